Context: an optimization exercise on an open-source flow, tuned for small area and a short achievable clock period. The choices shown serve that exercise and are no tape-out recipe.
At most, simulation tests tie the RTL to the original design; equivalence was not proved.
Runs are listed by start time; runs that overlapped did not see each other's results, and the first one shown may already differ from the original design.
Some runs may be left out. An edit can pass the tests and still lose a function that they never use.
The RTL of run 2 was laid out without a check of its function.
Power figures rest on the tool's default switching activity, not on a simulated workload.

## run.sh

```bash
#!/bin/bash
# synth_recipe.tcl (not shown) runs the flow's synth.tcl, then flattens the netlist and writes it again
# the make line also repeats each setting of config.mk as NAME=value (left out here)
make -C /OpenROAD-flow-scripts/flow DESIGN_CONFIG=/design/flow/config.mk WORK_HOME=/design/flow/orfs CLKGATE_MAP_FILE= SYNTH_SCRIPT=/design/flow/synth_recipe.tcl finish
```

## config.mk

```make
export PLATFORM = sky130hd
export DESIGN_NAME = pipeline
export DESIGN_NICKNAME = pipeline
export VERILOG_FILES = /design/flow/design.v
export SDC_FILE = /design/flow/constraint.sdc
export NUM_CORES = 4
export LEC_CHECK = 0
export CAP_MARGIN = 20
export CORE_MARGIN = 2
export CORE_UTILIZATION = 30
export SLEW_MARGIN = 20
```

## constraint.sdc

```tcl
create_clock -name core_clock -period 9.0 [get_ports {clk}]
set_input_delay 1.8000 -clock core_clock [delete_from_list [all_inputs] [get_ports {clk}]]
set_output_delay 1.8000 -clock core_clock [all_outputs]
set_load 0.01 [all_outputs]
```

## design.v

```verilog
`timescale 1ns / 1ps
module sumador (
    input [6:0] pc,
    output[6:0] pc_inc
    );	 
	 assign pc_inc = pc+1'b1;
endmodule
`timescale 1ns / 1ps
module mux #(parameter nbits = 7)(
	 input rst,
    input [nbits-1:0] msb,
    input [nbits-1:0] lsb,
    output reg [nbits-1:0] out,
    input dec
    );
	 always@(msb or lsb or dec or rst) begin
		if (rst == 1) out <= 0;
		else begin
			 if (dec == 0) begin
				out <= lsb;
			 end
			 else begin
				out <= msb;
			 end
		end	
	 end
endmodule
`timescale 1ns / 1ps
module mux4(
	 input rst,
    input [31:0] in00,
    input [31:0] in01,
    input [31:0] in02,
    input [31:0] in03,
    input [1:0] signal,
    output reg [31:0] out_mux4
    );
	always@(*) begin
		if (rst == 1) out_mux4 <= 0;
		else begin	
			 case(signal)
				2'b00: begin
							out_mux4 <= in00;
							end
				2'b01: begin
							out_mux4 <= in01;
							end
				2'b10: begin
							out_mux4 <= in02;
							end
				2'b11: begin
							out_mux4 <= in03;
							end
			endcase
		end
	end
endmodule
`timescale 1ns / 1ps
module alu #(parameter ANCHO_BUS = 32)( 
    input rst,
	 input [ANCHO_BUS-1:0] data1,  		 
	 input [ANCHO_BUS-1:0] data2,
	 input [3:0] operation,				 
    output reg[ANCHO_BUS-1:0] alu_result	 
	 );
	 always @(*) begin
		if (rst == 1) begin
			alu_result 	= 0;
		end
		else begin
			case(operation)
				4'b0000: begin
							alu_result = data1 & data2;
							end
				4'b0001: begin
							alu_result = data1 | data2; 
							end
				4'b0010: begin
							alu_result = data1 + data2;  
							end
				4'b0100: begin
							alu_result = data1 ^ data2;  
							end
				4'b0101: begin
							alu_result = ~(data1 | data2);   
							end
				4'b0110: begin
							alu_result = data1 - data2;  
							end
				4'b1001: begin
							alu_result = data1 ^ data2;  
							end
				4'b0111: begin
								if(data1 < data2)
									begin
										alu_result = 0;
									end
								else
									begin
										alu_result = 1;
									end
							end
				default :begin 
								alu_result = 0;
							end
			endcase
		end
	end
endmodule
`timescale 1ns / 1ps
module alu_ctrl(
    input [3:0] ff,
    input [5:0] aluOp,
    output reg [3:0] operation
    );
	 always @(*) begin
		if(aluOp[5]) begin
			case (aluOp[4:2]) 
				3'b000: begin
						  operation <= 4'b0010;  
						  end
				3'b001: begin
						  operation <= 4'b0010;  
						  end
				3'b010: begin
						  operation <= 4'b0111;  
						  end
				3'b011: begin
						  operation <= 4'b0111;  
						  end
				3'b100: begin
						  operation <= 4'b0000;  
						  end
				3'b101: begin
						  operation <= 4'b0001;  
						  end
				3'b110: begin
						  operation <= 4'b0110;  
						  end
				3'b111: begin
						  operation <= 4'b0010;  
						  end
			endcase
		end
		else begin
			operation[0] <= (ff[0] || ff[3]) && (aluOp[1]);
			operation[1] <= ~(ff[2]) || ~(aluOp[1]);
			operation[2] <= (aluOp[1] && ff[1]) || aluOp[0];
			operation[3] <= 0;
		end
	end 
endmodule
`timescale 1ns / 1ps
module branch_sum  #(parameter PC_WIDE = 7)(
    input rst,
	 input [5:0]opcode,
	 input [31:0] d1,
	 input [31:0] d2,
	 input [PC_WIDE - 1:0] pc_next,
    input [6:0] pc_branch,
	 output reg taken,
    output reg [PC_WIDE - 1:0] branch_pc
    );
	localparam BEQ = 6'b000100;
	localparam BNE = 6'b000101;
	localparam JUMP = 6'b000010;
	always @(*) begin
		if (rst == 1) begin
			branch_pc <= 0;
			taken <= 0;
		end
		else begin
			case(opcode)
				BEQ: begin
							if(d1 == d2) begin
								branch_pc <= pc_next + pc_branch[PC_WIDE - 1:0];
								taken <= 1;
							end
							else begin
								taken <= 0;
								branch_pc <= 0;
							end
						end
				BNE: begin
							if(d1 != d2) begin
								branch_pc <= pc_next + pc_branch[PC_WIDE - 1:0];
								taken <= 1;
							end
							else begin
								taken <= 0;
								branch_pc <= 0;
							end
						end
				JUMP: begin
							branch_pc <= pc_branch;
							taken <= 1;
						end
				default: begin
								branch_pc <= 0;
								taken <= 0;
						end
			endcase
		end
	end
endmodule
`timescale 1ns / 1ps
module forwarding(
    input [4:0] rs,
    input [4:0] rt,
	 input [4:0] dst_ex,
    input [4:0] dst_mem,
    input [4:0] dst_wb,
	 input wb_ex,
    input wb_mem,
    input wb_wb,
    output [1:0] cortoA,
    output [1:0] cortoB
    );
	wire x,y,z,i,j,k;
	assign x = ((rs[0]~^dst_ex[0]) & (rs[1]~^dst_ex[1]) & (rs[2]~^dst_ex[2]) & (rs[3]~^dst_ex[3]) & (rs[4]~^dst_ex[4])) & wb_ex;
	assign y = ((rs[0]~^dst_mem[0]) & (rs[1]~^dst_mem[1]) & (rs[2]~^dst_mem[2]) & (rs[3]~^dst_mem[3]) & (rs[4]~^dst_mem[4])) & wb_mem;
	assign z = ((rs[0]~^dst_wb[0]) & (rs[1]~^dst_wb[1]) & (rs[2]~^dst_wb[2]) & (rs[3]~^dst_wb[3]) & (rs[4]~^dst_wb[4])) & wb_wb;
	assign cortoA[0] = x | (z & ~y);
	assign cortoA[1] = ~x & (z | y);
	assign i = ((rt[0]~^dst_ex[0]) & (rt[1]~^dst_ex[1]) & (rt[2]~^dst_ex[2]) & (rt[3]~^dst_ex[3]) & (rt[4]~^dst_ex[4])) & wb_ex;
	assign j = ((rt[0]~^dst_mem[0]) & (rt[1]~^dst_mem[1]) & (rt[2]~^dst_mem[2]) & (rt[3]~^dst_mem[3]) & (rt[4]~^dst_mem[4])) & wb_mem;
	assign k = ((rt[0]~^dst_wb[0]) & (rt[1]~^dst_wb[1]) & (rt[2]~^dst_wb[2]) & (rt[3]~^dst_wb[3]) & (rt[4]~^dst_wb[4])) & wb_wb;
	assign cortoB[0] = i | (k & ~j);
	assign cortoB[1] = ~i & (k | j);
endmodule
`timescale 1ns / 1ps
module hazard(
    input [9:0] instruction,
    input [4:0] rt_ex,
    input mem_to_reg_ex,
    output reg stop
    );
	wire cond1, cond2;
	assign cond1 = instruction[9:5]~^(rt_ex);
	assign cond2 = instruction[4:0]~^(rt_ex);
	always @(*) begin 
		stop = (cond1 | cond2) & mem_to_reg_ex;
	end
endmodule
`timescale 1ns / 1ps
module register_bank(
	 input clk,
	 input rst,
    input [4:0]read_register1,	 
	 input [4:0]read_register2,	 
	 input [4:0]write_register,			 
	 input [31:0]write_data,		 
	 input Reg_write,					 
	 output [31:0] busA,
    output [31:0] busB,
	 output wire [1023:0] registros
    );
	reg [31:0] registers [31:0];
	genvar g;
	generate
		for (g = 0; g < 32; g = g + 1) begin : regs
			assign registros[32*g+31:32*g] = registers[g];
			always @(posedge clk or posedge rst) begin
				if (rst == 1) registers[g] <= 0;
				else if (Reg_write == 1 && write_register == g) registers[g] <= write_data;
			end
		end
	endgenerate
	assign busA = registers[read_register1];
	assign busB = registers[read_register2];
endmodule
`timescale 1ns / 1ps
module sign_extended(
	 input rst,
    input [15:0] offset,
    output [31:0] extension
    );
	 assign extension = (rst == 1) ? 32'd0 : {{16{offset[15]}},offset};
endmodule
`timescale 1ns / 1ps
module ctrl_unit(
	 input rst,
	 input ena,
    input [5:0] opcode,
	 output reg Branch,
	 output reg MemWrite,
	 output reg MemtoReg,
	 output reg RegDst,
	 output reg RegWrite,
	 output reg ALUSrc,
	 output reg [5:0] AluOp
	);
	wire load, store, i_type, b_type, r_type, j;
	assign load		= (~opcode[3]) && (~opcode[4]) && opcode[5];
	assign store	= opcode[3] && (~opcode[4]) && opcode[5];
	assign i_type	= opcode[3] && (~opcode[4]) && (~opcode[5]);
	assign b_type	= (~opcode[1])&&opcode[2]&&(~opcode[3])&&(~opcode[4])&&(~opcode[5]);
	assign r_type	= (~opcode[0])&&(~opcode[1])&&(~opcode[2])&&(~opcode[3])&&(~opcode[4])&&(~opcode[5]);
	assign j 		= (~opcode[0])&&(opcode[1])&&(~opcode[2])&&(~opcode[3])&&(~opcode[4])&&(~opcode[5]);
	always @(*) begin
		Branch 	= 0;
		MemWrite = 0;
		MemtoReg = 0;
		RegDst 	= 0;
		RegWrite = 0;
		ALUSrc 	= 0;
		AluOp 	= 0;
		if (rst == 0 && ena && opcode != 6'b111111) begin
			Branch 		= (~load) && (~store) && (~r_type) && b_type && (~i_type) && (~j);
			MemWrite 	= (~load) && store && (~r_type) && (~b_type) && (~i_type) && (~j);
			MemtoReg 	= load && (~r_type) && (~i_type);
			RegDst 		= (~load) && (r_type) && (~i_type);
			RegWrite 	= (load || r_type || i_type) &&(~store) && (~b_type);
			ALUSrc 		= (load || store || i_type) && (~r_type) && (~b_type);
			AluOp[0] 	= (~load) && (~store) && (~r_type) && (b_type || i_type);
			AluOp[1] 	= (r_type || i_type) && (~load) && (~store) && (~b_type);
			AluOp[2] 	= opcode[0];
			AluOp[3] 	= opcode[1];
			AluOp[4] 	= opcode[2];
			AluOp[5] 	= opcode[3] & (~opcode[5]);  
		end
	end
endmodule
`timescale 1ns / 1ps
module decode_stage(
	 input clk,
	 input rst,
	 input ena,
	 input stop,
	 input reg_write_in,
	 input [31:0] instruccion,
    input [4:0] WR,
    input [31:0] WD,
    output [31:0] data1,
    output [31:0] data2,
    output [31:0] ext_sig,
	 output [11:0] palabra_salida,
	 output wire [1023:0] registros
    ); 
	 wire [5:0] alu_op;
	 wire branch, mem_write, mem_to_reg, reg_dst, reg_write_out, alu_src;
	 register_bank banco (
		.clk(clk),
		.rst(rst),
		.read_register1(instruccion[25:21]), 
		.read_register2(instruccion[20:16]), 
		.write_register(WR), 
		.write_data(WD), 
		.Reg_write(reg_write_in), 
		.busA(data1), 
		.busB(data2),
		.registros(registros)
	);
	sign_extended extension_signo (
		.rst(rst),
		.offset(instruccion[15:0]), 
		.extension(ext_sig)
	);
	ctrl_unit unidad_control (
		.rst(rst),
		.ena(ena),
		.opcode(instruccion[31:26]),
		.Branch(branch),
		.MemWrite(mem_write), 
		.MemtoReg(mem_to_reg), 
		.RegDst(reg_dst), 
		.RegWrite(reg_write_out), 
		.ALUSrc(alu_src), 
		.AluOp(alu_op)
	);
	wire [11:0] word;
	assign word = {branch, mem_write, mem_to_reg, reg_dst, reg_write_out, alu_src, alu_op[5:0]};
	mux #(.nbits(12)) mux1(
		.rst(rst),
		.dec(stop),
		.msb(12'b0),
		.lsb(word),
		.out(palabra_salida)
	);	
endmodule
`timescale 1ns / 1ps
module fetch_stage(
	 input wire clk,
	 input wire dec,
	 input rst,
	 input enbl,
    input [6:0] pc_mux,
    output [6:0] pc_out,
    output [31:0] DR,
	 output [6:0] imem_addr,
	 input [31:0] imem_data
    );
	 wire [6:0] pc_in;
	 wire [6:0] pc_inc;
	 wire [6:0] pc_next;
	 reg [6:0] PC;
	mux mux1(
		.rst(rst),
		.dec(dec),
		.msb(pc_mux),
		.lsb(pc_inc),
		.out(pc_in)
	);
	mux #(.nbits(32))branches(
		.rst(rst),
		.dec(dec),
		.msb(32'b11111100000000000000000000000000),
		.lsb(imem_data),  
		.out(DR)
	);
	sumador sum (
		.pc(PC), 
		.pc_inc(pc_inc)
	);
	assign pc_next = enbl ? pc_in : PC;
	sumador sum_out (
		.pc(pc_next), 
		.pc_inc(pc_out)
	);
	assign imem_addr = PC;
	always@(posedge clk or posedge rst)
	if (rst == 1) PC <= 0;
	else PC <= pc_next;
endmodule
`timescale 1ns / 1ps
module latch_ex(
    input clk,
	 input rst,
	 input alu_src,
    input [5:0] alu_op,
    input reg_dst,
    output reg alu_src_reg,
    output reg [5:0] alu_op_reg,
    output reg reg_dst_reg
    );
	always @(posedge clk or posedge rst) begin
		if (rst == 1) begin
			alu_src_reg	<= 0;
			alu_op_reg 	<= 0;
			reg_dst_reg <= 0;
		end
		else begin
			alu_src_reg	<= alu_src;
			alu_op_reg 	<= alu_op;
			reg_dst_reg <= reg_dst;
		end
	end
endmodule
`timescale 1ns / 1ps
module latch_m(
	 input clk,
	 input rst,
    input mem_write,
    output reg mem_write_reg
    );
	always @(posedge clk or posedge rst) begin
		if (rst == 1) begin
			mem_write_reg	<= 0;
		end
		else begin
			mem_write_reg	<= mem_write;
		end
	end	
endmodule
`timescale 1ns / 1ps
module latch_wb(
	 input clk,
	 input rst,
    input reg_write,
    input mem_to_reg,
    output reg reg_write_reg,
    output reg mem_to_reg_reg
    );
	 always @(posedge clk or posedge rst) begin
		if (rst == 1)  begin
				reg_write_reg <= 0;
				mem_to_reg_reg <= 0;
		end
		else begin	
				reg_write_reg <= reg_write;
				mem_to_reg_reg <= mem_to_reg;
		end
	 end
endmodule
`timescale 1ns / 1ps
module latch_if_id(
    input clk,
	 input rst,
	 input ena,
	 input stop,
	 input [6:0] next_pc,
    input [31:0] instruction,
	 output reg ena_if_id_reg,
    output reg [6:0] next_pc_reg,
    output reg [31:0] instruction_reg
    );
	always @(posedge clk or posedge rst) begin
		if (rst == 1) begin
			next_pc_reg 		<= 0;
			instruction_reg 	<= 0;
			ena_if_id_reg		<= 0;
		end
		else begin
			if(~stop) begin
				next_pc_reg 		<= next_pc;
				instruction_reg 	<= instruction;
				ena_if_id_reg		<= ena;
			end
		end
	end
endmodule
`timescale 1ns / 1ps
module latch_id_ex(
    input [5:0] alu_op,
    input reg_dst,
    input alu_src,
    input mem_write,
    input reg_write,
    input mem_to_reg,
    input [31:0] data1,
    input [31:0] data2,
    input [31:0] sign_extend,
    input [4:0] reg1,
    input [4:0] reg2,
    input clk,
	 input rst,
	 output [5:0] alu_op_reg,
    output reg_dst_reg,
    output alu_src_reg,
    output mem_write_reg,
    output reg_write_reg,
    output mem_to_reg_reg,
    output reg[31:0] data1_reg,
    output reg[31:0] data2_reg,
    output reg[31:0] sign_extend_reg,
    output reg[4:0] reg1_reg,
    output reg[4:0] reg2_reg
    );
	 latch_ex ex (
		.clk(clk),
		.rst(rst),		
		.alu_src(alu_src), 
		.alu_op(alu_op), 
		.reg_dst(reg_dst), 
		.alu_src_reg(alu_src_reg), 
		.alu_op_reg(alu_op_reg), 
		.reg_dst_reg(reg_dst_reg)
	);
	 latch_m m (
		.clk(clk),
		.rst(rst),		
		.mem_write(mem_write),
		.mem_write_reg(mem_write_reg)
	);
	 latch_wb wb (
		.clk(clk),
		.rst(rst),		
		.reg_write(reg_write), 
		.mem_to_reg(mem_to_reg), 
		.reg_write_reg(reg_write_reg), 
		.mem_to_reg_reg(mem_to_reg_reg)
	);
	always@(posedge clk or posedge rst) begin
		if (rst == 1) 	begin
			data1_reg <= 0;
			data2_reg <= 0;
			sign_extend_reg <= 0;
			reg1_reg <= 0;
			reg2_reg <= 0;
		end
		else begin
			data1_reg <= data1;
			data2_reg <= data2;
			sign_extend_reg <= sign_extend;
			reg1_reg <= reg1;
			reg2_reg <= reg2;
		end
	end
endmodule
`timescale 1ns / 1ps
module latch_ex_m(
    input mem_to_reg,
    input reg_write,
    input mem_write,
    input [31:0] alu_result,
    input [31:0] data2,
    input [4:0] dst,
	 input clk,
	 input rst,
	 output mem_to_reg_reg,
    output reg_write_reg,
    output mem_write_reg,
    output reg [31:0] alu_result_reg,
    output reg [31:0] data2_reg,
    output reg [4:0] dst_reg
    );
	latch_m m (
		.clk(clk),
		.rst(rst),
		.mem_write(mem_write),  
		.mem_write_reg(mem_write_reg)
	);
	 latch_wb wb (
		.clk(clk),
		.rst(rst),
		.reg_write(reg_write), 
		.mem_to_reg(mem_to_reg), 
		.reg_write_reg(reg_write_reg), 
		.mem_to_reg_reg(mem_to_reg_reg)
	);
	always@(posedge clk or posedge rst) begin
		if (rst == 1) begin
			data2_reg <= 0;
			alu_result_reg <= 0;
			dst_reg <= 0;
		end
		else begin
				data2_reg <= data2;
				alu_result_reg <= alu_result;
				dst_reg <= dst;
		end
	end
endmodule
`timescale 1ns / 1ps
module latch_m_wb(
    input reg_write,
    input mem_to_reg,
    input [31:0] alu_result,
    input [31:0] data_load,
    input [4:0] dst,
    input clk,
	 input rst,
	 output reg_write_reg,
    output mem_to_reg_reg,
    output reg [31:0] alu_result_reg,
    output reg [31:0] data_load_reg,
    output reg [4:0] dst_reg
    );
	latch_wb wb (
		.clk(clk),
		.rst(rst), 
		.reg_write(reg_write), 
		.mem_to_reg(mem_to_reg), 
		.reg_write_reg(reg_write_reg), 
		.mem_to_reg_reg(mem_to_reg_reg)
	);
	always@(posedge clk or posedge rst) begin
		if (rst == 1) begin
			alu_result_reg <= 0;
			data_load_reg <= 0;
			dst_reg <= 0;
		end
		else begin
			alu_result_reg <= alu_result;
			data_load_reg <= data_load;
			dst_reg <= dst;
		end
	end
endmodule
`timescale 1ns / 1ps
module execute_stage(
    input rst,
	 input alu_src,
    input [5:0] alu_op,
    input reg_dst,
    input [31:0] data1,
    input [31:0] data2,
    input [31:0] sign_extend,
    input [4:0] reg1,
    input [4:0] reg2,
    output [31:0] alu_result,
    output [31:0] data2_out,
    output [4:0] dst
    );
	 wire [3:0]  wire_operation;
	 wire [31:0] wire_data2;
	 assign data2_out = data2;
	 alu alu_instance (
		.rst(rst),
		.data1(data1), 
		.data2(wire_data2), 
		.operation(wire_operation), 
		.alu_result(alu_result)
	 );
	 alu_ctrl alu_ctrl_instance (
		.ff(sign_extend[3:0]), 
		.aluOp(alu_op), 
		.operation(wire_operation)
	 );
	 mux #(.nbits(32)) mux_data(
		.rst(rst),
		.msb(sign_extend), 
		.lsb(data2), 
		.out(wire_data2), 
		.dec(alu_src)
	 );
	 mux #(.nbits(5)) mux_reg(
		.rst(rst),
		.msb(reg2), 
		.lsb(reg1), 
		.out(dst), 
		.dec(reg_dst)
	 );
endmodule
`timescale 1ns / 1ps
module wb_stage(
	 input rst,
    input mem_to_reg,
    input [31:0] data_in,
    input [31:0] dir,
    output [31:0] data_out
    );
	 mux #(.nbits(32)) wb_mux(
		.rst(rst),
		.msb(data_in),	 
		.lsb(dir), 		 
		.out(data_out), 
		.dec(mem_to_reg)
	);
endmodule
`timescale 1ns / 1ps
module pipeline(
		input wire clk,
		input wire rst,
		output wire [6:0] imem_addr,
		input wire [31:0] imem_data,
		output wire [6:0] dmem_addr,
		output wire [31:0] dmem_wdata,
		output wire dmem_we,
		input wire [31:0] dmem_rdata,
		output wire [1023:0] registros
		);
	 wire enable;
	 assign enable = 1'b1;
	 wire stop;
	 wire [6:0] pc_out;
	 wire [6:0] branch_pc ;
	 wire [31:0] DR;
	 wire stop_enable;
	 wire [31:0] data1;
	 wire [31:0] data2;
	 wire [31:0] ext_sig;
	 wire [11:0] palabra;
	 wire taken;
	 assign stop_enable = enable & (~stop);
	fetch_stage ifetch_instance (
		.clk(clk),
		.dec(taken),  
		.rst(rst), 
		.enbl(stop_enable),
		.pc_mux(branch_pc),  
		.pc_out(pc_out),   
		.DR(DR),  
		.imem_addr(imem_addr),
		.imem_data(imem_data)
	); 
	 wire ena_id;
	 wire [6:0] next_pc_reg;
	 wire [31:0] instruction_reg;
	 latch_if_id if_id_instance (
		.clk(clk),  
		.rst(rst),
		.ena(enable),
		.stop(stop),
		.next_pc(pc_out),  
		.instruction(DR),  
		.ena_if_id_reg(ena_id),  
		.next_pc_reg(next_pc_reg),  
		.instruction_reg(instruction_reg)  
	);
	 wire reg_write_in;
	 wire [4:0] WR;
	 wire [31:0] WD;
	 decode_stage decode_instance (
		.clk(clk), 
		.rst(rst),
		.stop(stop),
		.ena(ena_id),
		.reg_write_in(reg_write_in),  
		.instruccion(instruction_reg),  
		.WR(WR),  
		.WD(WD),  
		.data1(data1),  
		.data2(data2),  
		.ext_sig(ext_sig),  
		.palabra_salida(palabra),  
		.registros(registros)
	);
	wire [31:0] cortoA_out;
	wire [31:0] cortoB_out;
	branch_sum next_hop (
		.rst(rst),
		.opcode(instruction_reg[31:26]),
		.d1(cortoA_out),
		.d2(cortoB_out),
		.pc_next(next_pc_reg), 
		.pc_branch(ext_sig[6:0]), 
		.taken(taken),
		.branch_pc(branch_pc)
	 );
	 wire [31:0] data1_ex;
	 wire [31:0] data2_ex;
	 wire [31:0] sign_extend_ex;
	 wire mem_write_ex;
	 wire mem_to_reg_ex;
	 wire reg_dst_ex;
	 wire reg_write_ex;
	 wire alu_src_ex;
	 wire [5:0] alu_op_ex;
	 wire [4:0] reg1_ex;
	 wire [4:0] reg2_ex;
	latch_id_ex id_ex_instance (
		.alu_op(palabra[5:0]),  
		.reg_dst(palabra[8]),  
		.alu_src(palabra[6]),  
		.mem_write(palabra[10]),  
		.reg_write(palabra[7]),  
		.mem_to_reg(palabra[9]),  
		.data1(cortoA_out),  
		.data2(cortoB_out),  
		.sign_extend(ext_sig),  
		.reg1(instruction_reg[20:16]),   
		.reg2(instruction_reg[15:11]),  
		.clk(clk),  
		.rst(rst),
		.alu_op_reg(alu_op_ex),  
		.reg_dst_reg(reg_dst_ex),  
		.alu_src_reg(alu_src_ex),  
		.mem_write_reg(mem_write_ex),  
		.reg_write_reg(reg_write_ex),  
		.mem_to_reg_reg(mem_to_reg_ex),  
		.data1_reg(data1_ex),  
		.data2_reg(data2_ex),  
		.sign_extend_reg(sign_extend_ex),  
		.reg1_reg(reg1_ex),  
		.reg2_reg(reg2_ex)
	);
	wire [1:0] cortoA;
	wire [1:0] cortoB;
	wire [31:0] alu_result;
	wire [31:0] data2_out;
	wire [4:0] dst;
	execute_stage execute_instance (
		.rst(rst),
		.alu_src(alu_src_ex),  
		.alu_op(alu_op_ex),  
		.reg_dst(reg_dst_ex),  
		.data1(data1_ex),  
		.data2(data2_ex),  
		.sign_extend(sign_extend_ex),  
		.reg1(reg1_ex),  
		.reg2(reg2_ex),  
		.alu_result(alu_result),  
		.data2_out(data2_out),  
		.dst(dst)  
	);
	wire mem_to_reg_m; 
   wire reg_write_m; 
	wire mem_write_m; 
	wire [31:0] alu_result_m; 
	wire [31:0] data2_m; 
	wire [4:0] dst_m;
	latch_ex_m ex_m_instance (
		.mem_to_reg(mem_to_reg_ex),  
		.reg_write(reg_write_ex),  
		.mem_write(mem_write_ex),  
		.alu_result(alu_result),  
		.data2(data2_out),  
		.dst(dst),  
		.clk(clk),  
		.rst(rst),
		.mem_to_reg_reg(mem_to_reg_m),  
		.reg_write_reg(reg_write_m),  
		.mem_write_reg(mem_write_m),  
		.alu_result_reg(alu_result_m),  
		.data2_reg(data2_m),  
		.dst_reg(dst_m)  
	);
	wire [31:0] data_out;
	assign dmem_addr = alu_result_m[6:0];
	assign dmem_wdata = data2_m;
	assign dmem_we = mem_write_m;
	assign data_out = dmem_rdata;
	wire mem_to_reg_wb;
	wire [31:0] alu_result_wb;
	wire [31:0] data_load_wb;
	latch_m_wb m_wb_instance (
		.reg_write(reg_write_m),  
		.mem_to_reg(mem_to_reg_m),  
		.alu_result(alu_result_m),  
		.data_load(data_out),  
		.dst(dst_m),  
		.clk(clk),  
		.rst(rst),
		.reg_write_reg(reg_write_in),  
		.mem_to_reg_reg(mem_to_reg_wb),  
		.alu_result_reg(alu_result_wb),  
		.data_load_reg(data_load_wb),  
		.dst_reg(WR)  
	);
	wb_stage wb_instance (
		.rst(rst),
		.mem_to_reg(mem_to_reg_wb),  
		.data_in(data_load_wb),  
		.dir(alu_result_wb),  
		.data_out(WD)  
	);
	forwarding unidadCorto(
		.rs(instruction_reg[25:21]), 
		.rt(instruction_reg[20:16]), 
		.dst_ex(dst),
		.dst_mem(dst_m), 
		.dst_wb(WR),
		.wb_ex(reg_write_ex),
		.wb_mem(reg_write_m), 
		.wb_wb(reg_write_in), 
		.cortoA(cortoA), 
		.cortoB(cortoB)
	);
	mux4 rs_cortoA (
		.rst(rst),
		.in00(data1), 
		.in01(alu_result), 
		.in02(alu_result_m), 
		.in03(WD), 
		.signal(cortoA), 
		.out_mux4(cortoA_out)
	);
	mux4 rt_cortoB (
		.rst(rst),
		.in00(data2), 
		.in01(alu_result), 
		.in02(alu_result_m), 
		.in03(WD), 
		.signal(cortoB), 
		.out_mux4(cortoB_out)
	);
	hazard data_hazard_instance (
		.instruction(instruction_reg[25:16]), 
		.rt_ex(reg1_ex), 
		.mem_to_reg_ex(mem_to_reg_ex), 
		.stop(stop)
	);
endmodule
```

==> results of run 1 <==
## Yosys cell counts (40+ instances only)
library cell	n
dfrtp_1	1315
a221oi_1	76
a21oi_1	167
inv_1	126
mux2i_1	62
nor2_1	306
ha_1	105
nand3_1	288
and3_1	320
xnor2_1	44
buf_2	186
o21ai_0	1178
a2111oi_0	89
nor4_1	62
nand2_1	1358
nor3_1	82
or2_2	56
nand2b_1	42
nor2b_1	47
clkbuf_1	473
o22ai_1	48
a22o_1	76
a22oi_1	507
o221ai_1	40
nand4_1	166
## area by class of cell
class	instances	area (um2)
Multi-Input combinational cell	5812	35200
Tap cell	3150	3940
Antenna cell	49	123
Inverter	128	489
Sequential cell	1315	32900
Timing Repair Buffer	1463	14100
Clock inverter	72	1210
Clock buffer	211	4410
Fill cell	23260	142000
## critical path, delay by kind of cell (launching register included)
kind	cells	cell delay, ns
and+or+nand+nor	7	2.70
DFF	1	0.94
AOI/OAI and AO/OA	11	3.29
buffers and inverters	3	1.02
adders and majority gates	1	0.20
## cells by family (layout without fill, tap and decap cells)
group / after synthesis / in the layout / share of synthesized area [%]
DFF: 1315 / 1315 / 46.6
and+or+nand+nor: 2929 / 2929 / 19.9
adders and majority gates: 108 / 108 / 1.95
other: 0 / 49 / 0
muxes: 80 / 80 / 1.17
xor gates and xnor gates: 68 / 68 / 0.854
buffers and inverters: 855 / 1874 / 5.13
AOI/OAI and AO/OA: 2627 / 2627 / 24.4
## per-layer routing
layer  track usage, %  vias to the layer above
met5             1.17                        -
met4             38.3                       60
met3             23.6                     2438
met2             63.7                     7861
met1             55.2                    41217
li1                 -                    31038
## path summary, 6_finish.rpt
kind	depth (start not counted)	slack, ns	from	to
worst max register to register	22	0.65	if_id_instance.instruction_reg[22]	if_id_instance.next_pc_reg[6]
worst max-delay path	22	0.65	if_id_instance.instruction_reg[22]	if_id_instance.next_pc_reg[6]
max in group asynchronous	7	3.66	rst	decode_instance.banco.registers[3][31]
worst min-delay path	0	0.35	ex_m_instance.wb.mem_to_reg_reg	m_wb_instance.wb.mem_to_reg_reg
worst min register to register	0	0.35	ex_m_instance.wb.mem_to_reg_reg	m_wb_instance.wb.mem_to_reg_reg
min in group asynchronous	2	1.13	rst	m_wb_instance.data_load_reg[10]
## through the flow
| step | TNS, ns | cell area, um2 | hold WS (ns) | util (%) |
|---|---|---|---|---|
| floorplan | -39.93 | 70800 | 0.331 | - |
| global placement | 0 | 86400 | 0.337 | 36.8 |
| detailed placement | 0 | 86500 | 0.337 | 36.9 |
| CTS | 0 | 92100 | 0.353 | 39.3 |
| global route | 0 | 92300 | 0.353 | 39.4 |
| finish | 0 | 92400 | 0.354 | 39.4 |
## power breakdown
part / internal [uW] / leakage (uW) / switching [uW]
combinational: 2930 / 0.0250 / 5000
sequential: 6830 / 0.0135 / 2300
clock: 4160 / 0.00272 / 2970
==> flow_summary.yaml, run 1 <==
clock_network:
  cts-htree-levels: 4
  cts.clk_slew.worst_paths_ns: 0.07
  cts_setup_buffers: 0
  clockBufferDepth: 3
  cts-root-buf: "clkbuf_16"
  clock_sinks: 1315
  numCtsBuffers: 157
  worstSkewPairLatency_ns: 0.88
  cts_tree: "done"
  post_cts_resized: 0
  hold_buffers: 0
detailed_routing:
  top_layer_used: "met5"
  post_drt_wl_per_cell_um: 47.6
  via_per_inst: 6.77
  wl_met3_um: 85800
  vias: 82614
  drt-initial-drc-count: 14362
  wl_met2_um: 227000
  m1WireLength_um: 206000
  routed_wl_um: 581000
  firstDrtPassIters: 11
  ant_nets: 0
  remaining_drc_errors: 0
sta:
  slew_viol_final: 0
  setup_ws_ns: 0.654
  fmax_ghz: 0.120
  rsz0062_at_grt: "no"
  fin_worst_skew_ns: 0.0801
  fin_crit_ns: 8.35
  tightest_slew_ns: 1.41
  hold_violations: 0
  max-slew-margin-rel_pct: 5.82
  finalSetupViolations: 0
  fin_crit_sh_pct: 92.7
yosys:
  ys_ff_latch: 1315
  synth_edf_count: 0
  synth_area_leader_cell: "dfrtp_1"
  synth_cells: 7982
  ys_seq_area_share_pct: 46.6
  syn_avg_cell_area_um2: 8.84
  synth.distinct_cells: 125
  synth_nets: 8156
  yosys-top-cells-area: "dfrtp_1 (47%), o21ai_0 (8.4%), nand2_1 (7.2%)"
  ys.flop_type: "dfrtp_1"
  async_reset_ff_share_pct: 100
  synth_top_area_share_pct: 46.6
  netlist_area_um2: 70600
  synth_warnings: 20
setup_path:
  endpoint_kind: "flip-flop"
  startpoint_type: "flip-flop"
  slowest_stage: "a31oi_1"
  crit_top_cell: "buf_4"
  critical_path_class: "flip-flop to flip-flop"
  cp.required_ns: 9.71
  path_cells: "nand3_1, nor2_4, buf_4, a22oi_1, and3_1, a31oi_1, o21ai_0, o21ai_0, a21bo_2, a32oi_1, buf_4, and4_1, buf_4, and4_1, o2111ai_4, nand2_1, o221a_4, o21ai_4, ha_2, and4b_1, a31oi_1, o31ai_2"
  worstPathArrival_ns: 9.05
  crit_path_max_incr_delay_ns: 0.99
  crit_path_max_fanout: 38
global_route:
  grt_max_degree: 156
  grt.total_usage_pct: 47.0
  grt_antenna_before_repair: 93
  grt_pass1_wl_um: 751000
  grt-ovfl-total: 0
  first_global_vias: 75523
cells_and_area:
  drive_gt1_share_pct: 10.0
  final_cell_mix: "nand2_1 (1323), dfrtp_1 (1304), o21ai_0 (1176)"
  largest_register_ff_count: 1024
  top_register: "decode_instance.banco.registers"
  final_cells: 12200
  area_growth_pct: 30.9
  final_common_cell: "nand2_1"
  fin_nets: 9051
placed_design:
  portBuffers: 1136
  dpl.hpwl_um: 421000
  dpl_worst_slack_ns: 0.397
  place_inst: 11863
  place.gp.congestion: 1.06
pwr:
  power.total_uw: 24200
  p_leak_uw: 0.0412
  ir_drop_v: 0.000212
  powerDensity_nw_per_um2: 262
status:
  run_status: "complete, no violations"
floorplan:
  dieWidth_um: 489
  die_y_um: 489
  rows: 178
  core_region_area_um2: 235000
  start_util_pct: 30.1
  ios: 1137
  die_area_um2: 239000
run:
  cap_violations: 0
worst_hold_path:
  hold_class: "flip-flop to flip-flop"
==> run 2: changes to the inputs <==
==> design.v (replaced) <==
`timescale 1ns / 1ps
module pipeline(
		input wire clk,
		input wire rst,
		output wire [6:0] imem_addr,
		input wire [31:0] imem_data,
		output wire [6:0] dmem_addr,
		output wire [31:0] dmem_wdata,
		output wire dmem_we,
		input wire [31:0] dmem_rdata,
		output wire [1023:0] registros
		);
	reg [6:0]  pc;
	reg [5:0]  ir_op;        
	reg [25:0] ir_lo;        
	wire [31:0] ir = {ir_op, ir_lo};
	reg        ena_id;       
	reg [31:0] a_ex;         
	reg [31:0] b_ex;         
	reg [31:0] d2_ex;        
	reg [4:0]  dst_ex;
	reg        rt0_ex;       
	reg        cin_ex;       
	reg        f_sum_ex, f_and_ex, f_or_ex, f_xor_ex, f_nor_ex, f_slt_ex;
	reg        mem_write_ex, reg_write_ex, mem_to_reg_ex;
	reg [6:0]  alu_m_lo;
	reg [31:7] alu_m_hi;
	wire [31:0] alu_m = {alu_m_hi, alu_m_lo};
	reg [31:0] d2_m;
	reg [4:0]  dst_m;
	reg        mem_write_m, reg_write_m, mem_to_reg_m;
	reg [31:0] wd_wb;
	reg [4:0]  dst_wb;
	reg        reg_write_wb;
	reg [1023:0] rf;
	assign registros = rf;
	wire [5:0] op = ir[31:26];
	wire [4:0] rs = ir[25:21];
	wire [4:0] rt = ir[20:16];
	wire [4:0] rd = ir[15:11];
	wire [3:0] ff = ir[3:0];
	wire stop = mem_to_reg_ex & ((rs[0] ~^ rt0_ex) | (rt[0] ~^ rt0_ex));
	wire g = ena_id & ~stop & (op != 6'b111111);
	wire is_load  = op[5] & ~op[4] & ~op[3];
	wire is_store = op[5] & ~op[4] &  op[3];
	wire is_i     = ~op[5] & ~op[4] & op[3];
	wire is_b     = ~op[5] & ~op[4] & ~op[3] & op[2] & ~op[1];
	wire is_r     = (op == 6'b000000);
	wire c_alu_src = is_load | is_store | is_i;
	wire c_aluop0  = is_b | is_i;
	wire c_aluop1  = is_r | is_i;
	wire c_aluop5  = op[3] & ~op[5];
	reg [2:0] oper;
	always @(*) begin
		if (c_aluop5) begin
			case (op[2:0])
				3'b010, 3'b011: oper = 3'b111;  
				3'b100:         oper = 3'b000;  
				3'b101:         oper = 3'b001;  
				3'b110:         oper = 3'b110;  
				default:        oper = 3'b010;  
			endcase
		end else begin
			oper[0] = (ff[0] | ff[3]) & c_aluop1;
			oper[1] = ~ff[2] | ~c_aluop1;
			oper[2] = (c_aluop1 & ff[1]) | c_aluop0;
		end
	end
	wire [2:0] oper_g = g ? oper : 3'b010;
	wire alu_src_g = g & c_alu_src;
	wire inv_g = (oper_g == 3'b110) | (oper_g == 3'b111);
	wire [31:0] rs_oh = 32'd1 << rs;
	wire [31:0] rt_oh = 32'd1 << rt;
	reg  [31:0] r1, r2;
	integer k;
	always @(*) begin
		r1 = 32'd0;
		r2 = 32'd0;
		for (k = 0; k < 32; k = k + 1) begin
			r1 = r1 | (rf[32*k +: 32] & {32{rs_oh[k]}});
			r2 = r2 | (rt_oh[k] ? rf[32*k +: 32] : 32'd0);
		end
	end
	wire [32:0] sum = {1'b0, a_ex} + {1'b0, b_ex} + {32'd0, cin_ex};
	wire [31:0] alu =
		  ({32{f_sum_ex}} & sum[31:0])
		| ({32{f_and_ex}} & (a_ex & b_ex))
		| ({32{f_or_ex}}  & (a_ex | b_ex))
		| ({32{f_xor_ex}} & (a_ex ^ b_ex))
		| ({32{f_nor_ex}} & ~(a_ex | b_ex))
		| {31'd0, f_slt_ex & sum[32]};
	wire xa = reg_write_ex & (rs == dst_ex);
	wire ya = reg_write_m  & (rs == dst_m);
	wire za = reg_write_wb & (rs == dst_wb);
	wire xb = reg_write_ex & (rt == dst_ex);
	wire yb = reg_write_m  & (rt == dst_m);
	wire zb = reg_write_wb & (rt == dst_wb);
	wire [31:0] d1 = xa ? alu : ya ? alu_m : za ? wd_wb : r1;
	wire [31:0] d2 = xb ? alu : yb ? alu_m : zb ? wd_wb : r2;
	wire eq = (d1 == d2);
	wire is_beq = (op == 6'b000100);
	wire is_bne = (op == 6'b000101);
	wire is_j   = (op == 6'b000010);
	wire taken = is_j | (is_beq & eq) | (is_bne & ~eq);
	wire [6:0] pc_inc = pc + 7'd1;
	wire [6:0] branch_pc = is_j ? ir[6:0] : pc_inc + ir[6:0];
	wire [31:0] sext = {{16{ir[15]}}, ir[15:0]};
	wire [31:0] b_sel = alu_src_g ? sext : d2;
	always @(posedge clk or posedge rst) begin
		if (rst) begin
			pc <= 7'd0;
			ir_op <= 6'd0;
			ena_id <= 1'b0;
			f_sum_ex <= 1'b0; f_and_ex <= 1'b0; f_or_ex <= 1'b0;
			f_xor_ex <= 1'b0; f_nor_ex <= 1'b0; f_slt_ex <= 1'b0;
			cin_ex <= 1'b0;
			mem_write_ex <= 1'b0; reg_write_ex <= 1'b0; mem_to_reg_ex <= 1'b0;
			d2_ex <= 32'd0;
			alu_m_lo <= 7'd0;
			d2_m <= 32'd0;
			mem_write_m <= 1'b0; reg_write_m <= 1'b0; mem_to_reg_m <= 1'b0;
			reg_write_wb <= 1'b0;
		end else begin
			if (!stop) begin
				pc <= taken ? branch_pc : pc_inc;
				ir_op <= taken ? 6'b111111 : imem_data[31:26];
				ena_id <= 1'b1;
			end
			f_sum_ex <= (oper_g == 3'b010) | (oper_g == 3'b110);
			f_and_ex <= (oper_g == 3'b000);
			f_or_ex  <= (oper_g == 3'b001);
			f_xor_ex <= (oper_g == 3'b100);
			f_nor_ex <= (oper_g == 3'b101);
			f_slt_ex <= (oper_g == 3'b111);
			cin_ex <= inv_g;
			mem_write_ex <= g & is_store;
			reg_write_ex <= g & (is_load | is_r | is_i);
			mem_to_reg_ex <= g & is_load;
			d2_ex <= d2;
			alu_m_lo <= alu[6:0];
			d2_m <= d2_ex;
			mem_write_m <= mem_write_ex;
			reg_write_m <= reg_write_ex;
			mem_to_reg_m <= mem_to_reg_ex;
			reg_write_wb <= reg_write_m;
		end
	end
	always @(posedge clk) begin
		if (!stop) begin
			ir_lo[25:16] <= taken ? 10'd0 : imem_data[25:16];
			ir_lo[15:0] <= imem_data[15:0];
		end
		a_ex <= d1;
		b_ex <= inv_g ? ~b_sel : b_sel;
		dst_ex <= is_r ? rd : rt;
		rt0_ex <= rt[0];
		alu_m_hi <= alu[31:7];
		dst_m <= dst_ex;
		wd_wb <= mem_to_reg_m ? dmem_rdata : alu_m;
		dst_wb <= dst_m;
	end
	wire [31:0] we_oh = ({31'd0, reg_write_wb} << dst_wb) | {32{rst}};
	wire [31:0] wdata = wd_wb & {32{~rst}};
	integer w;
	always @(posedge clk)
		for (w = 0; w < 32; w = w + 1)
			if (we_oh[w]) rf[32*w +: 32] <= wdata;
	assign imem_addr = pc;
	assign dmem_addr = alu_m[6:0];
	assign dmem_wdata = d2_m;
	assign dmem_we = mem_write_m;
endmodule
==> run 2 against run 1 <==
Combinational power increased by 4.2%. Setup slack improved by 0.34 ns. Count of clock-buffer cells in the layout decreased by 32. First-iteration DRC count decreased by 3.5%. Synthesized cell count decreased by 42%. Via count decreased by 26%. Non-clock buffer count decreased by 97. Still clean. Critical endpoint is now pc[2]. Largest cell class is now flip-flops and latches. Die area decreased by 16%. Global-route usage increased by 0.050 points. Synthesized area decreased by 17%. Final area decreased by 14%.
==> flow_summary.yaml, run 2 <==
status:
  run_status: "complete, no violations"
global_route:
  grt-ovfl-total: 0
  grt.total_usage_pct: 47.1
  grt_use_met1_pct: 53.9
  grt_antenna_before_repair: 60
  grt_pass1_wl_um: 609000
  grt_max_degree: 61
  first_global_vias: 55370
  grt.met3_usage_pct: 24.9
  grt_util_met2_pct: 64.2
  grt-busiest-layer: "met2"
yosys:
  netlist_area_um2: 58900
  yosysMostFrequentCell: "edfxtp_1"
  ys_ff_latch: 1286
  synth_top_family_by_area: "compound AO/OA/AOI/OAI gates"
  synth-simple-area-share_pct: 10.2
  synthAdderAreaFrac_pct: 1.61
  syn_avg_cell_area_um2: 12.8
  synthMuxAreaShare_pct: 2.13
  synth.distinct_cells: 108
  synth_warnings: 1
  netlist_top_cells_count: "edfxtp_1 (1050), a22oi_1 (712), nand2_1 (294)"
  synth_cells: 4606
  synth_nets: 4746
  synth_xor_area_share_pct: 1.69
  yosys-top-cells-area: "edfxtp_1 (54%), a22oi_1 (9.1%), dfxtp_1 (4.7%)"
  synth_area_leader_cell: "edfxtp_1"
  ys_seq_area_share_pct: 62.4
  synth_edf_count: 1050
  synth-compound-area-share_pct: 18.4
  ys.flop_type: "edfxtp_1"
  synth_top_area_share_pct: 53.5
  async_reset_ff_share_pct: 7.70
sta:
  slew_viol_final: 0
  max-slew-margin-rel_pct: 11.8
  hold_violations: 0
  fmax_ghz: 0.125
  tightest_slew_ns: 1.32
  hold_ws_ns: 0.346
  fin_crit_ns: 8.00
  fin_setup_tns_ns: 0
  fin_crit_sh_pct: 88.9
  fin_worst_skew_ns: 0.0688
  rsz0062_at_grt: "no"
  finalSetupViolations: 0
floorplan:
  core_region_area_um2: 195000
  start_util_pct: 30.2
  dieWidth_um: 447
  rows: 162
  die_y_um: 447
  die_area_um2: 200000
  ios: 1137
placed_design:
  place.gp.congestion: 1.09
  place_inst: 8261
  dpl.hpwl_um: 353000
  portBuffers: 1136
pwr:
  ir_drop_v: 0.000231
  p_leak_uw: 0.0288
  powerDensity_nw_per_um2: 319
clock_network:
  worstSkewPairLatency_ns: 0.88
  post_cts_resized: 0
  numCtsBuffers: 147
  cts_tree: "done"
  clock_sinks: 1286
  cts-htree-levels: 4
  cts_setup_buffers: 0
  cts.clk_slew.worst_paths_ns: 0.06
  hold_buffers: 0
  clockBufferDepth: 3
  cts-root-buf: "clkbuf_16"
worst_hold_path:
  hold_class: "flip-flop to flip-flop"
setup_path:
  critical_path_class: "flip-flop to flip-flop"
  endpoint_kind: "flip-flop"
  crit_path_max_fanout: 14
  worstPathArrival_ns: 8.71
  startpoint_type: "flip-flop"
  cp.required_ns: 9.70
detailed_routing:
  firstDrtPassIters: 13
  drt-initial-drc-count: 13860
  post_drt_wl_per_cell_um: 56.7
  via_per_inst: 7.17
  ant_nets: 0
  remaining_drc_errors: 0
  vias: 61492
  routed_wl_um: 486000
cells_and_area:
  final_cell_mix: "clkdlybuf4s50_1 (1135), edfxtp_1 (1050), a22oi_1 (712)"
  fin_nets: 5930
  largest_register_ff_count: 1024
  post-route-util_pct: 40.9
  top_register: "rf"
  fillers: 18236
  drive_gt1_share_pct: 12.0
  area_growth_pct: 35.3
  final_common_cell: "clkdlybuf4s50_1"
  final_cells: 8578
run:
  cap_violations: 0
## run 2: changes by cell type in the layout (fill, tap and decap cells not counted), sizes merged, moves of 147 or more
cell	change
edfxtp	+1050
dfrtp	-1216
nor2	-147
o21ai	-1085
a22oi	+205
nand2	-1062
and3	-217
nand3	-189
## run 2: logic make-up after synthesis
family,count (synthesis)
mux,117
flops,1286
xor+xnor,113
fa+ha+maj,74
compound gates,1447
buf+inv,449
simple gates,1120
## run 2: stage by stage
step | setup WS [ns] | total power (uW) | area, um2
floorplan | 1.44 | 12500 | 58900
global placement | 1.49 | 18400 | 74300
detailed placement | 1.52 | 18300 | 74500
CTS | 1.49 | 24700 | 79500
global route | 1.17 | 25600 | 79600
finish | 0.996 | 25400 | 79700
## run 2: report_power, final
part           internal, uW  total (uW)  leakage [uW]  switching [uW]
Combinational          3020        8260        0.0133            5240
Clock                  3610        6410       0.00242            2790
Sequential             8200       10700        0.0131            2530
Total                 14800       25400        0.0288           10600
## run 2: layout make-up
cell class	count	area [um2]	area share (%)
sequential	1286	36800	46.1
multi-input combinational	2871	20900	26.2
timing repair buffer	1366	13200	16.6
clock buffer	179	3960	4.97
tap	2624	3280	4.12
clock inverter	89	1060	1.33
inverter	118	448	0.562
antenna	45	113	0.141
## run 2: final timing paths
check,startpoint,endpoint,slack [ns],cells past startpoint
max,ir_lo[21],pc[2],1.0,17
min,d2_ex[12],d2_m[12],0.35,0
max reg2reg,ir_lo[21],pc[2],1.0,17
min reg2reg,d2_ex[12],d2_m[12],0.35,0
max in group asynchronous,rst,pc[2],6.34,4
min in group asynchronous,rst,d2_ex[23],1.31,3
## run 2: routing by layer
metal / share of wire (%) / wire length, um
met3: 16 / 77600
met4: 11 / 54300
met5: 0.12 / 604
met1: 33 / 162000
met2: 39 / 191000
## run 2: critical path, stage by stage, from the launching register on
cell and delay (ns):
edfxtp_1 0.63, nand2b_1 1.00, nor2_4 0.38, buf_16 0.29
a32oi_1 0.47, nand4_1 0.20, nor4_1 1.07, a22oi_1 0.35
o21ai_0 0.38, nand2b_1 0.19, o211ai_1 0.10, or4_1 0.47
or4_4 0.49, nor4_4 0.41, xor2_2 0.18, a21oi_2 0.63
mux2_4 0.36, o22a_1 0.19
==> run 3: changes to the inputs <==
--- a/design.v
+++ b/design.v
@@ -16,4 +16,10 @@
 	wire [31:0] ir = {ir_op, ir_lo};
 	reg        ena_id;       
+	reg        sq;           
+	reg [31:0] r1_q, r2_q;   
+	reg        xa, ya, za, wa, ka, ra;
+	reg        xb, yb, zb, wb, kb, rb;
+	reg        pm, pw, pk, p1, p2;
+	reg        bothx, anyx;
 	reg [31:0] a_ex;         
 	reg [31:0] b_ex;         
@@ -35,4 +41,5 @@
 	reg [1023:0] rf;
 	assign registros = rf;
+	wire [31:0] rf0 = rf[31:0];
 	wire [5:0] op = ir[31:26];
 	wire [4:0] rs = ir[25:21];
@@ -70,33 +77,33 @@
 	wire alu_src_g = g & c_alu_src;
 	wire inv_g = (oper_g == 3'b110) | (oper_g == 3'b111);
-	wire [31:0] rs_oh = 32'd1 << rs;
-	wire [31:0] rt_oh = 32'd1 << rt;
-	reg  [31:0] r1, r2;
-	integer k;
-	always @(*) begin
-		r1 = 32'd0;
-		r2 = 32'd0;
-		for (k = 0; k < 32; k = k + 1) begin
-			r1 = r1 | (rf[32*k +: 32] & {32{rs_oh[k]}});
-			r2 = r2 | (rt_oh[k] ? rf[32*k +: 32] : 32'd0);
-		end
-	end
 	wire [32:0] sum = {1'b0, a_ex} + {1'b0, b_ex} + {32'd0, cin_ex};
+	wire [31:0] h = a_ex ^ b_ex;
+	wire [31:0] logic_r =
+		  ({32{f_and_ex}} & (a_ex & b_ex))
+		| ({32{f_or_ex}}  & (a_ex | b_ex))
+		| ({32{f_xor_ex}} & h)
+		| ({32{f_nor_ex}} & ~(a_ex | b_ex));
 	wire [31:0] alu =
 		  ({32{f_sum_ex}} & sum[31:0])
-		| ({32{f_and_ex}} & (a_ex & b_ex))
-		| ({32{f_or_ex}}  & (a_ex | b_ex))
-		| ({32{f_xor_ex}} & (a_ex ^ b_ex))
-		| ({32{f_nor_ex}} & ~(a_ex | b_ex))
+		| logic_r
 		| {31'd0, f_slt_ex & sum[32]};
-	wire xa = reg_write_ex & (rs == dst_ex);
-	wire ya = reg_write_m  & (rs == dst_m);
-	wire za = reg_write_wb & (rs == dst_wb);
-	wire xb = reg_write_ex & (rt == dst_ex);
-	wire yb = reg_write_m  & (rt == dst_m);
-	wire zb = reg_write_wb & (rt == dst_wb);
-	wire [31:0] d1 = xa ? alu : ya ? alu_m : za ? wd_wb : r1;
-	wire [31:0] d2 = xb ? alu : yb ? alu_m : zb ? wd_wb : r2;
-	wire eq = (d1 == d2);
+	wire [31:0] e1 = ({32{ya}} & alu_m) | ({32{wa}} & wd_wb) | ({32{ka}} & rf0) | ({32{ra}} & r1_q);
+	wire [31:0] e2 = ({32{yb}} & alu_m) | ({32{wb}} & wd_wb) | ({32{kb}} & rf0) | ({32{rb}} & r2_q);
+	wire [31:0] d1 = xa ? alu : e1;
+	wire [31:0] d2 = xb ? alu : e2;
+	wire [31:0] partner = ({32{pm}} & alu_m) | ({32{pw}} & wd_wb) | ({32{pk}} & rf0)
+		| ({32{p1}} & r1_q) | ({32{p2}} & r2_q);
+	wire [31:0] ab_and = a_ex & b_ex;
+	wire [31:0] ab_or = a_ex | b_ex;
+	wire [31:0] u = h ^ {ab_and[30:0], cin_ex};
+	wire [31:0] v = h ^ {ab_or[30:0], cin_ex};
+	wire [31:0] p_lo = {partner[30:0], 1'b0};
+	wire [31:0] ok = ~((p_lo & (partner ^ u)) | (~p_lo & (partner ^ v)));
+	wire eq_sum = &ok;
+	wire eq_logic = (logic_r == partner);
+	wire eq_slt = (partner[31:1] == 31'd0) & (partner[0] == sum[32]);
+	wire eq_alu = f_sum_ex ? eq_sum : f_slt_ex ? eq_slt : eq_logic;
+	wire eq_early = (e1 == e2);
+	wire eq = bothx | (anyx ? eq_alu : eq_early);
 	wire is_beq = (op == 6'b000100);
 	wire is_bne = (op == 6'b000101);
@@ -107,4 +114,51 @@
 	wire [31:0] sext = {{16{ir[15]}}, ir[15:0]};
 	wire [31:0] b_sel = alu_src_g ? sext : d2;
+	wire [4:0] ns = imem_data[25:21];
+	wire [4:0] nt = imem_data[20:16];
+	wire [31:0] we_wb = {31'd0, reg_write_wb} << dst_wb;
+	wire [31:0] rs_sel = (32'd1 << ns) & ~we_wb & {32{~stop}};
+	wire [31:0] rt_sel = (32'd1 << nt) & ~we_wb & {32{~stop}};
+	wire bp1 = ~stop & reg_write_wb & (dst_wb == ns);
+	wire bp2 = ~stop & reg_write_wb & (dst_wb == nt);
+	reg  [31:0] r1, r2;
+	integer k;
+	always @(*) begin
+		r1 = ({32{bp1}} & wd_wb) | ({32{stop}} & d1);
+		r2 = ({32{bp2}} & wd_wb) | ({32{stop}} & d2);
+		for (k = 0; k < 32; k = k + 1) begin
+			r1 = r1 | (rf[32*k +: 32] & {32{rs_sel[k]}});
+			r2 = r2 | (rf[32*k +: 32] & {32{rt_sel[k]}});
+		end
+	end
+	wire [4:0] dst_id = is_r ? rd : rt;
+	wire rw_id = ena_id & (op != 6'b111111) & (is_load | is_r | is_i);
+	reg nxa, nya, nza, nxb, nyb, nzb, nsq;
+	always @(*) begin
+		if (stop) begin
+			nxa = 1'b0; nya = xa; nza = ya;
+			nxb = 1'b0; nyb = xb; nzb = yb;
+			nsq = sq;
+		end else if (taken) begin
+			nxa = rw_id & (dst_id == 5'd0);
+			nya = reg_write_ex & (dst_ex == 5'd0);
+			nza = reg_write_m & (dst_m == 5'd0);
+			nxb = nxa; nyb = nya; nzb = nza;
+			nsq = 1'b1;
+		end else begin
+			nxa = rw_id & (ns == dst_id);
+			nya = reg_write_ex & (ns == dst_ex);
+			nza = reg_write_m & (ns == dst_m);
+			nxb = rw_id & (nt == dst_id);
+			nyb = reg_write_ex & (nt == dst_ex);
+			nzb = reg_write_m & (nt == dst_m);
+			nsq = 1'b0;
+		end
+	end
+	wire nwa = ~nya & nza;
+	wire nka = ~nya & ~nza & nsq;
+	wire nra = ~nya & ~nza & ~nsq;
+	wire nwb = ~nyb & nzb;
+	wire nkb = ~nyb & ~nzb & nsq;
+	wire nrb = ~nyb & ~nzb & ~nsq;
 	always @(posedge clk or posedge rst) begin
 		if (rst) begin
@@ -112,4 +166,9 @@
 			ir_op <= 6'd0;
 			ena_id <= 1'b0;
+			sq <= 1'b1;
+			xa <= 1'b0; ya <= 1'b0; za <= 1'b0; wa <= 1'b0; ka <= 1'b1; ra <= 1'b0;
+			xb <= 1'b0; yb <= 1'b0; zb <= 1'b0; wb <= 1'b0; kb <= 1'b1; rb <= 1'b0;
+			pm <= 1'b0; pw <= 1'b0; pk <= 1'b1; p1 <= 1'b0; p2 <= 1'b0;
+			bothx <= 1'b0; anyx <= 1'b0;
 			f_sum_ex <= 1'b0; f_and_ex <= 1'b0; f_or_ex <= 1'b0;
 			f_xor_ex <= 1'b0; f_nor_ex <= 1'b0; f_slt_ex <= 1'b0;
@@ -127,4 +186,14 @@
 				ena_id <= 1'b1;
 			end
+			sq <= nsq;
+			xa <= nxa; ya <= nya; za <= nza; wa <= nwa; ka <= nka; ra <= nra;
+			xb <= nxb; yb <= nyb; zb <= nzb; wb <= nwb; kb <= nkb; rb <= nrb;
+			pm <= nxa ? nyb : nya;
+			pw <= nxa ? nwb : nwa;
+			pk <= nxa ? nkb : nka;
+			p1 <= ~nxa & nra;
+			p2 <= nxa & nrb;
+			bothx <= nxa & nxb;
+			anyx <= nxa | nxb;
 			f_sum_ex <= (oper_g == 3'b010) | (oper_g == 3'b110);
 			f_and_ex <= (oper_g == 3'b000);
@@ -151,7 +220,9 @@
 			ir_lo[15:0] <= imem_data[15:0];
 		end
+		r1_q <= r1;
+		r2_q <= r2;
 		a_ex <= d1;
 		b_ex <= inv_g ? ~b_sel : b_sel;
-		dst_ex <= is_r ? rd : rt;
+		dst_ex <= dst_id;
 		rt0_ex <= rt[0];
 		alu_m_hi <= alu[31:7];
@@ -160,5 +231,5 @@
 		dst_wb <= dst_m;
 	end
-	wire [31:0] we_oh = ({31'd0, reg_write_wb} << dst_wb) | {32{rst}};
+	wire [31:0] we_oh = we_wb | {32{rst}};
 	wire [31:0] wdata = wd_wb & {32{~rst}};
 	integer w;
==> flow/run.sh (new file) <==
#!/bin/bash
# The standard layout, except that the input and output ports are
# buffered with the smallest buffer cell (buf_1) instead of the delay cell
# buffer_ports picks on its own. ORFS keeps each step's log under
# orfs/logs/; standard.sh's own output goes to standard_sh.log.
set -euo pipefail
export BUFFER_PORTS_ARGS="-buffer_cell sky130_fd_sc_hd__buf_1"
bash standard.sh > standard_sh.log 2>&1
==> standard.sh (new file) <==
#!/bin/bash
# synth_recipe.tcl (not shown) runs the flow's synth.tcl, then flattens the netlist and writes it again
# the make line also repeats each setting of config.mk as NAME=value (left out here)
make -C /OpenROAD-flow-scripts/flow DESIGN_CONFIG=/design/flow/config.mk WORK_HOME=/design/flow/orfs CLKGATE_MAP_FILE= SYNTH_SCRIPT=/design/flow/synth_recipe.tcl "${@:-finish}"
--- a/config.mk
+++ b/config.mk
@@ -9,3 +9,4 @@
 export CORE_MARGIN = 2
 export CORE_UTILIZATION = 30
+export SETUP_SLACK_MARGIN = 5
 export SLEW_MARGIN = 20
removed: run.sh
==> run 3 against run 2 <==
Count of clock-buffer cells in the layout is 26 higher. Maximum frequency is 89% higher. Via count is 7.9% higher. Power is 5.1% higher. Setup slack better by 3.8 ns. Synthesized cell count is 5.3% higher. Combinational power is 3.3% higher. Sequential power is 7% higher. Synthesized area is 5.2% higher. First-iteration DRC count is 12% higher. Hold slack worse by 0.033 ns. Still clean. Final area is 2.2% lower.
==> flow_summary.yaml, run 3 <==
clock_network:
  worstSkewPairLatency_ns: 0.87
  cts-htree-levels: 4
  cts.clk_slew.worst_paths_ns: 0.06
  clockBufferDepth: 3
  clock_sinks: 1364
  cts_tree: "done"
  cts-root-buf: "clkbuf_16"
  numCtsBuffers: 154
  hold_buffers: 0
setup_path:
  startpoint_type: "flip-flop"
  crit_path_max_incr_delay_ns: 0.82
  worstPathArrival_ns: 4.98
  slowest_stage: "dfxtp_1"
  crit_buf_inv: 2
  timing.rr.end: "p1"
  r2r_start: "wd_wb[27]"
  cp_top_family: "compound AO/OA/AOI/OAI gates"
  r2r_cells: 13
  critical_path_class: "flip-flop to flip-flop"
  path_cells: "a222oi_1, buf_4, and3_1, or3_4, a211oi_2, nand4_1, or4_4, buf_6, o211a_4, a211oi_4, a2111oi_4, o22ai_4, and4b_1"
  reg2reg_slack_ns: 4.76
  cp-startpoint: "wd_wb[27]"
  crit_path_max_fanout: 8
  endpoint_kind: "flip-flop"
  cp.required_ns: 9.75
cells_and_area:
  final_cells: 8989
  area_growth_pct: 25.8
  largest_register_ff_count: 1024
  final_common_cell: "buf_1"
  top_register: "rf"
  final_cell_mix: "buf_1 (1131), edfxtp_1 (1046), a22oi_1 (976)"
  drive_gt1_share_pct: 14.3
  fin_nets: 6297
detailed_routing:
  remaining_drc_errors: 0
  drt-initial-drc-count: 15515
  routed_wl_um: 515000
  ant_nets: 0
  via_per_inst: 7.38
  post_drt_wl_per_cell_um: 57.3
  firstDrtPassIters: 13
  vias: 66378
floorplan:
  ios: 1137
  start_util_pct: 30.2
  die_area_um2: 210000
  dieWidth_um: 459
  die_y_um: 459
  core_region_area_um2: 205000
  rows: 166
yosys:
  synth.distinct_cells: 81
  yosys-top-cells-area: "edfxtp_1 (51%), a22oi_1 (12%), dfxtp_1 (6.5%)"
  async_reset_ff_share_pct: 8.58
  netlist_top_cells_count: "edfxtp_1 (1046), a22oi_1 (979), clkbuf_1 (299)"
  ys_ff_latch: 1364
  synth_edf_count: 1046
  synth_warnings: 1
  netlist_area_um2: 62000
  ys.flop_type: "edfxtp_1"
  yosysMostFrequentCell: "edfxtp_1"
  synth_area_leader_cell: "edfxtp_1"
  synth_top_area_share_pct: 50.7
  synth_nets: 5021
  ys_seq_area_share_pct: 61.9
  synth_cells: 4851
  syn_avg_cell_area_um2: 12.8
global_route:
  grt_pass1_wl_um: 645000
  first_global_vias: 59003
  grt.total_usage_pct: 47.1
  grt_antenna_before_repair: 70
  grt-ovfl-total: 0
  grt_max_degree: 80
placed_design:
  dpl.hpwl_um: 367000
  portBuffers: 1136
  place.gp.congestion: 1.07
  place_inst: 8571
sta:
  max-slew-margin-rel_pct: 12.6
  tightest_slew_ns: 1.27
  fmax_ghz: 0.236
  fin_worst_skew_ns: 0.0738
  rsz0062_at_grt: "yes"
  slew_viol_final: 0
  fin_crit_ns: 4.24
  fin_crit_sh_pct: 47.1
  fin_setup_tns_ns: 0
  hold_violations: 0
  finalSetupViolations: 0
status:
  run_status: "complete, no violations"
run:
  cap_violations: 0
pwr:
  p_leak_uw: 0.0273
  ir_drop_v: 0.000229
  powerDensity_nw_per_um2: 342
worst_hold_path:
  hold_class: "flip-flop to flip-flop"
  min_path_cells: 0
  min_from: "d2_ex[12]"
  hold_end: "d2_m[12]"
-- run 3: per-layer routing --
layer / up-vias / part of all wire, % / global-route usage [%]
met4: 48 / 10 / 37.6
met5: - / 0.12 / 1.19
li1: 22272 / - / -
met3: 2243 / 17 / 25.2
met2: 8397 / 38 / 62.5
met1: 33418 / 34 / 55.8
-- run 3: timing repair --
action / in CTS / in global routing
pin swaps: 39 / 36
resized for setup: 119 / 86
cloned: 1 / 1
buffers inserted: 50 / 35
setup endpoints to repair: 112 / 83
-- run 3: cells by family after synthesis --
group	share of synthesized area (%)
compound gates	18.8
xor+xnor	2.94
fa+ha+maj	2.50
buf+inv	3.14
flops	61.9
mux	2.35
simple gates	8.37
-- run 3: worst max path at each step --
stage	endpoint	slack (ns)	cells after the start
2_1_floorplan	rf[100]	5.06	4
3_3_place_gp	r2_q[29]	3.50	10
3_5_place_dp	r2_q[29]	3.44	10
4_1_cts	pk	4.82	11
5_1_grt	p1	4.80	16
6_report	p1	4.76	13
-- run 3: through the flow --
step	hold slack [ns]	area, um2	power (uW)	worst slack, ns	util (%)
2_1_floorplan	0.331	62000	13700	5.06	-
3_3_place_gp	0.333	70900	19000	3.50	34.6
6_report	0.314	77900	26700	4.76	38.0
4_1_cts	0.311	77100	25600	4.82	37.6
3_5_place_dp	0.335	71000	18900	3.44	34.6
5_1_grt	0.329	77800	26800	4.80	38.0
-- run 3: power by group --
| part | internal [uW] | switching (uW) |
|---|---|---|
| Combinational | 2530 | 6000 |
| Clock | 3690 | 2940 |
| Sequential | 8650 | 2880 |
| Total | 14900 | 11800 |
-- run 3: area by class of cell --
| type | count | area [um2] |
|---|---|---|
| antenna | 46 | 115 |
| inverter | 152 | 578 |
| clock buffer | 205 | 4350 |
| multi-input combinational | 2986 | 23300 |
| tap | 2688 | 3360 |
| sequential | 1364 | 38400 |
| timing repair buffer | 1469 | 7090 |
| clock inverter | 79 | 805 |
| fill | 19896 | 127000 |
==> run 4: changes to the inputs <==
--- a/design.v
+++ b/design.v
@@ -47,5 +47,5 @@
 	wire [4:0] rd = ir[15:11];
 	wire [3:0] ff = ir[3:0];
-	wire stop = mem_to_reg_ex & ((rs[0] ~^ rt0_ex) | (rt[0] ~^ rt0_ex));
+	reg stop;
 	wire g = ena_id & ~stop & (op != 6'b111111);
 	wire is_load  = op[5] & ~op[4] & ~op[3];
@@ -77,5 +77,16 @@
 	wire alu_src_g = g & c_alu_src;
 	wire inv_g = (oper_g == 3'b110) | (oper_g == 3'b111);
-	wire [32:0] sum = {1'b0, a_ex} + {1'b0, b_ex} + {32'd0, cin_ex};
+	wire [31:0] kp0 = a_ex ^ b_ex;
+	wire [31:0] kg0 = (a_ex & b_ex) | {31'd0, kp0[0] & cin_ex};
+	wire [31:0] kp1 = kp0 & {kp0[30:0], 1'b0};
+	wire [31:0] kg1 = kg0 | (kp0 & {kg0[30:0], 1'b0});
+	wire [31:0] kp2 = kp1 & {kp1[29:0], 2'b0};
+	wire [31:0] kg2 = kg1 | (kp1 & {kg1[29:0], 2'b0});
+	wire [31:0] kp3 = kp2 & {kp2[27:0], 4'b0};
+	wire [31:0] kg3 = kg2 | (kp2 & {kg2[27:0], 4'b0});
+	wire [31:0] kp4 = kp3 & {kp3[23:0], 8'b0};
+	wire [31:0] kg4 = kg3 | (kp3 & {kg3[23:0], 8'b0});
+	wire [31:0] kg5 = kg4 | (kp4 & {kg4[15:0], 16'b0});
+	wire [32:0] sum = {kg5[31], kp0 ^ {kg5[30:0], cin_ex}};
 	wire [31:0] h = a_ex ^ b_ex;
 	wire [31:0] logic_r =
@@ -109,5 +120,6 @@
 	wire is_bne = (op == 6'b000101);
 	wire is_j   = (op == 6'b000010);
-	wire taken = is_j | (is_beq & eq) | (is_bne & ~eq);
+	wire t_eq = is_j | is_beq;
+	wire t_ne = is_j | is_bne;
 	wire [6:0] pc_inc = pc + 7'd1;
 	wire [6:0] branch_pc = is_j ? ir[6:0] : pc_inc + ir[6:0];
@@ -124,6 +136,6 @@
 	integer k;
 	always @(*) begin
-		r1 = ({32{bp1}} & wd_wb) | ({32{stop}} & d1);
-		r2 = ({32{bp2}} & wd_wb) | ({32{stop}} & d2);
+		r1 = ({32{bp1}} & wd_wb) | ({32{stop}} & e1);
+		r2 = ({32{bp2}} & wd_wb) | ({32{stop}} & e2);
 		for (k = 0; k < 32; k = k + 1) begin
 			r1 = r1 | (rf[32*k +: 32] & {32{rs_sel[k]}});
@@ -133,35 +145,38 @@
 	wire [4:0] dst_id = is_r ? rd : rt;
 	wire rw_id = ena_id & (op != 6'b111111) & (is_load | is_r | is_i);
-	reg nxa, nya, nza, nxb, nyb, nzb, nsq;
-	always @(*) begin
-		if (stop) begin
-			nxa = 1'b0; nya = xa; nza = ya;
-			nxb = 1'b0; nyb = xb; nzb = yb;
-			nsq = sq;
-		end else if (taken) begin
-			nxa = rw_id & (dst_id == 5'd0);
-			nya = reg_write_ex & (dst_ex == 5'd0);
-			nza = reg_write_m & (dst_m == 5'd0);
-			nxb = nxa; nyb = nya; nzb = nza;
-			nsq = 1'b1;
-		end else begin
-			nxa = rw_id & (ns == dst_id);
-			nya = reg_write_ex & (ns == dst_ex);
-			nza = reg_write_m & (ns == dst_m);
-			nxb = rw_id & (nt == dst_id);
-			nyb = reg_write_ex & (nt == dst_ex);
-			nzb = reg_write_m & (nt == dst_m);
-			nsq = 1'b0;
-		end
-	end
-	wire nwa = ~nya & nza;
-	wire nka = ~nya & ~nza & nsq;
-	wire nra = ~nya & ~nza & ~nsq;
-	wire nwb = ~nyb & nzb;
-	wire nkb = ~nyb & ~nzb & nsq;
-	wire nrb = ~nyb & ~nzb & ~nsq;
+	function [19:0] bundle(input bsq, input bxa, input bya, input bza,
+			input bxb, input byb, input bzb);
+		reg bwa, bka, bra, bwb, bkb, brb;
+		begin
+			bwa = ~bya & bza; bka = ~bya & ~bza & bsq; bra = ~bya & ~bza & ~bsq;
+			bwb = ~byb & bzb; bkb = ~byb & ~bzb & bsq; brb = ~byb & ~bzb & ~bsq;
+			bundle = {bsq, bxa, bya, bza, bwa, bka, bra, bxb, byb, bzb, bwb, bkb, brb,
+				bxa ? byb : bya, bxa ? bwb : bwa, bxa ? bkb : bka, ~bxa & bra, bxa & brb,
+				bxa & bxb, bxa | bxb};
+		end
+	endfunction
+	wire s0x = rw_id & (dst_id == 5'd0);
+	wire s0y = reg_write_ex & (dst_ex == 5'd0);
+	wire s0z = reg_write_m & (dst_m == 5'd0);
+	wire [19:0] bun_stop = bundle(sq, 1'b0, xa, ya, 1'b0, xb, yb);
+	wire [19:0] bun_sq = bundle(1'b1, s0x, s0y, s0z, s0x, s0y, s0z);
+	wire [19:0] bun_go = bundle(1'b0,
+		rw_id & (ns == dst_id), reg_write_ex & (ns == dst_ex), reg_write_m & (ns == dst_m),
+		rw_id & (nt == dst_id), reg_write_ex & (nt == dst_ex), reg_write_m & (nt == dst_m));
+	wire [19:0] bun_next = stop ? bun_stop : eq ? (t_eq ? bun_sq : bun_go) : (t_ne ? bun_sq : bun_go);
+	wire mtr_id = g & is_load;
+	wire stop_sq = mtr_id & ~rt[0];
+	wire stop_go = mtr_id & ((ns[0] ~^ rt[0]) | (nt[0] ~^ rt[0]));
+	wire stop_next = ~stop & (eq ? (t_eq ? stop_sq : stop_go) : (t_ne ? stop_sq : stop_go));
+	wire [6:0] pc_go = stop ? pc : pc_inc;
+	wire [6:0] pc_br = stop ? pc : branch_pc;
+	wire [6:0] pc_next = eq ? (t_eq ? pc_br : pc_go) : (t_ne ? pc_br : pc_go);
+	wire [15:0] ir_go = stop ? ir[31:16] : imem_data[31:16];
+	wire [15:0] ir_sq = stop ? ir[31:16] : {6'b111111, 10'd0};
+	wire [15:0] ir_next = eq ? (t_eq ? ir_sq : ir_go) : (t_ne ? ir_sq : ir_go);
 	always @(posedge clk or posedge rst) begin
 		if (rst) begin
 			pc <= 7'd0;
+			stop <= 1'b0;
 			ir_op <= 6'd0;
 			ena_id <= 1'b0;
@@ -181,19 +196,10 @@
 			reg_write_wb <= 1'b0;
 		end else begin
-			if (!stop) begin
-				pc <= taken ? branch_pc : pc_inc;
-				ir_op <= taken ? 6'b111111 : imem_data[31:26];
-				ena_id <= 1'b1;
-			end
-			sq <= nsq;
-			xa <= nxa; ya <= nya; za <= nza; wa <= nwa; ka <= nka; ra <= nra;
-			xb <= nxb; yb <= nyb; zb <= nzb; wb <= nwb; kb <= nkb; rb <= nrb;
-			pm <= nxa ? nyb : nya;
-			pw <= nxa ? nwb : nwa;
-			pk <= nxa ? nkb : nka;
-			p1 <= ~nxa & nra;
-			p2 <= nxa & nrb;
-			bothx <= nxa & nxb;
-			anyx <= nxa | nxb;
+			pc <= pc_next;
+			stop <= stop_next;
+			ir_op <= ir_next[15:10];
+			if (!stop) ena_id <= 1'b1;
+			{sq, xa, ya, za, wa, ka, ra, xb, yb, zb, wb, kb, rb,
+				pm, pw, pk, p1, p2, bothx, anyx} <= bun_next;
 			f_sum_ex <= (oper_g == 3'b010) | (oper_g == 3'b110);
 			f_and_ex <= (oper_g == 3'b000);
@@ -217,7 +223,7 @@
 	always @(posedge clk) begin
 		if (!stop) begin
-			ir_lo[25:16] <= taken ? 10'd0 : imem_data[25:16];
 			ir_lo[15:0] <= imem_data[15:0];
 		end
+		ir_lo[25:16] <= ir_next[9:0];
 		r1_q <= r1;
 		r2_q <= r2;
--- a/config.mk
+++ b/config.mk
@@ -9,4 +9,6 @@
 export CORE_MARGIN = 2
 export CORE_UTILIZATION = 30
+export CTS_CLUSTER_DIAMETER = 80
+export CTS_CLUSTER_SIZE = 22
 export SETUP_SLACK_MARGIN = 5
 export SLEW_MARGIN = 20
==> run 4 against run 3 <==
Still clean. Clock skew increased by 0.00082 ns. Power is 11% lower. Register-to-register slack got worse by 0.05 ns. Final area is 3.5% lower. Global-route usage decreased by 1.7 points. Sequential power decreased by 4%. Critical endpoint is now pc[2]. Largest cell class unchanged.
==> flow_summary.yaml, run 4 <==
yosys:
  synth_area_leader_cell: "edfxtp_1"
  synth_top_area_share_pct: 50.5
  netlist_area_um2: 61800
  syn_avg_cell_area_um2: 12.9
  yosysMostFrequentCell: "edfxtp_1"
  synth.distinct_cells: 75
  ys.flop_type: "edfxtp_1"
  synth_edf_count: 1040
  ys_ff_latch: 1362
  async_reset_ff_share_pct: 8.59
  synth_warnings: 1
  synth_cells: 4777
  yosys-top-cells-area: "edfxtp_1 (51%), a22oi_1 (6.7%), dfxtp_1 (6.6%)"
  ys_seq_area_share_pct: 61.9
  netlist_top_cells_count: "edfxtp_1 (1040), a22oi_1 (553), clkbuf_1 (306)"
  synth_nets: 4947
placed_design:
  place_inst: 8429
  place.gp.congestion: 1.04
  portBuffers: 1136
  dpl.hpwl_um: 336000
detailed_routing:
  vias: 64628
  remaining_drc_errors: 0
  ant_nets: 0
  firstDrtPassIters: 12
  routed_wl_um: 497000
  drt-initial-drc-count: 15601
  post_drt_wl_per_cell_um: 57.1
  via_per_inst: 7.42
sta:
  fin_crit_ns: 4.29
  slew_viol_final: 0
  fin_worst_skew_ns: 0.0746
  finalSetupViolations: 0
  tightest_slew_ns: 1.33
  hold_ws_ns: 0.352
  fin_setup_tns_ns: 0
  fmax_ghz: 0.233
  rsz0062_at_grt: "yes"
  max-slew-margin-rel_pct: 11.3
  fin_crit_sh_pct: 47.7
  hold_violations: 0
floorplan:
  ios: 1137
  rows: 166
  die_y_um: 458
  start_util_pct: 30.2
  core_region_area_um2: 205000
  dieWidth_um: 458
  die_area_um2: 210000
setup_path:
  critical_path_class: "flip-flop to flip-flop"
  path_cells: "a22oi_1, nand2_1, xnor2_1, nand4_1, nor2_1, a41o_1, nor4_4, mux2i_4, nand2_4, mux2_4, o22a_1"
  crit_path_max_incr_delay_ns: 0.89
  endpoint_kind: "flip-flop"
  startpoint_type: "flip-flop"
  r2r_start: "rf[27]"
  cp.required_ns: 9.66
  r2r_cells: 11
  worstPathArrival_ns: 4.95
  reg2reg_slack_ns: 4.71
  cp-startpoint: "rf[27]"
  crit_path_max_fanout: 6
  slowest_stage: "edfxtp_1"
cells_and_area:
  final_cell_mix: "buf_1 (1127), edfxtp_1 (1040), a22oi_1 (544)"
  final_cells: 8712
  fin_nets: 6085
  area_growth_pct: 21.8
  drive_gt1_share_pct: 12.2
  top_register: "rf"
  largest_register_ff_count: 1024
  final_common_cell: "buf_1"
clock_network:
  worstSkewPairLatency_ns: 0.81
  hold_buffers: 0
  cts-htree-levels: 3
  cts-root-buf: "clkbuf_16"
  numCtsBuffers: 95
  cts.clk_slew.worst_paths_ns: 0.09
  clockBufferDepth: 3
  cts_tree: "done"
  clock_sinks: 1362
global_route:
  grt_antenna_before_repair: 36
  first_global_vias: 58421
  grt.total_usage_pct: 45.4
  grt_max_degree: 121
  grt-ovfl-total: 0
  grt_pass1_wl_um: 624000
worst_hold_path:
  min_from: "d2_ex[30]"
  min_path_cells: 0
  hold_class: "flip-flop to flip-flop"
run:
  cap_violations: 0
status:
  run_status: "complete, no violations"
pwr:
  power.total_uw: 23700
  powerDensity_nw_per_um2: 314
  p_leak_uw: 0.0265
  ir_drop_v: 0.000167
==> run 4: timing repair <==
| item | 4_1_cts | 5_1_grt |
|---|---|---|
| endpoints found under the hold margin | 0 | 0 |
| pin swaps | 31 | 30 |
| endpoints found under the setup margin | 423 | 257 |
| resized for setup | 92 | 97 |
| cloned | 2 | 2 |
| buffers inserted | 52 | 21 |
==> run 4: worst paths after layout <==
path	to
setup / recovery	pc[2]
hold / removal	d2_m[30]
setup reg to reg	pc[2]
hold reg to reg	d2_m[30]
max in group asynchronous	d2_m[21]
min in group asynchronous	f_slt_ex
==> run 4: critical path: cells and delay by family, from the launching register on <==
family	cells	cell delay [ns]
flops	1	0.89
compound gates	3	0.71
simple gates	5	1.36
xor+xnor	1	0.39
mux	2	0.77
==> run 4: area by class of cell <==
class,instances,area [um2]
well taps,2688,3360
multi-input cells,2933,23200
clock buffers,118,2490
clock inverters,58,748
inverters,119,459
diodes,30,75.1
fillers,19836,129000
repair buffers,1404,6600
flip-flops and latches,1362,38300
==> run 4: kinds of logic (layout without fill, tap and decap cells) <==
family | Yosys count | count (layout) | synth area share, %
XOR/XNOR | 203 | 203 | 2.88
multiplexers | 106 | 106 | 1.82
buffers and inverters | 485 | 1699 | 3.05
other | 0 | 30 | 0
AND/OR/NAND/NOR | 947 | 950 | 7.76
adder cells (fa/ha/maj) | 104 | 104 | 2.51
AO/OA/AOI/OAI | 1570 | 1570 | 20.0
flip-flops | 1362 | 1362 | 61.9
==> run 4: power by group <==
part	switching [uW]	leakage (uW)	internal (uW)
clock	2700	0.00156	2150
sequential	2440	0.0138	8560
combinational	5470	0.0111	2340
total	10600	0.0265	13000
==> run 4: metal layers <==
layer / vias to the layer above / global-route usage (%) / routed length (um)
met2: 7849 / 60.3 / 192000
met3: 2206 / 22.9 / 79200
li1: 21836 / - / -
met4: 26 / 36.7 / 52300
met1: 32711 / 54.5 / 173000
met5: - / 0.505 / 309
==> run 4: per-stage QoR <==
| stage | setup WS [ns] | utilization [%] | area [um2] |
|---|---|---|---|
| global placement | 3.48 | 34.4 | 70300 |
| global route | 4.80 | 36.7 | 75200 |
| CTS | 4.88 | 36.4 | 74500 |
| finish | 4.71 | 36.8 | 75200 |
| floorplan | 5.01 | - | 61900 |
| detailed placement | 3.57 | 34.4 | 70400 |
==> run 5: changes to the inputs <==
--- a/design.v
+++ b/design.v
@@ -17,8 +17,7 @@
 	reg        ena_id;       
 	reg        sq;           
-	reg [31:0] r1_q, r2_q;   
-	reg        xa, ya, za, wa, ka, ra;
-	reg        xb, yb, zb, wb, kb, rb;
-	reg        pm, pw, pk, p1, p2;
+	reg [31:0] r1_q, r2_q, e0_q;
+	reg        xa, ya, xb, yb;
+	reg        s0, s1, q0, q1, q2;
 	reg        bothx, anyx;
 	reg [31:0] a_ex;         
@@ -26,5 +25,4 @@
 	reg [31:0] d2_ex;        
 	reg [4:0]  dst_ex;
-	reg        rt0_ex;       
 	reg        cin_ex;       
 	reg        f_sum_ex, f_and_ex, f_or_ex, f_xor_ex, f_nor_ex, f_slt_ex;
@@ -48,5 +46,6 @@
 	wire [3:0] ff = ir[3:0];
 	reg stop;
-	wire g = ena_id & ~stop & (op != 6'b111111);
+	wire nop = sq | (op == 6'b111111);
+	wire g = ena_id & ~stop & ~nop;
 	wire is_load  = op[5] & ~op[4] & ~op[3];
 	wire is_store = op[5] & ~op[4] &  op[3];
@@ -99,10 +98,9 @@
 		| logic_r
 		| {31'd0, f_slt_ex & sum[32]};
-	wire [31:0] e1 = ({32{ya}} & alu_m) | ({32{wa}} & wd_wb) | ({32{ka}} & rf0) | ({32{ra}} & r1_q);
-	wire [31:0] e2 = ({32{yb}} & alu_m) | ({32{wb}} & wd_wb) | ({32{kb}} & rf0) | ({32{rb}} & r2_q);
+	wire [31:0] e1 = ({32{s0}} & e0_q) | ({32{s1}} & r1_q);
+	wire [31:0] e2 = ({32{s0}} & e0_q) | ({32{s1}} & r2_q);
 	wire [31:0] d1 = xa ? alu : e1;
 	wire [31:0] d2 = xb ? alu : e2;
-	wire [31:0] partner = ({32{pm}} & alu_m) | ({32{pw}} & wd_wb) | ({32{pk}} & rf0)
-		| ({32{p1}} & r1_q) | ({32{p2}} & r2_q);
+	wire [31:0] partner = ({32{q0}} & e0_q) | ({32{q1}} & r1_q) | ({32{q2}} & r2_q);
 	wire [31:0] ab_and = a_ex & b_ex;
 	wire [31:0] ab_or = a_ex | b_ex;
@@ -115,54 +113,64 @@
 	wire eq_slt = (partner[31:1] == 31'd0) & (partner[0] == sum[32]);
 	wire eq_alu = f_sum_ex ? eq_sum : f_slt_ex ? eq_slt : eq_logic;
-	wire eq_early = (e1 == e2);
+	wire eq_early = sq | (r1_q == r2_q);
 	wire eq = bothx | (anyx ? eq_alu : eq_early);
 	wire is_beq = (op == 6'b000100);
 	wire is_bne = (op == 6'b000101);
 	wire is_j   = (op == 6'b000010);
-	wire t_eq = is_j | is_beq;
-	wire t_ne = is_j | is_bne;
+	wire t_eq = ~sq & (is_j | is_beq);
+	wire t_ne = ~sq & (is_j | is_bne);
 	wire [6:0] pc_inc = pc + 7'd1;
 	wire [6:0] branch_pc = is_j ? ir[6:0] : pc_inc + ir[6:0];
 	wire [31:0] sext = {{16{ir[15]}}, ir[15:0]};
 	wire [31:0] b_sel = alu_src_g ? sext : d2;
+	wire [31:0] wd_next = mem_to_reg_m ? dmem_rdata : alu_m;
 	wire [4:0] ns = imem_data[25:21];
 	wire [4:0] nt = imem_data[20:16];
+	wire [4:0] dst_id = is_r ? rd : rt;
+	wire rw_id = ena_id & ~nop & (is_load | is_r | is_i);
+	wire xga = rw_id & (ns == dst_id);
+	wire yga = reg_write_ex & (ns == dst_ex);
+	wire zga = reg_write_m & (ns == dst_m);
+	wire xgb = rw_id & (nt == dst_id);
+	wire ygb = reg_write_ex & (nt == dst_ex);
+	wire zgb = reg_write_m & (nt == dst_m);
 	wire [31:0] we_wb = {31'd0, reg_write_wb} << dst_wb;
-	wire [31:0] rs_sel = (32'd1 << ns) & ~we_wb & {32{~stop}};
-	wire [31:0] rt_sel = (32'd1 << nt) & ~we_wb & {32{~stop}};
-	wire bp1 = ~stop & reg_write_wb & (dst_wb == ns);
-	wire bp2 = ~stop & reg_write_wb & (dst_wb == nt);
-	reg  [31:0] r1, r2;
+	wire [31:0] rs_sel = (stop ? (32'd1 << rs) : (32'd1 << ns)) & ~we_wb;
+	wire [31:0] rt_sel = (stop ? (32'd1 << rt) : (32'd1 << nt)) & ~we_wb;
+	wire bp1 = reg_write_wb & (stop ? (dst_wb == rs) : (dst_wb == ns));
+	wire bp2 = reg_write_wb & (stop ? (dst_wb == rt) : (dst_wb == nt));
+	wire y1 = stop ? xa : yga;
+	wire z1 = stop ? ya : zga;
+	wire y2 = stop ? xb : ygb;
+	wire z2 = stop ? yb : zgb;
+	reg  [31:0] rd1, rd2;
 	integer k;
 	always @(*) begin
-		r1 = ({32{bp1}} & wd_wb) | ({32{stop}} & e1);
-		r2 = ({32{bp2}} & wd_wb) | ({32{stop}} & e2);
+		rd1 = {32{bp1}} & wd_wb;
+		rd2 = {32{bp2}} & wd_wb;
 		for (k = 0; k < 32; k = k + 1) begin
-			r1 = r1 | (rf[32*k +: 32] & {32{rs_sel[k]}});
-			r2 = r2 | (rf[32*k +: 32] & {32{rt_sel[k]}});
-		end
-	end
-	wire [4:0] dst_id = is_r ? rd : rt;
-	wire rw_id = ena_id & (op != 6'b111111) & (is_load | is_r | is_i);
-	function [19:0] bundle(input bsq, input bxa, input bya, input bza,
-			input bxb, input byb, input bzb);
-		reg bwa, bka, bra, bwb, bkb, brb;
-		begin
-			bwa = ~bya & bza; bka = ~bya & ~bza & bsq; bra = ~bya & ~bza & ~bsq;
-			bwb = ~byb & bzb; bkb = ~byb & ~bzb & bsq; brb = ~byb & ~bzb & ~bsq;
-			bundle = {bsq, bxa, bya, bza, bwa, bka, bra, bxb, byb, bzb, bwb, bkb, brb,
-				bxa ? byb : bya, bxa ? bwb : bwa, bxa ? bkb : bka, ~bxa & bra, bxa & brb,
-				bxa & bxb, bxa | bxb};
-		end
-	endfunction
+			rd1 = rd1 | (rf[32*k +: 32] & {32{rs_sel[k]}});
+			rd2 = rd2 | (rf[32*k +: 32] & {32{rt_sel[k]}});
+		end
+	end
+	wire [31:0] go1 = y1 ? alu : z1 ? wd_next : rd1;
+	wire [31:0] go2 = y2 ? alu : z2 ? wd_next : rd2;
 	wire s0x = rw_id & (dst_id == 5'd0);
 	wire s0y = reg_write_ex & (dst_ex == 5'd0);
 	wire s0z = reg_write_m & (dst_m == 5'd0);
-	wire [19:0] bun_stop = bundle(sq, 1'b0, xa, ya, 1'b0, xb, yb);
-	wire [19:0] bun_sq = bundle(1'b1, s0x, s0y, s0z, s0x, s0y, s0z);
-	wire [19:0] bun_go = bundle(1'b0,
-		rw_id & (ns == dst_id), reg_write_ex & (ns == dst_ex), reg_write_m & (ns == dst_m),
-		rw_id & (nt == dst_id), reg_write_ex & (nt == dst_ex), reg_write_m & (nt == dst_m));
-	wire [19:0] bun_next = stop ? bun_stop : eq ? (t_eq ? bun_sq : bun_go) : (t_ne ? bun_sq : bun_go);
+	wire s0w = reg_write_wb & (dst_wb == 5'd0);
+	wire [31:0] sq0 = s0y ? alu : s0z ? wd_next : s0w ? wd_wb : rf0;
+	function [9:0] bundle(input bsq, input bxa, input bya, input bxb, input byb);
+		begin
+			bundle = {bsq, bxa, bya, bxb, byb, bsq, ~bsq,
+				bsq, ~bsq & ~bxa, ~bsq & bxa};
+		end
+	endfunction
+	wire [9:0] bun_stop = bundle(sq, 1'b0, xa, 1'b0, xb);
+	wire [9:0] bun_sq = bundle(1'b1, s0x, s0y, s0x, s0y);
+	wire [9:0] bun_go = bundle(1'b0, xga, yga, xgb, ygb);
+	wire [9:0] bun_next = stop ? bun_stop : eq ? (t_eq ? bun_sq : bun_go) : (t_ne ? bun_sq : bun_go);
+	wire nx_any = stop ? 1'b0 : eq ? (t_eq ? s0x : xga | xgb) : (t_ne ? s0x : xga | xgb);
+	wire nx_both = stop ? 1'b0 : eq ? (t_eq ? s0x : xga & xgb) : (t_ne ? s0x : xga & xgb);
 	wire mtr_id = g & is_load;
 	wire stop_sq = mtr_id & ~rt[0];
@@ -172,17 +180,12 @@
 	wire [6:0] pc_br = stop ? pc : branch_pc;
 	wire [6:0] pc_next = eq ? (t_eq ? pc_br : pc_go) : (t_ne ? pc_br : pc_go);
-	wire [15:0] ir_go = stop ? ir[31:16] : imem_data[31:16];
-	wire [15:0] ir_sq = stop ? ir[31:16] : {6'b111111, 10'd0};
-	wire [15:0] ir_next = eq ? (t_eq ? ir_sq : ir_go) : (t_ne ? ir_sq : ir_go);
 	always @(posedge clk or posedge rst) begin
 		if (rst) begin
 			pc <= 7'd0;
 			stop <= 1'b0;
-			ir_op <= 6'd0;
 			ena_id <= 1'b0;
 			sq <= 1'b1;
-			xa <= 1'b0; ya <= 1'b0; za <= 1'b0; wa <= 1'b0; ka <= 1'b1; ra <= 1'b0;
-			xb <= 1'b0; yb <= 1'b0; zb <= 1'b0; wb <= 1'b0; kb <= 1'b1; rb <= 1'b0;
-			pm <= 1'b0; pw <= 1'b0; pk <= 1'b1; p1 <= 1'b0; p2 <= 1'b0;
+			xa <= 1'b0; ya <= 1'b0; xb <= 1'b0; yb <= 1'b0;
+			s0 <= 1'b0; s1 <= 1'b0; q0 <= 1'b0; q1 <= 1'b0; q2 <= 1'b0;
 			bothx <= 1'b0; anyx <= 1'b0;
 			f_sum_ex <= 1'b0; f_and_ex <= 1'b0; f_or_ex <= 1'b0;
@@ -198,8 +201,8 @@
 			pc <= pc_next;
 			stop <= stop_next;
-			ir_op <= ir_next[15:10];
 			if (!stop) ena_id <= 1'b1;
-			{sq, xa, ya, za, wa, ka, ra, xb, yb, zb, wb, kb, rb,
-				pm, pw, pk, p1, p2, bothx, anyx} <= bun_next;
+			{sq, xa, ya, xb, yb, s0, s1, q0, q1, q2} <= bun_next;
+			bothx <= nx_both;
+			anyx <= nx_any;
 			f_sum_ex <= (oper_g == 3'b010) | (oper_g == 3'b110);
 			f_and_ex <= (oper_g == 3'b000);
@@ -223,13 +226,13 @@
 	always @(posedge clk) begin
 		if (!stop) begin
-			ir_lo[15:0] <= imem_data[15:0];
-		end
-		ir_lo[25:16] <= ir_next[9:0];
-		r1_q <= r1;
-		r2_q <= r2;
+			ir_op <= imem_data[31:26];
+			ir_lo <= imem_data[25:0];
+		end
+		r1_q <= go1;
+		r2_q <= go2;
+		e0_q <= sq0;
 		a_ex <= d1;
 		b_ex <= inv_g ? ~b_sel : b_sel;
 		dst_ex <= dst_id;
-		rt0_ex <= rt[0];
 		alu_m_hi <= alu[31:7];
 		dst_m <= dst_ex;
==> run 5 against run 4 <==
Sequential power barely moved. Via count fell by 1.0%. Synthesized cell count grew 1.6%. Critical endpoint is now r1_q[0]. Largest cell class unchanged.
==> flow_summary.yaml, run 5 <==
run:
  cap_violations: 0
yosys:
  synth_top_area_share_pct: 50.3
  synth.distinct_cells: 72
  synth_cells: 4853
  synth_warnings: 1
  netlist_top_cells_count: "edfxtp_1 (1056), a221oi_1 (492), a22o_1 (479)"
  synth_nets: 5023
  yosysMostFrequentCell: "edfxtp_1"
  ys_seq_area_share_pct: 61.8
  synth_area_leader_cell: "edfxtp_1"
  syn_avg_cell_area_um2: 13.0
  async_reset_ff_share_pct: 7.54
  synth_edf_count: 1056
  ys.flop_type: "edfxtp_1"
  ys_ff_latch: 1393
  yosys-top-cells-area: "edfxtp_1 (50%), dfxtp_1 (7.4%), a221oi_1 (6.8%)"
  netlist_area_um2: 63100
setup_path:
  crit_top_cell: "buf_4"
  startpoint_type: "primary input"
  path_cells: "buf_4, nor2_1, a32oi_4, buf_4, buf_4, nor3_4, buf_8, a22o_1, a221oi_2, nand4_1, o41ai_4, o21ai_1"
  slowest_stage: "o41ai_4"
  cp.required_ns: 9.64
  endpoint_kind: "flip-flop"
  crit_path_max_fanout: 30
  worstPathArrival_ns: 4.75
  critical_path_class: "primary input to flip-flop"
  crit_path_max_incr_delay_ns: 0.59
cells_and_area:
  final_common_cell: "buf_1"
  post-route-util_pct: 37.4
  area_growth_pct: 24.1
  top_register: "rf"
  drive_gt1_share_pct: 13.2
  fin_nets: 6213
  largest_register_ff_count: 1024
  final_cell_mix: "buf_1 (1124), edfxtp_1 (1056), a22o_1 (478)"
  final_area_um2: 78300
global_route:
  grt-ovfl-total: 0
  grt_max_degree: 72
  grt_pass1_wl_um: 627000
  grt.total_usage_pct: 44.6
  grt_antenna_before_repair: 45
  first_global_vias: 57693
sta:
  fmax_ghz: 0.243
  hold_violations: 0
  rsz0062_at_grt: "yes"
  finalSetupViolations: 0
  hold_ws_ns: 0.332
  fin_worst_skew_ns: 0.0619
  max-slew-margin-rel_pct: 12.2
  fin_crit_ns: 4.11
  fin_crit_sh_pct: 45.7
  slew_viol_final: 0
  fin_setup_tns_ns: 0
  tightest_slew_ns: 1.28
floorplan:
  rows: 168
  die_area_um2: 214000
  core_region_area_um2: 209000
  die_y_um: 463
  dieWidth_um: 463
  start_util_pct: 30.1
  ios: 1137
pwr:
  switchingPower_uw: 10500
  powerDensity_nw_per_um2: 301
  seqPwrFrac_pct: 47.6
  sw_frac_of_total_pct: 44.5
  p_leak_uw: 0.0277
  clockPowerShare_pct: 20.0
  ir_drop_v: 0.000168
  p_int_uw: 13100
  pwr-share-comb_pct: 32.4
detailed_routing:
  drt-initial-drc-count: 12290
  post_drt_wl_per_cell_um: 56.0
  vias: 63980
  remaining_drc_errors: 0
  routed_wl_um: 501000
  firstDrtPassIters: 8
  via_per_inst: 7.16
  ant_nets: 0
worst_hold_path:
  hold_class: "flip-flop to flip-flop"
clock_network:
  hold_buffers: 0
  cts.clk_slew.worst_paths_ns: 0.08
  clock_sinks: 1393
  clockBufferDepth: 3
  cts-root-buf: "clkbuf_16"
  cts-htree-levels: 3
  cts_tree: "done"
  worstSkewPairLatency_ns: 0.82
  numCtsBuffers: 93
status:
  run_status: "complete, no violations"
placed_design:
  place.gp.congestion: 1.08
  detailed_place.area_um2: 72400
  dpl.hpwl_um: 347000
  portBuffers: 1136
[run 5: per-layer routing]
layer | vias to the layer above | track usage (%) | share of wire, %
met5 | - | 0.156 | 0.077
met4 | 32 | 37.6 | 11
met3 | 2086 | 20.4 | 15
met2 | 7284 | 60.7 | 39
met1 | 32515 | 53.2 | 35
li1 | 22063 | - | -
[run 5: logic make-up (layout without fill, tap and decap cells)]
family | Yosys count | in the layout | share of synthesized area, %
flip-flops | 1393 | 1393 | 61.8
XOR/XNOR | 235 | 235 | 3.26
AND/OR/NAND/NOR | 850 | 850 | 6.52
adder cells (fa/ha/maj) | 104 | 104 | 2.45
AO/OA/AOI/OAI | 1622 | 1622 | 20.7
multiplexers | 135 | 135 | 2.17
buffers and inverters | 514 | 1768 | 3.16
other | 0 | 28 | 0
[run 5: layout make-up]
cell class | instances | area (um2)
Tap cell | 2805 | 3510
Clock buffer | 110 | 2400
Inverter | 141 | 538
Fill cell | 20333 | 131000
Timing Repair inverter | 1 | 5.00
Sequential cell | 1393 | 39000
Clock inverter | 49 | 661
Antenna cell | 28 | 70.1
Multi-Input combinational cell | 2946 | 24500
Timing Repair Buffer | 1467 | 7650
[run 5: worst max-delay path, delay by kind of cell]
family / cells / cell delay [ns]
compound gates: 5 / 1.67
buf+inv: 4 / 0.75
simple gates: 3 / 0.36
[run 5: final timing paths]
check                                    from     endpoint  slack (ns)  depth (start not counted)
worst max-delay path            imem_data[23]      r1_q[0]        4.89                         12
worst min-delay path                d2_ex[15]     d2_m[15]        0.33                          0
worst max register to register       r1_q[27]           ya        5.00                         11
worst min register to register      d2_ex[15]     d2_m[15]        0.33                          0
max in group asynchronous                 rst     d2_m[31]        5.61                          5
min in group asynchronous                 rst  alu_m_lo[3]        1.96                          4
[run 5: timing repair]
item	4_1_cts	5_1_grt
gates cloned	1	3
setup buffers	57	48
resized for setup	216	166
endpoints found under the setup margin	123	82
pin swaps	44	59
[run 5: per-stage QoR]
| stage | setup WS (ns) | std cells | power (uW) |
|---|---|---|---|
| 6_report | 4.89 | 8940 | 23600 |
| 5_1_grt | 4.90 | 8913 | 23800 |
| 4_1_cts | 4.90 | 8861 | 22800 |
| 3_5_place_dp | 2.84 | 8644 | 18000 |
| 3_3_place_gp | 2.47 | 8642 | 18000 |
| 2_1_floorplan | 4.62 | 4853 | 13300 |
[run 5: power groups by stage]
stage	Clock (uW)	Sequential (uW)	Combinational [uW]
after floorplan	0	10100	3250
after global placement	0	11100	6920
after detailed placement	0	11100	6950
after CTS	4700	11000	7160
after global routing	4920	11100	7820
final	4730	11200	7650
==> run 6: changes to the inputs <==
--- a/design.v
+++ b/design.v
@@ -17,7 +17,8 @@
 	reg        ena_id;       
 	reg        sq;           
-	reg [31:0] r1_q, r2_q, e0_q;
-	reg        xa, ya, xb, yb;
-	reg        s0, s1, q0, q1, q2;
+	reg [31:0] r1_q, r2_q;   
+	reg        xa, ya, za, wa, ka, ra;
+	reg        xb, yb, zb, wb, kb, rb;
+	reg        pm, pw, pk, p1, p2;
 	reg        bothx, anyx;
 	reg [31:0] a_ex;         
@@ -98,9 +99,10 @@
 		| logic_r
 		| {31'd0, f_slt_ex & sum[32]};
-	wire [31:0] e1 = ({32{s0}} & e0_q) | ({32{s1}} & r1_q);
-	wire [31:0] e2 = ({32{s0}} & e0_q) | ({32{s1}} & r2_q);
+	wire [31:0] e1 = ({32{ya}} & alu_m) | ({32{wa}} & wd_wb) | ({32{ka}} & rf0) | ({32{ra}} & r1_q);
+	wire [31:0] e2 = ({32{yb}} & alu_m) | ({32{wb}} & wd_wb) | ({32{kb}} & rf0) | ({32{rb}} & r2_q);
 	wire [31:0] d1 = xa ? alu : e1;
 	wire [31:0] d2 = xb ? alu : e2;
-	wire [31:0] partner = ({32{q0}} & e0_q) | ({32{q1}} & r1_q) | ({32{q2}} & r2_q);
+	wire [31:0] partner = ({32{pm}} & alu_m) | ({32{pw}} & wd_wb) | ({32{pk}} & rf0)
+		| ({32{p1}} & r1_q) | ({32{p2}} & r2_q);
 	wire [31:0] ab_and = a_ex & b_ex;
 	wire [31:0] ab_or = a_ex | b_ex;
@@ -113,5 +115,5 @@
 	wire eq_slt = (partner[31:1] == 31'd0) & (partner[0] == sum[32]);
 	wire eq_alu = f_sum_ex ? eq_sum : f_slt_ex ? eq_slt : eq_logic;
-	wire eq_early = sq | (r1_q == r2_q);
+	wire eq_early = (e1 == e2);
 	wire eq = bothx | (anyx ? eq_alu : eq_early);
 	wire is_beq = (op == 6'b000100);
@@ -124,53 +126,43 @@
 	wire [31:0] sext = {{16{ir[15]}}, ir[15:0]};
 	wire [31:0] b_sel = alu_src_g ? sext : d2;
-	wire [31:0] wd_next = mem_to_reg_m ? dmem_rdata : alu_m;
 	wire [4:0] ns = imem_data[25:21];
 	wire [4:0] nt = imem_data[20:16];
+	wire [31:0] we_wb = {31'd0, reg_write_wb} << dst_wb;
+	wire [31:0] rs_sel = (32'd1 << ns) & ~we_wb & {32{~stop}};
+	wire [31:0] rt_sel = (32'd1 << nt) & ~we_wb & {32{~stop}};
+	wire bp1 = ~stop & reg_write_wb & (dst_wb == ns);
+	wire bp2 = ~stop & reg_write_wb & (dst_wb == nt);
+	reg  [31:0] r1, r2;
+	integer k;
+	always @(*) begin
+		r1 = ({32{bp1}} & wd_wb) | ({32{stop}} & e1);
+		r2 = ({32{bp2}} & wd_wb) | ({32{stop}} & e2);
+		for (k = 0; k < 32; k = k + 1) begin
+			r1 = r1 | (rf[32*k +: 32] & {32{rs_sel[k]}});
+			r2 = r2 | (rf[32*k +: 32] & {32{rt_sel[k]}});
+		end
+	end
 	wire [4:0] dst_id = is_r ? rd : rt;
 	wire rw_id = ena_id & ~nop & (is_load | is_r | is_i);
-	wire xga = rw_id & (ns == dst_id);
-	wire yga = reg_write_ex & (ns == dst_ex);
-	wire zga = reg_write_m & (ns == dst_m);
-	wire xgb = rw_id & (nt == dst_id);
-	wire ygb = reg_write_ex & (nt == dst_ex);
-	wire zgb = reg_write_m & (nt == dst_m);
-	wire [31:0] we_wb = {31'd0, reg_write_wb} << dst_wb;
-	wire [31:0] rs_sel = (stop ? (32'd1 << rs) : (32'd1 << ns)) & ~we_wb;
-	wire [31:0] rt_sel = (stop ? (32'd1 << rt) : (32'd1 << nt)) & ~we_wb;
-	wire bp1 = reg_write_wb & (stop ? (dst_wb == rs) : (dst_wb == ns));
-	wire bp2 = reg_write_wb & (stop ? (dst_wb == rt) : (dst_wb == nt));
-	wire y1 = stop ? xa : yga;
-	wire z1 = stop ? ya : zga;
-	wire y2 = stop ? xb : ygb;
-	wire z2 = stop ? yb : zgb;
-	reg  [31:0] rd1, rd2;
-	integer k;
-	always @(*) begin
-		rd1 = {32{bp1}} & wd_wb;
-		rd2 = {32{bp2}} & wd_wb;
-		for (k = 0; k < 32; k = k + 1) begin
-			rd1 = rd1 | (rf[32*k +: 32] & {32{rs_sel[k]}});
-			rd2 = rd2 | (rf[32*k +: 32] & {32{rt_sel[k]}});
-		end
-	end
-	wire [31:0] go1 = y1 ? alu : z1 ? wd_next : rd1;
-	wire [31:0] go2 = y2 ? alu : z2 ? wd_next : rd2;
+	function [19:0] bundle(input bsq, input bxa, input bya, input bza,
+			input bxb, input byb, input bzb);
+		reg bwa, bka, bra, bwb, bkb, brb;
+		begin
+			bwa = ~bya & bza; bka = ~bya & ~bza & bsq; bra = ~bya & ~bza & ~bsq;
+			bwb = ~byb & bzb; bkb = ~byb & ~bzb & bsq; brb = ~byb & ~bzb & ~bsq;
+			bundle = {bsq, bxa, bya, bza, bwa, bka, bra, bxb, byb, bzb, bwb, bkb, brb,
+				bxa ? byb : bya, bxa ? bwb : bwa, bxa ? bkb : bka, ~bxa & bra, bxa & brb,
+				bxa & bxb, bxa | bxb};
+		end
+	endfunction
 	wire s0x = rw_id & (dst_id == 5'd0);
 	wire s0y = reg_write_ex & (dst_ex == 5'd0);
 	wire s0z = reg_write_m & (dst_m == 5'd0);
-	wire s0w = reg_write_wb & (dst_wb == 5'd0);
-	wire [31:0] sq0 = s0y ? alu : s0z ? wd_next : s0w ? wd_wb : rf0;
-	function [9:0] bundle(input bsq, input bxa, input bya, input bxb, input byb);
-		begin
-			bundle = {bsq, bxa, bya, bxb, byb, bsq, ~bsq,
-				bsq, ~bsq & ~bxa, ~bsq & bxa};
-		end
-	endfunction
-	wire [9:0] bun_stop = bundle(sq, 1'b0, xa, 1'b0, xb);
-	wire [9:0] bun_sq = bundle(1'b1, s0x, s0y, s0x, s0y);
-	wire [9:0] bun_go = bundle(1'b0, xga, yga, xgb, ygb);
-	wire [9:0] bun_next = stop ? bun_stop : eq ? (t_eq ? bun_sq : bun_go) : (t_ne ? bun_sq : bun_go);
-	wire nx_any = stop ? 1'b0 : eq ? (t_eq ? s0x : xga | xgb) : (t_ne ? s0x : xga | xgb);
-	wire nx_both = stop ? 1'b0 : eq ? (t_eq ? s0x : xga & xgb) : (t_ne ? s0x : xga & xgb);
+	wire [19:0] bun_stop = bundle(sq, 1'b0, xa, ya, 1'b0, xb, yb);
+	wire [19:0] bun_sq = bundle(1'b1, s0x, s0y, s0z, s0x, s0y, s0z);
+	wire [19:0] bun_go = bundle(1'b0,
+		rw_id & (ns == dst_id), reg_write_ex & (ns == dst_ex), reg_write_m & (ns == dst_m),
+		rw_id & (nt == dst_id), reg_write_ex & (nt == dst_ex), reg_write_m & (nt == dst_m));
+	wire [19:0] bun_next = stop ? bun_stop : eq ? (t_eq ? bun_sq : bun_go) : (t_ne ? bun_sq : bun_go);
 	wire mtr_id = g & is_load;
 	wire stop_sq = mtr_id & ~rt[0];
@@ -186,6 +178,7 @@
 			ena_id <= 1'b0;
 			sq <= 1'b1;
-			xa <= 1'b0; ya <= 1'b0; xb <= 1'b0; yb <= 1'b0;
-			s0 <= 1'b0; s1 <= 1'b0; q0 <= 1'b0; q1 <= 1'b0; q2 <= 1'b0;
+			xa <= 1'b0; ya <= 1'b0; za <= 1'b0; wa <= 1'b0; ka <= 1'b0; ra <= 1'b0;
+			xb <= 1'b0; yb <= 1'b0; zb <= 1'b0; wb <= 1'b0; kb <= 1'b0; rb <= 1'b0;
+			pm <= 1'b0; pw <= 1'b0; pk <= 1'b0; p1 <= 1'b0; p2 <= 1'b0;
 			bothx <= 1'b0; anyx <= 1'b0;
 			f_sum_ex <= 1'b0; f_and_ex <= 1'b0; f_or_ex <= 1'b0;
@@ -202,7 +195,6 @@
 			stop <= stop_next;
 			if (!stop) ena_id <= 1'b1;
-			{sq, xa, ya, xb, yb, s0, s1, q0, q1, q2} <= bun_next;
-			bothx <= nx_both;
-			anyx <= nx_any;
+			{sq, xa, ya, za, wa, ka, ra, xb, yb, zb, wb, kb, rb,
+				pm, pw, pk, p1, p2, bothx, anyx} <= bun_next;
 			f_sum_ex <= (oper_g == 3'b010) | (oper_g == 3'b110);
 			f_and_ex <= (oper_g == 3'b000);
@@ -229,7 +221,6 @@
 			ir_lo <= imem_data[25:0];
 		end
-		r1_q <= go1;
-		r2_q <= go2;
-		e0_q <= sq0;
+		r1_q <= r1;
+		r2_q <= r2;
 		a_ex <= d1;
 		b_ex <= inv_g ? ~b_sel : b_sel;
==> run 6 against run 5 <==
Synthesized cell count is 1.4% lower. Die area fell by 2.0%. Register-to-register slack got worse by 0.44 ns. Hold slack better by 0.018 ns. Non-clock buffer count down 55. Count of clock-buffer cells in the layout grew 12. Final area down 3.8%. Global-route usage grew 0.52 points. Critical path type is now flip-flop to flip-flop. Largest cell class unchanged.
==> flow_summary.yaml, run 6 <==
sta:
  hold_violations: 0
  setup_ws_ns: 4.56
  fin_setup_tns_ns: 0
  slew_viol_final: 0
  finalSetupViolations: 0
  max-slew-margin-rel_pct: 13.5
  tightest_slew_ns: 1.29
  fin_worst_skew_ns: 0.0896
  fin_crit_sh_pct: 49.4
  fmax_ghz: 0.225
  fin_crit_ns: 4.44
  rsz0062_at_grt: "yes"
global_route:
  grt.met3_usage_pct: 22.0
  grt-busiest-layer: "met2"
  grt_max_degree: 71
  grt_util_met2_pct: 60.0
  first_global_vias: 57764
  grt_antenna_before_repair: 52
  grt.total_usage_pct: 45.1
  grt_pass1_wl_um: 621000
  grt_use_met1_pct: 54.1
  grt-ovfl-total: 0
floorplan:
  ios: 1137
  die_y_um: 458
  rows: 166
  core_region_area_um2: 205000
  die_area_um2: 210000
  dieWidth_um: 458
  start_util_pct: 30.2
setup_path:
  worstPathArrival_ns: 5.15
  startpoint_type: "flip-flop"
  timing.rr.end: "pw"
  r2r_cells: 12
  reg2reg_slack_ns: 4.56
  cp-startpoint: "rf[26]"
  endpoint_kind: "flip-flop"
  critical_path_class: "flip-flop to flip-flop"
  crit_path_max_fanout: 6
  crit_path_end: "pw"
  r2r_start: "rf[26]"
  cp.required_ns: 9.70
pwr:
  power.total_uw: 23700
  sw_frac_of_total_pct: 44.6
  p_leak_uw: 0.0266
  clockPowerShare_pct: 21.7
  p_int_uw: 13100
  powerDensity_nw_per_um2: 315
  switchingPower_uw: 10600
  seqPwrFrac_pct: 46.0
  pwr-share-comb_pct: 32.3
  ir_drop_v: 0.000167
placed_design:
  dpl.hpwl_um: 348000
  dpl_worst_slack_ns: 3.35
  detailed_place.area_um2: 70500
  place.gp.congestion: 1.10
  portBuffers: 1136
cells_and_area:
  ff_latch_area_um2: 38400
  drive_gt1_share_pct: 12.2
  fin_nets: 6118
  largest_register_ff_count: 1024
  final_cell_mix: "buf_1 (1127), edfxtp_1 (1051), a22oi_1 (573)"
  post-route-util_pct: 36.8
  final_common_cell: "buf_1"
  final_area_um2: 75300
  area_growth_pct: 21.8
  top_register: "rf"
  multi_input_comb_area_um2: 22900
  fillers: 20119
yosys:
  ys_ff_latch: 1362
  synth_warnings: 1
  netlist_area_um2: 61800
  synth_cells: 4787
  yosys-top-cells-area: "edfxtp_1 (51%), a22oi_1 (7.0%), dfxtp_1 (6.5%)"
  synth_edf_count: 1051
  ys.flop_type: "edfxtp_1"
  synth_top_area_share_pct: 51.0
  synth_area_leader_cell: "edfxtp_1"
  ys_seq_area_share_pct: 62.0
  yosysMostFrequentCell: "edfxtp_1"
  async_reset_ff_share_pct: 8.15
  syn_avg_cell_area_um2: 12.9
  synth_nets: 4957
  netlist_top_cells_count: "edfxtp_1 (1051), a22oi_1 (575), clkbuf_1 (282)"
  synth.distinct_cells: 74
run:
  cap_violations: 0
clock_network:
  clock_sinks: 1362
  cts-htree-levels: 3
  hold_buffers: 0
  cts-root-buf: "clkbuf_16"
  clockBufferDepth: 3
  numCtsBuffers: 101
  worstSkewPairLatency_ns: 0.82
  cts.clk_slew.worst_paths_ns: 0.09
  cts_tree: "done"
worst_hold_path:
  hold_class: "flip-flop to flip-flop"
detailed_routing:
  vias: 64561
  post_drt_wl_per_cell_um: 56.6
  remaining_drc_errors: 0
  drt-initial-drc-count: 15359
  firstDrtPassIters: 13
  via_per_inst: 7.37
  ant_nets: 0
  routed_wl_um: 496000
status:
  run_status: "complete, no violations"
-- run 6: cell count changes in the layout (fill, tap and decap cells not counted), sizes merged, moves of 51 or more --
| cell | previous run | this run |
|---|---|---|
| a21o | 65 | 14 |
| a22oi | 120 | 575 |
| a221oi | 492 | 260 |
| buf | 1460 | 1408 |
| mux2i | 121 | 60 |
| nor3 | 79 | 162 |
| nand3 | 21 | 107 |
| a22o | 479 | 257 |
| a222oi | 32 | 160 |
| nand2 | 362 | 257 |
| nor2 | 82 | 144 |
| o21ai | 129 | 54 |
-- run 6: worst min path at each step --
stage | from | to | cells after the start
CTS | d2_ex[23] | d2_m[23] | 0
global placement | d2_ex[0] | d2_m[0] | 0
floorplan | d2_ex[0] | d2_m[0] | 0
global route | d2_ex[5] | d2_m[5] | 0
finish | d2_ex[24] | d2_m[24] | 0
detailed placement | d2_ex[23] | d2_m[23] | 0
-- run 6: what timing repair did --
| action | 4_1_cts | 5_1_grt |
|---|---|---|
| endpoints found under the setup margin | 111 | 74 |
| pin swaps | 41 | 25 |
| gates resized for setup | 91 | 56 |
| buffers inserted | 41 | 16 |
| gates cloned | 0 | 1 |
-- run 6: cell families after synthesis --
kind of cell / count (synthesis) / synth area share, %
compound gates: 1551 / 19.9
flops: 1362 / 62.0
simple gates: 994 / 7.98
buf+inv: 471 / 2.98
xor+xnor: 201 / 2.85
mux: 104 / 1.79
fa+ha+maj: 104 / 2.50
-- run 6: power groups by stage --
stage | combinational [uW] | clock (uW) | sequential (uW)
2_1_floorplan | 3100 | 0 | 9900
3_3_place_gp | 6990 | 0 | 10800
3_5_place_dp | 6930 | 0 | 10800
4_1_cts | 7140 | 5140 | 10700
5_1_grt | 7770 | 5340 | 10800
6_report | 7670 | 5150 | 10900
-- run 6: layout make-up --
cell class,count,area share [%]
Clock buffer,122,3.54
Clock inverter,65,1.18
Tap cell,2688,4.46
Antenna cell,37,0.123
Inverter,117,0.590
Timing Repair Buffer,1412,8.73
Sequential cell,1362,50.9
Multi-Input combinational cell,2954,30.4
-- run 6: per-stage QoR --
step                      instances  hold WS [ns]
final                          8757         0.349
after global routing           8731         0.360
after CTS                      8703         0.348
after detailed placement       8475         0.335
after floorplan                4787         0.331
after global placement         8470         0.335
-- run 6: worst max-delay path, stage by stage (launching register included) --
cell and delay [ns]:
edfxtp_1 0.76, a22oi_1 0.31, nand2_1 0.39, xnor2_1 0.67, nand4_1 0.17, nor4_1 0.54
a31oi_1 0.18, and4_4 0.26, mux2i_4 0.21, o21ai_4 0.11, buf_6 0.16, or4_4 0.44
o211ai_1 0.11
-- run 6: per-layer routing --
metal | vias up | routed length, um
met1 | 32658 | 173000
met5 | - | 327
met4 | 26 | 53500
met3 | 2302 | 77600
met2 | 7694 | 191000
li1 | 21881 | -
==> run 7: changes to the inputs <==
--- a/design.v
+++ b/design.v
@@ -17,8 +17,7 @@
 	reg        ena_id;       
 	reg        sq;           
-	reg [31:0] r1_q, r2_q;   
-	reg        xa, ya, za, wa, ka, ra;
-	reg        xb, yb, zb, wb, kb, rb;
-	reg        pm, pw, pk, p1, p2;
+	reg [31:0] r1_q, r2_q;
+	reg        xa, ya, za, xb, yb;
+	reg        s0, s1, q1, q2;
 	reg        bothx, anyx;
 	reg [31:0] a_ex;         
@@ -99,10 +98,10 @@
 		| logic_r
 		| {31'd0, f_slt_ex & sum[32]};
-	wire [31:0] e1 = ({32{ya}} & alu_m) | ({32{wa}} & wd_wb) | ({32{ka}} & rf0) | ({32{ra}} & r1_q);
-	wire [31:0] e2 = ({32{yb}} & alu_m) | ({32{wb}} & wd_wb) | ({32{kb}} & rf0) | ({32{rb}} & r2_q);
+	wire [31:0] e0 = ya ? alu_m : za ? wd_wb : rf0;
+	wire [31:0] e1 = ({32{s0}} & e0) | ({32{s1}} & r1_q);
+	wire [31:0] e2 = ({32{s0}} & e0) | ({32{s1}} & r2_q);
 	wire [31:0] d1 = xa ? alu : e1;
 	wire [31:0] d2 = xb ? alu : e2;
-	wire [31:0] partner = ({32{pm}} & alu_m) | ({32{pw}} & wd_wb) | ({32{pk}} & rf0)
-		| ({32{p1}} & r1_q) | ({32{p2}} & r2_q);
+	wire [31:0] partner = ({32{q1}} & r1_q) | ({32{q2}} & r2_q);
 	wire [31:0] ab_and = a_ex & b_ex;
 	wire [31:0] ab_or = a_ex | b_ex;
@@ -115,5 +114,5 @@
 	wire eq_slt = (partner[31:1] == 31'd0) & (partner[0] == sum[32]);
 	wire eq_alu = f_sum_ex ? eq_sum : f_slt_ex ? eq_slt : eq_logic;
-	wire eq_early = (e1 == e2);
+	wire eq_early = (r1_q == r2_q);
 	wire eq = bothx | (anyx ? eq_alu : eq_early);
 	wire is_beq = (op == 6'b000100);
@@ -125,44 +124,52 @@
 	wire [6:0] branch_pc = is_j ? ir[6:0] : pc_inc + ir[6:0];
 	wire [31:0] sext = {{16{ir[15]}}, ir[15:0]};
-	wire [31:0] b_sel = alu_src_g ? sext : d2;
+	wire [31:0] b_other = (alu_src_g ? sext : e2) ^ {32{inv_g}};
+	wire fwd_b = xb & ~alu_src_g;
+	wire [31:0] wd_next = mem_to_reg_m ? dmem_rdata : alu_m;
 	wire [4:0] ns = imem_data[25:21];
 	wire [4:0] nt = imem_data[20:16];
+	wire [4:0] dst_id = is_r ? rd : rt;
+	wire rw_id = ena_id & ~nop & (is_load | is_r | is_i);
+	wire xga = rw_id & (ns == dst_id);
+	wire yga = reg_write_ex & (ns == dst_ex);
+	wire zga = reg_write_m & (ns == dst_m);
+	wire xgb = rw_id & (nt == dst_id);
+	wire ygb = reg_write_ex & (nt == dst_ex);
+	wire zgb = reg_write_m & (nt == dst_m);
 	wire [31:0] we_wb = {31'd0, reg_write_wb} << dst_wb;
-	wire [31:0] rs_sel = (32'd1 << ns) & ~we_wb & {32{~stop}};
-	wire [31:0] rt_sel = (32'd1 << nt) & ~we_wb & {32{~stop}};
-	wire bp1 = ~stop & reg_write_wb & (dst_wb == ns);
-	wire bp2 = ~stop & reg_write_wb & (dst_wb == nt);
-	reg  [31:0] r1, r2;
+	wire [31:0] rs_sel = (stop ? (32'd1 << rs) : (32'd1 << ns)) & ~we_wb;
+	wire [31:0] rt_sel = (stop ? (32'd1 << rt) : (32'd1 << nt)) & ~we_wb;
+	wire bp1 = reg_write_wb & (stop ? (dst_wb == rs) : (dst_wb == ns));
+	wire bp2 = reg_write_wb & (stop ? (dst_wb == rt) : (dst_wb == nt));
+	wire y1 = stop ? xa : yga;
+	wire z1 = stop ? ya : zga;
+	wire y2 = stop ? xb : ygb;
+	wire z2 = stop ? yb : zgb;
+	reg  [31:0] rd1, rd2;
 	integer k;
 	always @(*) begin
-		r1 = ({32{bp1}} & wd_wb) | ({32{stop}} & e1);
-		r2 = ({32{bp2}} & wd_wb) | ({32{stop}} & e2);
+		rd1 = {32{bp1}} & wd_wb;
+		rd2 = {32{bp2}} & wd_wb;
 		for (k = 0; k < 32; k = k + 1) begin
-			r1 = r1 | (rf[32*k +: 32] & {32{rs_sel[k]}});
-			r2 = r2 | (rf[32*k +: 32] & {32{rt_sel[k]}});
-		end
-	end
-	wire [4:0] dst_id = is_r ? rd : rt;
-	wire rw_id = ena_id & ~nop & (is_load | is_r | is_i);
-	function [19:0] bundle(input bsq, input bxa, input bya, input bza,
-			input bxb, input byb, input bzb);
-		reg bwa, bka, bra, bwb, bkb, brb;
-		begin
-			bwa = ~bya & bza; bka = ~bya & ~bza & bsq; bra = ~bya & ~bza & ~bsq;
-			bwb = ~byb & bzb; bkb = ~byb & ~bzb & bsq; brb = ~byb & ~bzb & ~bsq;
-			bundle = {bsq, bxa, bya, bza, bwa, bka, bra, bxb, byb, bzb, bwb, bkb, brb,
-				bxa ? byb : bya, bxa ? bwb : bwa, bxa ? bkb : bka, ~bxa & bra, bxa & brb,
-				bxa & bxb, bxa | bxb};
-		end
-	endfunction
+			rd1 = rd1 | (rf[32*k +: 32] & {32{rs_sel[k]}});
+			rd2 = rd2 | (rf[32*k +: 32] & {32{rt_sel[k]}});
+		end
+	end
+	wire [31:0] go1 = y1 ? alu : z1 ? wd_next : rd1;
+	wire [31:0] go2 = y2 ? alu : z2 ? wd_next : rd2;
 	wire s0x = rw_id & (dst_id == 5'd0);
 	wire s0y = reg_write_ex & (dst_ex == 5'd0);
 	wire s0z = reg_write_m & (dst_m == 5'd0);
-	wire [19:0] bun_stop = bundle(sq, 1'b0, xa, ya, 1'b0, xb, yb);
-	wire [19:0] bun_sq = bundle(1'b1, s0x, s0y, s0z, s0x, s0y, s0z);
-	wire [19:0] bun_go = bundle(1'b0,
-		rw_id & (ns == dst_id), reg_write_ex & (ns == dst_ex), reg_write_m & (ns == dst_m),
-		rw_id & (nt == dst_id), reg_write_ex & (nt == dst_ex), reg_write_m & (nt == dst_m));
-	wire [19:0] bun_next = stop ? bun_stop : eq ? (t_eq ? bun_sq : bun_go) : (t_ne ? bun_sq : bun_go);
+	function [9:0] bundle(input bsq, input bxa, input bya, input bza, input bxb, input byb);
+		begin
+			bundle = {bsq, bxa, bya, bza, bxb, byb, bsq, ~bsq, ~bxa, bxa};
+		end
+	endfunction
+	wire [9:0] bun_stop = bundle(sq, 1'b0, xa, ya, 1'b0, xb);
+	wire [9:0] bun_sq = bundle(1'b1, s0x, s0y, s0z, s0x, s0y);
+	wire [9:0] bun_go = bundle(1'b0, xga, yga, zga, xgb, ygb);
+	wire [9:0] bun_next = stop ? bun_stop : eq ? (t_eq ? bun_sq : bun_go) : (t_ne ? bun_sq : bun_go);
+	wire nx_any = stop ? 1'b0 : eq ? (t_eq ? s0x : xga | xgb) : (t_ne ? s0x : xga | xgb);
+	wire nx_both = stop ? 1'b0 : eq ? (t_eq ? s0x : xga & xgb) : (t_ne ? s0x : xga & xgb);
 	wire mtr_id = g & is_load;
 	wire stop_sq = mtr_id & ~rt[0];
@@ -178,7 +185,6 @@
 			ena_id <= 1'b0;
 			sq <= 1'b1;
-			xa <= 1'b0; ya <= 1'b0; za <= 1'b0; wa <= 1'b0; ka <= 1'b0; ra <= 1'b0;
-			xb <= 1'b0; yb <= 1'b0; zb <= 1'b0; wb <= 1'b0; kb <= 1'b0; rb <= 1'b0;
-			pm <= 1'b0; pw <= 1'b0; pk <= 1'b0; p1 <= 1'b0; p2 <= 1'b0;
+			xa <= 1'b0; ya <= 1'b0; za <= 1'b0; xb <= 1'b0; yb <= 1'b0;
+			s0 <= 1'b0; s1 <= 1'b0; q1 <= 1'b0; q2 <= 1'b0;
 			bothx <= 1'b0; anyx <= 1'b0;
 			f_sum_ex <= 1'b0; f_and_ex <= 1'b0; f_or_ex <= 1'b0;
@@ -195,6 +201,7 @@
 			stop <= stop_next;
 			if (!stop) ena_id <= 1'b1;
-			{sq, xa, ya, za, wa, ka, ra, xb, yb, zb, wb, kb, rb,
-				pm, pw, pk, p1, p2, bothx, anyx} <= bun_next;
+			{sq, xa, ya, za, xb, yb, s0, s1, q1, q2} <= bun_next;
+			bothx <= nx_both;
+			anyx <= nx_any;
 			f_sum_ex <= (oper_g == 3'b010) | (oper_g == 3'b110);
 			f_and_ex <= (oper_g == 3'b000);
@@ -221,8 +228,8 @@
 			ir_lo <= imem_data[25:0];
 		end
-		r1_q <= r1;
-		r2_q <= r2;
+		r1_q <= go1;
+		r2_q <= go2;
 		a_ex <= d1;
-		b_ex <= inv_g ? ~b_sel : b_sel;
+		b_ex <= fwd_b ? (alu ^ {32{inv_g}}) : b_other;
 		dst_ex <= dst_id;
 		alu_m_hi <= alu[31:7];
@@ -231,6 +238,10 @@
 		dst_wb <= dst_m;
 	end
-	wire [31:0] we_oh = we_wb | {32{rst}};
-	wire [31:0] wdata = wd_wb & {32{~rst}};
+	reg rf_clear;
+	always @(posedge clk or posedge rst)
+		if (rst) rf_clear <= 1'b1;
+		else rf_clear <= 1'b0;
+	wire [31:0] we_oh = we_wb | {32{rf_clear}};
+	wire [31:0] wdata = wd_wb & {32{~rf_clear}};
 	integer w;
 	always @(posedge clk)
==> run 7 against run 6 <==
Still clean. Synthesized cell count grew 1.1%. Hold slack improved by 0.0030 ns. Wire length rose by 2.6%. Sequential share of layout area shrank 0.33 points. Via count shrank 2.8%. Global-route usage up 0.94 points. Flip-flop and latch count is the same. Combinational power up 1%. Register-to-register slack better by 0.28 ns. Final area rose by 0.70%. Synthesized area up 1.0%. Non-clock buffer count is 26 lower. Critical endpoint is now r2_q[3]. Largest cell class unchanged.
==> flow_summary.yaml, run 7 <==
setup_path:
  path_cells: "or4b_2, nor2_1, nor3_4, buf_4, a22o_1, a221oi_1, nand4_1, o32ai_4, o21ai_0"
  worstPathArrival_ns: 4.80
  crit_path_max_fanout: 22
  crit_path_end: "r2_q[3]"
  cp.depth: 9
  crit_path_max_incr_delay_ns: 0.74
  critical_path_class: "flip-flop to flip-flop"
  slowest_stage: "or4b_2"
  cp_top_family: "simple AND/OR/NAND/NOR gates"
  cp.required_ns: 9.64
  cp-startpoint: "reg_write_wb"
  startpoint_type: "flip-flop"
  endpoint_kind: "flip-flop"
  crit_buf_inv: 1
  r2r_cells: 9
  r2r_start: "reg_write_wb"
  timing.rr.end: "r2_q[3]"
  reg2reg_slack_ns: 4.84
cells_and_area:
  top_register: "rf"
  largest_register_ff_count: 1024
  final_cells: 8842
  final_area_um2: 75900
  final_common_cell: "buf_1"
  fin_nets: 6134
  final_cell_mix: "buf_1 (1126), edfxtp_1 (1056), a22oi_1 (438)"
  drive_gt1_share_pct: 11.5
  area_growth_pct: 21.5
clock_network:
  cts_tree: "done"
  hold_buffers: 0
  cts-htree-levels: 3
  cts-root-buf: "clkbuf_16"
  numCtsBuffers: 98
  clock_sinks: 1362
  worstSkewPairLatency_ns: 0.85
  cts.clk_slew.worst_paths_ns: 0.09
  clockBufferDepth: 3
yosys:
  ys_seq_area_share_pct: 61.4
  synth_area_leader_cell: "edfxtp_1"
  synth_cells: 4841
  synth_top_area_share_pct: 50.8
  netlist_area_um2: 62500
  synth_edf_count: 1056
  ys_ff_latch: 1362
  synth.distinct_cells: 91
  yosysMostFrequentCell: "edfxtp_1"
  synth_warnings: 1
  syn_avg_cell_area_um2: 12.9
  ys.flop_type: "edfxtp_1"
  async_reset_ff_share_pct: 7.78
  netlist_top_cells_count: "edfxtp_1 (1056), a22oi_1 (448), nand2_1 (334)"
  yosys-top-cells-area: "edfxtp_1 (51%), dfxtp_1 (6.4%), a22oi_1 (5.4%)"
  synth_nets: 5011
placed_design:
  portBuffers: 1136
  place.gp.congestion: 1.05
  place_inst: 8587
  detailed_place.area_um2: 71000
  dpl.hpwl_um: 355000
sta:
  slew_viol_final: 0
  tightest_slew_ns: 1.35
  fin_worst_skew_ns: 0.0979
  max-slew-margin-rel_pct: 9.92
  fin_crit_ns: 4.16
  rsz0062_at_grt: "yes"
  fin_crit_sh_pct: 46.2
  finalSetupViolations: 0
  fin_setup_tns_ns: 0
  hold_violations: 0
  fmax_ghz: 0.240
detailed_routing:
  vias: 62756
  ant_nets: 0
  remaining_drc_errors: 0
  firstDrtPassIters: 12
  post_drt_wl_per_cell_um: 57.5
  via_per_inst: 7.10
  drt-initial-drc-count: 13110
  routed_wl_um: 508000
worst_hold_path:
  hold_class: "flip-flop to flip-flop"
floorplan:
  die_y_um: 460
  rows: 167
  dieWidth_um: 460
  core_region_area_um2: 207000
  die_area_um2: 212000
  start_util_pct: 30.2
  ios: 1137
global_route:
  grt-ovfl-total: 0
  grt_max_degree: 75
  grt.met3_usage_pct: 21.1
  grt.total_usage_pct: 46.1
  grt_antenna_before_repair: 42
  grt-busiest-layer: "met2"
  first_global_vias: 56107
  grt_pass1_wl_um: 630000
  grt_use_met1_pct: 56.0
  grt_util_met2_pct: 61.9
pwr:
  powerDensity_nw_per_um2: 313
  ir_drop_v: 0.000170
  p_leak_uw: 0.0266
status:
  run_status: "complete, no violations"
run:
  cap_violations: 0
## run 7: cell count changes after synthesis, sizes merged, moves of 26 or more
cell and change:
a21o +27, a221oi +65, a222oi -128, a22oi -116, mux2i +75, nand2 +77
nor2 -42, nor3 -103, nor3b +28, nor4 +35, o21ai +27, o32ai +27
or2 +26, xor2 +35
## run 7: worst reg2reg max path, delay by kind of cell, from the launching register on
family	cells	cell delay (ns)
DFF	1	0.72
buffers and inverters	1	0.33
and+or+nand+nor	4	1.64
AOI/OAI and AO/OA	4	1.36
## run 7: worst min path at each step
stage                   end          start  slack, ns  cells past startpoint
6_report           d2_m[30]      d2_ex[30]       0.35                      0
5_1_grt            d2_m[17]      d2_ex[17]       0.36                      0
4_1_cts            d2_m[21]      d2_ex[21]       0.35                      0
3_5_place_dp   mem_to_reg_m  mem_to_reg_ex       0.33                      0
3_3_place_gp        d2_m[9]       d2_ex[9]       0.34                      0
2_1_floorplan       d2_m[0]       d2_ex[0]       0.33                      0
## run 7: through the flow
stage / worst slack [ns] / hold WS [ns] / utilization (%) / power, uW
after floorplan: 5.00 / 0.331 / - / 13200
after global placement: 3.01 / 0.335 / 34.2 / 18000
after detailed placement: 3.01 / 0.335 / 34.3 / 18000
after CTS: 4.91 / 0.354 / 36.3 / 23000
after global routing: 4.89 / 0.357 / 36.6 / 23900
final: 4.84 / 0.352 / 36.6 / 23800
## run 7: area by class of cell
class	count	area [um2]
fillers	20244	131000
flip-flops and latches	1362	38400
multi-input cells	3009	23500
repair buffers	1386	6600
well taps	2788	3490
clock buffers	110	2540
clock inverters	61	863
inverters	107	405
diodes	19	47.5
## run 7: cell families after synthesis
| family | Yosys count | share of synthesized area [%] |
|---|---|---|
| compound gates | 1506 | 18.8 |
| flops | 1362 | 61.4 |
| simple gates | 992 | 8.13 |
| buf+inv | 471 | 3.02 |
| xor+xnor | 231 | 3.24 |
| mux | 174 | 2.87 |
| fa+ha+maj | 104 | 2.48 |
| other cells | 1 | 0.00600 |
## run 7: what timing repair did
item,CTS,global route
setup endpoints to repair,97,78
gates cloned,1,0
pin swaps,24,18
buffers inserted,38,26
resized for setup,110,66
## run 7: report_power, final
group / internal, uW / leakage (uW) / switching, uW / total (uW)
logic: 2250 / 0.0111 / 5510 / 7760
clock network: 2230 / 0.00163 / 2750 / 4970
registers: 8530 / 0.0138 / 2490 / 11000
total: 13000 / 0.0266 / 10700 / 23800
## run 7: layer usage
layer	share of wire [%]	wire, um
met4	11	54200
met2	39	196000
met1	35	180000
met3	15	77300
met5	0.094	476
==> run 8: changes to the inputs <==
--- a/config.mk
+++ b/config.mk
@@ -8,5 +8,5 @@
 export CAP_MARGIN = 20
 export CORE_MARGIN = 2
-export CORE_UTILIZATION = 30
+export CORE_UTILIZATION = 36
 export CTS_CLUSTER_DIAMETER = 80
 export CTS_CLUSTER_SIZE = 22
==> run 8 against run 7 <==
Critical path depth is 1 higher. Non-clock buffer count decreased by 24. Critical endpoint is now r1_q[13]. Largest cell class unchanged. Wire length down 5.2%.
==> flow_summary.yaml, run 8 <==
detailed_routing:
  remaining_drc_errors: 0
  drt-initial-drc-count: 14671
  firstDrtPassIters: 19
  vias: 64432
  ant_nets: 0
  via_per_inst: 7.71
  routed_wl_um: 482000
  post_drt_wl_per_cell_um: 57.7
floorplan:
  rows: 152
  ios: 1137
  die_y_um: 421
  dieWidth_um: 421
  start_util_pct: 36.3
  die_area_um2: 177000
  core_region_area_um2: 172000
yosys:
  synth_nets: 5011
  netlist_top_cells_count: "edfxtp_1 (1056), a22oi_1 (448), nand2_1 (334)"
  ys_ff_latch: 1362
  synth_top_area_share_pct: 50.8
  ys_seq_area_share_pct: 61.4
  syn_avg_cell_area_um2: 12.9
  synth_area_leader_cell: "edfxtp_1"
  yosys-top-cells-area: "edfxtp_1 (51%), dfxtp_1 (6.4%), a22oi_1 (5.4%)"
  synth.distinct_cells: 91
  synth_edf_count: 1056
  synth_warnings: 1
  ys.flop_type: "edfxtp_1"
  yosysMostFrequentCell: "edfxtp_1"
  netlist_area_um2: 62500
  async_reset_ff_share_pct: 7.78
  synth_cells: 4841
setup_path:
  crit_path_max_incr_delay_ns: 1.22
  cp_top_family: "compound AO/OA/AOI/OAI gates"
  crit_path_max_fanout: 32
  slowest_stage: "a222oi_1"
  path_cells: "buf_2, or3b_2, a21o_2, nor3_4, buf_6, a222oi_1, a21boi_0, nand4_1, o22ai_1, mux2i_1"
  endpoint_kind: "flip-flop"
  cp.depth: 10
  crit_buf_inv: 2
  startpoint_type: "primary input"
  worstPathArrival_ns: 4.91
  critical_path_class: "primary input to flip-flop"
  r2r_cells: 7
  reg2reg_slack_ns: 4.86
  cp.required_ns: 9.68
sta:
  hold_ws_ns: 0.352
  slew_viol_final: 0
  fmax_ghz: 0.236
  tightest_slew_ns: 1.41
  rsz0062_at_grt: "yes"
  fin_crit_ns: 4.23
  hold_violations: 0
  fin_worst_skew_ns: 0.0924
  finalSetupViolations: 0
  fin_setup_tns_ns: 0
  fin_crit_sh_pct: 47.0
  max-slew-margin-rel_pct: 5.72
clock_network:
  cts-htree-levels: 3
  hold_buffers: 0
  numCtsBuffers: 94
  clockBufferDepth: 3
  clock_sinks: 1362
  cts.clk_slew.worst_paths_ns: 0.08
  cts_tree: "done"
  cts-root-buf: "clkbuf_16"
  worstSkewPairLatency_ns: 0.84
global_route:
  grt.total_usage_pct: 52.5
  first_global_vias: 57687
  grt_pass1_wl_um: 605000
  grt_max_degree: 71
  grt-ovfl-total: 0
  grt_antenna_before_repair: 48
pwr:
  powerDensity_nw_per_um2: 312
  p_leak_uw: 0.0264
  ir_drop_v: 0.000163
placed_design:
  dpl.hpwl_um: 327000
  portBuffers: 1136
  place_inst: 8102
  place.gp.congestion: 1.10
cells_and_area:
  post-route-util_pct: 43.6
  drive_gt1_share_pct: 10.8
  final_common_cell: "buf_1"
  fin_nets: 6105
  largest_register_ff_count: 1024
  final_cell_mix: "buf_1 (1126), edfxtp_1 (1056), a22oi_1 (445)"
  top_register: "rf"
  final_cells: 8358
  area_growth_pct: 20.0
run:
  cap_violations: 0
status:
  run_status: "complete, no violations"
worst_hold_path:
  hold_class: "flip-flop to flip-flop"
  min_path_cells: 0
run 8: metal layers:
metal  GRT usage, %  vias up  routed length [um]
met4           46.0       28               57100
met1           58.3    31989              154000
met3           32.2     2710               85400
met5           3.72        -                 769
met2           69.2     8021              185000
li1               -    21684                   -
run 8: kinds of logic after synthesis:
logic type      synth area share [%]
other cells                  0.00600
fa+ha+maj                       2.48
buf+inv                         3.02
compound gates                  18.8
flops                           61.4
simple gates                    8.13
xor+xnor                        3.24
mux                             2.87
run 8: layout make-up:
cell class,count,area (um2)
Inverter,107,405
Antenna cell,37,92.6
Timing Repair Buffer,1362,6460
Clock inverter,52,759
Tap cell,2310,2890
Multi-Input combinational cell,3008,23500
Clock buffer,120,2520
Fill cell,16120,96900
Sequential cell,1362,38400
run 8: worst register-to-register path, delay by kind of cell, from the launching register on:
family,cells,cell delay (ns)
compound gates,2,1.50
mux,2,0.57
simple gates,1,0.26
buf+inv,1,0.67
flops,1,0.82
xor+xnor,1,0.18
run 8: path summary, 6_finish.rpt:
| check | from | endpoint |
|---|---|---|
| max | imem_data[25] | r1_q[13] |
| min | d2_ex[7] | d2_m[7] |
| max reg2reg | za | b_ex[7] |
| min reg2reg | d2_ex[7] | d2_m[7] |
| max in group asynchronous | rst | f_xor_ex |
| min in group asynchronous | rst | yb |
run 8: timing repair:
action,CTS,global route
setup endpoints to repair,94,81
setup buffers,27,16
pin swaps,24,15
gates resized for setup,91,68
hold endpoints to repair,0,0
run 8: through the flow:
stage | cell area, um2 | total power, uW | setup WS [ns]
4_1_cts | 74400 | 22500 | 4.94
6_report | 75000 | 23400 | 4.77
3_5_place_dp | 70400 | 17700 | 3.10
5_1_grt | 74900 | 23500 | 4.90
3_3_place_gp | 70300 | 17700 | 3.10
2_1_floorplan | 62700 | 13200 | 5.00
run 8: report_power, final:
part           switching (uW)  internal [uW]  total (uW)
logic                    5290           2230        7520
registers                2490           8530       11000
clock network            2680           2160        4840
==> run 9: changes to the inputs <==
==> flow/run.sh (replaced) <==
#!/bin/bash
# The standard layout, except that:
#  - the input and output ports are buffered with the smallest buffer cell
#    (buf_1) instead of the delay cell buffer_ports picks on its own;
set -euo pipefail
export BUFFER_PORTS_ARGS="-buffer_cell sky130_fd_sc_hd__buf_1"
bash standard.sh SETUP_SLACK_MARGIN=5.25 finish > standard_sh.log 2>&1
--- a/config.mk
+++ b/config.mk
@@ -8,7 +8,6 @@
 export CAP_MARGIN = 20
 export CORE_MARGIN = 2
-export CORE_UTILIZATION = 36
+export CORE_UTILIZATION = 30
 export CTS_CLUSTER_DIAMETER = 80
 export CTS_CLUSTER_SIZE = 22
-export SETUP_SLACK_MARGIN = 5
 export SLEW_MARGIN = 20
==> run 9 against run 8 <==
Still clean. Global-route usage fell by 7.3 points. Combinational power rose by 6.0%. Clock power grew 2%. Die area grew 20%. Non-clock buffer count up 49. Sequential share of layout area fell by 1.5 points. Maximum frequency increased by 6.2%. Wire length up 3.6%. Core utilization shrank 6.3 points. Setup slack gained 0.25 ns. Critical endpoint is now b_ex[7]. Highest routed layer unchanged.
==> flow_summary.yaml, run 9 <==
detailed_routing:
  post_drt_wl_per_cell_um: 56.2
  remaining_drc_errors: 0
  routed_wl_um: 499000
  firstDrtPassIters: 14
  vias: 63388
  ant_nets: 0
  drt-initial-drc-count: 13919
  via_per_inst: 7.14
sta:
  fin_setup_tns_ns: 0
  fin_crit_ns: 3.99
  rsz0062_at_grt: "yes"
  slew_viol_final: 0
  fmax_ghz: 0.251
  tightest_slew_ns: 1.33
  hold_violations: 0
  finalSetupViolations: 0
  fin_worst_skew_ns: 0.103
  fin_crit_sh_pct: 44.3
  setup_ws_ns: 5.01
  max-slew-margin-rel_pct: 11.2
placed_design:
  portBuffers: 1136
  dpl.hpwl_um: 341000
  dpl_worst_slack_ns: 3.34
  place.gp.congestion: 1.08
setup_path:
  slowest_stage: "o21ai_0"
  startpoint_type: "flip-flop"
  cp-startpoint: "za"
  crit_top_cell: "mux2i_1"
  critical_path_class: "flip-flop to flip-flop"
  worstPathArrival_ns: 4.66
  path_cells: "buf_4, mux2i_1, o21ai_0, nand2_1, a31oi_2, mux2i_1, xnor2_1"
  crit_path_max_fanout: 17
  cp.required_ns: 9.67
  r2r_cells: 7
  cp.depth: 7
  cp_top_family: "compound AO/OA/AOI/OAI gates"
  r2r_start: "za"
  crit_path_max_incr_delay_ns: 0.84
  crit_buf_inv: 1
  endpoint_kind: "flip-flop"
cells_and_area:
  largest_register_ff_count: 1024
  final_cell_mix: "buf_1 (1113), edfxtp_1 (1056), a22oi_1 (430)"
  drive_gt1_share_pct: 13.7
  area_growth_pct: 23.7
  fin_nets: 6157
  top_register: "rf"
  final_common_cell: "buf_1"
yosys:
  synth.distinct_cells: 91
  netlist_top_cells_count: "edfxtp_1 (1056), a22oi_1 (448), nand2_1 (334)"
  ys.flop_type: "edfxtp_1"
  synth_edf_count: 1056
  syn_avg_cell_area_um2: 12.9
  async_reset_ff_share_pct: 7.78
  ys_seq_area_share_pct: 61.4
  yosys-top-cells-area: "edfxtp_1 (51%), dfxtp_1 (6.4%), a22oi_1 (5.4%)"
  synth_nets: 5011
  synth_cells: 4841
  yosysMostFrequentCell: "edfxtp_1"
  synth_warnings: 1
  synth_top_area_share_pct: 50.8
  netlist_area_um2: 62500
  ys_ff_latch: 1362
  synth_area_leader_cell: "edfxtp_1"
run:
  cap_violations: 0
worst_hold_path:
  min_path_cells: 0
  hold_class: "flip-flop to flip-flop"
  min_from: "d2_ex[19]"
floorplan:
  core_region_area_um2: 207000
  rows: 167
  ios: 1137
  start_util_pct: 30.2
  die_area_um2: 212000
  die_y_um: 460
  dieWidth_um: 460
global_route:
  grt_antenna_before_repair: 55
  grt-ovfl-total: 0
  first_global_vias: 56748
  grt_max_degree: 92
  grt.total_usage_pct: 45.3
  grt_pass1_wl_um: 621000
clock_network:
  cts-htree-levels: 3
  clockBufferDepth: 3
  cts_tree: "done"
  cts.clk_slew.worst_paths_ns: 0.09
  worstSkewPairLatency_ns: 0.86
  clock_sinks: 1362
  hold_buffers: 0
  numCtsBuffers: 96
  cts-root-buf: "clkbuf_16"
pwr:
  power.total_uw: 23900
  p_leak_uw: 0.0269
  ir_drop_v: 0.000176
  powerDensity_nw_per_um2: 309
status:
  run_status: "complete, no violations"
==> run 9: cell counts after synthesis <==
No cell type changed its count.
==> run 9: power breakdown <==
| part | switching, uW | total (uW) | leakage [uW] | internal [uW] |
|---|---|---|---|---|
| clock | 2690 | 4930 | 0.00161 | 2240 |
| combinational | 5520 | 7970 | 0.0115 | 2440 |
| sequential | 2460 | 11000 | 0.0138 | 8540 |
| total | 10700 | 23900 | 0.0269 | 13200 |
==> run 9: layer usage <==
metal,track usage (%),wire (um),up-vias
met5,2.11,1060,-
met4,37.2,55900,46
met3,25.6,82500,2309
met2,59.3,188000,7430
met1,52.8,172000,31843
li1,-,-,21760
==> run 9: cell type report <==
type	instances	area (um2)
Inverter	107	405
Fill cell	20104	130000
Clock inverter	48	791
Sequential cell	1362	38400
Multi-Input combinational cell	3009	24300
Timing Repair Buffer	1411	7180
Tap cell	2788	3490
Clock buffer	124	2560
Antenna cell	32	80.1
==> run 9: logic make-up (layout without fill, tap and decap cells) <==
kind of cell    count (synthesis)  count (layout)  synth area share, %
xor+xnor                      231             231                 3.24
simple gates                  992             993                 8.13
mux                           174             174                 2.87
buf+inv                       471            1690                 3.02
fa+ha+maj                     104             104                 2.48
compound gates               1506            1506                 18.8
flops                        1362            1362                 61.4
other cells                     1              33              0.00600
==> run 9: what timing repair did <==
item | 4_1_cts | 5_1_grt
setup buffers | 67 | 49
endpoints found under the setup margin | 127 | 118
cloned | 1 | 0
pin swaps | 54 | 44
resized for setup | 209 | 159
==> run 9: final timing paths <==
check,endpoint,slack [ns]
max in group asynchronous,d2_m[23],6.59
min reg2reg,d2_m[19],0.34
max reg2reg,b_ex[7],5.01
max,b_ex[7],5.01
min in group asynchronous,pc[0],1.23
min,d2_m[19],0.34
==> run 9: per-stage QoR <==
| step | hold WS [ns] | instance area [um2] | util, % | cells |
|---|---|---|---|---|
| 2_1_floorplan | 0.331 | 63700 | - | 4841 |
| 3_3_place_gp | 0.334 | 71000 | 34.3 | 8553 |
| 3_5_place_dp | 0.335 | 71100 | 34.3 | 8557 |
| 4_1_cts | 0.336 | 76100 | 36.7 | 8797 |
| 5_1_grt | 0.334 | 77200 | 37.3 | 8856 |
| 6_report | 0.339 | 77300 | 37.3 | 8881 |

==> static timing again, ports no longer ideal <==
Ports are ideal in the flow. The routed layouts listed here were re-timed in OpenROAD.
Step 1: set_driving_cell puts a clkbuf_16 on clk and a buf_2 on each other input, an assumption about the parent block.
Step 2 adds t to the input delays and takes it off the output delays; t is the mean of the earliest and latest rising clock arrival at the registers after step 1. Input paths then give back, and output paths get back, about the clock's delay inside the block.
Slacks: ideal / step 1 / step 2; pairs: ideal / step 1.
run	t, ns	slack for setup (ns)	worst hold slack (ns)
run 1	0.950	0.654 / 0.654 / 0.172	0.354 / 0.354 / 0.354
run 2	0.955	0.996 / 0.996 / 0.996	0.346 / 0.346 / 0.346
run 3	0.931	4.762 / 4.762 / 3.854	0.314 / 0.314 / 0.314
run 4	0.869	4.708 / 4.708 / 4.004	0.352 / 0.352 / 0.352
run 5	0.875	4.886 / 4.907 / 4.031	0.332 / 0.332 / 0.332
run 6	0.877	4.557 / 4.557 / 3.947	0.349 / 0.349 / 0.349
run 7	0.896	4.838 / 4.838 / 3.999	0.352 / 0.352 / 0.352
run 8	0.890	4.767 / 4.776 / 3.886	0.352 / 0.352 / 0.352
run 9	0.906	5.013 / 5.013 / 4.121	0.339 / 0.339 / 0.339
After both steps setup and hold are still met in every run listed. For run 3, which loses most, drivers alone change the setup slack by 0.000 ns; drivers and shift together by -0.908 ns.
